This design comes from an exercise in tuning for small area on the open sky130 flow, not from production work.
At most, simulation tests tie the RTL to the original design; equivalence was not proved.
Runs are listed by start time; runs that overlapped did not see each other's results, and the first one shown may already differ from the original design.
Some runs may be left out. An edit can pass the tests and still lose a function that they never use.
Only the layout flow was run in runs 1 to 3; the RTL was not checked for function there.
The clock port is modelled as an ideal driver; clocking choices that lean on that would not hold on a real chip.
Power is estimated from default activity; no workload was simulated.

--- design/flow/run.sh ---
#!/bin/bash
# synth_recipe.tcl (not shown) runs the flow's synth.tcl, then flattens the netlist and writes it again
# the make line also repeats each setting of config.mk as NAME=value (left out here)
make -C /OpenROAD-flow-scripts/flow DESIGN_CONFIG=/design/flow/config.mk WORK_HOME=/design/flow/orfs CLKGATE_MAP_FILE= SYNTH_SCRIPT=/design/flow/synth_recipe.tcl finish
--- design/flow/config.mk ---
export PLATFORM = sky130hd
export DESIGN_NAME = VGA
export DESIGN_NICKNAME = VGA
export VERILOG_FILES = /design/flow/design.v
export SDC_FILE = /design/flow/constraint.sdc
export NUM_CORES = 4
export LEC_CHECK = 0
export CAP_MARGIN = 20
export CORE_MARGIN = 2
export CORE_UTILIZATION = 40
export SLEW_MARGIN = 20
--- design/flow/constraint.sdc ---
create_clock -name core_clock -period 10.0 [get_ports {CLOCK_50}]
set_input_delay 2.0000 -clock core_clock [delete_from_list [all_inputs] [get_ports {CLOCK_50}]]
set_output_delay 2.0000 -clock core_clock [all_outputs]
set_load 0.01 [all_outputs]
--- design/flow/design.v ---
module BCD_DisplayO(
input BCDValue3, BCDValue2, BCDValue1, BCDValue0,
output LEDSegment0, LEDSegment1, LEDSegment2, LEDSegment3, LEDSegment4, LEDSegment5, LEDSegment6
);
	assign LEDSegment0 = ~(BCDValue3 | BCDValue1 | BCDValue2 & BCDValue0 | ~BCDValue2 & ~BCDValue0);
	assign LEDSegment1 = ~(~BCDValue2 | ~BCDValue1 & ~BCDValue0 | BCDValue1 & BCDValue0);
	assign LEDSegment2 = ~(BCDValue2 | ~BCDValue1 | BCDValue0);
	assign LEDSegment3 = ~(~BCDValue2 & ~BCDValue0 | BCDValue1 & ~BCDValue0 | BCDValue2 & ~BCDValue1 & BCDValue0 | ~BCDValue2 & BCDValue1 | BCDValue3);
	assign LEDSegment4 = ~(~BCDValue2 & ~BCDValue0 | BCDValue1 & ~BCDValue0);
	assign LEDSegment5 = ~(BCDValue3 | ~BCDValue1 & ~BCDValue0 | BCDValue2 & ~BCDValue1 | BCDValue2 & ~BCDValue0);
	assign LEDSegment6 = ~(BCDValue3 | BCDValue2 & ~BCDValue1 | ~BCDValue2 & BCDValue1 | BCDValue1 & ~BCDValue0);
endmodule
module slowclock(input wire fastclock,
                 input wire reset,
                 output reg slowclk
);
reg [9:0] count;
wire [9:0] dinputs;
always @(posedge fastclock)
begin
	if (reset) 
		count <= 10'b0000000000;
	else
		count <= dinputs;
end
assign dinputs = (count == 10'b1001110001) ? 10'b0000000000 : count + 1;
assign slowclk = (count == 10'b0000000000) ?   1'b1 : 1'b0;
endmodule
module slowerclock(input wire fastclock,
					    input wire reset,
                   output reg slowclk
);
reg [8:0] count;
wire [8:0] dinputs;
always @(posedge fastclock)
begin
	if (reset) 
		count <= 9'b000000000;
	else
		count <= dinputs;
end
assign dinputs = (count == 9'b100111000) ? 9'b000000000 : count + 1;
assign slowclk = (count == 9'b000000000) ?   1'b1 : 1'b0;
endmodule
module slowestclock(input wire fastclock,
					    input wire reset,
                   output reg slowclk
);
reg [7:0] count;
wire [7:0] dinputs;
always @(posedge fastclock)
begin
	if (reset) 
		count <= 8'b00000000;
	else
		count <= dinputs;
end
assign dinputs = (count == 8'b10011100) ? 8'b00000000 : count + 1;
assign slowclk = (count == 8'b00000000) ?   1'b1 : 1'b0;
endmodule
module timer (
	input wire clk,
	input wire r,
	output reg [9:0] timer
);
reg [21:0] summed_counter;
always @(posedge clk)
	begin
		if (r)
			begin
				summed_counter <= 0;
			end
		else
			begin
				summed_counter <= summed_counter + 1'b1;
			end
	end
assign timer[9:0] = summed_counter[21:12];
endmodule
module ballMove(
	input wire 	     clk,
	input wire       reset,
	input wire       en,
	input wire [9:0] paddle1Y,
	input wire [9:0] paddle2Y,
	input wire [0:0] pause,
	output reg [9:0] ball_X,
	output reg [9:0] ball_Y,
	output reg [6:0] HEX0_D,
	output reg [6:0] HEX2_D
);
reg [9:0] ballX;
reg [9:0] ballY;
reg [3:0] p1Score;
reg [3:0] p2Score;
reg [2:0] vector;
reg [9:0] ballX_r;
reg [9:0] ballY_r;
reg [3:0] p1Score_r;
reg [3:0] p2Score_r;
reg [2:0] vector_r;
always @(posedge clk)
	begin
	ballX = ballX_r;
	ballY = ballY_r;
	p1Score = p1Score_r;
	p2Score = p2Score_r;
	vector = vector_r;
	if (reset) begin
		ballX = 320;
		ballY = 235;
		p1Score = 4'b0000;
		p2Score = 4'b0000;
		vector = 3'b000;
	end
	else if (en)
	if (pause == 0) begin
		if (ballY == 0)
			begin
				vector = ((vector == 3'b001) ? 3'b101 : 3'b100);
			end
		else if (ballY == 470)
			begin
				vector = ((vector == 3'b101) ? 3'b001 : 3'b010);
			end
		if (ballX <= 9) 
			begin
				if (ballX == 9)
					begin
						if ((ballY >= (paddle1Y - 9)) && (ballY <= (paddle1Y + 60)))
							begin
								if ((ballY >= (paddle1Y - 9)) && (ballY <= (paddle1Y + 14)))
									begin
										vector = 3'b001;
									end
								else if ((ballY >= (paddle1Y + 15)) && (ballY <= (paddle1Y + 36)))
									begin
										vector = 3'b000;
									end
								else if ((ballY >= (paddle1Y + 37)) && (ballY <= (paddle1Y + 60)))
									begin
										vector = 3'b101;
									end
							end
					end
				else if (ballX == 0)
					begin
						ballX = 320;
						ballY = 235;
						vector = 3'b011;
						if (p2Score < 9)
							begin
								p2Score++;
							end
						else if (p2Score == 9)
							begin
								p2Score = 0;
							end
					end
			end
		else if (ballX >= 621)
			begin
				if (ballX == 621)
					begin
						if ((ballY >= (paddle2Y - 9)) && (ballY <= (paddle2Y + 60)))
							begin
								if ((ballY >= (paddle2Y - 9)) && (ballY <= (paddle2Y + 14)))
									begin
										vector = 3'b010;
									end
								else if ((ballY >= (paddle2Y + 15)) && (ballY <= (paddle2Y + 36)))
									begin
										vector = 3'b011;
									end
								else if ((ballY >= (paddle2Y + 37)) && (ballY <= (paddle2Y + 60)))
									begin
										vector = 3'b100;
									end
							end
					end
				else if (ballX ==640)
					begin
						ballX = 320;
						ballY = 235;
						vector = 3'b000;
						if (p1Score < 9)
							begin
								p1Score++;
							end
						else if (p1Score == 9)
							begin
								p1Score = 0;
							end
					end
			end
		if (vector == 3'b000)
			begin
				ballX++;
			end
		else if (vector == 3'b001) 
			begin
				ballX++;
				ballY--;
			end
		else if (vector == 3'b010) 
			begin
				ballX--;
				ballY--;
			end
		else if (vector == 3'b011) 
			begin
				ballX--;
			end
		else if (vector == 3'b100) 
			begin
				ballX--;
				ballY++;
			end
		else if (vector == 3'b101) 
			begin
				ballX++;
				ballY++;
			end
		end
	ballX_r <= ballX;
	ballY_r <= ballY;
	p1Score_r <= p1Score;
	p2Score_r <= p2Score;
	vector_r <= vector;
	end
	BCD_DisplayO BCD0 (.BCDValue3(p2Score_r[3]), .BCDValue2(p2Score_r[2]), .BCDValue1(p2Score_r[1]), .BCDValue0(p2Score_r[0]),
				 .LEDSegment0(HEX0_D[0]), .LEDSegment1(HEX0_D[1]), .LEDSegment2(HEX0_D[2]), .LEDSegment3(HEX0_D[3]), .LEDSegment4(HEX0_D[4]), .LEDSegment5(HEX0_D[5]), .LEDSegment6(HEX0_D[6]));
	BCD_DisplayO BCD2 (.BCDValue3(p1Score_r[3]), .BCDValue2(p1Score_r[2]), .BCDValue1(p1Score_r[1]), .BCDValue0(p1Score_r[0]),
				 .LEDSegment0(HEX2_D[0]), .LEDSegment1(HEX2_D[1]), .LEDSegment2(HEX2_D[2]), .LEDSegment3(HEX2_D[3]), .LEDSegment4(HEX2_D[4]), .LEDSegment5(HEX2_D[5]), .LEDSegment6(HEX2_D[6]));
	assign ball_X = ballX_r;
	assign ball_Y = ballY_r;
endmodule
module paddleMove (
	input wire clk,
	input wire reset,
	input wire en,
	input wire [1:0] btn,
	input wire p2SW,
	input wire AISW,
	input wire [0:0] pause,
	output reg [9:0] paddle1Y,
	output reg [9:0] paddle2Y
);
reg [9:0] paddle_1Y;
reg [9:0] paddle_2Y;
always @(posedge clk)
	begin
	if (reset) begin
		paddle_1Y <= 210;
		paddle_2Y <= 210;
	end
	else if (en)
	if (pause != 1) begin
		if (btn[0] == 0)
			begin
				if (p2SW == 0)  
					begin
						if (paddle_1Y <= 419)  
							begin
								paddle_1Y <= paddle_1Y + 1;
							end
					end
				else if ((p2SW == 1) && (AISW == 0))  
					begin
						if (paddle_2Y <= 419)  
							begin
								paddle_2Y <= paddle_2Y + 1;
							end
					end
			end
		else if (btn[1] == 0)
			begin
				if (p2SW == 0)  
					begin
						if (paddle_1Y >= 1)  
							begin
								paddle_1Y <= paddle_1Y - 1;
							end
					end
				else if ((p2SW == 1) && (AISW == 0))  
					begin
						if (paddle_2Y >= 1)  
							begin
								paddle_2Y <= paddle_2Y - 1;
							end
					end
			end
		end
	end
assign paddle1Y = paddle_1Y;
assign paddle2Y = paddle_2Y;
endmodule
module AIMode(
	input wire clk,
	input wire reset,
	input wire en,
	input wire [9:0] ballY,
	input wire AISW,
	output reg [9:0] paddle_2Y
);
reg [9:0] paddle2Y;
always @(posedge clk)
	begin
		if (reset)
			paddle2Y <= 210;
		else if (en)
		if (AISW == 1)  
			begin
				if ((ballY >= 30) && (ballY <= 450))
					begin
						if (ballY < paddle2Y - 9)  
							begin
								paddle2Y <= paddle2Y - 1;
							end
						else if (ballY > paddle2Y + 60)  
							begin
								paddle2Y <= paddle2Y + 1;
							end
					end
			end
	end
assign paddle_2Y = paddle2Y;
endmodule
module DE0_VGA 
(
	 clk_50, reset, pixel_color, VGA_BUS_R, VGA_BUS_G, VGA_BUS_B, VGA_HS, VGA_VS, X_pix, Y_pix, H_visible, V_visible, pixel_cnt
);
input		wire				clk_50;
input		wire				reset;
input		wire	[11:0]	pixel_color;
output	reg	[3:0]		VGA_BUS_R;
output	reg	[3:0]		VGA_BUS_G;
output	reg	[3:0]		VGA_BUS_B;
output	reg	[0:0]		VGA_HS;
output	reg	[0:0]		VGA_VS;
output	wire	[10:0]	X_pix;
output	wire	[10:0]	Y_pix;
output	reg	[0:0]		H_visible;
output	reg	[0:0]		V_visible;
output	reg	[9:0]		pixel_cnt;
			reg	[10:0]	HS_counter;
			reg	[10:0]	VS_counter;
parameter HSNC_STRT 		= 16;
parameter HSNC_END  		= HSNC_STRT + 96;
parameter HBCK_PRCH_END = HSNC_END + 48;
parameter HVSBL_END		= HBCK_PRCH_END + 640;
parameter VSNC_STRT		= 10;
parameter VSNC_END		= VSNC_STRT + 2;
parameter VBCK_PRCH_END	= VSNC_END + 33;
parameter VVSBL_END		= VBCK_PRCH_END + 480;
assign X_pix 	= (HS_counter - HBCK_PRCH_END) > 0 ? (HS_counter - HBCK_PRCH_END) : 0;
assign Y_pix	= (VS_counter - VBCK_PRCH_END) > 0 ? (VS_counter - VBCK_PRCH_END) : 0;
always @(posedge clk_50)
	begin
		if (reset)
			begin
				pixel_cnt	<= 1;
				VGA_BUS_R 	<= 4'b0000;
				VGA_BUS_G 	<= 4'b0000;
				VGA_BUS_B 	<= 4'b0000;
			end
		else if((H_visible == 1'b1) && (V_visible == 1'b1))
			begin
				VGA_BUS_R 	<= pixel_color[3:0];
				VGA_BUS_G 	<= pixel_color[7:4];
				VGA_BUS_B 	<= pixel_color[11:8];
				pixel_cnt	<= pixel_cnt + 1'b1;
			end
		else
			begin
				pixel_cnt	<= 0;
				VGA_BUS_R 	<= 4'b0000;
				VGA_BUS_G 	<= 4'b0000;
				VGA_BUS_B 	<= 4'b0000;	
			end
	end
always @(posedge clk_50)
	begin
		if (reset)
			begin
				VGA_HS		<= 1'b1;
				H_visible	<= 1'b0;
				HS_counter	<=	11'b0;
				VS_counter	<= 11'b0;
			end
		else
		case(HS_counter)
			HSNC_STRT:						 
			begin	
				VGA_HS <= 1'b0;
				H_visible <= H_visible;
				HS_counter <= HS_counter + 1'b1; 
			end
			HSNC_END:							 
			begin
				VGA_HS <= 1'b1;
				H_visible <= H_visible;
				HS_counter <= HS_counter + 1'b1; 
			end			
			HBCK_PRCH_END:				 
			begin
				VGA_HS <= VGA_HS;
				H_visible <= 1'b1;
				HS_counter <= HS_counter + 1'b1; 
			end	
			HVSBL_END:					 
			begin
				VGA_HS <= VGA_HS;
				H_visible <= 1'b0;
				HS_counter <= 1;
				if (VS_counter == VVSBL_END)	 
					begin
						VS_counter <= 1;
					end
				else
					begin
						VS_counter <= VS_counter + 1'b1;
					end
			end
			default:
			begin
				VGA_HS <= VGA_HS;
				H_visible <= H_visible;
				HS_counter <= HS_counter + 1'b1; 
			end
		endcase
	end
always @(posedge clk_50)
	begin
		if (reset)
			begin
				VGA_VS		<= 1'b1;
				V_visible	<= 1'b0;
			end
		else
		case(VS_counter)
			VSNC_STRT:					 
			begin	
				VGA_VS <= 1'b0;
				V_visible	<= V_visible;
			end
			VSNC_END:					 
			begin
				VGA_VS <= 1'b1;
				V_visible	<= V_visible;
			end			
			VBCK_PRCH_END:				 
			begin
				VGA_VS <= VGA_VS;
				V_visible	<= 1'b1;
			end	
			VVSBL_END:					 
			begin
				VGA_VS <= VGA_VS;
				V_visible	<= 1'b0;
			end
			default
			begin
				VGA_VS <= VGA_VS;
				V_visible	<= V_visible;
			end
		endcase
	end
endmodule
module VGA(CLOCK_50, reset, VGA_R, VGA_G, VGA_B, VGA_HS, VGA_VS, SW, PaddleBtn, PauseBtn, HEX0_D, HEX1_D, HEX2_D, LEDG);
input		wire				CLOCK_50;		 
input		wire				reset;			 
input 	wire	[9:0]		SW;
input		wire	[1:0]		PaddleBtn;
input		wire				PauseBtn;
output 	wire 	[2:0]		LEDG;
output 	wire 	[6:0]		HEX0_D;
output 	wire 	[6:0]		HEX1_D = 7'b0111111;  
output 	wire 	[6:0]		HEX2_D;
output	wire	[3:0]		VGA_R;			 
output	wire	[3:0]		VGA_G;			 
output	wire	[3:0]		VGA_B;			 
output	wire	[0:0]		VGA_HS;			 
output	wire	[0:0]		VGA_VS;			 
wire				[9:0]		X_pix;			 
wire				[9:0]		Y_pix;			 
wire				[0:0]		H_visible;		 
wire				[0:0]		V_visible;		 
wire				[10:0]		X_pix_full;		 
wire				[10:0]		Y_pix_full;		 
wire				[9:0]		pixel_cnt;		 
reg				[11:0]	pixel_color;	 
reg 							CLOCK_10;
reg							CLOCK_20;
reg							CLOCK_30;
reg							CLOCK;
reg							CLOCK_q;		 
wire							game_tick;		 
reg				[9:0]		timer;
reg							timerReset;
reg 				[0:0]		pause;
reg 				[9:0] 	ballX;
reg 				[9:0] 	ballY;
reg 				[9:0] 	paddle1Y;
reg				[9:0] 	paddle2Y;
reg				[9:0]		p2p;
reg				[9:0]		AIp;
slowclock 	sclk 	(.fastclock(CLOCK_50), .reset(SW[9] | reset), .slowclk(CLOCK_10));		
slowerclock srclk (.fastclock(CLOCK_50), .reset(SW[9] | reset), .slowclk(CLOCK_20));	
slowestclock stclk (.fastclock(CLOCK_50), .reset(SW[9] | reset), .slowclk(CLOCK_30));
timer tr (.clk(CLOCK_50), .r(timerReset | reset), .timer(timer));
assign timerReset = (((ballX == 0) || (ballX == 640)) ? 1 : 0);
assign CLOCK = ((timer < 30) ? CLOCK_10 : ((timer < 60) && (timer >= 30)) ? CLOCK_20 : CLOCK_30);
always @(posedge CLOCK_50)
begin
	if (reset)
		CLOCK_q <= 1'b1;
	else
		CLOCK_q <= CLOCK;
end
assign game_tick = CLOCK & ~CLOCK_q;
always @(posedge CLOCK_50)
begin
	if (reset)
		pause <= 0;
	else if (game_tick)
	begin
	if ((ballX == 0) || (ballX == 640))
		pause <= 1;
	else if ((!PauseBtn))
		pause <= 0;
	end
end 
assign LEDG[0] = pause;
assign LEDG[2:1] = 2'b00;
ballMove 	bM 	(.clk(CLOCK_50), .reset(reset), .en(game_tick), .paddle1Y(paddle1Y), .paddle2Y(paddle2Y), .pause(pause), .ball_X(ballX), .ball_Y(ballY), .HEX0_D(HEX0_D), .HEX2_D(HEX2_D));
paddleMove 	pM 	(.clk(CLOCK_50), .reset(reset), .en(game_tick), .btn(PaddleBtn), .p2SW(SW[0]), .AISW(SW[8]), .pause(pause), .paddle1Y(paddle1Y), .paddle2Y(p2p));
AIMode 		aM 	(.clk(CLOCK_50), .reset(reset), .en(game_tick), .ballY(ballY), .AISW(SW[8]), .paddle_2Y(AIp));
assign paddle2Y = ((SW[8] == 0) ? p2p : AIp);
wire [9:0] player_1_paddle_width=10;
wire [9:0] player_1_paddle_height=60;
wire [9:0] player_1_paddle_x_location=0;
wire [9:0] player_1_paddle_y_location=paddle1Y;
reg player_1_paddle;
make_box_comb draw_first_player_paddle(
	.X_pix(X_pix),
	.Y_pix(Y_pix),
	.box_width(player_1_paddle_width),
	.box_height(player_1_paddle_height),
	.box_x_location(player_1_paddle_x_location),
	.box_y_location(player_1_paddle_y_location),
	.pixel_clk(CLOCK_50),
	.box(player_1_paddle)
);
wire [9:0] player_2_paddle_width=10;
wire [9:0] player_2_paddle_height=60;
wire [9:0] player_2_paddle_x_location=630;
wire [9:0] player_2_paddle_y_location=paddle2Y;
reg player_2_paddle;
make_box_comb draw_second_player_paddle(
	.X_pix(X_pix),
	.Y_pix(Y_pix),
	.box_width(player_2_paddle_width),
	.box_height(player_2_paddle_height),
	.box_x_location(player_2_paddle_x_location),
	.box_y_location(player_2_paddle_y_location),
	.pixel_clk(CLOCK_50),
	.box(player_2_paddle)
);
wire [9:0] ball_width=10;
wire [9:0] ball_height=10;
wire [9:0] ball_x_location=ballX;
wire [9:0] ball_y_location=ballY;
reg ball;
make_box_comb draw_ball(
	.X_pix(X_pix),
	.Y_pix(Y_pix),
	.box_width(ball_width),
	.box_height(ball_height),
	.box_x_location(ball_x_location),
	.box_y_location(ball_y_location),
	.pixel_clk(CLOCK_50),
	.box(ball)
);
wire [9:0] line1_width=3;
wire [9:0] line1_height=13;
wire [9:0] line1_x_location=324;
wire [9:0] line1_y_location=0;
reg line1;
make_box_comb draw_line1(
	.X_pix(X_pix),
	.Y_pix(Y_pix),
	.box_width(line1_width),
	.box_height(line1_height),
	.box_x_location(line1_x_location),
	.box_y_location(line1_y_location),
	.pixel_clk(CLOCK_50),
	.box(line1)
);
wire [9:0] line2_width=3;
wire [9:0] line2_height=13;
wire [9:0] line2_x_location=324;
wire [9:0] line2_y_location=16;
reg line2;
make_box_comb draw_line2(
	.X_pix(X_pix),
	.Y_pix(Y_pix),
	.box_width(line2_width),
	.box_height(line2_height),
	.box_x_location(line2_x_location),
	.box_y_location(line2_y_location),
	.pixel_clk(CLOCK_50),
	.box(line2)
);
wire [9:0] line3_width=3;
wire [9:0] line3_height=13;
wire [9:0] line3_x_location=324;
wire [9:0] line3_y_location=32;
reg line3;
make_box_comb draw_line3(
	.X_pix(X_pix),
	.Y_pix(Y_pix),
	.box_width(line3_width),
	.box_height(line3_height),
	.box_x_location(line3_x_location),
	.box_y_location(line3_y_location),
	.pixel_clk(CLOCK_50),
	.box(line3)
);
wire [9:0] line4_width=3;
wire [9:0] line4_height=13;
wire [9:0] line4_x_location=324;
wire [9:0] line4_y_location=48;
reg line4;
make_box_comb draw_line4(
	.X_pix(X_pix),
	.Y_pix(Y_pix),
	.box_width(line4_width),
	.box_height(line4_height),
	.box_x_location(line4_x_location),
	.box_y_location(line4_y_location),
	.pixel_clk(CLOCK_50),
	.box(line4)
);
wire [9:0] line5_width=3;
wire [9:0] line5_height=13;
wire [9:0] line5_x_location=324;
wire [9:0] line5_y_location=64;
reg line5;
make_box_comb draw_line5(
	.X_pix(X_pix),
	.Y_pix(Y_pix),
	.box_width(line5_width),
	.box_height(line5_height),
	.box_x_location(line5_x_location),
	.box_y_location(line5_y_location),
	.pixel_clk(CLOCK_50),
	.box(line5)
);
wire [9:0] line6_width=3;
wire [9:0] line6_height=13;
wire [9:0] line6_x_location=324;
wire [9:0] line6_y_location=80;
reg line6;
make_box_comb draw_line6(
	.X_pix(X_pix),
	.Y_pix(Y_pix),
	.box_width(line6_width),
	.box_height(line6_height),
	.box_x_location(line6_x_location),
	.box_y_location(line6_y_location),
	.pixel_clk(CLOCK_50),
	.box(line6)
);
wire [9:0] line7_width=3;
wire [9:0] line7_height=13;
wire [9:0] line7_x_location=324;
wire [9:0] line7_y_location=96;
reg line7;
make_box_comb draw_line7(
	.X_pix(X_pix),
	.Y_pix(Y_pix),
	.box_width(line7_width),
	.box_height(line7_height),
	.box_x_location(line7_x_location),
	.box_y_location(line7_y_location),
	.pixel_clk(CLOCK_50),
	.box(line7)
);
wire [9:0] line8_width=3;
wire [9:0] line8_height=13;
wire [9:0] line8_x_location=324;
wire [9:0] line8_y_location=112;
reg line8;
make_box_comb draw_line8(
	.X_pix(X_pix),
	.Y_pix(Y_pix),
	.box_width(line8_width),
	.box_height(line8_height),
	.box_x_location(line8_x_location),
	.box_y_location(line8_y_location),
	.pixel_clk(CLOCK_50),
	.box(line8)
);
wire [9:0] line9_width=3;
wire [9:0] line9_height=13;
wire [9:0] line9_x_location=324;
wire [9:0] line9_y_location=128;
reg line9;
make_box_comb draw_line9(
	.X_pix(X_pix),
	.Y_pix(Y_pix),
	.box_width(line9_width),
	.box_height(line9_height),
	.box_x_location(line9_x_location),
	.box_y_location(line9_y_location),
	.pixel_clk(CLOCK_50),
	.box(line9)
);
wire [9:0] line10_width=3;
wire [9:0] line10_height=13;
wire [9:0] line10_x_location=324;
wire [9:0] line10_y_location=144;
reg line10;
make_box_comb draw_line10(
	.X_pix(X_pix),
	.Y_pix(Y_pix),
	.box_width(line10_width),
	.box_height(line10_height),
	.box_x_location(line10_x_location),
	.box_y_location(line10_y_location),
	.pixel_clk(CLOCK_50),
	.box(line10)
);
wire [9:0] line11_width=3;
wire [9:0] line11_height=13;
wire [9:0] line11_x_location=324;
wire [9:0] line11_y_location=160;
reg line11;
make_box_comb draw_line11(
	.X_pix(X_pix),
	.Y_pix(Y_pix),
	.box_width(line11_width),
	.box_height(line11_height),
	.box_x_location(line11_x_location),
	.box_y_location(line11_y_location),
	.pixel_clk(CLOCK_50),
	.box(line11)
);
wire [9:0] line12_width=3;
wire [9:0] line12_height=13;
wire [9:0] line12_x_location=324;
wire [9:0] line12_y_location=176;
reg line12;
make_box_comb draw_line12(
	.X_pix(X_pix),
	.Y_pix(Y_pix),
	.box_width(line12_width),
	.box_height(line12_height),
	.box_x_location(line12_x_location),
	.box_y_location(line12_y_location),
	.pixel_clk(CLOCK_50),
	.box(line12)
);
wire [9:0] line13_width=3;
wire [9:0] line13_height=13;
wire [9:0] line13_x_location=324;
wire [9:0] line13_y_location=192;
reg line13;
make_box_comb draw_line13(
	.X_pix(X_pix),
	.Y_pix(Y_pix),
	.box_width(line13_width),
	.box_height(line13_height),
	.box_x_location(line13_x_location),
	.box_y_location(line13_y_location),
	.pixel_clk(CLOCK_50),
	.box(line13)
);
wire [9:0] line14_width=3;
wire [9:0] line14_height=13;
wire [9:0] line14_x_location=324;
wire [9:0] line14_y_location=208;
reg line14;
make_box_comb draw_line14(
	.X_pix(X_pix),
	.Y_pix(Y_pix),
	.box_width(line14_width),
	.box_height(line14_height),
	.box_x_location(line14_x_location),
	.box_y_location(line14_y_location),
	.pixel_clk(CLOCK_50),
	.box(line14)
);
wire [9:0] line15_width=3;
wire [9:0] line15_height=13;
wire [9:0] line15_x_location=324;
wire [9:0] line15_y_location=224;
reg line15;
make_box_comb draw_line15(
	.X_pix(X_pix),
	.Y_pix(Y_pix),
	.box_width(line15_width),
	.box_height(line15_height),
	.box_x_location(line15_x_location),
	.box_y_location(line15_y_location),
	.pixel_clk(CLOCK_50),
	.box(line15)
);
wire [9:0] line16_width=3;
wire [9:0] line16_height=13;
wire [9:0] line16_x_location=324;
wire [9:0] line16_y_location=240;
reg line16;
make_box_comb draw_line16(
	.X_pix(X_pix),
	.Y_pix(Y_pix),
	.box_width(line16_width),
	.box_height(line16_height),
	.box_x_location(line16_x_location),
	.box_y_location(line16_y_location),
	.pixel_clk(CLOCK_50),
	.box(line16)
);
wire [9:0] line17_width=3;
wire [9:0] line17_height=13;
wire [9:0] line17_x_location=324;
wire [9:0] line17_y_location=256;
reg line17;
make_box_comb draw_line17(
	.X_pix(X_pix),
	.Y_pix(Y_pix),
	.box_width(line17_width),
	.box_height(line17_height),
	.box_x_location(line17_x_location),
	.box_y_location(line17_y_location),
	.pixel_clk(CLOCK_50),
	.box(line17)
);
wire [9:0] line18_width=3;
wire [9:0] line18_height=13;
wire [9:0] line18_x_location=324;
wire [9:0] line18_y_location=272;
reg line18;
make_box_comb draw_line18(
	.X_pix(X_pix),
	.Y_pix(Y_pix),
	.box_width(line18_width),
	.box_height(line18_height),
	.box_x_location(line18_x_location),
	.box_y_location(line18_y_location),
	.pixel_clk(CLOCK_50),
	.box(line18)
);
wire [9:0] line19_width=3;
wire [9:0] line19_height=13;
wire [9:0] line19_x_location=324;
wire [9:0] line19_y_location=288;
reg line19;
make_box_comb draw_line19(
	.X_pix(X_pix),
	.Y_pix(Y_pix),
	.box_width(line19_width),
	.box_height(line19_height),
	.box_x_location(line19_x_location),
	.box_y_location(line19_y_location),
	.pixel_clk(CLOCK_50),
	.box(line19)
);
wire [9:0] line20_width=3;
wire [9:0] line20_height=13;
wire [9:0] line20_x_location=324;
wire [9:0] line20_y_location=304;
reg line20;
make_box_comb draw_line20(
	.X_pix(X_pix),
	.Y_pix(Y_pix),
	.box_width(line20_width),
	.box_height(line20_height),
	.box_x_location(line20_x_location),
	.box_y_location(line20_y_location),
	.pixel_clk(CLOCK_50),
	.box(line20)
);
wire [9:0] line21_width=3;
wire [9:0] line21_height=13;
wire [9:0] line21_x_location=324;
wire [9:0] line21_y_location=320;
reg line21;
make_box_comb draw_line21(
	.X_pix(X_pix),
	.Y_pix(Y_pix),
	.box_width(line21_width),
	.box_height(line21_height),
	.box_x_location(line21_x_location),
	.box_y_location(line21_y_location),
	.pixel_clk(CLOCK_50),
	.box(line21)
);
wire [9:0] line22_width=3;
wire [9:0] line22_height=13;
wire [9:0] line22_x_location=324;
wire [9:0] line22_y_location=336;
reg line22;
make_box_comb draw_line22(
	.X_pix(X_pix),
	.Y_pix(Y_pix),
	.box_width(line22_width),
	.box_height(line22_height),
	.box_x_location(line22_x_location),
	.box_y_location(line22_y_location),
	.pixel_clk(CLOCK_50),
	.box(line22)
);
wire [9:0] line23_width=3;
wire [9:0] line23_height=13;
wire [9:0] line23_x_location=324;
wire [9:0] line23_y_location=352;
reg line23;
make_box_comb draw_line23(
	.X_pix(X_pix),
	.Y_pix(Y_pix),
	.box_width(line23_width),
	.box_height(line23_height),
	.box_x_location(line23_x_location),
	.box_y_location(line23_y_location),
	.pixel_clk(CLOCK_50),
	.box(line23)
);
wire [9:0] line24_width=3;
wire [9:0] line24_height=13;
wire [9:0] line24_x_location=324;
wire [9:0] line24_y_location=368;
reg line24;
make_box_comb draw_line24(
	.X_pix(X_pix),
	.Y_pix(Y_pix),
	.box_width(line24_width),
	.box_height(line24_height),
	.box_x_location(line24_x_location),
	.box_y_location(line24_y_location),
	.pixel_clk(CLOCK_50),
	.box(line24)
);
wire [9:0] line25_width=3;
wire [9:0] line25_height=13;
wire [9:0] line25_x_location=324;
wire [9:0] line25_y_location=384;
reg line25;
make_box_comb draw_line25(
	.X_pix(X_pix),
	.Y_pix(Y_pix),
	.box_width(line25_width),
	.box_height(line25_height),
	.box_x_location(line25_x_location),
	.box_y_location(line25_y_location),
	.pixel_clk(CLOCK_50),
	.box(line25)
);
wire [9:0] line26_width=3;
wire [9:0] line26_height=13;
wire [9:0] line26_x_location=324;
wire [9:0] line26_y_location=400;
reg line26;
make_box_comb draw_line26(
	.X_pix(X_pix),
	.Y_pix(Y_pix),
	.box_width(line26_width),
	.box_height(line26_height),
	.box_x_location(line26_x_location),
	.box_y_location(line26_y_location),
	.pixel_clk(CLOCK_50),
	.box(line26)
);
wire [9:0] line27_width=3;
wire [9:0] line27_height=13;
wire [9:0] line27_x_location=324;
wire [9:0] line27_y_location=416;
reg line27;
make_box_comb draw_line27(
	.X_pix(X_pix),
	.Y_pix(Y_pix),
	.box_width(line27_width),
	.box_height(line27_height),
	.box_x_location(line27_x_location),
	.box_y_location(line27_y_location),
	.pixel_clk(CLOCK_50),
	.box(line27)
);
wire [9:0] line28_width=3;
wire [9:0] line28_height=13;
wire [9:0] line28_x_location=324;
wire [9:0] line28_y_location=432;
reg line28;
make_box_comb draw_line28(
	.X_pix(X_pix),
	.Y_pix(Y_pix),
	.box_width(line28_width),
	.box_height(line28_height),
	.box_x_location(line28_x_location),
	.box_y_location(line28_y_location),
	.pixel_clk(CLOCK_50),
	.box(line28)
);
wire [9:0] line29_width=3;
wire [9:0] line29_height=13;
wire [9:0] line29_x_location=324;
wire [9:0] line29_y_location=448;
reg line29;
make_box_comb draw_line29(
	.X_pix(X_pix),
	.Y_pix(Y_pix),
	.box_width(line29_width),
	.box_height(line29_height),
	.box_x_location(line29_x_location),
	.box_y_location(line29_y_location),
	.pixel_clk(CLOCK_50),
	.box(line29)
);
wire [9:0] line30_width=3;
wire [9:0] line30_height=13;
wire [9:0] line30_x_location=324;
wire [9:0] line30_y_location=464;
reg line30;
make_box_comb draw_line30(
	.X_pix(X_pix),
	.Y_pix(Y_pix),
	.box_width(line30_width),
	.box_height(line30_height),
	.box_x_location(line30_x_location),
	.box_y_location(line30_y_location),
	.pixel_clk(CLOCK_50),
	.box(line30)
);
always @(posedge CLOCK_50)
	begin
		if (player_1_paddle) pixel_color <= 12'b1111_1111_1111;
		else if (player_2_paddle) pixel_color <= 12'b1111_1111_1111;
		else if (ball) pixel_color <= 12'b1111_1111_1111;
		else if (line1) pixel_color <= 12'b1111_1111_1111;
		else if (line2) pixel_color <= 12'b1111_1111_1111;
		else if (line3) pixel_color <= 12'b1111_1111_1111;
		else if (line4) pixel_color <= 12'b1111_1111_1111;
		else if (line5) pixel_color <= 12'b1111_1111_1111;
		else if (line6) pixel_color <= 12'b1111_1111_1111;
		else if (line7) pixel_color <= 12'b1111_1111_1111;
		else if (line8) pixel_color <= 12'b1111_1111_1111;
		else if (line9) pixel_color <= 12'b1111_1111_1111;
		else if (line10) pixel_color <= 12'b1111_1111_1111;
		else if (line11) pixel_color <= 12'b1111_1111_1111;
		else if (line12) pixel_color <= 12'b1111_1111_1111;
		else if (line13) pixel_color <= 12'b1111_1111_1111;
		else if (line14) pixel_color <= 12'b1111_1111_1111;
		else if (line15) pixel_color <= 12'b1111_1111_1111;
		else if (line16) pixel_color <= 12'b1111_1111_1111;
		else if (line17) pixel_color <= 12'b1111_1111_1111;
		else if (line18) pixel_color <= 12'b1111_1111_1111;
		else if (line19) pixel_color <= 12'b1111_1111_1111;
		else if (line20) pixel_color <= 12'b1111_1111_1111;
		else if (line21) pixel_color <= 12'b1111_1111_1111;
		else if (line22) pixel_color <= 12'b1111_1111_1111;
		else if (line23) pixel_color <= 12'b1111_1111_1111;
		else if (line24) pixel_color <= 12'b1111_1111_1111;
		else if (line25) pixel_color <= 12'b1111_1111_1111;
		else if (line26) pixel_color <= 12'b1111_1111_1111;
		else if (line27) pixel_color <= 12'b1111_1111_1111;
		else if (line28) pixel_color <= 12'b1111_1111_1111;
		else if (line29) pixel_color <= 12'b1111_1111_1111;
		else if (line30) pixel_color <= 12'b1111_1111_1111;
		else pixel_color <= 12'b0000_0000_0000;
	end
		DE0_VGA VGA_Driver
		(
			.clk_50(CLOCK_50),
			.reset(reset),
			.pixel_color(pixel_color),
			.VGA_BUS_R(VGA_R), 
			.VGA_BUS_G(VGA_G), 
			.VGA_BUS_B(VGA_B), 
			.VGA_HS(VGA_HS), 
			.VGA_VS(VGA_VS), 
			.X_pix(X_pix_full), 
			.Y_pix(Y_pix_full), 
			.H_visible(H_visible),
			.V_visible(V_visible), 
			.pixel_cnt(pixel_cnt)
		);
assign X_pix = X_pix_full[9:0];
assign Y_pix = Y_pix_full[9:0];
endmodule
module make_box_comb(
	input [9:0] X_pix,
	input [9:0] Y_pix,
	input [9:0] box_width,
	input [9:0] box_height,
	input [9:0] box_x_location,
	input [9:0] box_y_location,
	input pixel_clk,
	output reg box
	);
	always @(posedge pixel_clk)
	begin
		if((X_pix>box_x_location)&&(X_pix<(box_x_location+box_width))&&(Y_pix>box_y_location)&&(Y_pix<(box_y_location+box_height))) 
			box<=1;
		else 
			box<=0;
	end
endmodule
==> results_dict.tcl, run 1 <==
set metrics [dict create \
    status "finished clean" \
    fp.dieH_um 208 \
    finalHoldViolations 0 \
    vias_per_cell 5.67 \
    rsz0062_at_grt "false" \
    cts_max_path_buffers 2 \
    io_buffers 36 \
    critPathArrivalTime_ns 8.08 \
    fin_tns_setup_ns 0 \
    multi_input_area_sq_um 12200 \
    power_density_nw_per_um2 99.5 \
    required_ns 10.37 \
    antenna_found_initial 0 \
    grt_pass1_wl_mm 74.4 \
    drv_slew 0 \
    cts_tree "built" \
    clk_latency_ns 0.47 \
    cp_slowest_cell "xnor2_1" \
    ctsResizeCount 0 \
    place_hpwl_mm 33.7 \
    r2r_start "pM.paddle_1Y[3]" \
    min_period_ns 7.71 \
    synth_seq_cells 173 \
    critical-path-max-stage-delay_ns 0.86 \
    start_util_pct 40.7 \
    async_flop_share_pct 0 \
    final_util_pct 43.7 \
    start_kind "input pin" \
    synth-xor-area-share_pct 11.4 \
    drt_iter0_drc 843 \
    synthFlopType "dfxtp_1" \
    worstSetupEndpointType "flip-flop" \
    grt_use_total_pct 21.1 \
    synth-simple-area-share_pct 23.1 \
    cts_setup_buffers 0 \
    cts_num_sinks 173 \
    vdd_drop_max_mv 0.108 \
    critical_path_class "in -> reg" \
    setup_violations 0 \
    synth_adder_area_share_pct 20.0 \
    wl_per_cell_um 17.4 \
    fillCellCount 4136 \
    vias 14946 \
    drive_gt1_share_pct 5.09 \
    synth_top_family_by_area "simple AND/OR/NAND/NOR gates" \
    ant_nets 0 \
    ys_seq_area_share_pct 20.7 \
    root_buffer "clkbuf_16" \
    place_area_sq_um 17400 \
    path_clk_slew_ns 0.08 \
    final_area_sq_um 17900 \
    worst_pin_slew_ns 1.07 \
    grt_pass1_vias 14309 \
    maxSlewHeadroom_pct 28.2 \
    maxCapViolCount 0 \
    synth_compound_area_share_pct 16.7 \
    dr.pass1.iters 5 \
    crit_fanout 22 \
    num_rows 74 \
    die_x_um 208 \
    synth.distinct_cells 93 \
    postSynthCellCount 2125 \
    dieArea_sq_um 43400 \
    core-area_sq_um 41000 \
    synthMuxAreaShare_pct 1.65 \
    route.detailed.drc 0 \
    period_share_pct 77.1 \
    hp-class "reg -> reg" \
    cts_buffers 17 \
    crit_chain "clkdlybuf4s50_1 > buf_4 > inv_1 > a21boi_1 > inv_1 > ha_1 > a21oi_1 > o21ai_1 > xnor2_1 > ha_1 > a21oi_1 > a21boi_0 > a2111oi_0 > a2111oi_0 > nor4_1 > a311oi_1 > and2_0 > buf_4 > xnor2_1 > o22ai_1 > a211o_1 > a211o_1" \
    syn_area_sq_um 16700 \
    synth_edf_count 0 \
    synth_area_per_cell_sq_um 7.87 \
    p_leak_nw 7.18 \
    routabilityCongestion 0.907 \
    grt.overflow.total 0 \
    syn2layout_area_growth_pct 7.37 \
    clock_skew_ns 0.0157 \
    final-seq-area_sq_um 3460 \
    path_buf_inv 5 \
    max_freq_mhz 130 \
    path_delay_family "compound AO/OA/AOI/OAI gates" \
    antenna_cells 0 \
    cts_hold_buffers 0 \
    worstHoldStart "draw_line17.box" \
    nNetsFinal 2372 \
    io_pins 53 \
    setup.worst_path.start "SW[8]" \
    ys_warn_count 22 \
    wirelength_mm 45.8 \
    htree_levels 4 \
    grt_max_degree 33 \
]
[registers in the layout (all words and copies together) (netlist names), 3 cells and up]
| register | cells |
|---|---|
| bM.ballY_r | 10 |
| srclk.count | 9 |
| bM.ballX_r | 10 |
| bM.p1Score_r | 4 |
| aM.paddle2Y | 10 |
| VGA_Driver.HS_counter | 11 |
| tr.summed_counter | 22 |
| stclk.count | 8 |
| pM.paddle_1Y | 10 |
| pM.paddle_2Y | 10 |
| bM.vector_r | 3 |
| VGA_Driver.VS_counter | 11 |
| sclk.count | 10 |
| bM.p2Score_r | 4 |
[layer usage]
| layer | share of wire (%) | global-route usage, % |
|---|---|---|
| met3 | 4.9 | 2.64 |
| met1 | 46 | 27.5 |
| met2 | 47 | 35.6 |
| met5 | 0 | 0 |
| met4 | 2.7 | 7.67 |
[synth_stat cells, types with 31 or more instances]
master	n	share of area, %
ha_1	265	20
nor2_1	234	5.3
dfxtp_1	173	21
nand2_1	153	3.4
xnor2_1	141	7.4
a21oi_1	114	3.4
inv_1	105	2.4
nand3_1	96	2.9
o21ai_0	93	2.8
xor2_1	74	3.9
clkbuf_1	72	1.6
nor3_1	63	1.9
buf_4	37	1.7
nand4_1	37	1.4
nor4_1	31	1.2
[metrics by stage]
| stage | setup slack [ns] | cells | total power [W] | hold slack (ns) |
|---|---|---|---|---|
| 6_report | 2.29 | 2636 | 0.00179 | 0.455 |
| 5_1_grt | 1.96 | 2636 | 0.00188 | 0.475 |
| 4_1_cts | 2.37 | 2636 | 0.00180 | 0.455 |
| 3_5_place_dp | 1.91 | 2604 | 0.00110 | 0.437 |
| 3_3_place_gp | 1.91 | 2604 | 0.00109 | 0.421 |
| 2_1_floorplan | 3.21 | 2132 | 0.00101 | 0.391 |
[report_power, final]
group,internal [W],switching (W)
combinational,0.000154,0.000221
clock,0.000336,0.000357
sequential,0.000698,0.0000191
total,0.00119,0.000597
[worst paths after layout]
path	cells after the start	slack [ns]	to
max	22	2.29	bM.ballY_r[6]
min reg2reg	2	0.46	pixel_color[10]
max reg2reg	16	4.18	bM.ballY_r[6]
min	2	0.46	pixel_color[10]
[layout make-up]
cell class / count / share of cell area, %
multi-input combinational: 1718 / 67.9
sequential: 173 / 19.3
tap: 532 / 3.71
timing repair buffer: 71 / 3.44
clock buffer: 17 / 2.37
inverter: 110 / 2.30
clock inverter: 15 / 0.934
[placed cells by master, fill, tap and decap left out, types with 27 or more instances in the layout]
| master | instances |
|---|---|
| a21o_1 | 27 |
| a21oi_1 | 114 |
| and3_1 | 27 |
| buf_4 | 35 |
| clkdlybuf4s50_1 | 35 |
| dfxtp_1 | 173 |
| ha_1 | 265 |
| inv_1 | 105 |
| nand2_1 | 153 |
| nand2b_1 | 30 |
| nand3_1 | 96 |
| nand4_1 | 37 |
| nor2_1 | 233 |
| nor3_1 | 63 |
| nor4_1 | 31 |
| o21a_1 | 29 |
| o21ai_0 | 93 |
| xnor2_1 | 141 |
| xor2_1 | 74 |
[cells by family (layout without fill, tap and decap cells)]
logic type / after synthesis / after routing
adder cells (fa/ha/maj): 266 / 266
AND/OR/NAND/NOR: 781 / 781
other: 2 / 9
AO/OA/AOI/OAI: 422 / 422
multiplexers: 24 / 24
XOR/XNOR: 216 / 216
flip-flops: 173 / 173
buffers and inverters: 241 / 213
[worst reg2reg max path, stage by stage, from the launching register on]
cell      delay [ns]
dfxtp_1         0.60
clkinv_1        0.44
ha_1            0.39
a21boi_0        0.48
xnor2_1         0.18
ha_1            0.27
or3_1           0.36
o21ai_0         0.07
a211oi_1        0.09
o21ai_0         0.52
o211ai_1        0.18
a32oi_1         0.32
a211oi_4        0.17
xnor2_1         0.88
o22ai_1         0.21
a211o_1         0.32
a211o_1         0.21
==> run 2, diff against run 1 <==
==> design/flow/design.v (replaced) <==
module VGA(CLOCK_50, reset, VGA_R, VGA_G, VGA_B, VGA_HS, VGA_VS, SW, PaddleBtn, PauseBtn, HEX0_D, HEX1_D, HEX2_D, LEDG);
input		wire				CLOCK_50;
input		wire				reset;
input 	wire	[9:0]		SW;
input		wire	[1:0]		PaddleBtn;
input		wire				PauseBtn;
output 	wire 	[2:0]		LEDG;
output 	wire 	[6:0]		HEX0_D;
output 	wire 	[6:0]		HEX1_D;
output 	wire 	[6:0]		HEX2_D;
output	wire	[3:0]		VGA_R;
output	wire	[3:0]		VGA_G;
output	wire	[3:0]		VGA_B;
output	wire	[0:0]		VGA_HS;
output	wire	[0:0]		VGA_VS;
reg [9:0] hx;
reg [9:0] vy;
reg       hs_r;
reg       vs_r;
wire      hend = (hx == 10'd640);
always @(posedge CLOCK_50) begin
	if (reset) begin
		hx <= 10'd864;
		vy <= 10'd979;
	end else if (hend) begin
		hx <= 10'd865;
		vy <= (vy == 10'd480) ? 10'd980 : vy + 10'd1;
	end else
		hx <= hx + 10'd1;
end
always @(posedge CLOCK_50) begin
	if (reset)               hs_r <= 1'b1;
	else if (hx == 10'd880)  hs_r <= 1'b0;
	else if (hx == 10'd976)  hs_r <= 1'b1;
end
always @(posedge CLOCK_50) begin
	if (reset)               vs_r <= 1'b1;
	else if (vy == 10'd989)  vs_r <= 1'b0;
	else if (vy == 10'd991)  vs_r <= 1'b1;
end
assign VGA_HS = hs_r;
assign VGA_VS = vs_r;
reg [9:0] bx;         
reg [9:0] by;         
reg       vr;         
reg       vu;         
reg       vd;         
reg [3:0] s1;         
reg [3:0] s2;         
reg [8:0] p1;         
reg [8:0] p2m;        
reg [8:0] p2a;        
reg       pause;
wire [8:0] p2 = SW[8] ? p2a : p2m;
reg [9:0]  c10;       
reg [7:0]  c30;       
reg [21:0] tmr;
reg        clk_q;
wire dclr = reset | SW[9];
always @(posedge CLOCK_50) begin
	if (dclr || c10 == 10'd625) c10 <= 10'd0; else c10 <= c10 + 10'd1;
	if (dclr || c30 == 8'd156)  c30 <= 8'd0;  else c30 <= c30 + 8'd1;
end
wire bx0   = (bx == 10'd0);
wire bx640 = (bx == 10'd640);
wire score = bx0 | bx640;
always @(posedge CLOCK_50) begin
	if (reset || score) tmr <= 22'd0; else tmr <= tmr + 22'd1;
end
wire clk10 = (c10 == 10'd0);
wire clk20 = clk10 | (c10 == 10'd313);
wire clk30 = (c30 == 8'd0);
wire [9:0] tm = tmr[21:12];
wire gclk = (tm < 10'd30) ? clk10 : (tm < 10'd60) ? clk20 : clk30;
always @(posedge CLOCK_50) clk_q <= reset | gclk;
wire tick = gclk & ~clk_q;
always @(posedge CLOCK_50) begin
	if (reset) pause <= 1'b0;
	else if (tick) begin
		if (score) pause <= 1'b1;
		else if (!PauseBtn) pause <= 1'b0;
	end
end
assign LEDG = {2'b00, pause};
wire [10:0] e1 = {1'b0, by} - {2'b00, p1};
wire [10:0] e2 = {1'b0, by} - {2'b00, p2};
wire p1_up = p1 <= 9'd419;
wire p1_dn = p1 != 9'd0;
wire p2_up = p2 <= 9'd419;
wire p2_dn = p2 != 9'd0;
wire play  = tick & ~pause;
always @(posedge CLOCK_50) begin
	if (reset) p1 <= 9'd210;
	else if (play && !SW[0]) begin
		if (!PaddleBtn[0]) begin
			if (p1_up) p1 <= p1 + 9'd1;
		end else if (!PaddleBtn[1]) begin
			if (p1_dn) p1 <= p1 - 9'd1;
		end
	end
end
wire by_ai  = (by >= 10'd30) && (by <= 10'd450);
wire ai_dec = $signed(e2) < -11'sd9;
wire ai_inc = $signed(e2) > 11'sd60;
always @(posedge CLOCK_50) begin
	if (reset) begin
		p2m <= 9'd210;
		p2a <= 9'd210;
	end else if (SW[8]) begin
		if (tick && by_ai) begin
			if (ai_dec)      p2a <= p2 - 9'd1;
			else if (ai_inc) p2a <= p2 + 9'd1;
		end
	end else if (play && SW[0]) begin
		if (!PaddleBtn[0]) begin
			if (p2_up) p2m <= p2 + 9'd1;
		end else if (!PaddleBtn[1]) begin
			if (p2_dn) p2m <= p2 - 9'd1;
		end
	end
end
wire hit1 = (p1 >= 9'd9) && ($signed(e1) >= -11'sd9) && ($signed(e1) <= 11'sd60);
wire sec1a = $signed(e1) <= 11'sd14;
wire sec1b = $signed(e1) <= 11'sd36;
wire hit2 = (p2 >= 9'd9) && ($signed(e2) >= -11'sd9) && ($signed(e2) <= 11'sd60);
wire sec2a = $signed(e2) <= 11'sd14;
wire sec2b = $signed(e2) <= 11'sd36;
reg       nr, nu, nd;
reg [9:0] nbx, nby;
reg [3:0] ns1, ns2;
always @(*) begin
	nr = vr; nu = vu; nd = vd;
	ns1 = s1; ns2 = s2;
	if (by == 10'd0) begin
		nr = vr & vu; nu = 1'b0; nd = 1'b1;
	end else if (by == 10'd470) begin
		nr = vr & vd; nu = 1'b1; nd = 1'b0;
	end
	if (bx == 10'd9) begin
		if (hit1) begin
			nr = 1'b1; nu = sec1a; nd = ~sec1b;
		end
	end else if (bx == 10'd621) begin
		if (hit2) begin
			nr = 1'b0; nu = sec2a; nd = ~sec2b;
		end
	end
	if (bx0) begin
		nr = 1'b0; nu = 1'b0; nd = 1'b0;
		ns2 = (s2 == 4'd9) ? 4'd0 : s2 + 4'd1;
	end else if (bx640) begin
		nr = 1'b1; nu = 1'b0; nd = 1'b0;
		ns1 = (s1 == 4'd9) ? 4'd0 : s1 + 4'd1;
	end
	if (score) begin
		nbx = nr ? 10'd321 : 10'd319;
		nby = 10'd235;
	end else begin
		nbx = nr ? bx + 10'd1 : bx - 10'd1;
		nby = nu ? by - 10'd1 : nd ? by + 10'd1 : by;
	end
end
always @(posedge CLOCK_50) begin
	if (reset) begin
		bx <= 10'd320; by <= 10'd235;
		vr <= 1'b1; vu <= 1'b0; vd <= 1'b0;
		s1 <= 4'd0; s2 <= 4'd0;
	end else if (play) begin
		bx <= nbx; by <= nby;
		vr <= nr; vu <= nu; vd <= nd;
		s1 <= ns1; s2 <= ns2;
	end
end
function [6:0] seg;
	input [3:0] v;
	begin
		seg[0] = ~(v[3] | v[1] | v[2] & v[0] | ~v[2] & ~v[0]);
		seg[1] = ~(~v[2] | ~v[1] & ~v[0] | v[1] & v[0]);
		seg[2] = ~(v[2] | ~v[1] | v[0]);
		seg[3] = ~(~v[2] & ~v[0] | v[1] & ~v[0] | v[2] & ~v[1] & v[0] | ~v[2] & v[1] | v[3]);
		seg[4] = ~(~v[2] & ~v[0] | v[1] & ~v[0]);
		seg[5] = ~(v[3] | ~v[1] & ~v[0] | v[2] & ~v[1] | v[2] & ~v[0]);
		seg[6] = ~(v[3] | v[2] & ~v[1] | ~v[2] & v[1] | v[1] & ~v[0]);
	end
endfunction
assign HEX0_D = seg(s2);
assign HEX2_D = seg(s1);
assign HEX1_D = 7'b0111111;
wire [8:0]  pv = hx[9] ? p2 : p1;
wire [10:0] dpy = {1'b0, vy} - {2'b00, pv};
wire [10:0] dbx = {1'b0, hx} - {1'b0, bx};
wire [10:0] dby = {1'b0, vy} - {1'b0, by};
wire in_px   = ((hx >= 10'd1) && (hx <= 10'd9)) || ((hx >= 10'd631) && (hx <= 10'd639));
wire in_py   = ($signed(dpy) >= 11'sd1) && ($signed(dpy) <= 11'sd59);
wire in_bx   = ($signed(dbx) >= 11'sd1) && ($signed(dbx) <= 11'sd9);
wire in_by   = ($signed(dby) >= 11'sd1) && ($signed(dby) <= 11'sd9);
wire in_line = ((hx == 10'd325) || (hx == 10'd326)) && (vy[3:0] >= 4'd1) && (vy[3:0] <= 4'd12) && (vy < 10'd480);
wire vis = (hx >= 10'd1) && (hx <= 10'd640) && (vy < 10'd480);
reg pix0, pix1, pix2;
always @(posedge CLOCK_50) begin
	pix0 <= (in_px & in_py) | (in_bx & in_by) | in_line;
	pix1 <= pix0;
	pix2 <= ~reset & vis & pix1;
end
assign VGA_R = {4{pix2}};
assign VGA_G = {4{pix2}};
assign VGA_B = {4{pix2}};
endmodule
==> run 2 against run 1 <==
Against the previous run: combinational power down 62%; setup slack got worse by 0.80 ns; total power fell by 30%; critical endpoint is now by[9]; via count decreased by 41%; still clean on timing, DRC and antenna.
==> results_dict.tcl, run 2 <==
set metrics [dict create \
    period_share_pct 85.1 \
    vdd_drop_max_mv 0.112 \
    synth_compound_area_share_pct 19.4 \
    reg2reg_to "by[9]" \
    root_buffer "clkbuf_16" \
    synth_area_leaders "dfxtp_1 25%, ha_1 11%, xnor2_1 5.3%" \
    ff2ff_path_depth 25 \
    mostFrequentLayoutCells "142 x nor2_1, 125 x dfxtp_1, 88 x ha_1" \
    synth.distinct_cells 92 \
    largest-register "tmr" \
    synth-simple-area-share_pct 23.9 \
    routabilityCongestion 0.838 \
    vias_per_cell 5.45 \
    critical_path_class "in -> reg" \
    dieArea_sq_um 26600 \
    hold_path_end "pix1" \
    largest_reg_flops 22 \
    p_leak_nw 4.43 \
    clock_skew_ns 0.0115 \
    cts_setup_buffers 0 \
    wirelength_mm 24.8 \
    htree_levels 4 \
    fin_tns_setup_ns 0 \
    io_buffers 36 \
    worstSetupEndpointType "flip-flop" \
    layout_commonest_cell "nor2_1" \
    die_x_um 163 \
    start_kind "input pin" \
    syn_area_sq_um 10100 \
    critical-path-max-stage-delay_ns 0.61 \
    dr.pass1.iters 4 \
    start_util_pct 40.5 \
    core-area_sq_um 25000 \
    maxCapViolCount 0 \
    wl_per_cell_um 15.5 \
    r2r_start "p2a[0]" \
    synth_commonest_cells "142 x nor2_1, 125 x dfxtp_1, 88 x ha_1" \
    cp_slowest_cell "mux2i_2" \
    drv_slew 0 \
    yosysTopAreaCellShare_pct 24.8 \
    synth_seq_cells 125 \
    drt_iter0_drc 532 \
    required_ns 10.35 \
    critPathArrivalTime_ns 8.86 \
    crit_fanout 12 \
    num_rows 58 \
    cts_num_sinks 125 \
    final-seq-area_sq_um 2500 \
    antenna_cells 0 \
    antenna_found_initial 0 \
    fp.dieH_um 163 \
    async_flop_share_pct 0 \
    synth_area_per_cell_sq_um 8.04 \
    yosysTopAreaCell "dfxtp_1" \
    grt_use_total_pct 19.1 \
    cts_max_path_buffers 2 \
    hp-class "reg -> reg" \
    ys_warn_count 1 \
    ctsResizeCount 0 \
    ant_nets 0 \
    drive_gt1_share_pct 6.57 \
    maxSlewHeadroom_pct 31.1 \
    synth_most_common_cell "nor2_1" \
    path_clk_slew_ns 0.06 \
    max_freq_mhz 117 \
    synthMuxAreaShare_pct 3.53 \
    nNetsFinal 1376 \
    holdPathStages 0 \
    cts_tree "built" \
    finalHoldViolations 0 \
    min_period_ns 8.51 \
    worst_pin_slew_ns 1.03 \
    postSynthCellCount 1257 \
    fillCellCount 2507 \
    synth_adder_area_share_pct 12.5 \
    final_util_pct 44.9 \
    synth-xor-area-share_pct 9.96 \
    r2r_setup_slack_ns 3.59 \
    status "finished clean" \
    grt_max_degree 73 \
    syn2layout_area_growth_pct 10.8 \
    grt_pass1_vias 8036 \
    io_pins 53 \
    grt.overflow.total 0 \
    grt_pass1_wl_mm 40.8 \
    route.detailed.drc 0 \
    ys_seq_area_share_pct 24.8 \
    cts_buffers 17 \
    synthFlopType "dfxtp_1" \
    place_hpwl_mm 18.2 \
    synth_edf_count 0 \
    vias 8764 \
    multi_input_area_sq_um 7040 \
    synth_top_family_by_area "simple AND/OR/NAND/NOR gates" \
    power_density_nw_per_um2 112 \
    rsz0062_at_grt "false" \
    setup_violations 0 \
    clk_latency_ns 0.43 \
    cts_hold_buffers 0 \
    worstHoldStart "pix0" \
]
[run 2: cell types whose count changed after synthesis, sizes merged, moves of 37 or more]
cell    before  now
dfxtp      173  125
ha         265   88
nor2       234  143
inv        108   69
nand2      153   66
a21oi      114   71
nand3       98   47
clkbuf      72   32
xnor2      141   61
nor3        65   28
[run 2: power breakdown]
part	total, W	switching, W	leakage (nW)	internal, W
registers	0.000516	0.0000105	1.01	0.000506
logic	0.000141	0.0000822	3.14	0.0000589
clock network	0.000598	0.000266	0.274	0.000332
[run 2: final cells by class]
class	count	area share, %
Clock buffer	18	3.92
Timing Repair Buffer	46	3.84
Tap cell	330	3.69
Clock inverter	14	1.07
Multi-Input combinational cell	1006	62.8
Sequential cell	125	22.3
Inverter	69	2.31
[run 2: critical path, delay by kind of cell]
kind            cells  cell delay (ns)
xor+xnor            2             0.26
simple gates        5             1.28
compound gates     13             2.75
mux                 1             0.61
fa+ha+maj           3             0.99
buf+inv             3             0.94
[run 2: kinds of logic after synthesis]
kind of cell | Yosys count
compound gates | 287
xor+xnor | 115
fa+ha+maj | 96
buf+inv | 133
flops | 125
mux | 29
other cells | 2
simple gates | 470
[run 2: worst max-delay path by stage]
stage	startpoint	endpoint	cells past startpoint
2_1_floorplan	SW[8]	by[9]	25
3_3_place_gp	SW[8]	by[9]	27
3_5_place_dp	SW[8]	by[9]	27
4_1_cts	SW[8]	by[9]	27
5_1_grt	SW[8]	by[9]	27
6_report	SW[8]	by[9]	27
[run 2: layer usage]
layer,up-vias,track usage (%),part of all wire (%)
li1,4483,-,-
met5,-,0,0
met2,155,30.2,44
met3,22,2.57,3.6
met4,0,5.55,1.4
met1,4104,27.1,51
[run 2: per-stage QoR]
stage / setup slack (ns) / power [W] / instances / cell area, sq um / hold slack [ns]
after floorplan: 2.89 / 0.000636 / 1264 / 10100 / 0.310
after global placement: 1.25 / 0.000665 / 1576 / 10600 / 0.313
after detailed placement: 1.15 / 0.000667 / 1576 / 10600 / 0.312
after CTS: 1.58 / 0.00127 / 1608 / 11200 / 0.326
after global routing: 0.976 / 0.00130 / 1608 / 11200 / 0.335
final: 1.49 / 0.00126 / 1608 / 11200 / 0.326
==> run 3, diff against run 2 <==
==> design/flow/design.v (replaced) <==
module VGA(CLOCK_50, reset, VGA_R, VGA_G, VGA_B, VGA_HS, VGA_VS, SW, PaddleBtn, PauseBtn, HEX0_D, HEX1_D, HEX2_D, LEDG);
input		wire				CLOCK_50;
input		wire				reset;
input 	wire	[9:0]		SW;
input		wire	[1:0]		PaddleBtn;
input		wire				PauseBtn;
output 	wire 	[2:0]		LEDG;
output 	wire 	[6:0]		HEX0_D;
output 	wire 	[6:0]		HEX1_D;
output 	wire 	[6:0]		HEX2_D;
output	wire	[3:0]		VGA_R;
output	wire	[3:0]		VGA_G;
output	wire	[3:0]		VGA_B;
output	wire	[0:0]		VGA_HS;
output	wire	[0:0]		VGA_VS;
function [10:0] add;
	input [10:0] a;
	input [10:0] b;
	input        ci;
	integer i;
	reg c;
	begin
		c = ci;
		for (i = 0; i < 11; i = i + 1) begin
			add[i] = a[i] ^ b[i] ^ c;
			c = (a[i] & b[i]) | (c & (a[i] ^ b[i]));
		end
	end
endfunction
function [9:0] updn;
	input [9:0] q;
	input       en;
	input       dn;
	integer i;
	reg c;
	begin
		c = en;
		for (i = 0; i < 10; i = i + 1) begin
			updn[i] = q[i] ^ c;
			c = c & (q[i] ^ dn);
		end
	end
endfunction
function ltu;
	input [10:0] a;
	input [10:0] b;
	integer i;
	reg lt;
	begin
		lt = 1'b0;
		for (i = 0; i < 11; i = i + 1)
			lt = (~a[i] & b[i]) | (~(a[i] ^ b[i]) & lt);
		ltu = lt;
	end
endfunction
reg [9:0] hx;
reg [9:0] vy;
reg       hs_r;
reg       vs_r;
wire      hend = (hx == 10'd640);
wire [9:0] hx_i = updn(hx, 1'b1, 1'b0);
wire [9:0] vy_i = updn(vy, 1'b1, 1'b0);
always @(posedge CLOCK_50) begin
	if (reset) begin
		hx <= 10'd864;
		vy <= 10'd979;
	end else if (hend) begin
		hx <= 10'd865;
		vy <= (vy == 10'd480) ? 10'd980 : vy_i;
	end else
		hx <= hx_i;
end
always @(posedge CLOCK_50) begin
	if (reset)               hs_r <= 1'b1;
	else if (hx == 10'd880)  hs_r <= 1'b0;
	else if (hx == 10'd976)  hs_r <= 1'b1;
end
always @(posedge CLOCK_50) begin
	if (reset)               vs_r <= 1'b1;
	else if (vy == 10'd989)  vs_r <= 1'b0;
	else if (vy == 10'd991)  vs_r <= 1'b1;
end
assign VGA_HS = hs_r;
assign VGA_VS = vs_r;
reg [9:0] bx;         
reg [9:0] by;         
reg       vr;         
reg       vu;         
reg       vd;         
reg [3:0] s1;         
reg [3:0] s2;         
reg [8:0] p1;         
reg [8:0] p2m;        
reg [8:0] p2a;        
reg       pause;
wire [8:0] p2 = SW[8] ? p2a : p2m;
reg [9:0]  c10;       
reg [7:0]  c30;       
reg [21:0] tmr;
reg        clk_q;
wire dclr = reset | SW[9];
wire [9:0] c10_i = updn(c10, 1'b1, 1'b0);
wire [9:0] c30_i = updn({2'b00, c30}, 1'b1, 1'b0);
always @(posedge CLOCK_50) begin
	if (dclr || c10 == 10'd625) c10 <= 10'd0; else c10 <= c10_i;
	if (dclr || c30 == 8'd156)  c30 <= 8'd0;  else c30 <= c30_i[7:0];
end
wire bx0   = (bx == 10'd0);
wire bx640 = (bx == 10'd640);
wire score = bx0 | bx640;
wire [9:0] tlo_i = updn({tmr[9:0]}, 1'b1, 1'b0);
wire       tlo_c = &tmr[9:0];
wire [9:0] tmd_i = updn({8'd0, tmr[11:10]}, tlo_c, 1'b0);
wire       tmd_c = tlo_c & (&tmr[11:10]);
wire [9:0] thi_i = updn(tmr[21:12], tmd_c, 1'b0);
always @(posedge CLOCK_50) begin
	if (reset || score) tmr <= 22'd0; else tmr <= {thi_i, tmd_i[1:0], tlo_i};
end
wire clk10 = (c10 == 10'd0);
wire clk20 = clk10 | (c10 == 10'd313);
wire clk30 = (c30 == 8'd0);
wire [9:0] tm = tmr[21:12];
wire gclk = ltu({1'b0, tm}, 11'd30) ? clk10 : ltu({1'b0, tm}, 11'd60) ? clk20 : clk30;
always @(posedge CLOCK_50) clk_q <= reset | gclk;
wire tick = gclk & ~clk_q;
always @(posedge CLOCK_50) begin
	if (reset) pause <= 1'b0;
	else if (tick) begin
		if (score) pause <= 1'b1;
		else if (!PauseBtn) pause <= 1'b0;
	end
end
assign LEDG = {2'b00, pause};
wire [10:0] e1 = add({1'b0, by}, ~{2'b00, p1}, 1'b1) ^ 11'h400;
wire [10:0] e2 = add({1'b0, by}, ~{2'b00, p2}, 1'b1) ^ 11'h400;
wire play  = tick & ~pause;
wire p1_up = ltu({2'b00, p1}, 11'd420);
wire p1_dn = |p1;
wire p1_en = play & ~SW[0] & (~PaddleBtn[0] ? p1_up : ~PaddleBtn[1] & p1_dn);
wire [9:0] p1_n = updn({1'b0, p1}, p1_en, PaddleBtn[0]);
wire p2_up = ltu({2'b00, p2m}, 11'd420);
wire p2_dn = |p2m;
wire p2_en = play & SW[0] & ~SW[8] & (~PaddleBtn[0] ? p2_up : ~PaddleBtn[1] & p2_dn);
wire [9:0] p2m_n = updn({1'b0, p2m}, p2_en, PaddleBtn[0]);
wire by_ai  = ~ltu({1'b0, by}, 11'd30) & ltu({1'b0, by}, 11'd451);
wire ai_dec = ltu(e2, (11'h400 + (-9)));
wire ai_inc = ~ltu(e2, (11'h400 + (61)));
wire ai_en  = tick & SW[8] & by_ai & (ai_dec | ai_inc);
wire [9:0] p2a_n = updn({1'b0, p2a}, ai_en, ai_dec);
always @(posedge CLOCK_50) begin
	if (reset) begin
		p1  <= 9'd210;
		p2m <= 9'd210;
		p2a <= 9'd210;
	end else begin
		p1  <= p1_n[8:0];
		p2m <= p2m_n[8:0];
		p2a <= p2a_n[8:0];
	end
end
wire hit1  = ~ltu({2'b00, p1}, 11'd9) & ~ltu(e1, (11'h400 + (-9))) & ltu(e1, (11'h400 + (61)));
wire sec1a = ltu(e1, (11'h400 + (15)));
wire sec1b = ltu(e1, (11'h400 + (37)));
wire hit2  = ~ltu({2'b00, p2}, 11'd9) & ~ai_dec & ~ai_inc;
wire sec2a = ltu(e2, (11'h400 + (15)));
wire sec2b = ltu(e2, (11'h400 + (37)));
reg       nr, nu, nd;
reg [3:0] ns1, ns2;
always @(*) begin
	nr = vr; nu = vu; nd = vd;
	ns1 = s1; ns2 = s2;
	if (by == 10'd0) begin
		nr = vr & vu; nu = 1'b0; nd = 1'b1;
	end else if (by == 10'd470) begin
		nr = vr & vd; nu = 1'b1; nd = 1'b0;
	end
	if (bx == 10'd9) begin
		if (hit1) begin
			nr = 1'b1; nu = sec1a; nd = ~sec1b;
		end
	end else if (bx == 10'd621) begin
		if (hit2) begin
			nr = 1'b0; nu = sec2a; nd = ~sec2b;
		end
	end
	if (bx0) begin
		nr = 1'b0; nu = 1'b0; nd = 1'b0;
		ns2 = (s2 == 4'd9) ? 4'd0 : s2 + 4'd1;
	end else if (bx640) begin
		nr = 1'b1; nu = 1'b0; nd = 1'b0;
		ns1 = (s1 == 4'd9) ? 4'd0 : s1 + 4'd1;
	end
end
wire [9:0] bx_n = updn(bx, play, ~nr);
wire [9:0] by_n = updn(by, play & (nu | nd), nu);
always @(posedge CLOCK_50) begin
	if (reset) begin
		bx <= 10'd320; by <= 10'd235;
		vr <= 1'b1; vu <= 1'b0; vd <= 1'b0;
		s1 <= 4'd0; s2 <= 4'd0;
	end else if (play & score) begin
		bx <= bx640 ? 10'd321 : 10'd319; by <= 10'd235;
		vr <= nr; vu <= nu; vd <= nd;
		s1 <= ns1; s2 <= ns2;
	end else begin
		bx <= bx_n; by <= by_n;
		if (play) begin
			vr <= nr; vu <= nu; vd <= nd;
		end
	end
end
function [6:0] seg;
	input [3:0] v;
	begin
		seg[0] = ~(v[3] | v[1] | v[2] & v[0] | ~v[2] & ~v[0]);
		seg[1] = ~(~v[2] | ~v[1] & ~v[0] | v[1] & v[0]);
		seg[2] = ~(v[2] | ~v[1] | v[0]);
		seg[3] = ~(~v[2] & ~v[0] | v[1] & ~v[0] | v[2] & ~v[1] & v[0] | ~v[2] & v[1] | v[3]);
		seg[4] = ~(~v[2] & ~v[0] | v[1] & ~v[0]);
		seg[5] = ~(v[3] | ~v[1] & ~v[0] | v[2] & ~v[1] | v[2] & ~v[0]);
		seg[6] = ~(v[3] | v[2] & ~v[1] | ~v[2] & v[1] | v[1] & ~v[0]);
	end
endfunction
assign HEX0_D = seg(s2);
assign HEX2_D = seg(s1);
assign HEX1_D = 7'b0111111;
wire [8:0]  pv  = hx[9] ? p2 : p1;
wire [10:0] dpy = add({2'b00, vy[8:0]}, ~{2'b00, pv}, 1'b1) ^ 11'h400;
wire [10:0] dbx = add({1'b0, hx}, ~{1'b0, bx}, 1'b1) ^ 11'h400;
wire [10:0] dby = add({2'b00, vy[8:0]}, ~{1'b0, by}, 1'b1) ^ 11'h400;
wire in_px   = (~hx[9] & ~hx[8] & ~hx[7] & ~hx[6] & ~hx[5] & ~hx[4] & (hx[3:0] != 4'd0) & ltu({7'd0, hx[3:0]}, 11'd10))
             | (hx[9] & ~hx[8] & hx[6] & hx[5] & hx[4] & (hx[3] | (hx[2] & hx[1] & hx[0])));
wire in_py   = ~ltu(dpy, (11'h400 + (1))) & ltu(dpy, (11'h400 + (60)));
wire in_bx   = ~ltu(dbx, (11'h400 + (1))) & ltu(dbx, (11'h400 + (10)));
wire in_by   = ~ltu(dby, (11'h400 + (1))) & ltu(dby, (11'h400 + (10)));
wire in_line = ((hx == 10'd325) || (hx == 10'd326)) && (vy[3:0] != 4'd0) && ltu({7'd0, vy[3:0]}, 11'd13);
wire vis = ~ltu({1'b0, hx}, 11'd1) & ltu({1'b0, hx}, 11'd641) & ltu({1'b0, vy}, 11'd480);
reg pix0, pix1, pix2;
always @(posedge CLOCK_50) begin
	pix0 <= (in_px & in_py) | (in_bx & in_by) | in_line;
	pix1 <= pix0;
	pix2 <= ~reset & vis & pix1;
end
assign VGA_R = {4{pix2}};
assign VGA_G = {4{pix2}};
assign VGA_B = {4{pix2}};
endmodule
==> run 3 against run 2 <==
Against the previous run: synthesized cell count decreased by 24%; sequential share of layout area increased by 4.1 points; final cell count decreased by 22%; setup slack got worse by 0.080 ns.
==> results_dict.tcl, run 3 <==
set metrics [dict create \
    core-area_sq_um 20800 \
    critical_path_class "in -> reg" \
    setup_violations 0 \
    r2r_setup_slack_ns 2.70 \
    die_x_um 149 \
    min_period_ns 8.59 \
    clk_latency_ns 0.44 \
    grt.overflow.total 0 \
    hp-class "reg -> reg" \
    synth_area_per_cell_sq_um 8.76 \
    clockPowerShare_pct 53.4 \
    async_flop_share_pct 0 \
    rsz0062_at_grt "false" \
    ys_seq_area_share_pct 29.8 \
    status "finished clean" \
    routabilityCongestion 0.818 \
    switching_power_w 0.000319 \
    dieArea_sq_um 22200 \
    mostFrequentLayoutCells "125 x dfxtp_1, 76 x nor2_1, 64 x ha_1" \
    cts_setup_buffers 0 \
    ys_warn_count 1 \
    drt_iter0_drc 368 \
    cts_max_path_buffers 2 \
    wl_per_cell_um 14.6 \
    cts_tree "built" \
    largest-register "tmr" \
    antenna_found_initial 0 \
    maxCapViolCount 0 \
    drive_gt1_share_pct 5.91 \
    synth_commonest_cells "125 x dfxtp_1, 76 x nor2_1, 64 x ha_1" \
    finalHoldViolations 0 \
    io_pins 53 \
    layout_commonest_cell "dfxtp_1" \
    place_hpwl_mm 13.4 \
    maxSlewHeadroom_pct 34.4 \
    synth_area_leaders "dfxtp_1 30%, fa_1 9.8%, ha_1 9.5%" \
    p_seq_share_pct 42.2 \
    critical-path-max-stage-delay_ns 0.47 \
    path_delay_family "adder cells" \
    antenna_cells 0 \
    vias_per_cell 5.22 \
    synth_edf_count 0 \
    start_kind "input pin" \
    postSynthCellCount 960 \
    grt_pass1_wl_mm 30.9 \
    syn_area_sq_um 8410 \
    vdd_drop_max_mv 0.102 \
    num_rows 53 \
    synth_most_common_cell "dfxtp_1" \
    cp_slowest_cell "nor4_1" \
    grt_use_total_pct 17.4 \
    synth_seq_cells 125 \
    route.detailed.drc 0 \
    start_util_pct 40.4 \
    syn2layout_area_growth_pct 12.7 \
    worst_pin_slew_ns 0.959 \
    wirelength_mm 18.3 \
    drv_slew 0 \
    power_density_nw_per_um2 127 \
    yosysTopAreaCellShare_pct 29.8 \
    nNetsFinal 1088 \
    worstSetupEndpointType "flip-flop" \
    path_buf_inv 7 \
    synth.distinct_cells 73 \
    cts_buffers 17 \
    finalPower_w 0.00120 \
    p_comb_share_pct 4.4 \
    root_buffer "clkbuf_16" \
    largest_reg_flops 22 \
    period_share_pct 85.9 \
    fin_tns_setup_ns 0 \
    crit_fanout 14 \
    vias 6559 \
    final_util_pct 45.5 \
    grt_pass1_vias 6299 \
    p_sw_share_pct 26.5 \
    ctsResizeCount 0 \
    grt_max_degree 73 \
    critPathArrivalTime_ns 8.95 \
    yosysTopAreaCell "dfxtp_1" \
    clock_skew_ns 0.0108 \
    required_ns 10.36 \
    max_freq_mhz 116 \
    cpMostUsedCell "fa_1" \
    io_buffers 36 \
    synthFlopType "dfxtp_1" \
    path_clk_slew_ns 0.07 \
    dr.pass1.iters 5 \
    fp.dieH_um 149 \
    htree_levels 4 \
    cts_num_sinks 125 \
    cts_hold_buffers 0 \
    p_leak_nw 3.90 \
    ant_nets 0 \
    p_int_w 0.000885 \
]
==> run 3: cell types whose count changed after synthesis, moves of 12 or more <==
cell	previous run	this run
nor2_1	142	76
and2_1	9	43
fa_1	8	41
xor2_1	54	21
a21oi_1	70	40
ha_1	88	64
o21ai_0	58	36
xnor2_1	61	39
a21o_1	24	5
nor2b_1	25	6
a211oi_1	22	5
nand2b_1	33	21
==> run 3: cells by family after synthesis <==
family / share of synthesized area (%)
and+or+nand+nor: 24.2
AOI/OAI and AO/OA: 11.5
DFF: 29.8
buffers and inverters: 6.49
adders and majority gates: 19.3
xor gates and xnor gates: 6.25
muxes: 2.51
other: 0.0893
==> run 3: path summary, 6_finish.rpt <==
path,startpoint,endpoint,cells past startpoint
setup / recovery,SW[8],by[9],27
hold / removal,pix0,pix1,0
setup reg to reg,by[0],bx[6],22
hold reg to reg,pix0,pix1,0
==> run 3: area by class of cell <==
cell class                 instances  area, sq um
fill                            2079        11300
multi-input combinational        721         5390
sequential                       125         2500
clock buffer                      17          425
timing repair buffer              40          385
tap                              275          344
inverter                          63          236
clock inverter                    15          195
==> run 3: worst reg2reg max path: stages, from the launching register on <==
cell and delay [ns]:
dfxtp_1 0.40, inv_1 0.23, ha_1 0.18, inv_1 0.05
fa_1 0.37, fa_1 0.39, fa_1 0.39, fa_1 0.39
fa_1 0.39, fa_1 0.39, fa_1 0.38, fa_1 0.36
inv_1 0.07, ha_1 0.13, nor4b_2 0.35, o32ai_1 0.23
a2111oi_0 0.88, o21ai_1 0.32, o2bb2ai_2 0.35, or3_1 0.17
mux2i_1 0.10, and3_1 0.20, or4_1 0.47
==> run 3: routing by layer <==
layer	vias up	track usage (%)	part of all wire, %
met1	3105	23.1	48
met4	0	4.81	1.2
met3	17	3.61	3.3
li1	3338	-	-
met2	99	28.8	48
met5	-	0	0
==> run 3: through the flow <==
stage	instances	cell area (sq um)	setup WS [ns]	hold slack, ns
floorplan	967	8440	1.99	0.310
global placement	1224	8860	1.14	0.310
detailed placement	1224	8860	0.995	0.314
CTS	1256	9480	1.47	0.332
global route	1256	9480	1.11	0.350
finish	1256	9480	1.41	0.321
==> run 3: power groups by stage <==
stage	Combinational (W)	Sequential, W	Clock, W
after floorplan	0.0000408	0.000518	0
after global placement	0.0000523	0.000519	0
after detailed placement	0.0000532	0.000519	0
after CTS	0.0000539	0.000508	0.000659
after global routing	0.0000601	0.000509	0.000684
final	0.0000529	0.000508	0.000644
==> run 4, diff against run 3 <==
--- a/design/flow/design.v
+++ b/design/flow/design.v
@@ -94,33 +94,40 @@
 reg [8:0] p2a;        
 reg       pause;
 wire [8:0] p2 = SW[8] ? p2a : p2m;
-reg [9:0]  c10;       
-reg [7:0]  c30;       
-reg [21:0] tmr;
+reg [8:0]  c20;
+reg        c20h;
+reg [7:0]  c30;
+reg [11:0] tlo;
+reg [9:0]  thi;
 reg        clk_q;
-wire dclr = reset | SW[9];
-wire [9:0] c10_i = updn(c10, 1'b1, 1'b0);
-wire [9:0] c30_i = updn({2'b00, c30}, 1'b1, 1'b0);
-always @(posedge CLOCK_50) begin
-	if (dclr || c10 == 10'd625) c10 <= 10'd0; else c10 <= c10_i;
-	if (dclr || c30 == 8'd156)  c30 <= 8'd0;  else c30 <= c30_i[7:0];
+wire dclr  = reset | SW[9];
+wire c20_z = (c20 == 9'd0);
+wire c20_l = (c20 == 9'd333);
+wire c30_z = (c30 == 8'd0);
+wire c30_l = (c30 == 8'd165);
+always @(posedge CLOCK_50) begin
+	if (dclr || c20_l) c20 <= 9'd0; else c20 <= {c20[7:0], ~(c20[8] ^ c20[4])};
+	if (dclr) c20h <= 1'b0; else c20h <= c20h ^ c20_l;
+	if (dclr || c30_l) c30 <= 8'd0; else c30 <= {c30[6:0], ~(c30[7] ^ c30[5] ^ c30[4] ^ c30[3])};
 end
 wire bx0   = (bx == 10'd0);
 wire bx640 = (bx == 10'd640);
 wire score = bx0 | bx640;
-wire [9:0] tlo_i = updn({tmr[9:0]}, 1'b1, 1'b0);
-wire       tlo_c = &tmr[9:0];
-wire [9:0] tmd_i = updn({8'd0, tmr[11:10]}, tlo_c, 1'b0);
-wire       tmd_c = tlo_c & (&tmr[11:10]);
-wire [9:0] thi_i = updn(tmr[21:12], tmd_c, 1'b0);
-always @(posedge CLOCK_50) begin
-	if (reset || score) tmr <= 22'd0; else tmr <= {thi_i, tmd_i[1:0], tlo_i};
-end
-wire clk10 = (c10 == 10'd0);
-wire clk20 = clk10 | (c10 == 10'd313);
-wire clk30 = (c30 == 8'd0);
-wire [9:0] tm = tmr[21:12];
-wire gclk = ltu({1'b0, tm}, 11'd30) ? clk10 : ltu({1'b0, tm}, 11'd60) ? clk20 : clk30;
+wire tlo_l = (tlo == 12'd2048);
+wire [9:0] thi_i = updn(thi, tlo_l, 1'b0);
+always @(posedge CLOCK_50) begin
+	if (reset || score) begin
+		tlo <= 12'd0;
+		thi <= 10'd0;
+	end else begin
+		tlo <= {tlo[10:0], ~(tlo[11] ^ tlo[5] ^ tlo[3] ^ tlo[0]) ^ (&tlo[10:0])};
+		thi <= thi_i;
+	end
+end
+wire clk20 = c20_z;
+wire clk10 = c20_z & ~c20h;
+wire clk30 = c30_z;
+wire gclk = ltu({1'b0, thi}, 11'd30) ? clk10 : ltu({1'b0, thi}, 11'd60) ? clk20 : clk30;
 always @(posedge CLOCK_50) clk_q <= reset | gclk;
 wire tick = gclk & ~clk_q;
 always @(posedge CLOCK_50) begin
@@ -225,14 +232,14 @@
 assign HEX2_D = seg(s1);
 assign HEX1_D = 7'b0111111;
 wire [8:0]  pv  = hx[9] ? p2 : p1;
-wire [10:0] dpy = add({2'b00, vy[8:0]}, ~{2'b00, pv}, 1'b1) ^ 11'h400;
-wire [10:0] dbx = add({1'b0, hx}, ~{1'b0, bx}, 1'b1) ^ 11'h400;
-wire [10:0] dby = add({2'b00, vy[8:0]}, ~{1'b0, by}, 1'b1) ^ 11'h400;
+wire [10:0] dpy = add({2'b00, vy[8:0]}, ~{2'b00, pv}, 1'b0);
+wire [10:0] dbx = add({1'b0, hx}, ~{1'b0, bx}, 1'b0);
+wire [10:0] dby = add({2'b00, vy[8:0]}, ~{2'b00, by[8:0]}, 1'b0);
 wire in_px   = (~hx[9] & ~hx[8] & ~hx[7] & ~hx[6] & ~hx[5] & ~hx[4] & (hx[3:0] != 4'd0) & ltu({7'd0, hx[3:0]}, 11'd10))
              | (hx[9] & ~hx[8] & hx[6] & hx[5] & hx[4] & (hx[3] | (hx[2] & hx[1] & hx[0])));
-wire in_py   = ~ltu(dpy, (11'h400 + (1))) & ltu(dpy, (11'h400 + (60)));
-wire in_bx   = ~ltu(dbx, (11'h400 + (1))) & ltu(dbx, (11'h400 + (10)));
-wire in_by   = ~ltu(dby, (11'h400 + (1))) & ltu(dby, (11'h400 + (10)));
+wire in_py   = ~dpy[10] & ltu(dpy, 11'd59);
+wire in_bx   = ~dbx[10] & (dbx[9:4] == 6'd0) & ~(dbx[3] & (dbx[2:0] != 3'd0));
+wire in_by   = ~by[9] & ~dby[10] & (dby[9:4] == 6'd0) & ~(dby[3] & (dby[2:0] != 3'd0));
 wire in_line = ((hx == 10'd325) || (hx == 10'd326)) && (vy[3:0] != 4'd0) && ltu({7'd0, vy[3:0]}, 11'd13);
 wire vis = ~ltu({1'b0, hx}, 11'd1) & ltu({1'b0, hx}, 11'd641) & ltu({1'b0, vy}, 11'd480);
 reg pix0, pix1, pix2;
--- a/design/flow/config.mk
+++ b/design/flow/config.mk
@@ -8,4 +8,7 @@
 export CAP_MARGIN = 20
 export CORE_MARGIN = 2
 export CORE_UTILIZATION = 40
+export CTS_BUF_LIST = sky130_fd_sc_hd__clkbuf_8
+export CTS_CLUSTER_DIAMETER = 100
+export CTS_CLUSTER_SIZE = 30
 export SLEW_MARGIN = 20
==> run 4 against run 3 <==
Against the previous run: via count increased by 0.67%; synthesized area is 1.8% lower; final cell count down 3.0%; synthesized cell count down 2.9%; register-to-register slack improved by 0.10 ns; sequential share of layout area grew 1.2 points; total power shrank 16%; flip-flop and latch count unchanged; cell area shrank 4.2%.
==> results_dict.tcl, run 4 <==
set metrics [dict create \
    hold_path_end "pix1" \
    layout_commonest_cell "dfxtp_1" \
    placed_cells 1186 \
    worstSetupEndpointType "flip-flop" \
    vias_per_cell 5.42 \
    largest-register "tlo" \
    status "finished clean" \
    cts_setup_buffers 0 \
    cts_buffers 17 \
    io_pins 53 \
    final_area_sq_um 9080 \
    grt_max_degree 69 \
    start_kind "input pin" \
    clock_skew_ns 0.0162 \
    wirelength_mm 18.8 \
    synth_edf_count 0 \
    hp-class "reg -> reg" \
    num_rows 52 \
    ctsResizeCount 0 \
    setup_violations 0 \
    syn_area_sq_um 8260 \
    maxCapViolCount 0 \
    ys_seq_area_share_pct 30.3 \
    antenna_found_initial 0 \
    ant_nets 0 \
    cts_hold_buffers 0 \
    maxSlewHeadroom_pct 40.7 \
    place_area_sq_um 8680 \
    drv_slew 0 \
    p_leak_nw 3.61 \
    route.detailed.drc 0 \
    holdPathStages 0 \
    worstHoldStart "pix0" \
    io_buffers 36 \
    htree_levels 4 \
    cpMostUsedCell "fa_1" \
    dr.pass1.iters 6 \
    hold-worst-slack_ns 0.336 \
    start_util_pct 40.8 \
    worst_pin_slew_ns 0.881 \
    finalHoldViolations 0 \
    cts_max_path_buffers 2 \
    synth_seq_cells 125 \
    power_density_nw_per_um2 111 \
    drt_iter0_drc 321 \
    wl_per_cell_um 15.4 \
    critical-path-max-stage-delay_ns 0.71 \
    r2r_setup_slack_ns 2.80 \
    postSynthCellCount 932 \
    synth_area_leaders "dfxtp_1 30%, fa_1 9.9%, ha_1 5.6%" \
    ff2ff_path_depth 19 \
    required_ns 10.36 \
    routabilityCongestion 0.837 \
    antenna_cells 0 \
    yosysTopAreaCellShare_pct 30.3 \
    yosysTopAreaCell "dfxtp_1" \
    vdd_drop_max_mv 0.0932 \
    largest_reg_flops 12 \
    r2r_start "by[0]" \
    core-area_sq_um 20200 \
    place_hpwl_mm 13.7 \
    synth_area_per_cell_sq_um 8.86 \
    critPathArrivalTime_ns 8.86 \
    path_clk_slew_ns 0.09 \
    grt_pass1_wl_mm 31.9 \
    nNetsFinal 1028 \
    dieArea_sq_um 21800 \
    clk_latency_ns 0.48 \
    cp_slowest_cell "o311ai_1" \
    synth_most_common_cell "dfxtp_1" \
    root_buffer "clkbuf_8" \
    rsz0062_at_grt "false" \
    grt.overflow.total 0 \
    finalPower_w 0.00101 \
    reg2reg_to "by[7]" \
    mostFrequentLayoutCells "125 x dfxtp_1, 70 x nor2_1, 52 x inv_1" \
    syn2layout_area_growth_pct 9.92 \
    cts_num_sinks 125 \
    ys_warn_count 1 \
    cts_tree "built" \
    min_period_ns 8.50 \
    critical_path_class "in -> reg" \
    period_share_pct 85.0 \
    synth.distinct_cells 81 \
    fin_cells 1218 \
    fin_tns_setup_ns 0 \
    synthFlopType "dfxtp_1" \
    fp.dieH_um 148 \
    max_freq_mhz 118 \
    synth_commonest_cells "125 x dfxtp_1, 70 x nor2_1, 52 x inv_1" \
    die_x_um 148 \
    vias 6603 \
    grt_pass1_vias 6394 \
    drive_gt1_share_pct 6.65 \
    grt_use_total_pct 18.1 \
    async_flop_share_pct 0 \
    crit_fanout 11 \
]
## run 4: cell count changes in the layout (fill, tap and decap cells not counted), moves of 6 or more
cell,previous run,this run
ha_1,64,37
nand2_1,61,38
clkbuf_16,17,0
clkbuf_8,0,17
inv_1,62,52
nand4_1,14,24
nor3_1,25,34
nor4_1,21,12
or3_1,20,12
nor2b_1,6,13
nor3b_1,0,7
nor2_1,76,70
## run 4: layout make-up
cell class	instances	area, sq um
clock inverter	15	160
tap	270	338
sequential	125	2500
inverter	52	195
fill	1992	11200
clock buffer	17	234
multi-input combinational	696	5240
timing repair buffer	43	408
## run 4: metrics by stage
step	utilization [%]	setup WS, ns
final	44.9	1.50
after global routing	44.9	1.07
after CTS	44.9	1.54
after detailed placement	42.9	1.08
after global placement	42.9	1.15
after floorplan	-	2.05
## run 4: worst max-delay path by stage
stage	startpoint	end	cells past startpoint
after global placement	SW[8]	by[2]	26
after detailed placement	SW[8]	by[4]	26
after CTS	SW[8]	by[4]	26
final	SW[8]	by[2]	26
after floorplan	SW[8]	by[4]	24
after global routing	SW[8]	by[9]	26
## run 4: worst max-delay path, delay by kind of cell
kind | cells | cell delay, ns
AO/OA/AOI/OAI | 5 | 1.73
AND/OR/NAND/NOR | 2 | 0.48
adder cells (fa/ha/maj) | 10 | 3.01
buffers and inverters | 7 | 1.11
multiplexers | 2 | 0.55
## run 4: where the power goes
part	internal (W)	switching [W]
sequential	0.000502	0.00000518
clock	0.000188	0.000260
combinational	0.0000212	0.0000311
## run 4: routing by layer
layer	track usage [%]	vias up	wire length [um]
met1	24.3	3169	8880
li1	-	3278	-
met3	4.29	30	781
met4	5.29	0	346
met2	29.0	126	8750
met5	0	-	0
## run 4: kinds of logic after synthesis
| kind of cell | share of synthesized area [%] |
|---|---|
| xor+xnor | 6.58 |
| mux | 2.64 |
| buf+inv | 6.56 |
| compound gates | 13.5 |
| simple gates | 24.8 |
| flops | 30.3 |
| other cells | 0.0909 |
| fa+ha+maj | 15.5 |
==> run 5, diff against run 4 <==
--- a/design/flow/config.mk
+++ b/design/flow/config.mk
@@ -7,8 +7,6 @@
 export LEC_CHECK = 0
 export CAP_MARGIN = 20
 export CORE_MARGIN = 2
-export CORE_UTILIZATION = 40
+export CORE_UTILIZATION = 70
 export CTS_BUF_LIST = sky130_fd_sc_hd__clkbuf_8
-export CTS_CLUSTER_DIAMETER = 100
-export CTS_CLUSTER_SIZE = 30
 export SLEW_MARGIN = 20
==> run 5 against run 4 <==
Against the previous run: still clean; setup slack worse by 0.44 ns; fmax is 4.9% lower; highest routed layer unchanged; clock power is 14% higher; die area is 42% lower; via count is 6.0% higher.
==> results_dict.tcl, run 5 <==
set metrics [dict create \
    die_x_um 113 \
    setup_violations 0 \
    vdd_drop_max_mv 0.190 \
    synthFlopType "dfxtp_1" \
    cts_max_path_buffers 2 \
    synth.distinct_cells 81 \
    grt_use_total_pct 32.6 \
    highest_layer "met4" \
    syn_area_sq_um 8260 \
    core-area_sq_um 11500 \
    drt_iter0_drc 688 \
    grt_pass1_vias 7163 \
    finalPower_w 0.00107 \
    fp.dieH_um 113 \
    p_leak_nw 3.63 \
    cts_setup_buffers 0 \
    hp-class "reg -> reg" \
    htree_levels 4 \
    cts_hold_buffers 0 \
    fin_ws_ns 1.06 \
    place_hpwl_mm 14.3 \
    dr.pass1.iters 8 \
    async_flop_share_pct 0 \
    num_rows 39 \
    ant_nets 0 \
    routabilityCongestion 0.975 \
    ff2ff_path_depth 21 \
    grt_max_degree 69 \
    yosysTopAreaCell "dfxtp_1" \
    synth_most_common_cell "dfxtp_1" \
    holdPathStages 0 \
    synth_area_per_cell_sq_um 8.86 \
    nNetsFinal 1024 \
    max_freq_mhz 112 \
    drive_gt1_share_pct 6.36 \
    cts_buffers 17 \
    maxCapViolCount 0 \
    critical_path_class "in -> reg" \
    maxSlewHeadroom_pct 40.4 \
    min_period_ns 8.94 \
    place_ws_ns 0.725 \
    met1_length_mm 7.87 \
    hold-worst-slack_ns 0.334 \
    grt_pass1_wl_mm 33.7 \
    worstSetupEndpointType "flip-flop" \
    vias_per_cell 6.44 \
    reg2reg_to "by[2]" \
    met3_length_mm 1.33 \
    largest_reg_flops 12 \
    synth_edf_count 0 \
    synth_area_leaders "dfxtp_1 30%, fa_1 9.9%, ha_1 5.6%" \
    layout_commonest_cell "dfxtp_1" \
    wl_per_cell_um 18.3 \
    required_ns 10.36 \
    io_buffers 36 \
    postSynthCellCount 932 \
    dieArea_sq_um 12700 \
    start_kind "input pin" \
    clock_skew_ns 0.0108 \
    syn2layout_area_growth_pct 8.44 \
    vias 7000 \
    drv_slew 0 \
    antenna_cells 0 \
    cts_tree "built" \
    route.detailed.drc 0 \
    ys_warn_count 1 \
    io_pins 53 \
    synth_commonest_cells "125 x dfxtp_1, 70 x nor2_1, 52 x inv_1" \
    cts_num_sinks 125 \
    fin_tns_setup_ns 0 \
    critPathArrivalTime_ns 9.30 \
    r2r_start "by[0]" \
    worst_pin_slew_ns 0.872 \
    crit_fanout 11 \
    grt.overflow.total 0 \
    clk_latency_ns 0.47 \
    ys_seq_area_share_pct 30.3 \
    period_share_pct 89.4 \
    yosysTopAreaCellShare_pct 30.3 \
    root_buffer "clkbuf_8" \
    hold_path_end "pix1" \
    worstHoldStart "pix0" \
    mostFrequentLayoutCells "125 x dfxtp_1, 70 x nor2_1, 52 x inv_1" \
    finalHoldViolations 0 \
    path_clk_slew_ns 0.08 \
    route.met2.wl_mm 9.80 \
    power_density_nw_per_um2 120 \
    rsz0062_at_grt "false" \
    wirelength_mm 19.8 \
    start_util_pct 72.0 \
    r2r_setup_slack_ns 2.77 \
    status "finished clean" \
    antenna_found_initial 0 \
    largest-register "tlo" \
    ctsResizeCount 0 \
    synth_seq_cells 125 \
]
run 5: cell counts after synthesis:
No cell type changed its count.
run 5: power breakdown:
part | internal, W | switching, W | leakage (nW)
Sequential | 0.000502 | 0.00000563 | 1.01
Clock | 0.000294 | 0.000219 | 0.230
Combinational | 0.0000210 | 0.0000319 | 2.39
Total | 0.000816 | 0.000256 | 3.63
run 5: critical path, cell delays in order:
cell,delay (ns)
clkdlybuf4s50_1,0.79
mux2_2,0.28
ha_1,0.14
inv_1,0.05
fa_1,0.37
fa_1,0.39
fa_1,0.39
fa_1,0.41
fa_1,0.39
inv_1,0.08
fa_1,0.17
fa_1,0.16
inv_1,0.05
fa_1,0.35
inv_1,0.06
ha_1,0.23
nor4b_1,0.42
o2111ai_1,0.23
a2111oi_0,0.84
nor2_1,0.09
o311ai_1,0.70
a21oi_2,0.19
o21ai_0,0.16
mux2_2,0.36
run 5: worst max-delay path by stage:
stage	cells past startpoint	endpoint	from	slack [ns]
after global placement	24	by[2]	SW[8]	0.90
after CTS	24	by[2]	SW[8]	1.16
after global routing	24	by[9]	SW[8]	0.59
after detailed placement	24	by[2]	SW[8]	0.73
final	24	by[2]	SW[8]	1.06
after floorplan	24	by[4]	SW[8]	2.05
run 5: metal layers:
metal  vias up  track usage [%]
li1       3258                -
met1      3334             39.1
met2       318             54.6
met3        90             7.67
met4         0             17.0
met5         -                0
run 5: stage by stage:
stage	cells	cell area (sq um)	util, %
after floorplan	939	8280	-
after global placement	1055	8490	74.1
after detailed placement	1055	8500	74.1
after CTS	1087	8950	78.1
after global routing	1087	8950	78.1
final	1087	8950	78.1
run 5: logic make-up (layout without fill, tap and decap cells):
kind of cell / Yosys count / in the layout / share of synthesized area, %
fa+ha+maj: 78 / 78 / 15.5
simple gates: 368 / 368 / 24.8
buf+inv: 118 / 123 / 6.56
mux: 21 / 21 / 2.64
other cells: 2 / 9 / 0.0909
xor+xnor: 62 / 62 / 6.58
compound gates: 158 / 158 / 13.5
flops: 125 / 125 / 30.3
run 5: layout make-up:
cell class	instances	area [sq um]
multi-input cells	696	5240
fillers	816	2510
flip-flops and latches	125	2500
repair buffers	39	378
clock buffers	20	275
inverters	52	195
clock inverters	12	181
well taps	143	179
==> run 6, diff against run 5 <==
--- a/design/flow/design.v
+++ b/design/flow/design.v
@@ -55,7 +55,6 @@
 endfunction
 reg [9:0] hx;
 reg [9:0] vy;
-reg       hs_r;
 reg       vs_r;
 wire      hend = (hx == 10'd640);
 wire [9:0] hx_i = updn(hx, 1'b1, 1'b0);
@@ -71,16 +70,11 @@
 		hx <= hx_i;
 end
 always @(posedge CLOCK_50) begin
-	if (reset)               hs_r <= 1'b1;
-	else if (hx == 10'd880)  hs_r <= 1'b0;
-	else if (hx == 10'd976)  hs_r <= 1'b1;
-end
-always @(posedge CLOCK_50) begin
 	if (reset)               vs_r <= 1'b1;
 	else if (vy == 10'd989)  vs_r <= 1'b0;
 	else if (vy == 10'd991)  vs_r <= 1'b1;
 end
-assign VGA_HS = hs_r;
+assign VGA_HS = ~(~ltu({1'b0, hx}, 11'd881) & ltu({1'b0, hx}, 11'd977));
 assign VGA_VS = vs_r;
 reg [9:0] bx;         
 reg [9:0] by;         
==> design/flow/flow/run.sh (new file) <==
#!/bin/bash
# Own layout flow: the standard synthesis, then an area-oriented re-mapping
# of the combinational logic (registers, adders and tie cells kept as they
# are), then the standard ORFS layout with small port buffers and a lighter
# clock tree.  Each tool writes its full output to a log_*.txt file here.
set -euo pipefail
W="$(cd "$(dirname "${BASH_SOURCE[0]}")/.." && pwd)"
cd "$W"
R="$W/orfs/results/${FLOW_PLATFORM:-sky130hd}/VGA/base"
LIB="$FLOW_HOME/platforms/sky130hd/lib/sky130_fd_sc_hd__tt_025C_1v80.lib"

# 1. standard synthesis
bash standard.sh synth > log_1_synth.txt 2>&1
cp "$R/1_2_yosys.v" "$W/standard_1_2_yosys.v"

# 2. re-map the combinational logic for area
DU=""
for c in $(sed -n '/^export DONT_USE_CELLS/,/^#/p' "$FLOW_HOME/platforms/sky130hd/config.mk" | grep -o 'sky130_fd_sc_hd__[a-z0-9_]*'); do
	DU="$DU -dont_use $c"
done
cat > "$W/resyn.ys" <<EOY
read_liberty -ignore_miss_func $LIB
blackbox sky130_fd_sc_hd__dfxtp_1 sky130_fd_sc_hd__conb_1 sky130_fd_sc_hd__fa_1 sky130_fd_sc_hd__ha_1
read_verilog $W/standard_1_2_yosys.v
hierarchy -top VGA
flatten
opt_clean -purge
abc -liberty $LIB $DU -script $W/flow/area.abc
opt_clean -purge
hilomap -singleton -hicell sky130_fd_sc_hd__conb_1 HI -locell sky130_fd_sc_hd__conb_1 LO
insbuf -buf sky130_fd_sc_hd__buf_4 A X
splitnets
opt_clean -purge
check -assert
tee -o $W/resyn_stat.txt stat -liberty $LIB
write_verilog -noattr -nohex -nodec $R/1_2_yosys.v
EOY
yosys -c /dev/null -s "$W/resyn.ys" > log_2_resyn.txt 2>&1

# 3. rebuild the synthesis database from the new netlist
bash standard.sh do-1_synth > log_3_synth_odb.txt 2>&1

# 4. the rest of the standard layout
bash standard.sh finish \
	"BUFFER_PORTS_ARGS=-buffer_cell sky130_fd_sc_hd__buf_1" \
	> log_4_layout.txt 2>&1
==> design/flow/flow/area.abc (new file) <==
strash
balance; rewrite; refactor; balance; rewrite; rewrite -z; balance; refactor -z; rewrite -z; balance
dch -f
amap
strash
balance; rewrite; refactor; balance; rewrite; rewrite -z; balance; refactor -z; rewrite -z; balance
dch -f
amap
topo
==> design/flow/standard.sh (new file) <==
#!/bin/bash
# synth_recipe.tcl (not shown) runs the flow's synth.tcl, then flattens the netlist and writes it again
# the make line also repeats each setting of config.mk as NAME=value (left out here)
make -C /OpenROAD-flow-scripts/flow DESIGN_CONFIG=/design/flow/config.mk WORK_HOME=/design/flow/orfs CLKGATE_MAP_FILE= SYNTH_SCRIPT=/design/flow/synth_recipe.tcl "${@:-finish}"
--- a/design/flow/config.mk
+++ b/design/flow/config.mk
@@ -7,6 +7,5 @@
 export LEC_CHECK = 0
 export CAP_MARGIN = 20
 export CORE_MARGIN = 2
-export CORE_UTILIZATION = 70
-export CTS_BUF_LIST = sky130_fd_sc_hd__clkbuf_8
+export CORE_UTILIZATION = 40
 export SLEW_MARGIN = 20
removed: design/flow/run.sh
==> run 6 against run 5 <==
Against the previous run: critical path type unchanged; global-route usage shrank 14 points; flip-flop and latch count shrank 1; count of clock-buffer cells in the layout shrank 3; clock power grew 24%; setup slack gained 0.93 ns; hold slack lost 0.0099 ns; die area grew 73%; total power grew 12%; cell area grew 1.8%.
==> results_dict.tcl, run 6 <==
set metrics [dict create \
    status "finished clean" \
    place_hpwl_mm 13.7 \
    cts_max_path_buffers 2 \
    antenna_cells 0 \
    mostFrequentLayoutCells "124 x dfxtp_1, 68 x nor2_1, 52 x inv_1" \
    start_util_pct 41.0 \
    vdd_drop_max_mv 0.101 \
    ctsResizeCount 0 \
    dr.pass1.iters 5 \
    ys_seq_area_share_pct 29.9 \
    drive_gt1_share_pct 7.38 \
    p_leak_nw 3.64 \
    wirelength_mm 18.9 \
    dieArea_sq_um 22000 \
    synth_area_leaders "dfxtp_1 30%, fa_1 9.9%, ha_1 5.6%" \
    root_buffer "clkbuf_16" \
    io_buffers 36 \
    hold-worst-slack_ns 0.324 \
    synth_seq_cells 124 \
    synth_compound_area_share_pct 14.2 \
    routabilityCongestion 0.900 \
    synth_commonest_cells "124 x dfxtp_1, 68 x nor2_1, 52 x inv_1" \
    cts_buffers 17 \
    ys_warn_count 1 \
    clock_skew_ns 0.0129 \
    io_pins 53 \
    cp_slowest_cell "a2111oi_2" \
    place_area_sq_um 8510 \
    vias_per_cell 5.39 \
    grt_pass1_vias 6154 \
    synth_most_common_cell "dfxtp_1" \
    cts_tree "built" \
    yosysTopAreaCellShare_pct 29.9 \
    worst_pin_slew_ns 0.944 \
    finalHoldViolations 0 \
    fillCellCount 1983 \
    synth_area_per_cell_sq_um 8.91 \
    synth.distinct_cells 86 \
    syn2layout_area_growth_pct 9.60 \
    fin_tns_setup_ns 0 \
    drt_iter0_drc 458 \
    fp.dieH_um 148 \
    synth-xor-area-share_pct 6.74 \
    largest_reg_flops 12 \
    ant_nets 0 \
    power_density_nw_per_um2 132 \
    drv_slew 0 \
    min_period_ns 8.01 \
    grt_max_degree 69 \
    syn_area_sq_um 8320 \
    path_clk_slew_ns 0.06 \
    critical-path-max-stage-delay_ns 0.54 \
    cpMostUsedCell "fa_1" \
    clk_latency_ns 0.43 \
    grt.overflow.total 0 \
    rsz0062_at_grt "false" \
    setup_violations 0 \
    die_x_um 148 \
    critical_path_class "in -> reg" \
    synth_edf_count 0 \
    num_rows 52 \
    r2r_start "by[0]" \
    synthFlopType "dfxtp_1" \
    critPathArrivalTime_ns 8.29 \
    max_freq_mhz 125 \
    period_share_pct 80.1 \
    synth-simple-area-share_pct 24.9 \
    start_kind "input pin" \
    grt_use_total_pct 18.2 \
    antenna_found_initial 0 \
    largest-register "tlo" \
    cts_hold_buffers 0 \
    synth_top_family_by_area "simple AND/OR/NAND/NOR gates" \
    core-area_sq_um 20300 \
    wl_per_cell_um 15.5 \
    cts_setup_buffers 0 \
    synth_adder_area_share_pct 15.4 \
    finalPower_w 0.00120 \
    async_flop_share_pct 0 \
    route.detailed.drc 0 \
    worstSetupEndpointType "flip-flop" \
    synthMuxAreaShare_pct 2.35 \
    layout_commonest_cell "dfxtp_1" \
    hp-class "reg -> reg" \
    required_ns 10.28 \
    final_area_sq_um 9110 \
    yosysTopAreaCell "dfxtp_1" \
    cts_num_sinks 124 \
    maxCapViolCount 0 \
    maxSlewHeadroom_pct 37.1 \
    setup.worst_path.start "SW[8]" \
    htree_levels 4 \
    nNetsFinal 1028 \
    vias 6565 \
    grt_pass1_wl_mm 31.9 \
    crit_fanout 13 \
    postSynthCellCount 933 \
    worstHoldStart "pix0" \
]
==> run 6: final timing paths <==
path / end / slack (ns) / cells after the start
worst max-delay path: by[6] / 1.99 / 25
worst min-delay path: pix1 / 0.32 / 0
worst max register to register: bx[6] / 2.98 / 19
worst min register to register: pix1 / 0.32 / 0
==> run 6: layout make-up <==
| type | instances | area (sq um) | area share [%] |
|---|---|---|---|
| inverter | 53 | 199 | 2.18 |
| tap | 270 | 338 | 3.71 |
| clock inverter | 15 | 175 | 1.92 |
| timing repair buffer | 41 | 174 | 1.91 |
| multi-input combinational | 698 | 5320 | 58.4 |
| clock buffer | 17 | 425 | 4.67 |
| sequential | 124 | 2480 | 27.2 |
==> run 6: cell families after synthesis <==
logic type      after synthesis
compound gates              162
mux                          19
fa+ha+maj                    78
buf+inv                     118
other cells                   2
flops                       124
xor+xnor                     64
simple gates                366
==> run 6: power by group <==
part	switching, W	internal [W]	total, W
registers	0.00000729	0.000499	0.000506
clock network	0.000261	0.000376	0.000637
logic	0.0000361	0.0000230	0.0000591
total	0.000304	0.000898	0.00120
==> run 6: routing by layer <==
metal | global-route usage (%) | wire length, um | part of all wire [%] | vias up
li1 | - | - | - | 3280
met1 | 24.8 | 8990 | 48 | 3135
met2 | 28.6 | 8730 | 46 | 129
met3 | 4.69 | 906 | 4.8 | 21
met4 | 5.29 | 268 | 1.4 | 0
met5 | 0 | 0 | 0 | -
==> run 6: through the flow <==
step | setup WS, ns | cells | utilization (%)
floorplan | 2.05 | 940 | -
global placement | 1.58 | 1186 | 41.9
detailed placement | 1.60 | 1186 | 41.9
CTS | 2.04 | 1218 | 44.9
global route | 1.50 | 1218 | 44.9
finish | 1.99 | 1218 | 44.9
==> run 6: worst max-delay path, delay by kind of cell <==
family,cells,cell delay [ns]
compound gates,4,1.27
simple gates,4,1.32
buf+inv,6,0.49
mux,1,0.25
fa+ha+maj,10,2.95
==> run 7, diff against run 6 <==
--- a/design/flow/design.v
+++ b/design/flow/design.v
@@ -55,6 +55,7 @@
 endfunction
 reg [9:0] hx;
 reg [9:0] vy;
+reg       hs_r;
 reg       vs_r;
 wire      hend = (hx == 10'd640);
 wire [9:0] hx_i = updn(hx, 1'b1, 1'b0);
@@ -70,11 +71,16 @@
 		hx <= hx_i;
 end
 always @(posedge CLOCK_50) begin
+	if (reset)               hs_r <= 1'b1;
+	else if (hx == 10'd880)  hs_r <= 1'b0;
+	else if (hx == 10'd976)  hs_r <= 1'b1;
+end
+always @(posedge CLOCK_50) begin
 	if (reset)               vs_r <= 1'b1;
 	else if (vy == 10'd989)  vs_r <= 1'b0;
 	else if (vy == 10'd991)  vs_r <= 1'b1;
 end
-assign VGA_HS = ~(~ltu({1'b0, hx}, 11'd881) & ltu({1'b0, hx}, 11'd977));
+assign VGA_HS = hs_r;
 assign VGA_VS = vs_r;
 reg [9:0] bx;         
 reg [9:0] by;         
==> design/flow/run.sh (new file) <==
#!/bin/bash
# synth_recipe.tcl (not shown) runs the flow's synth.tcl, then flattens the netlist and writes it again
# the make line also repeats each setting of config.mk as NAME=value (left out here)
make -C /OpenROAD-flow-scripts/flow DESIGN_CONFIG=/design/flow/config.mk WORK_HOME=/design/flow/orfs CLKGATE_MAP_FILE= SYNTH_SCRIPT=/design/flow/synth_recipe.tcl finish
--- a/design/flow/config.mk
+++ b/design/flow/config.mk
@@ -8,4 +8,5 @@
 export CAP_MARGIN = 20
 export CORE_MARGIN = 2
 export CORE_UTILIZATION = 40
+export CTS_BUF_LIST = sky130_fd_sc_hd__clkbuf_8
 export SLEW_MARGIN = 20
removed: design/flow/flow/run.sh
removed: design/flow/flow/area.abc
removed: design/flow/standard.sh
==> run 7 against run 6 <==
Against the previous run: largest cell class unchanged; still clean on timing, DRC and antenna; critical endpoint is now by[2]; via count is 0.58% higher; sequential share of layout area up 0.33 points; highest routed layer unchanged; die area down 0.67%; combinational power is 12% lower; routed wire length is 0.69% lower; synthesized cell count shrank 0.11%; non-clock buffer count up 2; final cell count did not move; setup slack got worse by 0.49 ns; first-iteration DRC count fell by 30%.
==> results_dict.tcl, run 7 <==
set metrics [dict create \
    syn_area_sq_um 8260 \
    worstSetupEndpointType "flip-flop" \
    synth_area_leaders "dfxtp_1 30%, fa_1 9.9%, ha_1 5.6%" \
    grt.overflow.total 0 \
    critical-path-max-stage-delay_ns 0.71 \
    io_pins 53 \
    required_ns 10.36 \
    dieArea_sq_um 21800 \
    route.detailed.drc 0 \
    max_freq_mhz 118 \
    synth.distinct_cells 81 \
    routabilityCongestion 0.837 \
    syn2layout_area_growth_pct 9.92 \
    num_rows 52 \
    cp_slowest_cell "o311ai_1" \
    maxSlewHeadroom_pct 40.7 \
    vias 6603 \
    rsz0062_at_grt "false" \
    synth_seq_cells 125 \
    ctsResizeCount 0 \
    mostFrequentLayoutCells "125 x dfxtp_1, 70 x nor2_1, 52 x inv_1" \
    grt_use_total_pct 18.1 \
    finalHoldViolations 0 \
    synthFlopType "dfxtp_1" \
    synth_edf_count 0 \
    worst_pin_slew_ns 0.881 \
    place_hpwl_mm 13.7 \
    synth_area_per_cell_sq_um 8.86 \
    vdd_drop_max_mv 0.0932 \
    start_kind "input pin" \
    largest-register "tlo" \
    drv_slew 0 \
    cts_buffers 17 \
    final_util_pct 44.9 \
    holdPathStages 0 \
    fin_tns_setup_ns 0 \
    path_clk_slew_ns 0.09 \
    clk_latency_ns 0.48 \
    critPathArrivalTime_ns 8.86 \
    status "finished clean" \
    nNetsFinal 1028 \
    p_leak_nw 3.61 \
    vias_per_cell 5.42 \
    wirelength_mm 18.8 \
    grt_max_degree 69 \
    dr.pass1.iters 6 \
    cts_hold_buffers 0 \
    min_period_ns 8.50 \
    power_density_nw_per_um2 111 \
    maxCapViolCount 0 \
    synth_commonest_cells "125 x dfxtp_1, 70 x nor2_1, 52 x inv_1" \
    antenna_cells 0 \
    root_buffer "clkbuf_8" \
    cts_max_path_buffers 2 \
    start_util_pct 40.8 \
    final-seq-area_sq_um 2500 \
    core-area_sq_um 20200 \
    ff2ff_path_depth 19 \
    layout_commonest_cell "dfxtp_1" \
    hp-class "reg -> reg" \
    antenna_found_initial 0 \
    htree_levels 4 \
    cts_tree "built" \
    die_x_um 148 \
    clock_skew_ns 0.0162 \
    drive_gt1_share_pct 6.65 \
    yosysTopAreaCellShare_pct 30.3 \
    grt_pass1_vias 6394 \
    yosysTopAreaCell "dfxtp_1" \
    cts_num_sinks 125 \
    ys_warn_count 1 \
    cpMostUsedCell "fa_1" \
    multi_input_area_sq_um 5240 \
    largest_reg_flops 12 \
    async_flop_share_pct 0 \
    ys_seq_area_share_pct 30.3 \
    synth_most_common_cell "dfxtp_1" \
    postSynthCellCount 932 \
    ant_nets 0 \
    io_buffers 36 \
    crit_fanout 11 \
    fp.dieH_um 148 \
    grt_pass1_wl_mm 31.9 \
    setup_violations 0 \
    period_share_pct 85.0 \
    fillCellCount 1992 \
    cts_setup_buffers 0 \
    drt_iter0_drc 321 \
    critical_path_class "in -> reg" \
    wl_per_cell_um 15.4 \
]
## run 7: cell count changes after synthesis, moves of 3 or more
cell / delta
nand4_1: +10
nor3_1: +3
nor4_1: -4
and3_1: -15
a2111oi_0: +4
o21ai_1: -3
o21ai_0: +6
or4_1: +4
and2_1: +4
a31o_2: -3
a211oi_1: -5
## run 7: worst paths after layout
kind	from	end	slack (ns)
worst max-delay path	SW[8]	by[2]	1.50
worst min register to register	pix0	pix1	0.34
worst max register to register	by[0]	by[7]	2.80
worst min-delay path	pix0	pix1	0.34
## run 7: kinds of logic after synthesis
group           share of synthesized area [%]
compound gates                           13.5
other cells                            0.0909
simple gates                             24.8
buf+inv                                  6.56
mux                                      2.64
fa+ha+maj                                15.5
flops                                    30.3
xor+xnor                                 6.58
## run 7: cell type report
| type | count | area share, % |
|---|---|---|
| sequential | 125 | 27.6 |
| clock buffer | 17 | 2.58 |
| timing repair buffer | 43 | 4.49 |
| clock inverter | 15 | 1.76 |
| multi-input combinational | 696 | 57.7 |
| tap | 270 | 3.72 |
| inverter | 52 | 2.15 |
## run 7: report_power, final
group          internal (W)  switching (W)
registers          0.000502     0.00000518
logic             0.0000212      0.0000311
clock network      0.000188       0.000260
## run 7: through the flow
step	cells	cell area, sq um	total power [W]	hold slack (ns)	worst slack, ns
detailed placement	1186	8680	0.000571	0.322	1.08
global placement	1186	8680	0.000570	0.311	1.15
finish	1218	9080	0.00101	0.336	1.50
global route	1218	9080	0.00105	0.342	1.07
floorplan	939	8280	0.000558	0.310	2.05
CTS	1218	9080	0.00102	0.341	1.54
## run 7: worst max-delay path: cells and delay by family
kind            cells  cell delay (ns)
compound gates      5             1.73
fa+ha+maj          10             3.01
buf+inv             7             1.11
mux                 2             0.55
simple gates        2             0.48
## run 7: routing by layer
layer / track usage, % / up-vias / routed length, um
met4: 5.29 / 0 / 346
li1: - / 3278 / -
met5: 0 / - / 0
met1: 24.3 / 3169 / 8880
met2: 29.0 / 126 / 8750
met3: 4.29 / 30 / 781
==> run 8, diff against run 7 <==
--- a/design/flow/design.v
+++ b/design/flow/design.v
@@ -55,7 +55,6 @@
 endfunction
 reg [9:0] hx;
 reg [9:0] vy;
-reg       hs_r;
 reg       vs_r;
 wire      hend = (hx == 10'd640);
 wire [9:0] hx_i = updn(hx, 1'b1, 1'b0);
@@ -71,16 +70,11 @@
 		hx <= hx_i;
 end
 always @(posedge CLOCK_50) begin
-	if (reset)               hs_r <= 1'b1;
-	else if (hx == 10'd880)  hs_r <= 1'b0;
-	else if (hx == 10'd976)  hs_r <= 1'b1;
-end
-always @(posedge CLOCK_50) begin
 	if (reset)               vs_r <= 1'b1;
 	else if (vy == 10'd989)  vs_r <= 1'b0;
 	else if (vy == 10'd991)  vs_r <= 1'b1;
 end
-assign VGA_HS = hs_r;
+assign VGA_HS = ~(~ltu({1'b0, hx}, 11'd881) & ltu({1'b0, hx}, 11'd977));
 assign VGA_VS = vs_r;
 reg [9:0] bx;         
 reg [9:0] by;         
==> design/flow/flow/run.sh (new file) <==
#!/bin/bash
# Own layout flow: the standard synthesis, then an area-oriented re-mapping
# of the combinational logic (registers, adders and tie cells kept as they
# are), then the standard ORFS layout with small port buffers and a lighter
# clock tree.  Each tool writes its full output to a log_*.txt file here.
set -euo pipefail
W="$(cd "$(dirname "${BASH_SOURCE[0]}")/.." && pwd)"
cd "$W"
R="$W/orfs/results/${FLOW_PLATFORM:-sky130hd}/VGA/base"
LIB="$FLOW_HOME/platforms/sky130hd/lib/sky130_fd_sc_hd__tt_025C_1v80.lib"

# 1. standard synthesis
bash standard.sh synth > log_1_synth.txt 2>&1
cp "$R/1_2_yosys.v" "$W/standard_1_2_yosys.v"

# 2. re-map the combinational logic for area
DU=""
for c in $(sed -n '/^export DONT_USE_CELLS/,/^#/p' "$FLOW_HOME/platforms/sky130hd/config.mk" | grep -o 'sky130_fd_sc_hd__[a-z0-9_]*'); do
	DU="$DU -dont_use $c"
done
cat > "$W/resyn.ys" <<EOY
read_liberty -ignore_miss_func $LIB
blackbox sky130_fd_sc_hd__dfxtp_1 sky130_fd_sc_hd__conb_1 sky130_fd_sc_hd__fa_1 sky130_fd_sc_hd__ha_1
read_verilog $W/standard_1_2_yosys.v
hierarchy -top VGA
flatten
opt_clean -purge
abc -liberty $LIB $DU -script $W/flow/area.abc
read_liberty -lib -overwrite -ignore_miss_func $LIB
opt_clean -purge
hilomap -singleton -hicell sky130_fd_sc_hd__conb_1 HI -locell sky130_fd_sc_hd__conb_1 LO
insbuf -buf sky130_fd_sc_hd__buf_4 A X
splitnets
opt_clean -purge
check -assert
tee -o $W/resyn_stat.txt stat -liberty $LIB
write_verilog -noattr -nohex -nodec $R/1_2_yosys.v
EOY
yosys -s "$W/resyn.ys" > log_2_resyn.txt 2>&1

# 3. rebuild the synthesis database from the new netlist
bash standard.sh do-1_synth > log_3_synth_odb.txt 2>&1

# 4. the rest of the standard layout
bash standard.sh finish \
	"BUFFER_PORTS_ARGS=-buffer_cell sky130_fd_sc_hd__buf_1" \
	> log_4_layout.txt 2>&1
==> design/flow/flow/area.abc (new file) <==
strash
balance; rewrite; refactor; balance; rewrite; rewrite -z; balance; refactor -z; rewrite -z; balance
dch -f
amap
strash
balance; rewrite; refactor; balance; rewrite; rewrite -z; balance; refactor -z; rewrite -z; balance
dch -f
amap
topo
==> design/flow/standard.sh (new file) <==
#!/bin/bash
# synth_recipe.tcl (not shown) runs the flow's synth.tcl, then flattens the netlist and writes it again
# the make line also repeats each setting of config.mk as NAME=value (left out here)
make -C /OpenROAD-flow-scripts/flow DESIGN_CONFIG=/design/flow/config.mk WORK_HOME=/design/flow/orfs CLKGATE_MAP_FILE= SYNTH_SCRIPT=/design/flow/synth_recipe.tcl "${@:-finish}"
--- a/design/flow/config.mk
+++ b/design/flow/config.mk
@@ -8,5 +8,4 @@
 export CAP_MARGIN = 20
 export CORE_MARGIN = 2
 export CORE_UTILIZATION = 40
-export CTS_BUF_LIST = sky130_fd_sc_hd__clkbuf_8
 export SLEW_MARGIN = 20
removed: design/flow/run.sh
==> run 8 against run 7 <==
Against the previous run: still clean; setup slack worse by 0.40 ns; sequential power hardly changed; combinational power is 34% higher; synthesized cell count is 0.75% lower; register-to-register slack worse by 0.47 ns; clock skew is 0.0089 ns lower; critical path type unchanged.
==> results_dict.tcl, run 8 <==
set metrics [dict create \
    status "finished clean" \
    ys_warn_count 1 \
    synth_area_per_cell_sq_um 8.14 \
    holdPathStages 0 \
    wirelength_mm 17.2 \
    cts_setup_buffers 0 \
    crit_fanout 11 \
    cts_hold_buffers 0 \
    maxCapViolCount 0 \
    fin_cells 1204 \
    grt_use_total_pct 18.3 \
    route.detailed.drc 0 \
    finalHoldViolations 0 \
    mostFrequentLayoutCells "159 x clkinv_1, 131 x nor2_1, 124 x dfxtp_1" \
    min_period_ns 8.90 \
    route.met2.wl_mm 7.84 \
    syn2layout_area_growth_pct 10.5 \
    dr.pass1.iters 4 \
    ff2ff_path_depth 29 \
    vias_per_cell 5.28 \
    setup_violations 0 \
    maxSlewHeadroom_pct 38.8 \
    start_util_pct 40.5 \
    multi_input_area_sq_um 4200 \
    postSynthCellCount 925 \
    drv_slew 0 \
    reg2reg_to "bx[8]" \
    worstSetupEndpointType "flip-flop" \
    setup.worst_path.start "SW[8]" \
    hp-class "reg -> reg" \
    period_share_pct 89.0 \
    p_leak_nw 2.93 \
    syn_area_sq_um 7530 \
    core-area_sq_um 18600 \
    largest-register "tlo" \
    drt_iter0_drc 346 \
    power_density_nw_per_um2 139 \
    wl_per_cell_um 14.3 \
    r2r_setup_slack_ns 2.33 \
    clock_skew_ns 0.00730 \
    nNetsFinal 1051 \
    p_seq_share_pct 43.6 \
    clockPowerShare_pct 50.3 \
    cts_max_path_buffers 2 \
    dieArea_sq_um 19900 \
    p_comb_share_pct 6.0 \
    antenna_found_initial 0 \
    met1_length_mm 8.43 \
    switching_power_w 0.000281 \
    vdd_drop_max_mv 0.123 \
    layout_commonest_cell "clkinv_1" \
    hold_path_end "pix1" \
    r2r_start "by[0]" \
    worstHoldStart "pix0" \
    drive_gt1_share_pct 3.71 \
    ant_nets 0 \
    htree_levels 4 \
    final-seq-area_sq_um 2480 \
    die_x_um 141 \
    critical-path-max-stage-delay_ns 0.45 \
    worst_pin_slew_ns 0.912 \
    fillCellCount 1899 \
    rsz0062_at_grt "false" \
    fp.dieH_um 141 \
    grt_pass1_wl_mm 29.6 \
    grt_max_degree 48 \
    critPathArrivalTime_ns 9.24 \
    io_buffers 36 \
    cts_buffers 17 \
    p_int_w 0.000878 \
    met3_length_um 547 \
    grt_pass1_vias 6045 \
    cts_tree "built" \
    required_ns 10.34 \
    fin_tns_setup_ns 0 \
    antenna_cells 0 \
    path_buf_inv 10 \
    routabilityCongestion 0.833 \
    cts_num_sinks 124 \
    max_freq_mhz 112 \
    io_pins 53 \
    root_buffer "clkbuf_16" \
    ctsResizeCount 0 \
    p_sw_share_pct 24.2 \
    path_clk_slew_ns 0.06 \
    highest_layer "met4" \
    place_hpwl_mm 13.0 \
    largest_reg_flops 12 \
    cp_slowest_cell "nor4_1" \
    grt.overflow.total 0 \
    start_kind "input pin" \
    placed_cells 1173 \
    critical_path_class "in -> reg" \
    num_rows 50 \
    vias 6355 \
    clk_latency_ns 0.42 \
    path_delay_family "adder cells" \
]
==> run 8: worst max path at each step <==
stage,endpoint,cells after the start,slack (ns)
2_1_floorplan,bx[8],33,1.71
3_3_place_gp,bx[8],34,0.86
3_5_place_dp,bx[8],34,0.71
4_1_cts,bx[8],34,1.12
5_1_grt,bx[8],34,0.29
6_report,bx[8],34,1.10
==> run 8: routing by layer <==
metal | global-route usage, % | up-vias
li1 | - | 3286
met1 | 24.7 | 2954
met2 | 29.3 | 91
met3 | 4.35 | 24
met4 | 5.74 | 0
met5 | 0 | -
==> run 8: metrics by stage <==
| step | area (sq um) | hold slack, ns | setup slack [ns] | power, W | util, % |
|---|---|---|---|---|---|
| 2_1_floorplan | 7550 | 0.310 | 1.71 | 0.000565 | - |
| 3_3_place_gp | 7760 | 0.333 | 0.862 | 0.000585 | 41.8 |
| 3_5_place_dp | 7760 | 0.316 | 0.711 | 0.000586 | 41.8 |
| 4_1_cts | 8320 | 0.331 | 1.12 | 0.00117 | 44.8 |
| 5_1_grt | 8320 | 0.350 | 0.291 | 0.00121 | 44.8 |
| 6_report | 8320 | 0.336 | 1.10 | 0.00116 | 44.8 |
==> run 8: cell type report <==
type                            count  area share [%]
Multi-Input combinational cell    613            50.5
Sequential cell                   124            29.8
Inverter                          159            7.17
Clock buffer                       22            5.58
Tap cell                          234            3.52
Timing Repair Buffer               43            2.27
Clock inverter                      9            1.08
==> run 8: power by group through the flow <==
stage / combinational, W / sequential, W / clock, W
detailed placement: 0.0000701 / 0.000516 / 0
global route: 0.0000817 / 0.000506 / 0.000620
global placement: 0.0000690 / 0.000516 / 0
finish: 0.0000701 / 0.000506 / 0.000583
CTS: 0.0000709 / 0.000505 / 0.000598
floorplan: 0.0000501 / 0.000515 / 0
==> run 9, diff against run 8 <==
--- a/design/flow/flow/run.sh
+++ b/design/flow/flow/run.sh
@@ -44,4 +44,5 @@
 # 4. the rest of the standard layout
 bash standard.sh finish \
 	"BUFFER_PORTS_ARGS=-buffer_cell sky130_fd_sc_hd__buf_1" \
+	"CTS_ARGS=-sink_clustering_enable -repair_clock_nets -buf_list sky130_fd_sc_hd__clkbuf_8 -dont_use_dummy_load" \
 	> log_4_layout.txt 2>&1
==> run 9 against run 8 <==
Against the previous run: fmax is 0.30% higher; total power is 23% lower; critical path depth stayed put; final cell count is 1.2% lower; setup slack better by 0.026 ns; largest cell class unchanged.
==> results_dict.tcl, run 9 <==
set metrics [dict create \
    status "finished clean" \
    ff2ff_path_depth 29 \
    ctsResizeCount 0 \
    worstHoldStart "pix0" \
    finalPower_w 0.000897 \
    worstSetupEndpointType "flip-flop" \
    fin_ws_ns 1.13 \
    hp-class "reg -> reg" \
    ys_warn_count 1 \
    largest_reg_flops 12 \
    clk_latency_ns 0.44 \
    io_buffers 36 \
    period_share_pct 88.7 \
    finalHoldViolations 0 \
    crit_fanout 11 \
    final_util_pct 43.1 \
    die_x_um 141 \
    min_period_ns 8.87 \
    route.detailed.drc 0 \
    place_ws_ns 0.711 \
    dieArea_sq_um 19900 \
    vdd_drop_max_mv 0.0801 \
    clock_skew_ns 0.0250 \
    critPathArrivalTime_ns 9.23 \
    grt_use_total_pct 18.3 \
    max_freq_mhz 113 \
    wl_per_cell_um 14.3 \
    critical-path-max-stage-delay_ns 0.45 \
    place_hpwl_mm 13.0 \
    syn_area_sq_um 7530 \
    required_ns 10.36 \
    drive_gt1_share_pct 2.62 \
    largest-register "tlo" \
    layout_commonest_cell "clkinv_1" \
    r2r_start "by[0]" \
    synth_area_per_cell_sq_um 8.14 \
    holdPathStages 0 \
    rsz0062_at_grt "false" \
    hold_path_end "pix1" \
    num_rows 50 \
    io_pins 53 \
    p_leak_nw 2.78 \
    drv_slew 0 \
    cts_buffers 17 \
    dr.pass1.iters 5 \
    path_delay_family "adder cells" \
    fp.dieH_um 141 \
    grt_pass1_vias 5997 \
    grt.overflow.total 0 \
    routabilityCongestion 0.833 \
    start_util_pct 40.5 \
    fin_tns_setup_ns 0 \
    reg2reg_to "bx[8]" \
    critical_path_class "in -> reg" \
    cts_max_path_buffers 2 \
    drt_iter0_drc 310 \
    core-area_sq_um 18600 \
    cp_slowest_cell "nor4_1" \
    grt_max_degree 48 \
    r2r_setup_slack_ns 2.32 \
    mostFrequentLayoutCells "159 x clkinv_1, 131 x nor2_1, 124 x dfxtp_1" \
    htree_levels 4 \
    path_clk_slew_ns 0.07 \
    maxSlewHeadroom_pct 38.8 \
    antenna_found_initial 0 \
    grt_pass1_wl_mm 29.2 \
    worst_pin_slew_ns 0.912 \
    ant_nets 0 \
    postSynthCellCount 925 \
    cts_hold_buffers 0 \
    antenna_cells 0 \
    cts_setup_buffers 0 \
    wirelength_mm 17.0 \
    syn2layout_area_growth_pct 6.27 \
    maxCapViolCount 0 \
    vias 6360 \
    power_density_nw_per_um2 112 \
    cts_num_sinks 124 \
    start_kind "input pin" \
    vias_per_cell 5.34 \
    nNetsFinal 1051 \
    path_buf_inv 10 \
    cts_tree "built" \
    root_buffer "clkbuf_8" \
    setup_violations 0 \
]
-- run 9: stage by stage --
step | hold slack, ns | area (sq um) | instances
3_5_place_dp | 0.316 | 7760 | 1173
3_3_place_gp | 0.333 | 7760 | 1173
2_1_floorplan | 0.310 | 7550 | 932
5_1_grt | 0.345 | 8000 | 1190
6_report | 0.337 | 8000 | 1190
4_1_cts | 0.329 | 8000 | 1190
-- run 9: cell type report --
cell class | instances | area [sq um]
Timing Repair Buffer | 43 | 189
Sequential cell | 124 | 2480
Clock buffer | 17 | 234
Multi-Input combinational cell | 613 | 4200
Inverter | 159 | 597
Fill cell | 1949 | 10600
Tap cell | 234 | 293
-- run 9: power by group --
group / internal [W] / switching (W)
Clock: 0.000149 / 0.000173
Sequential: 0.000499 / 0.00000585
Combinational: 0.0000246 / 0.0000453
-- run 9: layer usage --
layer / global-route usage (%) / vias to the layer above / part of all wire (%)
met5: 0 / - / 0
met3: 4.14 / 28 / 3.6
met4: 7.05 / 0 / 2.4
met1: 24.4 / 2952 / 49
li1: - / 3278 / -
met2: 28.8 / 102 / 45
-- run 9: how the worst max path moves through the flow --
stage / startpoint / cells past startpoint / slack, ns / to
floorplan: SW[8] / 33 / 1.71 / bx[8]
global placement: SW[8] / 34 / 0.86 / bx[8]
detailed placement: SW[8] / 34 / 0.71 / bx[8]
CTS: SW[8] / 34 / 1.16 / bx[8]
global route: SW[8] / 34 / 0.32 / bx[8]
finish: SW[8] / 34 / 1.13 / bx[8]
-- run 9: worst register-to-register path, delay by kind of cell, from the launching register on --
kind                     cells  cell delay [ns]
flip-flops                   1             0.34
buffers and inverters        6             0.81
AO/OA/AOI/OAI                7             1.36
AND/OR/NAND/NOR              6             1.66
adder cells (fa/ha/maj)     10             3.44
==> run 10, diff against run 9 <==
--- a/design/flow/flow/run.sh
+++ b/design/flow/flow/run.sh
@@ -1,6 +1,6 @@
 #!/bin/bash
 # Own layout flow: the standard synthesis, then an area-oriented re-mapping
-# of the combinational logic (registers, adders and tie cells kept as they
+# of the combinational logic (registers, full adders and tie cells kept as they
 # are), then the standard ORFS layout with small port buffers and a lighter
 # clock tree.  Each tool writes its full output to a log_*.txt file here.
 set -euo pipefail
@@ -20,7 +20,7 @@
 done
 cat > "$W/resyn.ys" <<EOY
 read_liberty -ignore_miss_func $LIB
-blackbox sky130_fd_sc_hd__dfxtp_1 sky130_fd_sc_hd__conb_1 sky130_fd_sc_hd__fa_1 sky130_fd_sc_hd__ha_1
+blackbox sky130_fd_sc_hd__dfxtp_1 sky130_fd_sc_hd__conb_1 sky130_fd_sc_hd__fa_1
 read_verilog $W/standard_1_2_yosys.v
 hierarchy -top VGA
 flatten
==> design/flow/flow/area.abc (replaced) <==
strash
&get -n
&st
&deepsyn -T 30
&put
dch -f
amap
topo
==> run 10 against run 9 <==
Against the previous run: still clean on timing, DRC and antenna; hold slack lost 0.0061 ns; die area shrank 4.7%; core utilization increased by 0.57 points; register-to-register slack better by 0.11 ns; combinational power shrank 19%; clock skew is 0.015 ns higher; synthesized cell count decreased by 0.43%; sequential share of layout area up 1.6 points; critical path type unchanged; critical endpoint is now by[8].
==> results_dict.tcl, run 10 <==
set metrics [dict create \
    p_leak_nw 2.50 \
    route.detailed.drc 0 \
    ff2ff_path_depth 30 \
    vias_per_cell 5.31 \
    rsz0062_at_grt "false" \
    met1_usage_pct 25.1 \
    period_share_pct 87.9 \
    wl_per_cell_um 14.1 \
    worstSetupEndpointType "flip-flop" \
    routabilityCongestion 0.853 \
    cts_tree "built" \
    fin_ws_ns 1.21 \
    fp.dieH_um 138 \
    finalPower_w 0.000875 \
    critPathArrivalTime_ns 9.15 \
    cts_buffers 17 \
    path_clk_slew_ns 0.07 \
    start_kind "input pin" \
    io_pins 53 \
    ctsResizeCount 0 \
    cts_setup_buffers 0 \
    num_rows 48 \
    r2r_start "p2m[0]" \
    largest_reg_flops 12 \
    antenna_found_initial 0 \
    layout_commonest_cell "nor2_1" \
    final-seq-area_sq_um 2480 \
    maxCapViolCount 0 \
    multi_input_area_sq_um 3900 \
    finalHoldViolations 0 \
    drv_slew 0 \
    start_util_pct 41.1 \
    cpMostUsedCell "fa_1" \
    drive_gt1_share_pct 2.22 \
    max_freq_mhz 114 \
    cp-endpoint "by[8]" \
    place_hpwl_mm 12.6 \
    status "finished clean" \
    grt_pass1_vias 5527 \
    grt_pass1_wl_mm 27.0 \
    dr.pass1.iters 5 \
    vdd_drop_max_mv 0.0754 \
    critical-path-max-stage-delay_ns 0.54 \
    min_period_ns 8.79 \
    ant_nets 0 \
    groute.layer.met3.usage_pct 4.79 \
    syn2layout_area_growth_pct 6.01 \
    critical_path_class "in -> reg" \
    syn_area_sq_um 7170 \
    cts_max_path_buffers 2 \
    cp_slowest_cell "nor4_1" \
    r2r_setup_slack_ns 2.43 \
    top_usage_layer "met2" \
    setup_violations 0 \
    grt_use_total_pct 18.3 \
    wirelength_mm 16.5 \
    maxSlewHeadroom_pct 43.0 \
    largest-register "tlo" \
    reg2reg_to "by[8]" \
    synth_area_per_cell_sq_um 7.78 \
    hp-class "reg -> reg" \
    nNetsFinal 1006 \
    path_depth 31 \
    crit_fanout 12 \
    gr-usage-met2_pct 28.3 \
    fillCellCount 1801 \
    required_ns 10.36 \
    path_buf_inv 7 \
    htree_levels 4 \
    die_x_um 138 \
    place_ws_ns 0.916 \
    grt.overflow.total 0 \
    fin_tns_setup_ns 0 \
    vias 6228 \
    root_buffer "clkbuf_8" \
    clock_skew_ns 0.0401 \
    core-area_sq_um 17400 \
    mostFrequentLayoutCells "146 x nor2_1, 144 x clkinv_1, 124 x dfxtp_1" \
    ys_warn_count 1 \
    postSynthCellCount 921 \
    power_density_nw_per_um2 115 \
    cts_num_sinks 124 \
    worst_pin_slew_ns 0.833 \
    drt_iter0_drc 306 \
    final_util_pct 43.6 \
    cts_hold_buffers 0 \
    setup.worst_path.start "SW[8]" \
    dieArea_sq_um 19000 \
    clk_latency_ns 0.45 \
    path_delay_family "adder cells" \
    grt_max_degree 48 \
    antenna_cells 0 \
    io_buffers 36 \
]
## run 10: final cells by class
cell class	count	area share, %
Clock buffer	17	3.08
Timing Repair Buffer	39	2.09
Inverter	144	7.11
Tap cell	225	3.71
Sequential cell	124	32.7
Multi-Input combinational cell	624	51.3
## run 10: how the worst min path moves through the flow
stage                     slack, ns  cells past startpoint   end  startpoint
after CTS                      0.33                      0  pix1        pix0
final                          0.33                      0  pix1        pix0
after global routing           0.35                      0  pix1        pix0
after detailed placement       0.32                      0  pix1        pix0
after floorplan                0.31                      0  pix1        pix0
after global placement         0.31                      0  pix1        pix0
## run 10: stage by stage
stage	cell area, sq um	cells	hold WS (ns)
after floorplan	7190	928	0.310
after global placement	7360	1156	0.310
after detailed placement	7360	1156	0.318
after CTS	7600	1173	0.334
after global routing	7600	1173	0.348
final	7600	1173	0.331
## run 10: routing by layer
metal | vias up | share of wire (%)
met3 | 15 | 4.7
met4 | 0 | 1.4
li1 | 3236 | -
met1 | 2844 | 50
met5 | - | 0
met2 | 133 | 44
## run 10: worst register-to-register path: cells and delay by family (launching register included)
family	cells	cell delay, ns
adders and majority gates	8	2.79
and+or+nand+nor	7	1.85
AOI/OAI and AO/OA	9	1.70
buffers and inverters	6	0.69
DFF	1	0.43
## run 10: power by group
| group | internal [W] | switching [W] |
|---|---|---|
| clock network | 0.000149 | 0.000169 |
| logic | 0.0000186 | 0.0000378 |
| registers | 0.000498 | 0.00000339 |
| total | 0.000665 | 0.000210 |
==> run 11, diff against run 10 <==
--- a/design/flow/design.v
+++ b/design/flow/design.v
@@ -213,13 +213,13 @@
 function [6:0] seg;
 	input [3:0] v;
 	begin
-		seg[0] = ~(v[3] | v[1] | v[2] & v[0] | ~v[2] & ~v[0]);
-		seg[1] = ~(~v[2] | ~v[1] & ~v[0] | v[1] & v[0]);
-		seg[2] = ~(v[2] | ~v[1] | v[0]);
-		seg[3] = ~(~v[2] & ~v[0] | v[1] & ~v[0] | v[2] & ~v[1] & v[0] | ~v[2] & v[1] | v[3]);
-		seg[4] = ~(~v[2] & ~v[0] | v[1] & ~v[0]);
-		seg[5] = ~(v[3] | ~v[1] & ~v[0] | v[2] & ~v[1] | v[2] & ~v[0]);
-		seg[6] = ~(v[3] | v[2] & ~v[1] | ~v[2] & v[1] | v[1] & ~v[0]);
+		seg[0] = (~v[3] & ~v[2] & ~v[1] & v[0]) | (v[2] & ~v[1] & ~v[0]);
+		seg[1] = v[2] & (v[1] ^ v[0]);
+		seg[2] = ~v[2] & v[1] & ~v[0];
+		seg[3] = seg[0] | (v[2] & v[1] & v[0]);
+		seg[4] = (v[2] & ~v[1]) | v[0];
+		seg[5] = (~v[3] & ~v[2] & v[0]) | (~v[2] & v[1]) | (v[1] & v[0]);
+		seg[6] = (~v[3] & ~v[2] & ~v[1]) | (v[2] & v[1] & v[0]);
 	end
 endfunction
 assign HEX0_D = seg(s2);
==> run 11 against run 10 <==
Against the previous run: still clean; first-iteration DRC count up 17%; register-to-register slack worse by 0.39 ns; synthesized area down 0.24%; cell area up 0.46%; final cell count up 0.60%; fmax down 3.9%; clock power about the same; largest cell class unchanged.
==> results_dict.tcl, run 11 <==
set metrics [dict create \
    clk_latency_ns 0.46 \
    cts_tree "built" \
    grt_pass1_vias 5518 \
    start_util_pct 41.2 \
    cts_num_sinks 124 \
    fp.dieH_um 138 \
    finalPower_w 0.000899 \
    hp-class "reg -> reg" \
    drive_gt1_share_pct 2.93 \
    layout_commonest_cell "nor2_1" \
    status "finished clean" \
    wirelength_mm 16.4 \
    route.detailed.drc 0 \
    min_period_ns 9.15 \
    setup_violations 0 \
    largest_reg_flops 12 \
    dr.pass1.iters 7 \
    dieArea_sq_um 19000 \
    synth_area_per_cell_sq_um 7.76 \
    cts_max_path_buffers 2 \
    path_clk_slew_ns 0.06 \
    syn_area_sq_um 7150 \
    grt.overflow.total 0 \
    required_ns 10.33 \
    htree_levels 4 \
    postSynthCellCount 921 \
    critical-path-max-stage-delay_ns 0.40 \
    p_leak_nw 2.57 \
    finalHoldViolations 0 \
    cts_hold_buffers 0 \
    root_buffer "clkbuf_8" \
    fillCellCount 1754 \
    largest-register "tlo" \
    maxSlewHeadroom_pct 59.5 \
    drv_slew 0 \
    ctsResizeCount 0 \
    cpMostUsedCell "fa_1" \
    place_hpwl_mm 12.6 \
    wl_per_cell_um 13.9 \
    mostFrequentLayoutCells "165 x nor2_1, 150 x clkinv_1, 124 x dfxtp_1" \
    multi_input_area_sq_um 3860 \
    cts_buffers 17 \
    drt_iter0_drc 359 \
    die_x_um 138 \
    worst_pin_slew_ns 0.598 \
    max_freq_mhz 109 \
    vias 6161 \
    period_share_pct 91.5 \
    vias_per_cell 5.22 \
    critPathArrivalTime_ns 9.47 \
    clock_skew_ns 0.0302 \
    critical_path_class "in -> reg" \
    final-seq-area_sq_um 2480 \
    grt_pass1_wl_mm 27.1 \
    num_rows 48 \
    io_pins 53 \
    grt_max_degree 46 \
    antenna_found_initial 0 \
    power_density_nw_per_um2 118 \
    cp_slowest_cell "fa_1" \
    core-area_sq_um 17400 \
    nNetsFinal 1013 \
    start_kind "input pin" \
    antenna_cells 0 \
    crit_fanout 9 \
    grt_use_total_pct 18.5 \
    ys_warn_count 1 \
    maxCapViolCount 0 \
    io_buffers 36 \
    worstSetupEndpointType "flip-flop" \
    cts_setup_buffers 0 \
    ant_nets 0 \
    routabilityCongestion 0.900 \
    syn2layout_area_growth_pct 6.76 \
    fin_tns_setup_ns 0 \
    vdd_drop_max_mv 0.0779 \
    rsz0062_at_grt "false" \
]
run 11: path summary, 6_finish.rpt:
kind                            start     to  cells past startpoint  slack (ns)
worst max-delay path            SW[8]  by[8]                     35        0.85
worst min-delay path             pix0   pix1                      0        0.32
worst min register to register   pix0   pix1                      0        0.32
worst max register to register  by[0]  by[8]                     30        2.04
run 11: metal layers:
metal | vias to the layer above | routed length (um) | track usage (%) | share of wire, %
li1 | 3221 | - | - | -
met1 | 2795 | 8180 | 25.7 | 50
met2 | 115 | 7090 | 27.7 | 43
met3 | 30 | 682 | 4.01 | 4.2
met4 | 0 | 450 | 8.33 | 2.7
met5 | - | 0 | 0 | 0
run 11: power breakdown:
| part | leakage, nW | switching [W] | internal [W] | total (W) |
|---|---|---|---|---|
| registers | 1.00 | 0.00000825 | 0.000501 | 0.000509 |
| logic | 1.45 | 0.0000454 | 0.0000255 | 0.0000709 |
| clock network | 0.122 | 0.000170 | 0.000149 | 0.000319 |
run 11: area by class of cell:
type / count / share of cell area [%]
timing repair buffer: 46 / 2.77
tap: 225 / 3.69
multi-input combinational: 618 / 50.6
inverter: 150 / 7.38
sequential: 124 / 32.5
clock buffer: 17 / 3.07
run 11: worst max-delay path, delay by kind of cell:
family | cells | cell delay [ns]
fa+ha+maj | 8 | 2.67
buf+inv | 6 | 0.69
simple gates | 9 | 1.81
compound gates | 12 | 2.30
run 11: through the flow:
step / cells / worst slack (ns) / util, % / hold slack [ns] / instance area [sq um]
after floorplan: 928 / 1.03 / - / 0.310 / 7180
after detailed placement: 1163 / 0.484 / 42.6 / 0.315 / 7400
after global routing: 1180 / 0.234 / 44.0 / 0.337 / 7630
after global placement: 1163 / 0.538 / 42.6 / 0.313 / 7400
final: 1180 / 0.854 / 44.0 / 0.324 / 7630
after CTS: 1180 / 0.947 / 44.0 / 0.324 / 7630
==> run 12, diff against run 11 <==
--- a/design/flow/flow/run.sh
+++ b/design/flow/flow/run.sh
@@ -18,14 +18,27 @@
 for c in $(sed -n '/^export DONT_USE_CELLS/,/^#/p' "$FLOW_HOME/platforms/sky130hd/config.mk" | grep -o 'sky130_fd_sc_hd__[a-z0-9_]*'); do
 	DU="$DU -dont_use $c"
 done
-cat > "$W/resyn.ys" <<EOY
+# ABC's deepsyn is randomised: run it with four seeds in parallel and keep
+# the smallest netlist.
+for S in 1 2 3 4; do
+	cat > "$W/area_$S.abc" <<EOA
+strash
+&get -n
+&st
+&deepsyn -T 40 -S $S
+&put
+dch -f
+amap
+topo
+EOA
+	cat > "$W/resyn_$S.ys" <<EOY
 read_liberty -ignore_miss_func $LIB
 blackbox sky130_fd_sc_hd__dfxtp_1 sky130_fd_sc_hd__conb_1 sky130_fd_sc_hd__fa_1
 read_verilog $W/standard_1_2_yosys.v
 hierarchy -top VGA
 flatten
 opt_clean -purge
-abc -liberty $LIB $DU -script $W/flow/area.abc
+abc -liberty $LIB $DU -script $W/area_$S.abc
 read_liberty -lib -overwrite -ignore_miss_func $LIB
 opt_clean -purge
 hilomap -singleton -hicell sky130_fd_sc_hd__conb_1 HI -locell sky130_fd_sc_hd__conb_1 LO
@@ -33,10 +46,19 @@
 splitnets
 opt_clean -purge
 check -assert
-tee -o $W/resyn_stat.txt stat -liberty $LIB
-write_verilog -noattr -nohex -nodec $R/1_2_yosys.v
+tee -o $W/resyn_stat_$S.txt stat -liberty $LIB
+write_verilog -noattr -nohex -nodec $W/resyn_$S.v
 EOY
-yosys -s "$W/resyn.ys" > log_2_resyn.txt 2>&1
+	yosys -s "$W/resyn_$S.ys" > "log_2_resyn_$S.txt" 2>&1 &
+done
+wait
+best=$(for S in 1 2 3 4; do
+	a=$(grep "Chip area" "$W/resyn_stat_$S.txt" 2>/dev/null | awk '{print $NF}')
+	if [[ -n "$a" ]]; then echo "$a $S"; fi
+done | sort -g | head -n 1 | awk '{print $2}')
+best_area=$(grep "Chip area" "$W/resyn_stat_$best.txt" | awk '{print $NF}')
+echo "kept seed $best, area $best_area" > log_2_resyn_choice.txt
+cp "$W/resyn_$best.v" "$R/1_2_yosys.v"
 
 # 3. rebuild the synthesis database from the new netlist
 bash standard.sh do-1_synth > log_3_synth_odb.txt 2>&1
removed: design/flow/flow/area.abc
==> run 12 against run 11 <==
Against the previous run: sequential power down 1%; non-clock buffer count is 7 lower; flip-flop and latch count did not move; fmax is 1.6% higher; cell area fell by 1.4%; routed wire length decreased by 3.4%; total power fell by 2.0%; clock skew grew 0.0072 ns; synthesized area is 0.72% lower; count of clock-buffer cells in the layout unchanged; core utilization is 0.45 points lower; combinational power down 18%.
==> results_dict.tcl, run 12 <==
set metrics [dict create \
    finalPower_w 0.000881 \
    ys_warn_count 1 \
    p_leak_nw 2.45 \
    worst_pin_slew_ns 0.958 \
    layout_commonest_cell "nor2_1" \
    grt.overflow.total 0 \
    start_kind "input pin" \
    syn2layout_area_growth_pct 6.06 \
    period_share_pct 90.0 \
    grt_use_total_pct 17.9 \
    drv_slew 0 \
    vias_per_cell 5.19 \
    cts_setup_buffers 0 \
    critPathArrivalTime_ns 9.33 \
    hp-class "reg -> reg" \
    num_rows 48 \
    ant_nets 0 \
    root_buffer "clkbuf_8" \
    core-area_sq_um 17300 \
    status "finished clean" \
    postSynthCellCount 913 \
    maxSlewHeadroom_pct 35.6 \
    crit_fanout 14 \
    cp_slowest_cell "fa_1" \
    vdd_drop_max_mv 0.0784 \
    antenna_found_initial 0 \
    io_pins 53 \
    fin_tns_setup_ns 0 \
    critical_path_class "in -> reg" \
    setup_violations 0 \
    largest_reg_flops 12 \
    syn_area_sq_um 7100 \
    clk_latency_ns 0.45 \
    synth_area_per_cell_sq_um 7.77 \
    largest-register "tlo" \
    dieArea_sq_um 18800 \
    grt_pass1_wl_mm 26.5 \
    cts_max_path_buffers 2 \
    grt_pass1_vias 5496 \
    power_density_nw_per_um2 117 \
    path_clk_slew_ns 0.06 \
    max_freq_mhz 111 \
    antenna_cells 0 \
    min_period_ns 9.00 \
    wirelength_mm 15.8 \
    clock_skew_ns 0.0374 \
    dr.pass1.iters 5 \
    rsz0062_at_grt "false" \
    finalHoldViolations 0 \
    nNetsFinal 998 \
    ctsResizeCount 0 \
    fp.dieH_um 137 \
    io_buffers 36 \
    die_x_um 137 \
    required_ns 10.33 \
    critical-path-max-stage-delay_ns 0.48 \
    drt_iter0_drc 321 \
    maxCapViolCount 0 \
    vias 6046 \
    routabilityCongestion 0.843 \
    htree_levels 4 \
    place_hpwl_mm 12.4 \
    drive_gt1_share_pct 2.23 \
    cts_tree "built" \
    route.detailed.drc 0 \
    cts_hold_buffers 0 \
    wl_per_cell_um 13.6 \
    cts_num_sinks 124 \
    grt_max_degree 45 \
    worstSetupEndpointType "flip-flop" \
    cts_buffers 17 \
    mostFrequentLayoutCells "161 x nor2_1, 159 x clkinv_1, 124 x dfxtp_1" \
    start_util_pct 41.0 \
]
-- run 12: final timing paths --
| check | from | to | slack, ns | cells past startpoint |
|---|---|---|---|---|
| setup / recovery | SW[8] | by[8] | 1.00 | 35 |
| setup reg to reg | by[0] | by[8] | 2.44 | 26 |
| hold / removal | pix0 | pix1 | 0.33 | 0 |
| hold reg to reg | pix0 | pix1 | 0.33 | 0 |
-- run 12: per-layer routing --
metal,wire [um],global-route usage (%),share of wire [%],vias to the layer above
met5,0,0,0,-
met3,592,4.08,3.7,9
met2,7180,28.5,45,91
met4,135,3.95,0.85,0
met1,7930,24.9,50,2749
li1,-,-,-,3197
-- run 12: cell type report --
class	count	area, sq um
fillers	1776	9770
multi-input cells	601	3770
flip-flops and latches	124	2480
inverters	159	597
well taps	225	282
clock buffers	17	234
repair buffers	39	159
-- run 12: power breakdown --
group / switching [W] / leakage (nW) / total [W] / internal, W
Clock: 0.000170 / 0.122 / 0.000320 / 0.000149
Combinational: 0.0000389 / 1.33 / 0.0000582 / 0.0000193
Sequential: 0.00000481 / 1.00 / 0.000503 / 0.000499
Total: 0.000214 / 2.45 / 0.000881 / 0.000667
-- run 12: per-stage QoR --
| step | area (sq um) | hold slack [ns] | utilization [%] | instances | setup slack (ns) |
|---|---|---|---|---|---|
| 6_report | 7530 | 0.328 | 43.5 | 1165 | 1.00 |
| 3_5_place_dp | 7290 | 0.314 | 42.2 | 1148 | 0.602 |
| 2_1_floorplan | 7120 | 0.310 | - | 920 | 1.93 |
| 3_3_place_gp | 7290 | 0.311 | 42.2 | 1148 | 0.684 |
| 5_1_grt | 7530 | 0.337 | 43.5 | 1165 | 0.273 |
| 4_1_cts | 7530 | 0.329 | 43.5 | 1165 | 1.07 |
-- run 12: worst max-delay path: cells and delay by family --
| kind | cells | cell delay [ns] |
|---|---|---|
| adders and majority gates | 8 | 2.73 |
| and+or+nand+nor | 9 | 1.62 |
| buffers and inverters | 10 | 1.61 |
| AOI/OAI and AO/OA | 8 | 1.36 |
==> run 13, diff against run 12 <==
--- a/design/flow/flow/run.sh
+++ b/design/flow/flow/run.sh
@@ -42,7 +42,7 @@
 read_liberty -lib -overwrite -ignore_miss_func $LIB
 opt_clean -purge
 hilomap -singleton -hicell sky130_fd_sc_hd__conb_1 HI -locell sky130_fd_sc_hd__conb_1 LO
-insbuf -buf sky130_fd_sc_hd__buf_4 A X
+insbuf -buf sky130_fd_sc_hd__buf_1 A X
 splitnets
 opt_clean -purge
 check -assert
@@ -66,5 +66,6 @@
 # 4. the rest of the standard layout
 bash standard.sh finish \
 	"BUFFER_PORTS_ARGS=-buffer_cell sky130_fd_sc_hd__buf_1" \
+	"SKIP_REPAIR_TIE_FANOUT=1" \
 	"CTS_ARGS=-sink_clustering_enable -repair_clock_nets -buf_list sky130_fd_sc_hd__clkbuf_8 -dont_use_dummy_load" \
 	> log_4_layout.txt 2>&1
==> run 13 against run 12 <==
Against the previous run: largest power group unchanged; non-clock buffer count grew 1; critical path depth shrank 1; still clean; flip-flop and latch count is the same; first-iteration DRC count grew 6.2%; combinational power grew 2%; routed wire length grew 1.8%; largest cell class unchanged; highest routed layer unchanged.
==> results_dict.tcl, run 13 <==
set metrics [dict create \
    synth_area_per_cell_sq_um 7.63 \
    fin_tns_setup_ns 0 \
    syn_area_sq_um 6960 \
    grt.overflow.total 0 \
    clock_skew_ns 0.0274 \
    met3_length_um 610 \
    crit_fanout 8 \
    critical-path-max-stage-delay_ns 0.47 \
    cts_max_path_buffers 2 \
    path_clk_slew_ns 0.06 \
    nNetsFinal 992 \
    route.detailed.drc 0 \
    root_buffer "clkbuf_8" \
    io_pins 53 \
    multi_input_area_sq_um 3750 \
    highest_layer "met4" \
    path_delay_family "adder cells" \
    finalHoldViolations 0 \
    hp-class "reg -> reg" \
    maxCapViolCount 0 \
    route.met2.wl_mm 7.44 \
    period_share_pct 85.6 \
    reg2reg_to "by[9]" \
    cpMostUsedCell "fa_1" \
    vias 6076 \
    final_util_pct 43.7 \
    io_buffers 36 \
    largest_reg_flops 12 \
    routabilityCongestion 0.840 \
    wirelength_mm 16.1 \
    start_kind "input pin" \
    antenna_found_initial 0 \
    worst_pin_slew_ns 0.998 \
    syn2layout_area_growth_pct 7.85 \
    dr.pass1.iters 7 \
    core-area_sq_um 17200 \
    mostFrequentLayoutCells "161 x nor2_1, 159 x clkinv_1, 124 x dfxtp_1" \
    rsz0062_at_grt "false" \
    cts_hold_buffers 0 \
    ctsResizeCount 0 \
    cp_slowest_cell "fa_1" \
    drv_slew 0 \
    worstSetupEndpointType "flip-flop" \
    hold_path_end "pix1" \
    ys_warn_count 1 \
    largest-register "tlo" \
    critical_path_class "in -> reg" \
    worstHoldStart "pix0" \
    cts_buffers 17 \
    start_util_pct 40.5 \
    drive_gt1_share_pct 2.36 \
    placed_cells 1142 \
    cts_num_sinks 124 \
    grt_pass1_vias 5739 \
    antenna_cells 0 \
    maxSlewHeadroom_pct 32.8 \
    required_ns 10.34 \
    cts_setup_buffers 0 \
    r2r_setup_slack_ns 2.29 \
    max_freq_mhz 117 \
    htree_levels 4 \
    ff2ff_path_depth 26 \
    postSynthCellCount 913 \
    vias_per_cell 5.24 \
    critPathArrivalTime_ns 8.89 \
    place_hpwl_mm 12.6 \
    power_density_nw_per_um2 118 \
    setup_violations 0 \
    cts_tree "built" \
    clk_latency_ns 0.45 \
    met1_length_mm 7.85 \
    vdd_drop_max_mv 0.0750 \
    die_x_um 136 \
    fin_cells 1159 \
    fillCellCount 1763 \
    drt_iter0_drc 341 \
    grt_pass1_wl_mm 27.5 \
    grt_use_total_pct 18.8 \
    num_rows 48 \
    status "finished clean" \
    layout_commonest_cell "nor2_1" \
    p_leak_nw 2.44 \
    holdPathStages 0 \
    dieArea_sq_um 18500 \
    fp.dieH_um 136 \
    ant_nets 0 \
    r2r_start "by[0]" \
    wl_per_cell_um 13.9 \
    final-seq-area_sq_um 2480 \
    path_buf_inv 8 \
    grt_max_degree 36 \
    min_period_ns 8.56 \
]
-- run 13: area by class of cell --
type | instances | share of cell area (%)
multi-input cells | 594 | 49.9
inverters | 159 | 7.95
flip-flops and latches | 124 | 33.1
clock buffers | 17 | 3.12
well taps | 225 | 3.75
repair buffers | 40 | 2.22
-- run 13: how the worst max path moves through the flow --
stage / start / end / slack [ns] / cells after the start
global route: SW[8] / by[8] / 0.86 / 34
CTS: SW[8] / by[9] / 1.60 / 34
global placement: SW[8] / by[8] / 1.30 / 35
finish: SW[8] / by[9] / 1.44 / 34
detailed placement: SW[8] / by[9] / 1.13 / 34
floorplan: SW[8] / by[8] / 1.93 / 33
-- run 13: per-stage QoR --
| stage | area, sq um | hold slack [ns] | setup WS (ns) | total power, W |
|---|---|---|---|---|
| finish | 7510 | 0.330 | 1.44 | 0.000883 |
| global route | 7510 | 0.347 | 0.858 | 0.000927 |
| CTS | 7510 | 0.330 | 1.60 | 0.000897 |
| detailed placement | 7280 | 0.316 | 1.13 | 0.000574 |
| global placement | 7280 | 0.312 | 1.30 | 0.000573 |
| floorplan | 6960 | 0.310 | 1.93 | 0.000554 |
-- run 13: metal layers --
layer | vias to the layer above | track usage [%]
met5 | - | 0
met4 | 0 | 4.86
li1 | 3181 | -
met2 | 91 | 30.6
met1 | 2792 | 25.2
met3 | 12 | 4.18
-- run 13: report_power, final --
part	switching, W	internal, W
clock network	0.000171	0.000149
logic	0.0000396	0.0000199
registers	0.00000478	0.000499
total	0.000215	0.000668
==> run 14, diff against run 13 <==
--- a/design/flow/flow/run.sh
+++ b/design/flow/flow/run.sh
@@ -1,8 +1,8 @@
 #!/bin/bash
 # Own layout flow: the standard synthesis, then an area-oriented re-mapping
 # of the combinational logic (registers, full adders and tie cells kept as they
-# are), then the standard ORFS layout with small port buffers and a lighter
-# clock tree.  Each tool writes its full output to a log_*.txt file here.
+# are), then the standard ORFS layout with small port buffers, one tie cell
+# per constant value and a lighter clock tree.  Each tool writes its full output to a log_*.txt file here.
 set -euo pipefail
 W="$(cd "$(dirname "${BASH_SOURCE[0]}")/.." && pwd)"
 cd "$W"
@@ -67,5 +67,6 @@
 bash standard.sh finish \
 	"BUFFER_PORTS_ARGS=-buffer_cell sky130_fd_sc_hd__buf_1" \
 	"SKIP_REPAIR_TIE_FANOUT=1" \
+	"POST_CTS_TCL=$W/flow/post_cts.tcl" \
 	"CTS_ARGS=-sink_clustering_enable -repair_clock_nets -buf_list sky130_fd_sc_hd__clkbuf_8 -dont_use_dummy_load" \
 	> log_4_layout.txt 2>&1
==> design/flow/flow/post_cts.tcl (new file) <==
# After clock tree synthesis: leaf clock buffers that drive six flip-flops or
# fewer are swapped from clkbuf_8 to clkbuf_4 (smaller; their clock-pin slew
# stays well under the limit).
set n 0
foreach inst [get_cells clkbuf_*] {
  set m [get_property $inst ref_name]
  if {$m != "sky130_fd_sc_hd__clkbuf_8"} { continue }
  set out [get_pins -of_objects $inst -filter "direction == output"]
  set net [get_nets -of_objects $out]
  set loads [get_pins -of_objects $net -filter "direction == input"]
  set nff 0
  set nother 0
  foreach l $loads {
    if {[string match "*dfxtp*" [get_property [get_cells -of_objects $l] ref_name]]} { incr nff } else { incr nother }
  }
  if {$nother == 0 && $nff <= 6} {
    replace_cell $inst sky130_fd_sc_hd__clkbuf_4
    incr n
  }
}
puts "post_cts: resized $n leaf clock buffers"
==> run 14 against run 13 <==
Against the previous run: still clean on timing, DRC and antenna; clock power is 7.2% lower; fmax grew 0.22%; first-iteration DRC count rose by 0.29%; final cell count unchanged; cell area down 0.42%; count of clock-buffer cells in the layout unchanged; setup slack better by 0.019 ns; sequential share of layout area up 0.14 points; critical path type unchanged; largest cell class unchanged.
==> results_dict.tcl, run 14 <==
set metrics [dict create \
    ant_nets 0 \
    start_kind "input pin" \
    clk_latency_ns 0.43 \
    syn_area_sq_um 6960 \
    cts_num_sinks 124 \
    postSynthCellCount 913 \
    drive_gt1_share_pct 2.36 \
    max_freq_mhz 117 \
    final-seq-area_sq_um 2480 \
    grt_use_total_pct 18.8 \
    antenna_found_initial 0 \
    drv_slew 0 \
    maxSlewHeadroom_pct 33.1 \
    largest-register "tlo" \
    maxCapViolCount 0 \
    critical_path_class "in -> reg" \
    grt.overflow.total 0 \
    fp.dieH_um 136 \
    num_rows 48 \
    layout_commonest_cell "nor2_1" \
    routabilityCongestion 0.840 \
    grt_max_degree 36 \
    power_density_nw_per_um2 115 \
    period_share_pct 85.4 \
    vdd_drop_max_mv 0.0751 \
    p_leak_nw 2.42 \
    final_util_pct 43.5 \
    cts_tree "built" \
    worstSetupEndpointType "flip-flop" \
    dr.pass1.iters 6 \
    status "finished clean" \
    syn2layout_area_growth_pct 7.40 \
    worst_pin_slew_ns 0.994 \
    required_ns 10.35 \
    vias 6064 \
    grt_pass1_wl_mm 27.5 \
    crit_fanout 8 \
    cp_slowest_cell "fa_1" \
    io_buffers 36 \
    start_util_pct 40.5 \
    path_clk_slew_ns 0.08 \
    antenna_cells 0 \
    nNetsFinal 992 \
    dieArea_sq_um 18500 \
    critPathArrivalTime_ns 8.89 \
    synth_area_per_cell_sq_um 7.63 \
    io_pins 53 \
    cpMostUsedCell "fa_1" \
    rsz0062_at_grt "false" \
    grt_pass1_vias 5739 \
    route.detailed.drc 0 \
    clock_skew_ns 0.0242 \
    wirelength_mm 16.1 \
    hp-class "reg -> reg" \
    ys_warn_count 1 \
    fillCellCount 1770 \
    multi_input_area_sq_um 3750 \
    largest_reg_flops 12 \
    mostFrequentLayoutCells "161 x nor2_1, 159 x clkinv_1, 124 x dfxtp_1" \
    core-area_sq_um 17200 \
    place_hpwl_mm 12.6 \
    fin_tns_setup_ns 0 \
    die_x_um 136 \
    wl_per_cell_um 13.9 \
    vias_per_cell 5.23 \
    drt_iter0_drc 342 \
    critical-path-max-stage-delay_ns 0.47 \
    setup_violations 0 \
    min_period_ns 8.54 \
    finalHoldViolations 0 \
]
==> run 14: path summary, 6_finish.rpt <==
| kind | slack [ns] | from | cells after the start | to |
|---|---|---|---|---|
| setup / recovery | 1.46 | SW[8] | 34 | by[9] |
| hold / removal | 0.33 | pix0 | 0 | pix1 |
| setup reg to reg | 2.30 | by[0] | 26 | by[9] |
| hold reg to reg | 0.33 | pix0 | 0 | pix1 |
==> run 14: area by class of cell <==
cell class | count | area share (%)
repair buffers | 40 | 2.23
flip-flops and latches | 124 | 33.2
clock buffers | 17 | 2.71
multi-input cells | 594 | 50.1
inverters | 159 | 7.98
well taps | 225 | 3.76
==> run 14: where the power goes <==
part / leakage [nW] / total [W] / switching, W / internal (W)
Combinational: 1.31 / 0.0000595 / 0.0000396 / 0.0000199
Clock: 0.109 / 0.000297 / 0.000168 / 0.000129
Sequential: 1.00 / 0.000503 / 0.00000478 / 0.000498
==> run 14: layer usage <==
layer | vias up | wire (um) | global-route usage [%]
li1 | 3179 | - | -
met1 | 2784 | 7840 | 25.2
met2 | 88 | 7430 | 30.6
met3 | 13 | 630 | 4.18
met4 | 0 | 215 | 4.86
met5 | - | 0 | 0
==> run 14: per-stage QoR <==
step           cells  instance area (sq um)  total power (W)  hold slack [ns]  setup slack, ns
6_report        1159                   7480         0.000859            0.330             1.46
5_1_grt         1159                   7480         0.000902            0.347            0.872
3_5_place_dp    1142                   7280         0.000574            0.316             1.13
3_3_place_gp    1142                   7280         0.000573            0.312             1.30
2_1_floorplan    913                   6960         0.000554            0.310             1.93
==> run 14: critical path: cells and delay by family <==
family          cells  cell delay (ns)
compound gates      8             1.37
fa+ha+maj           8             2.75
buf+inv             8             0.97
simple gates       10             1.80
==> run 15, diff against run 14 <==
--- a/design/flow/flow/run.sh
+++ b/design/flow/flow/run.sh
@@ -2,7 +2,8 @@
 # Own layout flow: the standard synthesis, then an area-oriented re-mapping
 # of the combinational logic (registers, full adders and tie cells kept as they
 # are), then the standard ORFS layout with small port buffers, one tie cell
-# per constant value and a lighter clock tree.  Each tool writes its full output to a log_*.txt file here.
+# per constant value and a lighter clock tree.  Each tool writes its full
+# output to a log_*.txt file here.
 set -euo pipefail
 W="$(cd "$(dirname "${BASH_SOURCE[0]}")/.." && pwd)"
 cd "$W"
==> run 15 against run 14 <==
Against the previous run: critical endpoint is now by[8]; combinational power decreased by 7.4%; sequential share of layout area is essentially flat; largest cell class unchanged; largest power group unchanged; core utilization barely moved; sequential power hardly changed; die area about the same; critical path type unchanged; total power decreased by 0.50%; flip-flop and latch count unchanged.
==> results_dict.tcl, run 15 <==
set metrics [dict create \
    route.detailed.drc 0 \
    wirelength_mm 17.2 \
    vias 6245 \
    final_util_pct 43.5 \
    cpMostUsedCell "fa_1" \
    status "finished clean" \
    critPathArrivalTime_ns 8.89 \
    grt.overflow.total 0 \
    largest-register "tlo" \
    rsz0062_at_grt "false" \
    fillCellCount 1813 \
    ant_nets 0 \
    placed_cells 1137 \
    fp.dieH_um 136 \
    dieArea_sq_um 18500 \
    grt_pass1_wl_mm 29.0 \
    critical-path-max-stage-delay_ns 0.47 \
    clock_skew_ns 0.0276 \
    io_pins 53 \
    period_share_pct 85.6 \
    hp-class "reg -> reg" \
    io_buffers 36 \
    wl_per_cell_um 14.9 \
    grt_pass1_vias 5880 \
    start_kind "input pin" \
    finalHoldViolations 0 \
    clk_latency_ns 0.44 \
    place_hpwl_mm 12.9 \
    dr.pass1.iters 5 \
    vdd_drop_max_mv 0.0902 \
    layout_commonest_cell "nor2_1" \
    routabilityCongestion 0.913 \
    power_density_nw_per_um2 114 \
    worst_pin_slew_ns 0.703 \
    grt_max_degree 43 \
    fin_tns_setup_ns 0 \
    antenna_found_initial 0 \
    cp_slowest_cell "fa_1" \
    critical_path_class "in -> reg" \
    syn_area_sq_um 6960 \
    required_ns 10.33 \
    drive_gt1_share_pct 2.37 \
    p_leak_nw 2.41 \
    drt_iter0_drc 440 \
    synth_area_per_cell_sq_um 7.67 \
    vias_per_cell 5.41 \
    drv_slew 0 \
    antenna_cells 0 \
    worstSetupEndpointType "flip-flop" \
    cts_num_sinks 124 \
    mostFrequentLayoutCells "164 x nor2_1, 138 x clkinv_1, 124 x dfxtp_1" \
    syn2layout_area_growth_pct 7.41 \
    die_x_um 136 \
    postSynthCellCount 908 \
    setup_violations 0 \
    grt_use_total_pct 20.0 \
    hold-worst-slack_ns 0.331 \
    maxSlewHeadroom_pct 52.5 \
    start_util_pct 40.5 \
    fin_cells 1154 \
    maxCapViolCount 0 \
    crit_fanout 10 \
    fin_ws_ns 1.44 \
    cts_tree "built" \
    max_freq_mhz 117 \
    ys_warn_count 1 \
    path_clk_slew_ns 0.07 \
    min_period_ns 8.56 \
    num_rows 48 \
    place_ws_ns 1.09 \
    nNetsFinal 987 \
    largest_reg_flops 12 \
    core-area_sq_um 17200 \
]
run 15: cell type report:
class / instances / area, sq um / area share (%)
sequential: 124 / 2480 / 33.2
clock buffer: 17 / 203 / 2.71
multi-input combinational: 610 / 3820 / 51.2
inverter: 138 / 518 / 6.93
timing repair buffer: 40 / 166 / 2.23
tap: 225 / 282 / 3.77
run 15: final timing paths:
kind	start	endpoint	slack, ns	cells past startpoint
setup reg to reg	by[0]	by[8]	2.60	24
hold / removal	pix0	pix1	0.33	0
setup / recovery	SW[8]	by[8]	1.44	29
hold reg to reg	pix0	pix1	0.33	0
run 15: metal layers:
metal  up-vias  global-route usage, %  share of wire, %
li1       3169                      -                 -
met1      2914                   27.0                48
met2       143                   31.9                46
met3        19                   4.77               4.6
met4         0                   5.96               1.6
met5         -                      0                 0
run 15: power breakdown:
group	switching (W)	internal [W]
clock	0.000170	0.000129
combinational	0.0000366	0.0000184
sequential	0.00000345	0.000497
run 15: per-stage QoR:
stage / area [sq um] / power, W
final: 7480 / 0.000855
after global routing: 7480 / 0.000897
after detailed placement: 7270 / 0.000567
after global placement: 7270 / 0.000566
after floorplan: 6960 / 0.000549
run 15: critical path, delay by kind of cell:
kind	cells	cell delay, ns
AOI/OAI and AO/OA	9	2.23
adders and majority gates	8	2.77
and+or+nand+nor	5	1.09
buffers and inverters	7	0.79
==> run 16, diff against run 15 <==
--- a/design/flow/flow/run.sh
+++ b/design/flow/flow/run.sh
@@ -68,6 +68,7 @@
 bash standard.sh finish \
 	"BUFFER_PORTS_ARGS=-buffer_cell sky130_fd_sc_hd__buf_1" \
 	"SKIP_REPAIR_TIE_FANOUT=1" \
+	"GPL_TIMING_DRIVEN=0" \
 	"POST_CTS_TCL=$W/flow/post_cts.tcl" \
 	"CTS_ARGS=-sink_clustering_enable -repair_clock_nets -buf_list sky130_fd_sc_hd__clkbuf_8 -dont_use_dummy_load" \
 	> log_4_layout.txt 2>&1
==> run 16 against run 15 <==
Against the previous run: sequential power about the same; hold slack got worse by 0.029 ns; sequential share of layout area decreased by 0.59 points; combinational power increased by about 10%; synthesized cell count increased by 0.55%; routed wire length decreased by 5.9%; critical endpoint is now by[9]; setup slack got worse by 0.58 ns; synthesized area about the same.
==> results_dict.tcl, run 16 <==
set metrics [dict create \
    crit_fanout 14 \
    holdPathStages 0 \
    cp_slowest_cell "fa_1" \
    antenna_cells 0 \
    synth_area_per_cell_sq_um 7.63 \
    ff2ff_path_depth 26 \
    ys_warn_count 1 \
    hold-worst-slack_ns 0.301 \
    reg2reg_to "by[9]" \
    min_period_ns 9.15 \
    worstHoldStart "pix0" \
    r2r_start "by[0]" \
    vias 6210 \
    routabilityCongestion 0.850 \
    r2r_setup_slack_ns 2.37 \
    dr.pass1.iters 4 \
    worstSetupEndpointType "flip-flop" \
    cts_num_sinks 124 \
    largest_reg_flops 12 \
    place_hpwl_mm 12.6 \
    core-area_sq_um 17200 \
    critical-path-max-stage-delay_ns 0.49 \
    clk_latency_ns 0.44 \
    finalHoldViolations 0 \
    clock_skew_ns 0.0319 \
    grt.overflow.total 0 \
    vdd_drop_max_mv 0.0894 \
    mostFrequentLayoutCells "161 x nor2_1, 159 x clkinv_1, 124 x dfxtp_1" \
    dieArea_sq_um 18500 \
    io_pins 53 \
    hp-class "reg -> reg" \
    route.detailed.drc 0 \
    io_buffers 36 \
    cts_tree "built" \
    die_x_um 136 \
    max_freq_mhz 109 \
    antenna_found_initial 0 \
    start_kind "input pin" \
    cpMostUsedCell "fa_1" \
    period_share_pct 91.5 \
    postSynthCellCount 913 \
    finalPower_w 0.000857 \
    path_delay_family "adder cells" \
    power_density_nw_per_um2 113 \
    vias_per_cell 5.21 \
    setup_violations 0 \
    path_buf_inv 8 \
    p_leak_nw 2.46 \
    grt_max_degree 24 \
    syn2layout_area_growth_pct 9.33 \
    required_ns 10.32 \
    ant_nets 0 \
    maxSlewHeadroom_pct 31.9 \
    drt_iter0_drc 314 \
    setup.worst_path.start "SW[8]" \
    fp.dieH_um 136 \
    hold_path_end "pix1" \
    status "finished clean" \
    worst_pin_slew_ns 1.01 \
    grt_use_total_pct 18.6 \
    rsz0062_at_grt "false" \
    grt_pass1_vias 5657 \
    wl_per_cell_um 13.6 \
    drive_gt1_share_pct 2.17 \
    wirelength_mm 16.2 \
    critical_path_class "in -> reg" \
    nNetsFinal 1025 \
    num_rows 48 \
    start_util_pct 40.5 \
    maxCapViolCount 0 \
    syn_area_sq_um 6960 \
    grt_pass1_wl_mm 27.1 \
    critPathArrivalTime_ns 9.47 \
    layout_commonest_cell "nor2_1" \
    path_clk_slew_ns 0.09 \
    drv_slew 0 \
    largest-register "tlo" \
]
[run 16: changes by cell type in the layout (fill, tap and decap cells not counted), moves of 5 or more]
cell      delta
a21oi_1      +5
o211ai_1     +5
nand3_1      -8
nand2_1      +7
buf_1       +35
clkinv_1    +21
a22oi_1      -5
o221ai_1     +5
[run 16: cell type report]
class	count	area (sq um)
fillers	1784	9560
multi-input cells	594	3750
flip-flops and latches	124	2480
inverters	159	597
well taps	225	282
clock buffers	17	196
repair buffers	37	165
plain buffers	36	135
[run 16: report_power, final]
group          internal, W  switching, W
combinational    0.0000207     0.0000399
clock             0.000125      0.000169
sequential        0.000498    0.00000478
[run 16: worst max path at each step]
| stage | end | slack, ns | cells after the start |
|---|---|---|---|
| 3_5_place_dp | by[9] | -0.07 | 33 |
| 5_1_grt | by[9] | 0.23 | 34 |
| 3_3_place_gp | by[9] | 0.08 | 34 |
| 2_1_floorplan | by[8] | 1.93 | 33 |
| 6_report | by[9] | 0.85 | 34 |
[run 16: worst reg2reg max path, cell delays in order, from the launching register on]
cell and delay [ns]:
dfxtp_1 0.39, clkinv_1 0.25, nand2_1 0.13, fa_1 0.40, fa_1 0.39, fa_1 0.40, fa_1 0.39, fa_1 0.38
fa_1 0.38, fa_1 0.39, fa_1 0.41, nor2_1 0.19, nand3_1 0.10, o31a_1 0.28, nor4_1 0.82, clkinv_1 0.16
o32ai_1 0.44, a21oi_1 0.13, nor2_1 0.16, clkinv_1 0.10, nor2_1 0.29, o21ai_0 0.22, clkinv_1 0.11, o221ai_1 0.18
a21oi_1 0.22, nor2_1 0.06, a211oi_1 0.17
[run 16: per-layer routing]
layer | GRT usage, % | up-vias | share of wire [%]
met2 | 30.9 | 83 | 47
li1 | - | 3253 | -
met5 | 0 | - | 0
met4 | 4.51 | 0 | 0.75
met1 | 24.7 | 2865 | 49
met3 | 4.06 | 9 | 2.9
[run 16: per-stage QoR]
step / cell area [sq um] / std cells / utilization [%] / worst slack [ns] / TNS (ns)
after detailed placement: 7410 / 1175 / 43.1 / -0.0737 / -0.141
after global routing: 7610 / 1192 / 44.3 / 0.228 / 0
after global placement: 7380 / 1174 / 43.0 / 0.0841 / 0
after floorplan: 6960 / 913 / - / 1.93 / 0
final: 7610 / 1192 / 44.3 / 0.855 / 0
==> run 17, diff against run 16 <==
--- a/design/flow/flow/run.sh
+++ b/design/flow/flow/run.sh
@@ -68,7 +68,6 @@
 bash standard.sh finish \
 	"BUFFER_PORTS_ARGS=-buffer_cell sky130_fd_sc_hd__buf_1" \
 	"SKIP_REPAIR_TIE_FANOUT=1" \
-	"GPL_TIMING_DRIVEN=0" \
 	"POST_CTS_TCL=$W/flow/post_cts.tcl" \
 	"CTS_ARGS=-sink_clustering_enable -repair_clock_nets -buf_list sky130_fd_sc_hd__clkbuf_8 -dont_use_dummy_load" \
 	> log_4_layout.txt 2>&1
--- a/design/flow/flow/post_cts.tcl
+++ b/design/flow/flow/post_cts.tcl
@@ -1,4 +1,4 @@
-# After clock tree synthesis: leaf clock buffers that drive six flip-flops or
+# After clock tree synthesis: leaf clock buffers that drive nine flip-flops or
 # fewer are swapped from clkbuf_8 to clkbuf_4 (smaller; their clock-pin slew
 # stays well under the limit).
 set n 0
@@ -13,7 +13,7 @@
   foreach l $loads {
     if {[string match "*dfxtp*" [get_property [get_cells -of_objects $l] ref_name]]} { incr nff } else { incr nother }
   }
-  if {$nother == 0 && $nff <= 6} {
+  if {$nother == 0 && $nff <= 9} {
     replace_cell $inst sky130_fd_sc_hd__clkbuf_4
     incr n
   }
==> run 17 against run 16 <==
Against the previous run: core utilization is 1.1 points lower; largest cell class unchanged; still clean on timing, DRC and antenna; sequential power about the same; hold slack improved by 0.034 ns; largest power group unchanged; flip-flop and latch count unchanged; critical path depth unchanged.
==> results_dict.tcl, run 17 <==
set metrics [dict create \
    power_density_nw_per_um2 110 \
    grt_pass1_wl_mm 27.5 \
    final_util_pct 43.2 \
    max_freq_mhz 117 \
    fillCellCount 1778 \
    vias_per_cell 5.26 \
    dr.pass1.iters 7 \
    grt_use_total_pct 18.8 \
    grt.overflow.total 0 \
    cts_tree "built" \
    io_buffers 36 \
    mostFrequentLayoutCells "161 x nor2_1, 159 x clkinv_1, 124 x dfxtp_1" \
    status "finished clean" \
    crit_fanout 8 \
    p_sw_share_pct 25.1 \
    critical-path-max-stage-delay_ns 0.47 \
    start_kind "input pin" \
    layout_commonest_cell "nor2_1" \
    fin_cells 1159 \
    worst_pin_slew_ns 1.00 \
    rsz0062_at_grt "false" \
    path_delay_family "adder cells" \
    drv_slew 0 \
    num_rows 48 \
    path_buf_inv 8 \
    placed_cells 1142 \
    multi_input_area_sq_um 3750 \
    p_int_w 0.000614 \
    drive_gt1_share_pct 2.36 \
    finalHoldViolations 0 \
    route.detailed.drc 0 \
    min_period_ns 8.54 \
    period_share_pct 85.4 \
    fp.dieH_um 136 \
    ys_warn_count 1 \
    place_hpwl_mm 12.6 \
    start_util_pct 40.5 \
    required_ns 10.32 \
    cpMostUsedCell "fa_1" \
    path_clk_slew_ns 0.08 \
    grt_max_degree 36 \
    fin_tns_setup_ns 0 \
    clk_latency_ns 0.42 \
    die_x_um 136 \
    cts_num_sinks 124 \
    postSynthCellCount 913 \
    drt_iter0_drc 317 \
    maxCapViolCount 0 \
    ant_nets 0 \
    clockPowerShare_pct 31.4 \
    grt_pass1_vias 5744 \
    antenna_cells 0 \
    syn2layout_area_growth_pct 6.68 \
    io_pins 53 \
    cp_slowest_cell "fa_1" \
    wl_per_cell_um 13.9 \
    antenna_found_initial 0 \
    p_seq_share_pct 61.3 \
    final-seq-area_sq_um 2480 \
    largest-register "tlo" \
    wirelength_mm 16.1 \
    setup_violations 0 \
    clock_skew_ns 0.0301 \
    nNetsFinal 992 \
    p_leak_nw 2.40 \
    finalPower_w 0.000820 \
    routabilityCongestion 0.840 \
    hp-class "reg -> reg" \
    critPathArrivalTime_ns 8.86 \
    synth_area_per_cell_sq_um 7.63 \
    p_comb_share_pct 7.2 \
    worstSetupEndpointType "flip-flop" \
    switching_power_w 0.000206 \
    critical_path_class "in -> reg" \
    vdd_drop_max_mv 0.0730 \
    hold-worst-slack_ns 0.336 \
    largest_reg_flops 12 \
    core-area_sq_um 17200 \
    maxSlewHeadroom_pct 32.5 \
    dieArea_sq_um 18500 \
    syn_area_sq_um 6960 \
    vias 6094 \
]
## run 17: through the flow
stage,setup slack (ns),cell area [sq um]
2_1_floorplan,1.93,6960
6_report,1.46,7430
3_5_place_dp,1.13,7280
5_1_grt,0.845,7430
3_3_place_gp,1.30,7280
## run 17: layout make-up
cell class,count,area share (%)
sequential,124,33.4
multi-input combinational,594,50.5
timing repair buffer,40,2.24
tap,225,3.79
inverter,159,8.03
clock buffer,17,2.05
## run 17: power groups by stage
stage	registers (W)	clock network (W)	logic, W
3_5_place_dp	0.000514	0	0.0000595
3_3_place_gp	0.000514	0	0.0000587
6_report	0.000503	0.000257	0.0000594
5_1_grt	0.000504	0.000291	0.0000685
2_1_floorplan	0.000513	0	0.0000410
## run 17: metal layers
metal	vias to the layer above	share of wire [%]	global-route usage [%]
met3	12	4.2	4.18
met5	-	0	0
met2	106	46	30.6
met1	2796	48	25.2
li1	3180	-	-
met4	0	1.3	4.86
## run 17: final timing paths
path,from,to,slack (ns),cells past startpoint
max,SW[8],by[9],1.46,34
max reg2reg,by[0],by[9],2.32,26
min,pix0,pix1,0.34,0
min reg2reg,pix0,pix1,0.34,0
==> run 18, diff against run 17 <==
--- a/design/flow/design.v
+++ b/design/flow/design.v
@@ -132,8 +132,13 @@
 	end
 end
 assign LEDG = {2'b00, pause};
-wire [10:0] e1 = add({1'b0, by}, ~{2'b00, p1}, 1'b1) ^ 11'h400;
-wire [10:0] e2 = add({1'b0, by}, ~{2'b00, p2}, 1'b1) ^ 11'h400;
+wire [8:0]  pe = tick ? p2 : p1;
+wire [10:0] e  = add({1'b0, by}, ~{2'b00, pe}, 1'b1) ^ 11'h400;
+wire e_lo  = ltu(e, (11'h400 + (-9)));      
+wire e_hi  = ~ltu(e, (11'h400 + (61)));     
+wire e_hit = ~ltu({2'b00, pe}, 11'd9) & ~e_lo & ~e_hi;
+wire e_a   = ltu(e, (11'h400 + (15)));
+wire e_b   = ltu(e, (11'h400 + (37)));
 wire play  = tick & ~pause;
 wire p1_up = ltu({2'b00, p1}, 11'd420);
 wire p1_dn = |p1;
@@ -144,8 +149,8 @@
 wire p2_en = play & SW[0] & ~SW[8] & (~PaddleBtn[0] ? p2_up : ~PaddleBtn[1] & p2_dn);
 wire [9:0] p2m_n = updn({1'b0, p2m}, p2_en, PaddleBtn[0]);
 wire by_ai  = ~ltu({1'b0, by}, 11'd30) & ltu({1'b0, by}, 11'd451);
-wire ai_dec = ltu(e2, (11'h400 + (-9)));
-wire ai_inc = ~ltu(e2, (11'h400 + (61)));
+wire ai_dec = e_lo;
+wire ai_inc = e_hi;
 wire ai_en  = tick & SW[8] & by_ai & (ai_dec | ai_inc);
 wire [9:0] p2a_n = updn({1'b0, p2a}, ai_en, ai_dec);
 always @(posedge CLOCK_50) begin
@@ -159,12 +164,15 @@
 		p2a <= p2a_n[8:0];
 	end
 end
-wire hit1  = ~ltu({2'b00, p1}, 11'd9) & ~ltu(e1, (11'h400 + (-9))) & ltu(e1, (11'h400 + (61)));
-wire sec1a = ltu(e1, (11'h400 + (15)));
-wire sec1b = ltu(e1, (11'h400 + (37)));
-wire hit2  = ~ltu({2'b00, p2}, 11'd9) & ~ai_dec & ~ai_inc;
-wire sec2a = ltu(e2, (11'h400 + (15)));
-wire sec2b = ltu(e2, (11'h400 + (37)));
+reg  hit1, sec1a, sec1b;
+always @(posedge CLOCK_50) begin
+	hit1  <= e_hit;
+	sec1a <= e_a;
+	sec1b <= e_b;
+end
+wire hit2  = e_hit;
+wire sec2a = e_a;
+wire sec2b = e_b;
 reg       nr, nu, nd;
 reg [3:0] ns1, ns2;
 always @(*) begin
==> run 18 against run 17 <==
Against the previous run: sequential share of layout area rose by 0.95 points; routed wire length down 0.32%; clock power about the same; flip-flop and latch count up 3; hold slack got worse by 0.021 ns; die area down 0.73%; count of clock-buffer cells in the layout unchanged; global-route usage about the same; critical path type unchanged.
==> results_dict.tcl, run 18 <==
set metrics [dict create \
    ant_nets 0 \
    path_clk_slew_ns 0.10 \
    clk_latency_ns 0.43 \
    drive_gt1_share_pct 2.64 \
    fp.dieH_um 135 \
    drt_iter0_drc 379 \
    io_pins 53 \
    cts_tree "built" \
    p_leak_nw 2.50 \
    num_rows 48 \
    dieArea_sq_um 18300 \
    fillCellCount 1784 \
    fin_tns_setup_ns 0 \
    routabilityCongestion 0.892 \
    route.detailed.drc 0 \
    cpMostUsedCell "fa_1" \
    drv_slew 0 \
    min_period_ns 8.79 \
    mostFrequentLayoutCells "167 x nor2_1, 149 x clkinv_1, 127 x dfxtp_1" \
    maxSlewHeadroom_pct 47.7 \
    max_freq_mhz 114 \
    dr.pass1.iters 5 \
    status "finished clean" \
    start_kind "input pin" \
    path_buf_inv 7 \
    synth_area_per_cell_sq_um 7.49 \
    worstSetupEndpointType "flip-flop" \
    syn_area_sq_um 6910 \
    place_hpwl_mm 12.4 \
    crit_fanout 12 \
    vias 6271 \
    vdd_drop_max_mv 0.0768 \
    path_delay_family "adder cells" \
    antenna_found_initial 0 \
    place_ws_ns 0.852 \
    grt_max_degree 43 \
    period_share_pct 87.9 \
    wirelength_mm 16.0 \
    required_ns 10.31 \
    io_buffers 36 \
    final_util_pct 43.2 \
    vias_per_cell 5.35 \
    hp-class "reg -> reg" \
    grt.overflow.total 0 \
    syn2layout_area_growth_pct 7.06 \
    cts_num_sinks 127 \
    critical_path_class "in -> reg" \
    nNetsFinal 997 \
    grt_pass1_wl_mm 27.3 \
    start_util_pct 40.4 \
    critPathArrivalTime_ns 9.11 \
    fin_ws_ns 1.21 \
    critical-path-max-stage-delay_ns 0.45 \
    core-area_sq_um 17100 \
    grt_use_total_pct 18.7 \
    die_x_um 135 \
    wl_per_cell_um 13.7 \
    rsz0062_at_grt "false" \
    postSynthCellCount 923 \
    grt_pass1_vias 5744 \
    largest_reg_flops 12 \
    antenna_cells 0 \
    worst_pin_slew_ns 0.781 \
    setup_violations 0 \
    power_density_nw_per_um2 114 \
    maxCapViolCount 0 \
    cp_slowest_cell "fa_1" \
    clock_skew_ns 0.0339 \
    layout_commonest_cell "nor2_1" \
    largest-register "tlo" \
    ys_warn_count 1 \
    finalHoldViolations 0 \
]
==> run 18: cell types whose count changed in the layout (fill, tap and decap cells not counted), sizes merged, moves of 6 or more <==
cell	delta
a21oi	-12
nand3	-6
fa	-8
a31oi	+7
a211oi	-7
nor2	+6
clkinv	-10
nand2	+8
and3	+7
nor3	+11
o22ai	+7
==> run 18: final timing paths <==
path                            startpoint  endpoint  slack (ns)  depth (start not counted)
worst max-delay path                 SW[8]     by[9]        1.21                         36
worst min-delay path                  pix0      pix1        0.31                          0
worst max register to register      c20[7]     by[9]        1.59                         42
worst min register to register        pix0      pix1        0.31                          0
==> run 18: per-layer routing <==
layer  vias to the layer above  routed length [um]  global-route usage [%]
li1                       3224                   -                       -
met1                      2883                7720                    25.0
met2                       138                7360                    30.0
met3                        26                 664                    3.97
met4                         0                 295                    6.66
met5                         -                   0                       0
==> run 18: power breakdown <==
| group | internal (W) | switching (W) | total (W) | leakage [nW] |
|---|---|---|---|---|
| Clock | 0.0000957 | 0.000163 | 0.000259 | 0.0886 |
| Combinational | 0.0000216 | 0.0000442 | 0.0000658 | 1.38 |
| Sequential | 0.000513 | 0.00000589 | 0.000519 | 1.03 |
==> run 18: metrics by stage <==
stage          std cells  hold slack [ns]  area (sq um)  power (W)
2_1_floorplan        923            0.310          6910   0.000574
3_3_place_gp        1155            0.312          7250   0.000595
3_5_place_dp        1155            0.314          7250   0.000596
5_1_grt             1172            0.327          7400   0.000883
6_report            1172            0.315          7400   0.000843
==> run 18: final cells by class <==
class | instances | area, sq um | share of cell area [%]
timing repair buffer | 43 | 189 | 2.55
clock buffer | 17 | 153 | 2.06
inverter | 149 | 559 | 7.56
multi-input combinational | 611 | 3670 | 49.7
tap | 225 | 282 | 3.81
sequential | 127 | 2540 | 34.4
==> run 19, diff against run 18 <==
--- a/design/flow/flow/run.sh
+++ b/design/flow/flow/run.sh
@@ -26,7 +26,7 @@
 strash
 &get -n
 &st
-&deepsyn -T 40 -S $S
+&deepsyn -T 60 -S $S
 &put
 dch -f
 amap
==> run 19 against run 18 <==
Against the previous run: global-route usage decreased by 0.15 points; combinational power decreased by 4.1%; cell area shrank 1.4%; sequential power barely moved; register-to-register slack got worse by 0.16 ns; first-iteration DRC count shrank 9.2%; critical path depth is 6 lower; fmax down 1.4%; synthesized cell count shrank 0.65%; synthesized area fell by 0.87%; sequential share of layout area grew 0.49 points; count of clock-buffer cells in the layout is the same; largest cell class unchanged; highest routed layer unchanged.
==> results_dict.tcl, run 19 <==
set metrics [dict create \
    status "finished clean" \
    required_ns 10.31 \
    switching_power_w 0.000213 \
    p_comb_share_pct 7.5 \
    cts_num_sinks 127 \
    largest-register "tlo" \
    grt_pass1_vias 5546 \
    setup.worst_path.start "SW[8]" \
    syn2layout_area_growth_pct 6.48 \
    critical-path-max-stage-delay_ns 0.51 \
    wirelength_mm 15.7 \
    reg2reg_to "by[8]" \
    path_clk_slew_ns 0.08 \
    num_rows 47 \
    postSynthCellCount 917 \
    cp-endpoint "by[8]" \
    cts_tree "built" \
    io_pins 53 \
    grt_use_total_pct 18.6 \
    core-area_sq_um 16600 \
    power_density_nw_per_um2 115 \
    max_freq_mhz 112 \
    min_period_ns 8.92 \
    layout_commonest_cell "nor2_1" \
    wl_per_cell_um 13.6 \
    drt_iter0_drc 344 \
    vdd_drop_max_mv 0.0971 \
    worst_pin_slew_ns 0.754 \
    dr.pass1.iters 5 \
    die_x_um 135 \
    dieArea_sq_um 18200 \
    hp-class "reg -> reg" \
    grt_pass1_wl_mm 27.0 \
    crit_fanout 14 \
    nNetsFinal 986 \
    mostFrequentLayoutCells "180 x nor2_1, 145 x clkinv_1, 127 x dfxtp_1" \
    finalPower_w 0.000841 \
    r2r_setup_slack_ns 1.43 \
    clockPowerShare_pct 31.1 \
    routabilityCongestion 0.865 \
    antenna_found_initial 0 \
    r2r_start "thi[3]" \
    synth_area_per_cell_sq_um 7.47 \
    place_hpwl_mm 12.0 \
    drive_gt1_share_pct 2.14 \
    io_buffers 36 \
    p_seq_share_pct 61.4 \
    clock_skew_ns 0.0293 \
    ys_warn_count 1 \
    largest_reg_flops 12 \
    p_int_w 0.000629 \
    setup_violations 0 \
    finalHoldViolations 0 \
    grt_max_degree 39 \
    cp_slowest_cell "a211oi_1" \
    grt.overflow.total 0 \
    fin_ws_ns 1.08 \
    start_util_pct 41.2 \
    ff2ff_path_depth 34 \
    p_sw_share_pct 25.3 \
    vias 6043 \
    rsz0062_at_grt "false" \
    p_leak_nw 2.43 \
    syn_area_sq_um 6850 \
    period_share_pct 89.2 \
    place_ws_ns 0.743 \
    critical_path_class "in -> reg" \
    maxSlewHeadroom_pct 49.3 \
    worstSetupEndpointType "flip-flop" \
    clk_latency_ns 0.42 \
    vias_per_cell 5.23 \
    fin_tns_setup_ns 0 \
    drv_slew 0 \
    antenna_cells 0 \
    ant_nets 0 \
    cpMostUsedCell "fa_1" \
    fp.dieH_um 135 \
    start_kind "input pin" \
    critPathArrivalTime_ns 9.23 \
    maxCapViolCount 0 \
    route.detailed.drc 0 \
]
## run 19: worst min-delay path by stage
stage,startpoint,to,depth (start not counted)
6_report,pix0,pix1,0
3_5_place_dp,pix0,pix1,0
5_1_grt,pix0,pix1,0
3_3_place_gp,pix0,pix1,0
2_1_floorplan,pix0,pix1,0
## run 19: per-layer routing
metal / global-route usage, % / vias up / wire (um)
met4: 4.85 / 0 / 193
met2: 28.1 / 114 / 6770
met3: 4.17 / 15 / 719
met1: 26.8 / 2731 / 8060
met5: 0 / - / 0
li1: - / 3183 / -
## run 19: power by group through the flow
stage / Clock (W) / Sequential, W / Combinational [W]
final: 0.000262 / 0.000517 / 0.0000631
after floorplan: 0 / 0.000527 / 0.0000443
after global routing: 0.000294 / 0.000518 / 0.0000723
after global placement: 0 / 0.000528 / 0.0000621
after detailed placement: 0 / 0.000529 / 0.0000623
## run 19: worst max-delay path, delay by kind of cell
family / cells / cell delay [ns]
AO/OA/AOI/OAI: 12 / 2.80
adder cells (fa/ha/maj): 8 / 2.37
buffers and inverters: 6 / 1.25
AND/OR/NAND/NOR: 4 / 0.79
## run 19: through the flow
step,instances,area [sq um],util (%),hold slack (ns)
after global placement,1139,7140,42.9,0.312
final,1156,7290,43.8,0.333
after detailed placement,1139,7140,42.9,0.318
after global routing,1156,7290,43.8,0.341
after floorplan,917,6850,-,0.310
## run 19: final cells by class
type / count / area, sq um
fillers: 1738 / 9350
repair buffers: 38 / 151
well taps: 220 / 275
flip-flops and latches: 127 / 2540
multi-input cells: 609 / 3630
clock buffers: 17 / 153
inverters: 145 / 544
==> run 20, diff against run 19 <==
--- a/design/flow/flow/run.sh
+++ b/design/flow/flow/run.sh
@@ -19,14 +19,14 @@
 for c in $(sed -n '/^export DONT_USE_CELLS/,/^#/p' "$FLOW_HOME/platforms/sky130hd/config.mk" | grep -o 'sky130_fd_sc_hd__[a-z0-9_]*'); do
 	DU="$DU -dont_use $c"
 done
-# ABC's deepsyn is randomised: run it with four seeds in parallel and keep
-# the smallest netlist.
-for S in 1 2 3 4; do
+# ABC's deepsyn is randomised: run it with eight seeds, four at a time, and
+# keep the smallest netlist.
+for S in 1 2 3 4 5 6 7 8; do
 	cat > "$W/area_$S.abc" <<EOA
 strash
 &get -n
 &st
-&deepsyn -T 60 -S $S
+&deepsyn -T 75 -S $S
 &put
 dch -f
 amap
@@ -51,9 +51,10 @@
 write_verilog -noattr -nohex -nodec $W/resyn_$S.v
 EOY
 	yosys -s "$W/resyn_$S.ys" > "log_2_resyn_$S.txt" 2>&1 &
+	if [[ $S == 4 ]]; then wait; fi
 done
 wait
-best=$(for S in 1 2 3 4; do
+best=$(for S in 1 2 3 4 5 6 7 8; do
 	a=$(grep "Chip area" "$W/resyn_stat_$S.txt" 2>/dev/null | awk '{print $NF}')
 	if [[ -n "$a" ]]; then echo "$a $S"; fi
 done | sort -g | head -n 1 | awk '{print $2}')
==> run 20 against run 19 <==
Against the previous run: first-iteration DRC count is 17% higher; total power up 2.4%; routed wire length rose by 1.0%; fmax rose by 2.1%; global-route usage decreased by 0.36 points; clock skew fell by 0.0027 ns; sequential power is essentially flat; non-clock buffer count up 1; sequential share of layout area shrank 0.12 points; flip-flop and latch count stayed put.
==> results_dict.tcl, run 20 <==
set metrics [dict create \
    antenna_cells 0 \
    switching_power_w 0.000219 \
    worstHoldStart "pix0" \
    syn2layout_area_growth_pct 6.87 \
    layout_commonest_cell "nor2_1" \
    fillCellCount 1742 \
    required_ns 10.35 \
    drv_slew 0 \
    start_util_pct 41.2 \
    wl_per_cell_um 13.8 \
    num_rows 47 \
    grt_pass1_wl_mm 26.6 \
    start_kind "input pin" \
    place_ws_ns 1.01 \
    routabilityCongestion 0.836 \
    clock_skew_ns 0.0267 \
    crit_fanout 11 \
    drive_gt1_share_pct 2.26 \
    power_density_nw_per_um2 118 \
    rsz0062_at_grt "false" \
    worstSetupEndpointType "flip-flop" \
    vias 6110 \
    synth_area_per_cell_sq_um 7.52 \
    cp_slowest_cell "fa_1" \
    drt_iter0_drc 403 \
    r2r_start "thi[3]" \
    io_buffers 36 \
    vias_per_cell 5.31 \
    fin_cells 1151 \
    setup.worst_path.start "SW[8]" \
    p_leak_nw 2.44 \
    critPathArrivalTime_ns 9.09 \
    dieArea_sq_um 18200 \
    multi_input_area_sq_um 3600 \
    mostFrequentLayoutCells "174 x nor2_1, 151 x clkinv_1, 127 x dfxtp_1" \
    worst_pin_slew_ns 0.850 \
    clk_latency_ns 0.43 \
    core-area_sq_um 16600 \
    fp.dieH_um 135 \
    vdd_drop_max_mv 0.0895 \
    ys_warn_count 1 \
    p_comb_share_pct 7.5 \
    maxCapViolCount 0 \
    finalHoldViolations 0 \
    status "finished clean" \
    p_int_w 0.000642 \
    critical_path_class "in -> reg" \
    hp-class "reg -> reg" \
    final-seq-area_sq_um 2540 \
    clockPowerShare_pct 32.4 \
    dr.pass1.iters 6 \
    max_freq_mhz 114 \
    period_share_pct 87.4 \
    nNetsFinal 981 \
    grt_use_total_pct 18.2 \
    die_x_um 135 \
    grt.overflow.total 0 \
    postSynthCellCount 911 \
    largest-register "tlo" \
    fin_ws_ns 1.26 \
    setup_violations 0 \
    wirelength_mm 15.9 \
    syn_area_sq_um 6850 \
    p_sw_share_pct 25.5 \
    cts_num_sinks 127 \
    ant_nets 0 \
    place_hpwl_mm 12.0 \
    route.detailed.drc 0 \
    io_pins 53 \
    maxSlewHeadroom_pct 43.1 \
    grt_max_degree 42 \
    fin_tns_setup_ns 0 \
    critical-path-max-stage-delay_ns 0.41 \
    p_seq_share_pct 60.1 \
    cts_tree "built" \
    path_clk_slew_ns 0.09 \
    antenna_found_initial 0 \
    placed_cells 1134 \
    largest_reg_flops 12 \
    grt_pass1_vias 5514 \
    min_period_ns 8.74 \
]
-- run 20: cell count changes in the layout (fill, tap and decap cells not counted), sizes merged, moves of 6 or more --
cell / delta
clkinv: +6
a21oi: -16
o22ai: +6
o21ai: -12
nor2: -6
-- run 20: layout make-up --
cell class	instances	share of cell area (%)
clock buffers	17	2.34
inverters	151	7.74
multi-input cells	597	49.2
flip-flops and latches	127	34.7
well taps	220	3.76
repair buffers	39	2.17
-- run 20: power by group through the flow --
stage | clock, W | combinational [W] | sequential (W)
2_1_floorplan | 0 | 0.0000459 | 0.000528
6_report | 0.000279 | 0.0000644 | 0.000518
5_1_grt | 0.000312 | 0.0000739 | 0.000519
3_3_place_gp | 0 | 0.0000631 | 0.000530
3_5_place_dp | 0 | 0.0000635 | 0.000529
-- run 20: critical path, delay by kind of cell --
family          cells  cell delay [ns]
compound gates      7             1.27
fa+ha+maj           8             2.36
buf+inv             6             1.36
simple gates       14             2.13
-- run 20: layer usage --
metal	part of all wire, %	GRT usage [%]	wire length [um]
met1	50	25.4	7990
met2	45	28.7	7150
met3	4.2	4.65	661
met4	0.61	3.63	97
met5	0	0	0
-- run 20: worst paths after layout --
check / depth (start not counted) / slack, ns / to
max: 35 / 1.26 / by[8]
min: 0 / 0.35 / pix1
max reg2reg: 38 / 1.66 / by[8]
min reg2reg: 0 / 0.35 / pix1
-- run 20: per-stage QoR --
stage / power, W / hold slack (ns) / cell area (sq um) / util, %
floorplan: 0.000574 / 0.310 / 6850 / -
global placement: 0.000593 / 0.312 / 7150 / 43.0
global route: 0.000905 / 0.367 / 7320 / 44.0
detailed placement: 0.000593 / 0.319 / 7150 / 43.0
finish: 0.000861 / 0.349 / 7320 / 44.0

==> port drivers added, routing unchanged <==
The results above use ideal ports. As a check the final layouts listed here were re-extracted and re-timed, cells and wires unchanged.
Step 1 (the two cells are an assumption about what drives the block):
set clk [get_ports {CLOCK_50}]
set_driving_cell -lib_cell sky130_fd_sc_hd__clkbuf_16 $clk
set_driving_cell -lib_cell sky130_fd_sc_hd__buf_2 [delete_from_list [all_inputs] $clk]
Step 2 times the ports against the registers' clock, not the clock port: input delays grow and output delays shrink by t, the midpoint of the rising clock arrivals with the driver on.
a / b / c = ideal ports / drivers / drivers and shift; a / b = the first two.
| run | shift t [ns] | setup WS [ns] | latest minus earliest clock arrival (ns) | worst register clock-pin slew, ns | worst data-port slew with drivers (ns) |
|---|---|---|---|---|---|
| run 1 | 0.521 | 2.289 / 2.322 / 1.801 | 0.017 / 0.016 | 0.09 / 0.09 | 0.03 |
| run 2 | 0.478 | 1.489 / 1.503 / 1.025 | 0.011 / 0.011 | 0.07 / 0.07 | 0.04 |
| run 3 | 0.474 | 1.409 / 1.428 / 0.954 | 0.011 / 0.011 | 0.07 / 0.07 | 0.05 |
| run 4 | 0.506 | 1.501 / 1.517 / 1.011 | 0.016 / 0.016 | 0.10 / 0.10 | 0.04 |
| run 5 | 0.502 | 1.062 / 1.061 / 0.558 | 0.013 / 0.013 | 0.08 / 0.08 | 0.04 |
| run 6 | 0.473 | 1.990 / 2.013 / 1.540 | 0.014 / 0.014 | 0.06 / 0.06 | 0.03 |
| run 7 | 0.506 | 1.501 / 1.517 / 1.011 | 0.016 / 0.016 | 0.10 / 0.10 | 0.04 |
| run 8 | 0.456 | 1.102 / 1.123 / 0.667 | 0.008 / 0.008 | 0.06 / 0.06 | 0.03 |
| run 9 | 0.471 | 1.128 / 1.145 / 0.674 | 0.030 / 0.030 | 0.08 / 0.08 | 0.03 |
| run 10 | 0.468 | 1.207 / 1.221 / 0.753 | 0.040 / 0.040 | 0.09 / 0.09 | 0.03 |
| run 11 | 0.478 | 0.854 / 0.869 / 0.392 | 0.033 / 0.033 | 0.08 / 0.08 | 0.04 |
| run 12 | 0.465 | 1.000 / 0.998 / 0.533 | 0.038 / 0.037 | 0.09 / 0.09 | 0.04 |
| run 13 | 0.465 | 1.442 / 1.441 / 0.976 | 0.037 / 0.036 | 0.08 / 0.08 | 0.04 |
| run 14 | 0.456 | 1.461 / 1.461 / 1.005 | 0.024 / 0.024 | 0.08 / 0.08 | 0.04 |
| run 15 | 0.467 | 1.439 / 1.451 / 0.984 | 0.027 / 0.028 | 0.08 / 0.08 | 0.03 |
| run 16 | 0.465 | 0.855 / 0.865 / 0.401 | 0.032 / 0.031 | 0.09 / 0.09 | 0.03 |
| run 17 | 0.443 | 1.463 / 1.462 / 1.020 | 0.030 / 0.031 | 0.10 / 0.10 | 0.04 |
| run 18 | 0.449 | 1.207 / 1.219 / 0.771 | 0.035 / 0.035 | 0.10 / 0.10 | 0.03 |
| run 19 | 0.444 | 1.083 / 1.096 / 0.653 | 0.029 / 0.029 | 0.10 / 0.10 | 0.03 |
| run 20 | 0.452 | 1.263 / 1.249 / 0.797 | 0.028 / 0.028 | 0.09 / 0.09 | 0.05 |
After both steps every run listed still meets setup and hold. The setup slack of run 5, which loses most, moves by -0.001 ns with the drivers and by -0.504 ns with both steps.
